From an optimization exercise on the open Yosys and OpenROAD flow, aimed at small area and a short achievable clock period; shortcuts taken in it are not production practice.
At most, simulation tests tie the RTL to the original design; equivalence was not proved.
The runs stand in the order in which they began. Some may have run side by side, so a run need not build on the results above it, and the first need not be the original design.
Not every run is shown, and edits may drop behaviour that the tests do not exercise.
Function not checked in runs 8 and 9: the RTL went through the layout flow alone.
The flow treats the clock pin as an ideal source, which a real chip does not have.
Power figures rest on the tool's default switching activity, not on a simulated workload.

==> flow/design.v <==
`timescale 1ns / 1ps
module encrypter_top(
    input             clk,
    input      [0:79] data_in,
    input      [0:63] master_key,
    input      [0:63] baby_key,
    output reg [0:79] data_out,
    output reg [0:7]  crc
    );
    reg  [0:79] data_q;
    reg  [0:63] master_q;
    reg  [0:63] baby_q;
    wire [0:79] data_c;
    wire [0:7]  crc_c;
    encrypter core (
        .data_in(data_q),
        .master_key(master_q),
        .baby_key(baby_q),
        .data_out(data_c),
        .crc(crc_c)
    );
    always @(posedge clk) begin
        data_q   <= data_in;
        master_q <= master_key;
        baby_q   <= baby_key;
        data_out <= data_c;
        crc      <= crc_c;
    end
endmodule

`timescale 1ns / 1ps
module CRC(
    input  [0:79] data_in,
    output [0:7]  crc
);
    localparam [7:0] POLY = 8'b01010101;
    wire [7:0] crc_chain [0:80];
    assign crc_chain[0] = 8'b0;
    genvar k;
    generate
        for (k = 0; k < 80; k = k + 1) begin : CRC_LOOP
            wire msb = crc_chain[k][7];
            wire msb_xor = data_in[k] ^ crc_chain[k][7];
            assign crc_chain[k+1] = msb ? ((crc_chain[k] << 1) | data_in[k]) ^ POLY : ((crc_chain[k] << 1) | data_in[k]);
        end
    endgenerate
    assign crc = crc_chain[80];
endmodule
`timescale 1ns / 1ps
module key_creation(
    input [0:63] master_key,
    input [0:63] baby_key,
    output [0:63] final_key
    );
    assign final_key[0:7] = (master_key[0:7] > baby_key[0:7])? master_key[0:7]:baby_key[0:7];
    assign final_key[8:15] = (master_key[8:15] > baby_key[8:15])? master_key[8:15]:baby_key[8:15];
    assign final_key[16:23] = (master_key[16:23] > baby_key[16:23])? master_key[16:23]:baby_key[16:23];
    assign final_key[24:31] = (master_key[24:31] > baby_key[24:31])? master_key[24:31]:baby_key[24:31];
    assign final_key[32:39] = (master_key[32:39] > baby_key[32:39])? master_key[32:39]:baby_key[32:39];
    assign final_key[40:47] = (master_key[40:47] > baby_key[40:47])? master_key[40:47]:baby_key[40:47];
    assign final_key[48:55] = (master_key[48:55] > baby_key[48:55])? master_key[48:55]:baby_key[48:55];
    assign final_key[56:63] = (master_key[56:63] > baby_key[56:63])? master_key[56:63]:baby_key[56:63];
endmodule
`timescale 1ns / 1ps
module bit_level_mixing_encode(
    input  [0:79] data_in,
    input  [0:63] final_key,
    output [0:79] data_out
);
    assign data_out[0:7]   = (data_in[0:7]   >> (final_key[0:7]   & 3'b111)) | (data_in[0:7]   << (8 - (final_key[0:7]   & 3'b111)));
    assign data_out[8:15]  = (data_in[8:15]  >> (final_key[8:15]  & 3'b111)) | (data_in[8:15]  << (8 - (final_key[8:15]  & 3'b111)));
    assign data_out[16:23] = (data_in[16:23] >> (final_key[16:23] & 3'b111)) | (data_in[16:23] << (8 - (final_key[16:23] & 3'b111)));
    assign data_out[24:31] = (data_in[24:31] >> (final_key[24:31] & 3'b111)) | (data_in[24:31] << (8 - (final_key[24:31] & 3'b111)));
    assign data_out[32:39] = (data_in[32:39] >> (final_key[32:39] & 3'b111)) | (data_in[32:39] << (8 - (final_key[32:39] & 3'b111)));
    assign data_out[40:47] = (data_in[40:47] >> (final_key[40:47] & 3'b111)) | (data_in[40:47] << (8 - (final_key[40:47] & 3'b111)));
    assign data_out[48:55] = (data_in[48:55] >> (final_key[48:55] & 3'b111)) | (data_in[48:55] << (8 - (final_key[48:55] & 3'b111)));
    assign data_out[56:63] = (data_in[56:63] >> (final_key[56:63] & 3'b111)) | (data_in[56:63] << (8 - (final_key[56:63] & 3'b111)));
    assign data_out[64:71] = (data_in[64:71] >> (final_key[0:7]   & 3'b111)) | (data_in[64:71] << (8 - (final_key[0:7]   & 3'b111)));
    assign data_out[72:79] = (data_in[72:79] >> (final_key[8:15]  & 3'b111)) | (data_in[72:79] << (8 - (final_key[8:15]  & 3'b111)));
endmodule
`timescale 1ns / 1ps
module shift_encoding(
    input  [0:79] data_in,
    input  [0:63] final_key,
    output [0:79] data_out
);
    wire [3:0] start;
    assign start = (final_key[0:7]   + final_key[8:15]  + 
                    final_key[16:23] + final_key[24:31] + 
                    final_key[32:39] + final_key[40:47] + 
                    final_key[48:55] + final_key[56:63]) % 10;
    wire [7:0] raw_step = final_key[0:7];
    wire [7:0] step_odd  = (raw_step[0] == 1'b0) ? raw_step + 1 : raw_step; 
    wire [7:0] step      = (step_odd % 5 == 0) ? step_odd + 2 : step_odd;  
    wire [0:7] bytes_in[0:9];
    genvar i;
    generate
        for (i=0; i<10; i=i+1) begin
            assign bytes_in[i] = data_in[8*i +: 8]; 
        end
    endgenerate
    wire [3:0] idx[0:9];
    genvar j;
    generate
        for (j=0; j<10; j=j+1) begin 
            wire [7:0] tmp = start + j*step;
            assign idx[j] = tmp % 10;  
        end
    endgenerate
    reg [0:79] data_out_reg;
    integer k;
    always @(*) begin
        data_out_reg = 80'b0;
        for (k=0; k<10; k=k+1) begin
            case(idx[k])
                0: data_out_reg[0:7]    = bytes_in[k];
                1: data_out_reg[8:15]   = bytes_in[k];
                2: data_out_reg[16:23]  = bytes_in[k];
                3: data_out_reg[24:31]  = bytes_in[k];
                4: data_out_reg[32:39]  = bytes_in[k];
                5: data_out_reg[40:47]  = bytes_in[k];
                6: data_out_reg[48:55]  = bytes_in[k];
                7: data_out_reg[56:63]  = bytes_in[k];
                8: data_out_reg[64:71]  = bytes_in[k];
                9: data_out_reg[72:79]  = bytes_in[k];
            endcase
        end
    end
    assign data_out = data_out_reg;
endmodule
`timescale 1ns / 1ps
module xor_encoding(
        input [0:79] data_in,
        input [0:63] final_key,
        output [0:79] data_out
    );
    assign data_out[0:7] = data_in[0:7] ^ final_key[0:7];
    assign data_out[8:15] = data_in[8:15] ^ final_key[8:15];
    assign data_out[16:23] = data_in[16:23] ^ final_key[16:23];
    assign data_out[24:31] = data_in[24:31] ^ final_key[24:31];
    assign data_out[32:39] = data_in[32:39] ^ final_key[32:39];
    assign data_out[40:47] = data_in[40:47] ^ final_key[40:47];
    assign data_out[48:55] = data_in[48:55] ^ final_key[48:55];
    assign data_out[56:63] = data_in[56:63] ^ final_key[56:63];
    assign data_out[64:71] = data_in[64:71] ^ final_key[0:7];
    assign data_out[72:79] = data_in[72:79] ^ final_key[8:15];    
endmodule
`timescale 1ns / 1ps
module encrypter(
    input [0:79] data_in,
    input [0:63] master_key,
    input [0:63] baby_key,
    output [0:79] data_out,
    output [0:7] crc
    );
    wire [0:63] final_key;
    wire [0:79] stage_1_in = data_in;
    wire [0:79] stage_1_out;
    CRC stage_crc( .data_in(stage_1_in), .crc(crc));
    key_creation creat_key( .master_key(master_key), .baby_key(baby_key), .final_key(final_key) );
    bit_level_mixing_encode stage_1( .data_in(stage_1_in), .data_out(stage_1_out), .final_key(final_key));
    wire [0:79] stage_2_out;
    shift_encoding stage_2( .data_in(stage_1_out), .final_key(final_key), .data_out(stage_2_out));
    xor_encoding stage_3( .data_in(stage_2_out), .final_key(final_key), .data_out(data_out));
endmodule
==> flow/run.sh <==
#!/bin/bash
# synth_recipe.tcl (not shown) runs the flow's synth.tcl, then flattens the netlist and writes it again
# the make line also repeats each setting of config.mk as NAME=value (left out here)
make -C /OpenROAD-flow-scripts/flow DESIGN_CONFIG=/design/flow/config.mk WORK_HOME=/design/flow/orfs CLKGATE_MAP_FILE= SYNTH_SCRIPT=/design/flow/synth_recipe.tcl finish
==> flow/config.mk <==
export PLATFORM = sky130hd
export DESIGN_NAME = encrypter_top
export DESIGN_NICKNAME = encrypter_top
export VERILOG_FILES = /design/flow/design.v
export SDC_FILE = /design/flow/constraint.sdc
export NUM_CORES = 4
export LEC_CHECK = 0
export CAP_MARGIN = 20
export CORE_MARGIN = 2
export CORE_UTILIZATION = 40
export SLEW_MARGIN = 20
==> flow/constraint.sdc <==
create_clock -name core_clock -period 22.0 [get_ports {clk}]
set_input_delay 4.4000 -clock core_clock [delete_from_list [all_inputs] [get_ports {clk}]]
set_output_delay 4.4000 -clock core_clock [all_outputs]
set_load 0.01 [all_outputs]
==> flow_summary.json, run 1 <==
{
  "relSlewSlack_pct": 14.0,
  "final_max_slew_viol_count": 0,
  "grt_max_degree": 56,
  "critPathArrivalTime_ps": 21450,
  "cp.required_ps": 22480,
  "port_buffers": 296,
  "cp_slowest_cell": "fa_1",
  "core_mm2": 0.0969,
  "synthToLayoutAreaGrowth_pct": 17.5,
  "synthCells": 5271,
  "routed_wl_mm": 182,
  "die-area_mm2": 0.100,
  "clkSlewWorstSetupHoldPaths_ps": 80,
  "overflow": 0,
  "min_period_ps": 20970,
  "vias": 45100,
  "place_inst": 6785,
  "cts.sinks": 296,
  "crit_top_cell": "inv_1",
  "seq_area_frac_synth_pct": 15.1,
  "ys.flop_type": "dfxtp_1",
  "antenna_found_initial": 5,
  "io_pins": 297,
  "syn_area_per_cell_um2": 7.43,
  "final_area_mm2": 0.0460,
  "async_flop_share_pct": 0,
  "start_kind": "register",
  "worstSkewPairLatency_ps": 620,
  "finClkSkew_ps": 24.7,
  "grt_pass1_wl_mm": 263,
  "cts_buffer_depth": 3,
  "placed_area_mm2": 0.0442,
  "fmax_ghz": 0.0477,
  "worst-path-max-fanout": 20,
  "status": "complete, no violations",
  "place_ws_ps": -423,
  "yosysUniqueCellTypes": 144,
  "syn_area_mm2": 0.0391,
  "drt_iter0_markers": 6209,
  "yosysWarnings": 3,
  "min_path_type": "reg -> reg",
  "end_kind": "register",
  "cpPeakStageDelay_ps": 660,
  "grt_pass1_vias": 41100,
  "die_y_um": 317,
  "fin_ws_ps": 1030,
  "synth_common_cells": "nor2_1 (482), nand2_1 (420), a21oi_1 (352)",
  "layout-drive-gt1-share_pct": 11.0,
  "ys_ff_latch": 296,
  "drc": 0,
  "tightest_slew_ps": 1280,
  "clock-root-buffer": "clkbuf_16",
  "num_rows": 114,
  "drtPass1Iterations": 9,
  "grt_usage_pct": 34.2,
  "place_congestion": 1.09,
  "cts_tree": "done",
  "dp_hpwl_mm": 144,
  "setup_viol": 0,
  "numCtsBuffers": 31,
  "synth_area_leaders": "dfxtp_1 (15%), ha_1 (6.7%), xnor2_1 (5.5%)",
  "post_drt_via_cell_ratio": 6.57,
  "ctsHtreeMaxLevel": 1,
  "synth_area_leader_cell": "dfxtp_1",
  "instances_no_fill": 6872,
  "yosysTopAreaCellShare_pct": 15.1,
  "die-width_um": 317,
  "initial_core_util_pct": 40.4,
  "finalCritPeriodShare_pct": 95.3,
  "final_util_pct": 47.5,
  "synth_edf_count": 0,
  "post_drt_wl_per_cell_um": 26.5,
  "yosysMostFrequentCell": "nor2_1",
  "worstSetupPathType": "reg -> reg",
  "hold_viol": 0,
  "drv_cap": 0,
  "ant_nets": 0,
  "nets": 6039
}
[logic make-up (layout without fill, tap and decap cells)]
| kind of cell | Yosys count | count (layout) | share of synthesized area (%) |
|---|---|---|---|
| AO/OA/AOI/OAI | 1870 | 1870 | 34.3 |
| AND/OR/NAND/NOR | 1732 | 1732 | 21.5 |
| buffers and inverters | 560 | 878 | 5.63 |
| XOR/XNOR | 312 | 312 | 7.31 |
| flip-flops | 296 | 296 | 15.1 |
| adder cells (fa/ha/maj) | 276 | 276 | 9.85 |
| multiplexers | 225 | 225 | 6.24 |
| other | 0 | 7 | 0 |
[layer usage]
| layer | share of wire (%) | global-route usage, % | vias up |
|---|---|---|---|
| li1 | - | - | 20500 |
| met1 | 42 | 46.6 | 21600 |
| met2 | 43 | 51.9 | 2493 |
| met3 | 11 | 8.45 | 491 |
| met4 | 4.5 | 13.0 | 6 |
| met5 | 0.062 | 0.521 | - |
[final cells by class]
class | count | area [um2]
Clock inverter | 18 | 263
Tap cell | 1276 | 1600
Fill cell | 9630 | 50900
Antenna cell | 7 | 17.5
Clock buffer | 40 | 860
Multi-Input combinational cell | 4415 | 31600
Inverter | 313 | 1180
Sequential cell | 296 | 5930
Timing Repair Buffer | 507 | 4560
[stage by stage]
stage	TNS, ps	hold WS, ps
floorplan	0	559
global route	-296	696
detailed placement	-3530	646
global placement	-619	626
CTS	0	666
finish	0	658
[cells in the final DEF, fill, tap and decap left out, types with 31 or more instances in the layout]
cell type / count
nor2_1: 475
nand2_1: 418
a21oi_1: 338
dfxtp_1: 296
clkdlybuf4s50_1: 296
inv_1: 280
xnor2_1: 242
o21ai_0: 240
buf_4: 209
ha_1: 208
nand3_1: 177
nor3_1: 160
mux2i_1: 157
o22ai_1: 157
o211ai_1: 91
a211oi_1: 91
a31oi_1: 68
nand2b_1: 62
a21o_1: 61
fa_1: 57
xor2_1: 55
and2_1: 55
or3_1: 54
o21ai_1: 54
o21a_1: 50
o221ai_1: 49
a22oi_1: 49
and3_1: 47
a211o_1: 46
o31ai_1: 44
or2_2: 44
mux2_2: 44
nor2b_1: 37
nand4_1: 36
a221oi_1: 31
clkbuf_16: 31
[what timing repair did]
item,in CTS,in global routing
buffers inserted,2,20
hold endpoints to repair,0,0
hold buffers,0,0
pin swaps,1,16
gates resized for setup,6,84
setup endpoints to repair,34,80
[final timing paths]
kind              startpoint      endpoint  slack, ps  cells after the start
setup / recovery  baby_q[14]  data_out[72]       1030                     80
hold / removal    baby_q[24]  data_out[24]        660                      2
setup reg to reg  baby_q[14]  data_out[72]       1030                     80
hold reg to reg   baby_q[24]  data_out[24]        660                      2
[worst max-delay path: cells and delay by family, from the launching register on]
kind / cells / cell delay, ps
flops: 1 / 340
xor+xnor: 5 / 1280
simple gates: 22 / 5670
buf+inv: 11 / 1410
fa+ha+maj: 11 / 4520
mux: 2 / 680
compound gates: 29 / 6920
Power of run 1 is left out: the tool's default activity adds up to more than one toggle a clock period on the data nets, which glitch-free logic cannot reach.
==> run 2, diff against run 1 <==
==> flow/design.v (replaced) <==
`timescale 1ns / 1ps
module encrypter_top(
    input             clk,
    input      [0:79] data_in,
    input      [0:63] master_key,
    input      [0:63] baby_key,
    output reg [0:79] data_out,
    output reg [0:7]  crc
    );
    reg  [0:79] data_q;
    reg  [0:63] master_q;
    reg  [0:63] baby_q;
    wire [0:79] data_c;
    wire [0:7]  crc_c;
    encrypter core (
        .data_in(data_q),
        .master_key(master_q),
        .baby_key(baby_q),
        .data_out(data_c),
        .crc(crc_c)
    );
    always @(posedge clk) begin
        data_q   <= data_in;
        master_q <= master_key;
        baby_q   <= baby_key;
        data_out <= data_c;
        crc      <= crc_c;
    end
endmodule

module CRC(
    input  [0:79] data_in,
    output [0:7]  crc
);
    wire [0:9] col [0:7];
    wire [0:9] par;
    genvar m, c;
    generate
        for (c = 0; c < 10; c = c + 1) begin : COL
            assign par[c] = data_in[c]      ^ data_in[c + 10] ^ data_in[c + 20] ^ data_in[c + 30] ^
                            data_in[c + 40] ^ data_in[c + 50] ^ data_in[c + 60] ^ data_in[c + 70];
        end
        for (c = 0; c < 8; c = c + 1) begin : OUT
            assign crc[c] = par[c + 2] ^ ((c % 2 == 0) ? par[0] : par[1]);
        end
    endgenerate
endmodule
`timescale 1ns / 1ps
module key_creation(
    input [0:63] master_key,
    input [0:63] baby_key,
    output [0:63] final_key
    );
    assign final_key[0:7] = (master_key[0:7] > baby_key[0:7])? master_key[0:7]:baby_key[0:7];
    assign final_key[8:15] = (master_key[8:15] > baby_key[8:15])? master_key[8:15]:baby_key[8:15];
    assign final_key[16:23] = (master_key[16:23] > baby_key[16:23])? master_key[16:23]:baby_key[16:23];
    assign final_key[24:31] = (master_key[24:31] > baby_key[24:31])? master_key[24:31]:baby_key[24:31];
    assign final_key[32:39] = (master_key[32:39] > baby_key[32:39])? master_key[32:39]:baby_key[32:39];
    assign final_key[40:47] = (master_key[40:47] > baby_key[40:47])? master_key[40:47]:baby_key[40:47];
    assign final_key[48:55] = (master_key[48:55] > baby_key[48:55])? master_key[48:55]:baby_key[48:55];
    assign final_key[56:63] = (master_key[56:63] > baby_key[56:63])? master_key[56:63]:baby_key[56:63];
endmodule
module bit_level_mixing_encode(
    input  [0:79] data_in,
    input  [0:63] final_key,
    output [0:79] data_out
);
    function [0:7] rotr;
        input [0:7] x;
        input [2:0] s;
        reg   [0:7] a, b;
        begin
            a    = s[0] ? {x[7],   x[0:6]} : x;
            b    = s[1] ? {a[6:7], a[0:5]} : a;
            rotr = s[2] ? {b[4:7], b[0:3]} : b;
        end
    endfunction
    genvar b;
    generate
        for (b = 0; b < 10; b = b + 1) begin : BYTE
            assign data_out[8*b +: 8] = rotr(data_in[8*b +: 8], final_key[8*(b % 8) + 5 +: 3]);
        end
    endgenerate
endmodule
module shift_encoding(
    input  [0:79] data_in,
    input  [0:63] final_key,
    output [0:79] data_out
);
    function [4:0] res5;
        input [3:0] x;
        begin
            res5[0] = (x == 4'd0) | (x == 4'd5) | (x == 4'd10) | (x == 4'd15);
            res5[1] = (x == 4'd1) | (x == 4'd6) | (x == 4'd11);
            res5[2] = (x == 4'd2) | (x == 4'd7) | (x == 4'd12);
            res5[3] = (x == 4'd3) | (x == 4'd8) | (x == 4'd13);
            res5[4] = (x == 4'd4) | (x == 4'd9) | (x == 4'd14);
        end
    endfunction
    function [4:0] add5;
        input [4:0] a, b;
        begin
            add5[0] = (a[0] & b[0]) | (a[1] & b[4]) | (a[2] & b[3]) | (a[3] & b[2]) | (a[4] & b[1]);
            add5[1] = (a[0] & b[1]) | (a[1] & b[0]) | (a[2] & b[4]) | (a[3] & b[3]) | (a[4] & b[2]);
            add5[2] = (a[0] & b[2]) | (a[1] & b[1]) | (a[2] & b[0]) | (a[3] & b[4]) | (a[4] & b[3]);
            add5[3] = (a[0] & b[3]) | (a[1] & b[2]) | (a[2] & b[1]) | (a[3] & b[0]) | (a[4] & b[4]);
            add5[4] = (a[0] & b[4]) | (a[1] & b[3]) | (a[2] & b[2]) | (a[3] & b[1]) | (a[4] & b[0]);
        end
    endfunction
    function [4:0] neg5;
        input [3:0] x;
        reg   [4:0] r;
        begin
            r    = res5(x);
            neg5 = {r[1], r[2], r[3], r[4], r[0]};
        end
    endfunction
    function [4:0] dec5;
        input [4:0] a;
        begin
            dec5 = {a[0], a[4:1]};
        end
    endfunction
    wire [7:0] kb [0:7];
    wire [4:0] kr [0:7];
    genvar i;
    generate
        for (i = 0; i < 8; i = i + 1) begin : KRES
            assign kb[i] = final_key[8*i +: 8];
            assign kr[i] = add5(res5(kb[i][7:4]), res5(kb[i][3:0]));
        end
    endgenerate
    wire [4:0] start5 = add5(add5(add5(kr[0], kr[1]), add5(kr[2], kr[3])),
                             add5(add5(kr[4], kr[5]), add5(kr[6], kr[7])));
    wire       start2 = kb[0][0] ^ kb[1][0] ^ kb[2][0] ^ kb[3][0] ^
                        kb[4][0] ^ kb[5][0] ^ kb[6][0] ^ kb[7][0];
    wire [3:0] start;
    assign start[0] = start2;
    assign start[1] = start2 ? (start5[3] | start5[2]) : (start5[2] | start5[1]);   
    assign start[2] = start2 ? (start5[0] | start5[2]) : (start5[4] | start5[1]);   
    assign start[3] = start2 ? start5[4] : start5[3];                               
    wire [7:0] s1   = {kb[0][7:1], 1'b1};
    wire [4:0] s1r  = add5(res5(s1[7:4]), res5(s1[3:0]));
    wire       bump = s1r[0];                  
    wire [7:0] step = bump ? s1 + 8'd2 : s1;
    wire       s1max = &s1;
    wire [4:0] s5   = bump ? (s1max ? 5'b00010 : 5'b00100) : s1r;
    wire [11:0] prod [1:9];
    assign prod[1] = {4'd0, step};
    assign prod[2] = {3'd0, step, 1'b0};
    assign prod[3] = {4'd0, step} + {3'd0, step, 1'b0};
    assign prod[4] = {2'd0, step, 2'b0};
    assign prod[5] = {4'd0, step} + {2'd0, step, 2'b0};
    assign prod[6] = {prod[3][10:0], 1'b0};
    assign prod[7] = {1'd0, step, 3'b0} - {4'd0, step};
    assign prod[8] = {1'd0, step, 3'b0};
    assign prod[9] = {1'd0, step, 3'b0} + {4'd0, step};
    wire [4:0] ix5 [0:9];
    assign ix5[0] = start5;
    genvar j, k;
    generate
        for (j = 1; j < 10; j = j + 1) begin : IDX
            wire [3:0] hi = prod[j][11:8];
            wire [7:0] lo = prod[j][7:0];
            wire [4:0] js5;
            for (k = 0; k < 5; k = k + 1) begin : JS
                if (j % 5 == 0) begin : Z
                    assign js5[k] = (k == 0);
                end else begin : P
                    assign js5[k] = s5[(k * ((j % 5 == 1) ? 1 : (j % 5 == 2) ? 3 :
                                             (j % 5 == 3) ? 2 : 4)) % 5];
                end
            end
            wire [4:0] a = add5(js5, neg5(hi));
            wire [3:0] l4 = lo[3:0];
            wire g0 = l4[0] & start[0], p0 = l4[0] | start[0];
            wire g1 = l4[1] & start[1], p1 = l4[1] | start[1];
            wire g2 = l4[2] & start[2], p2 = l4[2] | start[2];
            wire g3 = l4[3] & start[3], p3 = l4[3] | start[3];
            wire c  = (&lo[7:4]) & (g3 | (p3 & g2) | (p3 & p2 & g1) | (p3 & p2 & p1 & g0));
            wire [4:0] sa = add5(start5, a);
            assign ix5[j] = c ? dec5(sa) : sa;
        end
    endgenerate
    wire [4:0] sel [0:9];
    generate
        for (j = 0; j < 10; j = j + 1) begin : SEL
            if (j >= 8) begin : LAST
                assign sel[j] = ix5[j];
            end else if (j >= 6) begin : L1
                assign sel[j] = ix5[j] & ~ix5[j+2];
            end else if (j >= 4) begin : L2
                assign sel[j] = ix5[j] & ~(ix5[j+2] | ix5[j+4]);
            end else if (j >= 2) begin : L3
                assign sel[j] = ix5[j] & ~(ix5[j+2] | ix5[j+4] | ix5[j+6]);
            end else begin : L4
                assign sel[j] = ix5[j] & ~(ix5[j+2] | ix5[j+4] | ix5[j+6] | ix5[j+8]);
            end
        end
    endgenerate
    wire [7:0] ev [0:4];
    wire [7:0] od [0:4];
    generate
        for (k = 0; k < 5; k = k + 1) begin : SLOT
            assign ev[k] = ({8{sel[0][k]}} & data_in[0:7])   | ({8{sel[2][k]}} & data_in[16:23]) |
                           ({8{sel[4][k]}} & data_in[32:39]) | ({8{sel[6][k]}} & data_in[48:55]) |
                           ({8{sel[8][k]}} & data_in[64:71]);
            assign od[k] = ({8{sel[1][k]}} & data_in[8:15])  | ({8{sel[3][k]}} & data_in[24:31]) |
                           ({8{sel[5][k]}} & data_in[40:47]) | ({8{sel[7][k]}} & data_in[56:63]) |
                           ({8{sel[9][k]}} & data_in[72:79]);
        end
    endgenerate
    genvar p;
    generate
        for (p = 0; p < 10; p = p + 1) begin : POS
            assign data_out[8*p +: 8] = ((p % 2) == 0) ? (start2 ? od[p % 5] : ev[p % 5])
                                                       : (start2 ? ev[p % 5] : od[p % 5]);
        end
    endgenerate
endmodule
`timescale 1ns / 1ps
module xor_encoding(
        input [0:79] data_in,
        input [0:63] final_key,
        output [0:79] data_out
    );
    assign data_out[0:7] = data_in[0:7] ^ final_key[0:7];
    assign data_out[8:15] = data_in[8:15] ^ final_key[8:15];
    assign data_out[16:23] = data_in[16:23] ^ final_key[16:23];
    assign data_out[24:31] = data_in[24:31] ^ final_key[24:31];
    assign data_out[32:39] = data_in[32:39] ^ final_key[32:39];
    assign data_out[40:47] = data_in[40:47] ^ final_key[40:47];
    assign data_out[48:55] = data_in[48:55] ^ final_key[48:55];
    assign data_out[56:63] = data_in[56:63] ^ final_key[56:63];
    assign data_out[64:71] = data_in[64:71] ^ final_key[0:7];
    assign data_out[72:79] = data_in[72:79] ^ final_key[8:15];    
endmodule
`timescale 1ns / 1ps
module encrypter(
    input [0:79] data_in,
    input [0:63] master_key,
    input [0:63] baby_key,
    output [0:79] data_out,
    output [0:7] crc
    );
    wire [0:63] final_key;
    wire [0:79] stage_1_in = data_in;
    wire [0:79] stage_1_out;
    CRC stage_crc( .data_in(stage_1_in), .crc(crc));
    key_creation creat_key( .master_key(master_key), .baby_key(baby_key), .final_key(final_key) );
    bit_level_mixing_encode stage_1( .data_in(stage_1_in), .data_out(stage_1_out), .final_key(final_key));
    wire [0:79] stage_2_out;
    shift_encoding stage_2( .data_in(stage_1_out), .final_key(final_key), .data_out(stage_2_out));
    xor_encoding stage_3( .data_in(stage_2_out), .final_key(final_key), .data_out(data_out));
endmodule
==> flow_summary.json, run 2 <==
{
  "status": "complete, no violations",
  "grt_pass1_wl_mm": 180,
  "regArea_mm2": 0.00593,
  "min_period_ps": 10570,
  "async_flop_share_pct": 0,
  "die-width_um": 278,
  "cts.sinks": 296,
  "grt_usage_pct": 29.8,
  "final_max_slew_viol_count": 0,
  "syn_area_mm2": 0.0300,
  "grt_pass1_vias": 28700,
  "ys_ff_latch": 296,
  "ctsHtreeMaxLevel": 2,
  "worstSetupPathType": "reg -> reg",
  "yosysTopAreaCellShare_pct": 19.7,
  "routed_wl_mm": 122,
  "synth_edf_count": 0,
  "fillers": 7298,
  "overflow": 0,
  "ys.flop_type": "dfxtp_1",
  "initial_core_util_pct": 40.4,
  "multiInputGateArea_mm2": 0.0228,
  "top_layer": "met4",
  "post_cts_resized": 0,
  "finClkSkew_ps": 29.9,
  "nets": 4294,
  "yosysMostFrequentCell": "mux2i_1",
  "relSlewSlack_pct": 20.0,
  "port_buffers": 296,
  "end_kind": "register",
  "cpPeakStageDelay_ps": 800,
  "drv_cap": 0,
  "yosysUniqueCellTypes": 123,
  "final_common_cell": "mux2i_1",
  "fmax_ghz": 0.0946,
  "met2_length_mm": 53.2,
  "io_pins": 297,
  "clkSlewWorstSetupHoldPaths_ps": 60,
  "setup_viol": 0,
  "crit_top_cell": "nor2_1",
  "clock-root-buffer": "clkbuf_16",
  "synth_area_leader_cell": "dfxtp_1",
  "route.met3.wl_mm": 11.0,
  "drt-met1-wl_mm": 52.8,
  "cts_hold_buf": 0,
  "core_mm2": 0.0743,
  "post_drt_via_cell_ratio": 6.37,
  "num_rows": 100,
  "cp_slowest_cell": "o2bb2ai_1",
  "grt_max_degree": 63,
  "yosysWarnings": 3,
  "worstSkewPairLatency_ps": 580,
  "min_path_type": "reg -> reg",
  "grt_setup_unrepaired": "false",
  "tightest_slew_ps": 1200,
  "final_cell_mix": "mux2i_1 (444), nand2_1 (398), nor2_1 (318), dfxtp_1 (296), clkdlybuf4s50_1 (296)",
  "drtPass1Iterations": 10,
  "timing.setup.tns_ps": 0,
  "ant_nets": 0,
  "antenna_found_initial": 2,
  "place_congestion": 1.04,
  "finalCritPeriodShare_pct": 48.0,
  "layout-drive-gt1-share_pct": 8.08,
  "drc": 0,
  "start_kind": "register",
  "diodes": 0,
  "cp.required_ps": 22420,
  "synth_area_leaders": "dfxtp_1 (20%), mux2i_1 (15%), nand2_1 (5.0%)",
  "seq_area_frac_synth_pct": 19.7,
  "cts_setup_buffers": 0,
  "syn_area_per_cell_um2": 7.90,
  "dp_hpwl_mm": 95.4,
  "die_y_um": 278,
  "synthCells": 3801,
  "synthToLayoutAreaGrowth_pct": 17.5,
  "drt_iter0_markers": 4188,
  "cts_tree": "done",
  "critPathArrivalTime_ps": 10990,
  "numCtsBuffers": 39,
  "vias": 31800,
  "worst-path-max-fanout": 19,
  "biggestRegsByFlops": "data_out x80, data_q x80",
  "post_drt_wl_per_cell_um": 24.4,
  "cts_buffer_depth": 3,
  "synth_common_cells": "mux2i_1 (450), nand2_1 (399), nor2_1 (318)",
  "die-area_mm2": 0.0773,
  "hold_viol": 0
}
run 2: cell count changes in the layout (fill, tap and decap cells not counted), sizes merged, moves of 140 or more:
cell   change
mux2i    +294
inv      -188
o21ai    -177
nor2     -161
buf      -153
a21oi    -140
run 2: final cells by class:
type	instances	area share, %
Clock inverter	23	0.979
Inverter	121	1.29
Timing Repair Buffer	355	9.71
Tap cell	969	3.44
Multi-Input combinational cell	3179	64.7
Clock buffer	49	3.10
Sequential cell	296	16.8
run 2: kinds of logic after synthesis:
group	count (synthesis)	share of synthesized area (%)
muxes	547	18.9
adders and majority gates	95	4.02
and+or+nand+nor	1216	19.3
buffers and inverters	326	4.80
DFF	296	19.7
xor gates and xnor gates	207	6.04
AOI/OAI and AO/OA	1114	27.2
run 2: worst paths after layout:
| path | startpoint | endpoint | slack [ps] | cells after the start |
|---|---|---|---|---|
| hold / removal | master_q[50] | data_out[50] | 700 | 2 |
| setup / recovery | baby_q[1] | data_out[16] | 11430 | 34 |
| hold reg to reg | master_q[50] | data_out[50] | 700 | 2 |
| setup reg to reg | baby_q[1] | data_out[16] | 11430 | 34 |
run 2: per-stage QoR:
step	hold slack (ps)	area, um2	utilization (%)	worst slack, ps	instances
after floorplan	569	30000	-	13710	3801
after global placement	696	33800	45.4	11610	4919
after detailed placement	695	33800	45.5	11770	4919
after CTS	708	35200	47.4	11760	4991
after global routing	769	35300	47.5	10790	4992
final	699	35300	47.5	11430	4992
run 2: layer usage:
| metal | GRT usage [%] | vias up |
|---|---|---|
| met5 | 0 | - |
| met4 | 10.5 | 0 |
| met3 | 5.04 | 302 |
| met2 | 46.8 | 1689 |
| met1 | 41.1 | 15100 |
| li1 | - | 14800 |
run 2: critical path: cells and delay by family, from the launching register on:
| kind | cells | cell delay (ps) |
|---|---|---|
| xor gates and xnor gates | 2 | 560 |
| adders and majority gates | 2 | 650 |
| muxes | 1 | 420 |
| buffers and inverters | 3 | 760 |
| DFF | 1 | 430 |
| and+or+nand+nor | 11 | 2650 |
| AOI/OAI and AO/OA | 15 | 4940 |
Power of run 2 is not shown: the default activity estimate is doubtful for this run.
==> run 3, diff against run 2 <==
==> flow/flow/run.sh (new file) <==
#!/bin/bash
# Layout flow: the standard ORFS flow, except that synthesis maps the
# logic with flow/abc.script (delay-targeted mapping with area recovery)
# instead of ORFS's ABC speed script, and leaves adders to ABC instead of
# extracting full/half adder cells. Registers, flattening and renaming are
# those of the standard synthesis.
set -uo pipefail
export MY_ABC_SCRIPT="$PWD/flow/abc.script"
bash standard.sh SYNTH_SCRIPT="$PWD/flow/my_synth.tcl" ADDER_MAP_FILE= finish > flow_make.log 2>&1
status=$?
cp -f orfs/logs/*/*/*/*.log . 2>/dev/null || true
exit $status
==> flow/flow/abc.script (new file) <==
strash
dch
map -D 4500
topo
stime -c
buffer -c
upsize -c -D 4500
dnsize -c -D 4500
==> flow/flow/my_synth.tcl (new file) <==
# synth_recipe.tcl with ABC's technology mapping script replaced.
proc synth {args} { yosys synth -nofsm -noshare {*}$args }
proc abc {args} {
  set out {}
  set i 0
  while {$i < [llength $args]} {
    set a [lindex $args $i]
    if {$a eq "-script"} {
      lappend out -script $::env(MY_ABC_SCRIPT)
      incr i 2
      continue
    }
    if {$a eq "-D"} {
      incr i 2
      continue
    }
    lappend out $a
    incr i
  }
  puts "abc (flow/abc.script): $out"
  yosys abc {*}$out
}
source $::env(SCRIPTS_DIR)/synth.tcl
# left out here: clear keep_hierarchy, flatten, clean up, hide names made inside functions, write 1_2_yosys.v
==> flow/standard.sh (new file) <==
#!/bin/bash
# synth_recipe.tcl (not shown) runs the flow's synth.tcl, then flattens the netlist and writes it again
# the make line also repeats each setting of config.mk as NAME=value (left out here)
make -C /OpenROAD-flow-scripts/flow DESIGN_CONFIG=/design/flow/config.mk WORK_HOME=/design/flow/orfs CLKGATE_MAP_FILE= SYNTH_SCRIPT=/design/flow/synth_recipe.tcl "${@:-finish}"
removed: flow/run.sh
==> flow_summary.json, run 3 <==
{
  "status": "complete, no violations",
  "die-area_mm2": 0.0591,
  "worstSetupPathType": "reg -> reg",
  "diodes": 0,
  "grt_setup_unrepaired": "false",
  "routed_wl_mm": 92.3,
  "clock-root-buffer": "clkbuf_16",
  "drtPass1Iterations": 8,
  "timing.setup.tns_ps": 0,
  "cts_setup_buffers": 0,
  "final_max_slew_viol_count": 0,
  "cts_buffer_depth": 3,
  "io_pins": 297,
  "overflow": 0,
  "numCtsBuffers": 37,
  "synth_common_cells": "nand2_1 (885), nor2_1 (328), inv_1 (313)",
  "yosysUniqueCellTypes": 78,
  "r2r_slack_ps": 12880,
  "yosysTopAreaCellShare_pct": 25.9,
  "yosysWarnings": 3,
  "syn_area_mm2": 0.0229,
  "min_path_type": "reg -> reg",
  "ys.flop_type": "dfxtp_1",
  "cts_hold_buf": 0,
  "critPathArrivalTime_ps": 9550,
  "post_cts_resized": 0,
  "hold_viol": 0,
  "fmax_ghz": 0.110,
  "final_cell_mix": "nand2_1 (885), nor2_1 (325), inv_1 (313), dfxtp_1 (296), clkdlybuf4s50_1 (296)",
  "layout-drive-gt1-share_pct": 7.39,
  "core_mm2": 0.0565,
  "async_flop_share_pct": 0,
  "num_rows": 87,
  "synthToLayoutAreaGrowth_pct": 21.7,
  "holdCritStartpoint": "master_q[24]",
  "cts.sinks": 296,
  "drc": 0,
  "post_drt_via_cell_ratio": 5.73,
  "worst-path-max-fanout": 32,
  "cts_tree": "done",
  "synth_edf_count": 0,
  "setup_viol": 0,
  "biggestRegsByFlops": "data_out x80, data_q x80",
  "final_util_pct": 49.3,
  "ys_ff_latch": 296,
  "end_kind": "register",
  "rr_startpoint": "master_q[48]",
  "finClkSkew_ps": 27.3,
  "grt_pass1_wl_mm": 139,
  "nets": 3944,
  "grt_max_degree": 82,
  "cp.required_ps": 22420,
  "cpPeakStageDelay_ps": 640,
  "min_period_ps": 9120,
  "rr_endpoint": "data_out[49]",
  "drt_iter0_markers": 3209,
  "synth_area_leader_cell": "dfxtp_1",
  "relSlewSlack_pct": 11.5,
  "final_common_cell": "nand2_1",
  "ctsHtreeMaxLevel": 2,
  "finalCritPeriodShare_pct": 41.5,
  "drv_cap": 0,
  "crit_top_cell": "nand2_1",
  "port_buffers": 296,
  "grt_usage_pct": 30.0,
  "cp_slowest_cell": "a21oi_1",
  "initial_core_util_pct": 40.5,
  "worstSkewPairLatency_ps": 580,
  "reg2reg_depth": 35,
  "synth_area_leaders": "dfxtp_1 (26%), nand2_1 (15%), a22oi_1 (5.6%)",
  "min_to": "data_out[24]",
  "yosysMostFrequentCell": "nand2_1",
  "holdPathStages": 4,
  "tightest_slew_ps": 1310,
  "place_congestion": 1.04,
  "post_drt_wl_per_cell_um": 20.4,
  "synthCells": 3477,
  "syn_area_per_cell_um2": 6.58,
  "vias": 25900,
  "fillers": 5668,
  "die-width_um": 243,
  "grt_pass1_vias": 23200,
  "clkSlewWorstSetupHoldPaths_ps": 70,
  "start_kind": "register",
  "seq_area_frac_synth_pct": 25.9,
  "die_y_um": 243,
  "ant_nets": 0,
  "antenna_found_initial": 0,
  "dp_hpwl_mm": 74.5
}
==> run 3: changes by cell type in the layout (fill, tap and decap cells not counted), moves of 74 or more <==
cell / delta
o21ai_0: +75
a21oi_1: -95
a22oi_1: +102
ha_1: -90
xnor2_1: -107
xor2_1: +74
o21ai_1: +95
mux2_2: -77
inv_1: +200
nand2_1: +487
mux2i_1: -404
==> run 3: how the worst max path moves through the flow <==
stage,startpoint,endpoint,slack (ps),depth (start not counted)
detailed placement,master_q[48],data_out[39],13090,34
CTS,master_q[48],data_out[39],13090,34
finish,master_q[48],data_out[49],12880,35
global route,master_q[48],data_out[58],12110,34
global placement,master_q[48],data_out[39],13230,34
floorplan,master_q[1],data_out[59],16180,42
==> run 3: area by class of cell <==
type	instances	area, um2	share of cell area (%)
clock buffers	50	1080	3.86
clock inverters	17	226	0.813
inverters	358	1340	4.83
multi-input cells	2718	15200	54.4
flip-flops and latches	296	5930	21.3
well taps	756	946	3.40
repair buffers	324	3170	11.4
==> run 3: per-stage QoR <==
| step | hold WS, ps | setup slack (ps) | instances | area (um2) |
|---|---|---|---|---|
| floorplan | 545 | 16180 | 3477 | 22900 |
| global placement | 616 | 13230 | 4451 | 26500 |
| detailed placement | 624 | 13090 | 4451 | 26500 |
| CTS | 634 | 13090 | 4518 | 27800 |
| global route | 694 | 12110 | 4519 | 27900 |
| finish | 624 | 12880 | 4519 | 27900 |
==> run 3: critical path: cells and delay by family (launching register included) <==
kind | cells | cell delay, ps
AOI/OAI and AO/OA | 14 | 4110
xor gates and xnor gates | 1 | 230
DFF | 1 | 310
buffers and inverters | 4 | 950
and+or+nand+nor | 16 | 3360
==> run 3: logic make-up after synthesis <==
family	Yosys count	share of synthesized area, %
AOI/OAI and AO/OA	973	28.8
muxes	46	2.08
buffers and inverters	463	8.08
DFF	296	25.9
xor gates and xnor gates	172	6.58
and+or+nand+nor	1527	28.6
==> run 3: layer usage <==
layer / vias to the layer above / share of wire (%) / routed length (um) / GRT usage [%]
li1: 12600 / - / - / -
met1: 11700 / 41 / 37900 / 38.4
met2: 1297 / 43 / 40100 / 46.4
met5: - / 0 / 0 / 0
met4: 0 / 6.6 / 6130 / 17.8
met3: 265 / 8.8 / 8090 / 6.23
Power of run 3 is left out: the tool's default activity adds up to more than one toggle a clock period on the data nets, which glitch-free logic cannot reach.
==> run 4, diff against run 3 <==
--- a/flow/flow/run.sh
+++ b/flow/flow/run.sh
@@ -6,7 +6,7 @@
 # those of the standard synthesis.
 set -uo pipefail
 export MY_ABC_SCRIPT="$PWD/flow/abc.script"
-bash standard.sh SYNTH_SCRIPT="$PWD/flow/my_synth.tcl" ADDER_MAP_FILE= finish > flow_make.log 2>&1
+bash standard.sh SYNTH_SCRIPT="$PWD/flow/my_synth.tcl" ADDER_MAP_FILE= SETUP_SLACK_MARGIN=16 finish > flow_make.log 2>&1
 status=$?
 cp -f orfs/logs/*/*/*/*.log . 2>/dev/null || true
 exit $status
==> flow_summary.json, run 4 <==
{
  "status": "complete, no violations",
  "overflow": 0,
  "synthCells": 3477,
  "drc": 0,
  "post_drt_via_cell_ratio": 6.03,
  "antenna_found_initial": 0,
  "synth_area_leader_cell": "dfxtp_1",
  "end_kind": "register",
  "clock-root-buffer": "clkbuf_16",
  "synth_area_leaders": "dfxtp_1 (26%), nand2_1 (15%), a22oi_1 (5.6%)",
  "syn_area_mm2": 0.0229,
  "grt_pass1_wl_mm": 162,
  "grt_usage_pct": 34.8,
  "yosys.area_share.simple_pct": 28.6,
  "place_inst": 4451,
  "instances_no_fill": 4909,
  "ctsHtreeMaxLevel": 2,
  "layout-drive-gt1-share_pct": 34.7,
  "port_buffers": 296,
  "die-area_mm2": 0.0591,
  "yosys.area_share.adder_pct": 0,
  "cts_buffer_depth": 3,
  "routed_wl_mm": 113,
  "cpPeakStageDelay_ps": 390,
  "die_y_um": 243,
  "drtPass1Iterations": 7,
  "worstSetupPathType": "reg -> reg",
  "final_max_slew_viol_count": 0,
  "ys_ff_latch": 296,
  "cts.sinks": 296,
  "worst-path-max-fanout": 5,
  "busiest_layer": "met2",
  "ys.flop_type": "dfxtp_1",
  "cp_slowest_cell": "nor2_4",
  "core_mm2": 0.0565,
  "min_period_ps": 7110,
  "ant_nets": 0,
  "grt_max_degree": 82,
  "synth_edf_count": 0,
  "finalCritPeriodShare_pct": 32.3,
  "yosysMostFrequentCell": "nand2_1",
  "post_drt_wl_per_cell_um": 22.9,
  "synthMuxAreaShare_pct": 2.08,
  "drt_iter0_markers": 3758,
  "synth_compound_area_share_pct": 28.8,
  "final_cell_mix": "nand2_1 (695), buf_4 (316), clkdlybuf4s50_1 (295), inv_1 (288), dfxtp_1 (286)",
  "placed_area_mm2": 0.0265,
  "start_kind": "register",
  "grt_pass1_vias": 27200,
  "synth_top_family_by_area": "compound AO/OA/AOI/OAI gates",
  "tightest_slew_ps": 1380,
  "cts_hold_buf": 0,
  "r2r_slack_ps": 14890,
  "drv_cap": 0,
  "yosysWarnings": 3,
  "final_area_mm2": 0.0368,
  "use_met2_pct": 54.7,
  "num_rows": 87,
  "initial_core_util_pct": 40.5,
  "seq_area_frac_synth_pct": 25.9,
  "io_pins": 297,
  "timing.setup.tns_ps": 0,
  "yosysTopAreaCellShare_pct": 25.9,
  "syn_area_per_cell_um2": 6.58,
  "biggestRegsByFlops": "data_out x80, data_q x80",
  "worstSkewPairLatency_ps": 590,
  "synthXorXnorAreaFrac_pct": 6.58,
  "hold_slack_ps": 643,
  "clkSlewWorstSetupHoldPaths_ps": 60,
  "synth_common_cells": "nand2_1 (885), nor2_1 (328), inv_1 (313)",
  "cp.required_ps": 22440,
  "min_path_type": "reg -> reg",
  "fmax_ghz": 0.141,
  "final_common_cell": "nand2_1",
  "met3_usage_pct": 8.31,
  "nets": 4334,
  "use_met1_pct": 42.2,
  "hold_viol": 0,
  "place_congestion": 1.04,
  "relSlewSlack_pct": 7.11,
  "diodes": 0,
  "vias": 29600,
  "numCtsBuffers": 37,
  "yosysUniqueCellTypes": 78,
  "die-width_um": 243,
  "grt_setup_unrepaired": "true",
  "synthToLayoutAreaGrowth_pct": 60.7,
  "cts_tree": "done",
  "finClkSkew_ps": 33.3,
  "async_flop_share_pct": 0,
  "critPathArrivalTime_ps": 7550,
  "dp_hpwl_mm": 74.5,
  "setup_viol": 0
}
## run 4: logic make-up (layout without fill, tap and decap cells)
kind of cell	Yosys count	after routing
AOI/OAI and AO/OA	973	978
muxes	46	46
DFF	296	296
xor gates and xnor gates	172	172
buffers and inverters	463	1130
and+or+nand+nor	1527	1531
## run 4: critical path, delay by kind of cell, from the launching register on
kind	cells	cell delay, ps
and+or+nand+nor	19	2710
AOI/OAI and AO/OA	13	2320
buffers and inverters	10	1290
DFF	1	330
xor gates and xnor gates	1	230
## run 4: metal layers
metal / part of all wire, % / vias up
met5: 0 / -
met4: 8.3 / 0
met3: 10 / 543
met2: 44 / 1898
met1: 38 / 13700
li1: - / 13400
## run 4: final cells by class
type / instances / area, um2
Clock buffer: 50 / 1080
Inverter: 358 / 1440
Timing Repair inverter: 3 / 18.8
Fill cell: 4590 / 19700
Sequential cell: 296 / 5950
Clock inverter: 17 / 226
Multi-Input combinational cell: 2727 / 20300
Timing Repair Buffer: 702 / 6850
Tap cell: 756 / 946
## run 4: timing repair
action                                 4_1_cts  5_1_grt
endpoints found under the hold margin        0        0
cloned                                      17        5
gates resized for setup                    897      333
buffers inserted                           279       89
setup endpoints to repair                   84       81
pin swaps                                  211      208
## run 4: final timing paths
kind,startpoint,to,cells after the start
worst max-delay path,master_q[1],data_out[61],43
worst max register to register,master_q[1],data_out[61],43
worst min-delay path,master_q[24],data_out[24],4
worst min register to register,master_q[24],data_out[24],4
## run 4: per-stage QoR
step | setup WS, ps | util, %
finish | 14890 | 65.1
global route | 14680 | 65.1
detailed placement | 13090 | 47.0
global placement | 13230 | 47.0
floorplan | 16180 | -
CTS | 15420 | 61.2
Power of run 4 is left out for the same reason.
==> run 5, diff against run 4 <==
--- a/flow/design.v
+++ b/flow/design.v
@@ -45,20 +45,19 @@
         end
     endgenerate
 endmodule
-`timescale 1ns / 1ps
 module key_creation(
-    input [0:63] master_key,
-    input [0:63] baby_key,
-    output [0:63] final_key
-    );
-    assign final_key[0:7] = (master_key[0:7] > baby_key[0:7])? master_key[0:7]:baby_key[0:7];
-    assign final_key[8:15] = (master_key[8:15] > baby_key[8:15])? master_key[8:15]:baby_key[8:15];
-    assign final_key[16:23] = (master_key[16:23] > baby_key[16:23])? master_key[16:23]:baby_key[16:23];
-    assign final_key[24:31] = (master_key[24:31] > baby_key[24:31])? master_key[24:31]:baby_key[24:31];
-    assign final_key[32:39] = (master_key[32:39] > baby_key[32:39])? master_key[32:39]:baby_key[32:39];
-    assign final_key[40:47] = (master_key[40:47] > baby_key[40:47])? master_key[40:47]:baby_key[40:47];
-    assign final_key[48:55] = (master_key[48:55] > baby_key[48:55])? master_key[48:55]:baby_key[48:55];
-    assign final_key[56:63] = (master_key[56:63] > baby_key[56:63])? master_key[56:63]:baby_key[56:63];
+    input  [0:63] master_key,
+    input  [0:63] baby_key,
+    output [0:63] final_key,
+    output [0:7]  gt
+);
+    genvar i;
+    generate
+        for (i = 0; i < 8; i = i + 1) begin : BYTE
+            assign gt[i] = master_key[8*i +: 8] > baby_key[8*i +: 8];
+            assign final_key[8*i +: 8] = gt[i] ? master_key[8*i +: 8] : baby_key[8*i +: 8];
+        end
+    endgenerate
 endmodule
 module bit_level_mixing_encode(
     input  [0:79] data_in,
@@ -85,6 +84,9 @@
 module shift_encoding(
     input  [0:79] data_in,
     input  [0:63] final_key,
+    input  [0:63] master_key,
+    input  [0:63] baby_key,
+    input  [0:7]  key_gt,        
     output [0:79] data_out
 );
     function [4:0] res5;
@@ -107,82 +109,215 @@
             add5[4] = (a[0] & b[4]) | (a[1] & b[3]) | (a[2] & b[2]) | (a[3] & b[1]) | (a[4] & b[0]);
         end
     endfunction
-    function [4:0] neg5;
-        input [3:0] x;
-        reg   [4:0] r;
-        begin
-            r    = res5(x);
-            neg5 = {r[1], r[2], r[3], r[4], r[0]};
-        end
-    endfunction
-    function [4:0] dec5;
-        input [4:0] a;
-        begin
-            dec5 = {a[0], a[4:1]};
-        end
-    endfunction
     wire [7:0] kb [0:7];
     wire [4:0] kr [0:7];
     genvar i;
     generate
         for (i = 0; i < 8; i = i + 1) begin : KRES
+            wire [7:0] mb = master_key[8*i +: 8];
+            wire [7:0] bb = baby_key[8*i +: 8];
+            wire [4:0] mr = add5(res5(mb[7:4]), res5(mb[3:0]));
+            wire [4:0] br = add5(res5(bb[7:4]), res5(bb[3:0]));
             assign kb[i] = final_key[8*i +: 8];
-            assign kr[i] = add5(res5(kb[i][7:4]), res5(kb[i][3:0]));
+            assign kr[i] = key_gt[i] ? mr : br;
         end
     endgenerate
     wire [4:0] start5 = add5(add5(add5(kr[0], kr[1]), add5(kr[2], kr[3])),
                              add5(add5(kr[4], kr[5]), add5(kr[6], kr[7])));
     wire       start2 = kb[0][0] ^ kb[1][0] ^ kb[2][0] ^ kb[3][0] ^
                         kb[4][0] ^ kb[5][0] ^ kb[6][0] ^ kb[7][0];
-    wire [3:0] start;
-    assign start[0] = start2;
-    assign start[1] = start2 ? (start5[3] | start5[2]) : (start5[2] | start5[1]);   
-    assign start[2] = start2 ? (start5[0] | start5[2]) : (start5[4] | start5[1]);   
-    assign start[3] = start2 ? start5[4] : start5[3];                               
-    wire [7:0] s1   = {kb[0][7:1], 1'b1};
-    wire [4:0] s1r  = add5(res5(s1[7:4]), res5(s1[3:0]));
-    wire       bump = s1r[0];                  
-    wire [7:0] step = bump ? s1 + 8'd2 : s1;
-    wire       s1max = &s1;
-    wire [4:0] s5   = bump ? (s1max ? 5'b00010 : 5'b00100) : s1r;
-    wire [11:0] prod [1:9];
-    assign prod[1] = {4'd0, step};
-    assign prod[2] = {3'd0, step, 1'b0};
-    assign prod[3] = {4'd0, step} + {3'd0, step, 1'b0};
-    assign prod[4] = {2'd0, step, 2'b0};
-    assign prod[5] = {4'd0, step} + {2'd0, step, 2'b0};
-    assign prod[6] = {prod[3][10:0], 1'b0};
-    assign prod[7] = {1'd0, step, 3'b0} - {4'd0, step};
-    assign prod[8] = {1'd0, step, 3'b0};
-    assign prod[9] = {1'd0, step, 3'b0} + {4'd0, step};
-    wire [4:0] ix5 [0:9];
-    assign ix5[0] = start5;
-    genvar j, k;
+    wire [9:0] st10;
     generate
-        for (j = 1; j < 10; j = j + 1) begin : IDX
-            wire [3:0] hi = prod[j][11:8];
-            wire [7:0] lo = prod[j][7:0];
-            wire [4:0] js5;
-            for (k = 0; k < 5; k = k + 1) begin : JS
-                if (j % 5 == 0) begin : Z
-                    assign js5[k] = (k == 0);
-                end else begin : P
-                    assign js5[k] = s5[(k * ((j % 5 == 1) ? 1 : (j % 5 == 2) ? 3 :
-                                             (j % 5 == 3) ? 2 : 4)) % 5];
-                end
-            end
-            wire [4:0] a = add5(js5, neg5(hi));
-            wire [3:0] l4 = lo[3:0];
-            wire g0 = l4[0] & start[0], p0 = l4[0] | start[0];
-            wire g1 = l4[1] & start[1], p1 = l4[1] | start[1];
-            wire g2 = l4[2] & start[2], p2 = l4[2] | start[2];
-            wire g3 = l4[3] & start[3], p3 = l4[3] | start[3];
-            wire c  = (&lo[7:4]) & (g3 | (p3 & g2) | (p3 & p2 & g1) | (p3 & p2 & p1 & g0));
-            wire [4:0] sa = add5(start5, a);
-            assign ix5[j] = c ? dec5(sa) : sa;
+        for (i = 0; i < 10; i = i + 1) begin : ST10
+            assign st10[i] = start5[i % 5] & (start2 == (i % 2));
+        end
+    endgenerate
+    wire [9:1] ts;
+    generate
+        for (i = 1; i <= 9; i = i + 1) begin : TS
+            assign ts[i] = |(st10 >> i);
+        end
+    endgenerate
+    wire [6:0] r7   = kb[0][7:1];
+    wire       top  = &r7;
+    wire [4:0] s1r  = add5(res5(r7[6:3]), res5({r7[2:0], 1'b1}));
+    wire       bump = s1r[0];
+    wire [4:0] sg   = bump ? (top ? 5'b00010 : 5'b00100) : s1r;
+    wire [4:0] sm [0:4];
+    assign sm[0] = 5'b00001;
+    assign sm[1] = sg;
+    assign sm[2] = {sg[2], sg[4], sg[1], sg[3], 1'b0};    
+    assign sm[3] = {sg[3], sg[1], sg[4], sg[2], 1'b0};    
+    assign sm[4] = {sg[1], sg[2], sg[3], sg[4], 1'b0};    
+    wire [4:0] tq [0:4];
+    assign tq[0] = start5;
+    generate
+        for (i = 1; i < 5; i = i + 1) begin : TQ
+            assign tq[i] = add5(start5, sm[i]);
         end
     endgenerate
+    wire eq31 = ((r7 == 7'd15));
+    wire eq51 = ((r7 == 7'd25));
+    wire eq63 = ((r7 == 7'd31));
+    wire eq73 = ((r7 == 7'd36));
+    wire eq83 = ((r7 == 7'd41));
+    wire eq101 = ((r7 == 7'd50));
+    wire eq109 = ((r7 == 7'd54));
+    wire eq113 = ((r7 == 7'd56));
+    wire eq127 = ((r7 == 7'd62) | (r7 == 7'd63));
+    wire eq153 = ((r7 == 7'd76));
+    wire eq159 = ((r7 == 7'd79));
+    wire eq169 = ((r7 == 7'd84));
+    wire eq191 = ((r7 == 7'd95));
+    wire eq199 = ((r7 == 7'd99));
+    wire eq203 = ((r7 == 7'd101));
+    wire eq213 = ((r7 == 7'd106));
+    wire eq219 = ((r7 == 7'd109));
+    wire eq223 = ((r7 == 7'd111));
+    wire eq227 = ((r7 == 7'd112) | (r7 == 7'd113));
+    wire eq247 = ((r7 == 7'd122) | (r7 == 7'd123));
+    wire eq249 = ((r7 == 7'd124));
+    wire eq251 = ((r7 == 7'd125));
+    wire eq253 = ((r7 == 7'd126));
+    wire g_1_1 = (eq247 & ts[9]) | (eq249 & ts[7]) | (eq251 & ts[5]) | (eq253 & ts[3]);
+    wire g_2_1 = (r7[6] & ~top) | (eq127 & ts[2]);
+    wire g_2_2 = (eq253 & ts[6]);
+    wire g_3_1 = ((r7[6] | (r7[5] & (r7[4] | (r7[3] & (r7[2] | r7[1]))))) & ~top) | (eq83 & ts[7]);
+    wire g_3_2 = ((r7[6] & (r7[5] | (r7[4] & (r7[3] | (r7[2] & (r7[1] | r7[0])))))) & ~top) | (eq169 & ts[5]);
+    wire g_3_3 = (eq253 & ts[9]);
+    wire g_4_1 = ((r7[6] | r7[5]) & ~top) | (eq63 & ts[4]);
+    wire g_4_2 = (r7[6] & ~top) | (eq127 & ts[4]);
+    wire g_4_3 = ((r7[6] & r7[5]) & ~top) | (eq191 & ts[4]);
+    wire g_4_4 = 1'b0;
+    wire g_5_1 = ((r7[6] | (r7[5] | (r7[4] & (r7[3] & (r7[2] | r7[1]))))) & ~top) | (eq51 & ts[1]);
+    wire g_5_2 = ((r7[6] | (r7[5] & (r7[4] & (r7[3] | (r7[2] | (r7[1] & r7[0])))))) & ~top) | (eq101 & ts[7]);
+    wire g_5_3 = ((r7[6] & (r7[5] | (r7[4] | (r7[3] & (r7[2] & (r7[1] | r7[0])))))) & ~top) | (eq153 & ts[3]);
+    wire g_5_4 = ((r7[6] & (r7[5] & (r7[4] | (r7[3] | (r7[2] & r7[1]))))) & ~top) | (eq203 & ts[9]);
+    wire g_5_5 = 1'b0;
+    wire g_6_1 = ((r7[6] | (r7[5] | (r7[4] & (r7[3] | (r7[2] & (r7[1] | r7[0])))))) & ~top);
+    wire g_6_2 = ((r7[6] | (r7[5] & (r7[4] | (r7[3] & (r7[2] | r7[1]))))) & ~top);
+    wire g_6_3 = (r7[6] & ~top) | (eq127 & ts[6]);
+    wire g_6_4 = ((r7[6] & (r7[5] | (r7[4] & (r7[3] | (r7[2] & (r7[1] | r7[0])))))) & ~top);
+    wire g_6_5 = ((r7[6] & (r7[5] & (r7[4] | (r7[3] & (r7[2] | (r7[1] & r7[0])))))) & ~top) | (eq213 & ts[2]);
+    wire g_6_6 = 1'b0;
+    wire g_7_1 = ((r7[6] | (r7[5] | (r7[4] & (r7[3] | (r7[2] | (r7[1] | r7[0])))))) & ~top);
+    wire g_7_2 = ((r7[6] | (r7[5] & (r7[4] | (r7[3] | (r7[2] & (r7[1] | r7[0])))))) & ~top) | (eq73 & ts[1]);
+    wire g_7_3 = ((r7[6] | (r7[5] & (r7[4] & (r7[3] | (r7[2] & (r7[1] & r7[0])))))) & ~top) | (eq109 & ts[5]);
+    wire g_7_4 = ((r7[6] & (r7[5] | (r7[4] | r7[3]))) & ~top);
+    wire g_7_5 = ((r7[6] & (r7[5] | (r7[4] & (r7[3] & (r7[2] | (r7[1] & r7[0])))))) & ~top);
+    wire g_7_6 = ((r7[6] & (r7[5] & (r7[4] | (r7[3] & (r7[2] & r7[1]))))) & ~top) | (eq219 & ts[3]);
+    wire g_7_7 = 1'b0;
+    wire g_8_1 = ((r7[6] | (r7[5] | r7[4])) & ~top) | (eq31 & ts[8]);
+    wire g_8_2 = ((r7[6] | r7[5]) & ~top) | (eq63 & ts[8]);
+    wire g_8_3 = ((r7[6] | (r7[5] & (r7[4] | (r7[3] & (r7[2] & (r7[1] & r7[0])))))) & ~top);
+    wire g_8_4 = (r7[6] & ~top) | (eq127 & ts[8]);
+    wire g_8_5 = ((r7[6] & (r7[5] | r7[4])) & ~top) | (eq159 & ts[8]);
+    wire g_8_6 = ((r7[6] & r7[5]) & ~top) | (eq191 & ts[8]);
+    wire g_8_7 = ((r7[6] & (r7[5] & r7[4])) & ~top) | (eq223 & ts[8]);
+    wire g_8_8 = 1'b0;
+    wire g_9_1 = ((r7[6] | (r7[5] | (r7[4] | (r7[3] & (r7[2] & r7[1]))))) & ~top);
+    wire g_9_2 = ((r7[6] | (r7[5] | (r7[4] & (r7[3] & (r7[2] | (r7[1] & r7[0])))))) & ~top);
+    wire g_9_3 = ((r7[6] | (r7[5] & (r7[4] | (r7[3] & (r7[2] | r7[1]))))) & ~top);
+    wire g_9_4 = ((r7[6] | (r7[5] & (r7[4] & (r7[3] & (r7[2] | (r7[1] | r7[0])))))) & ~top) | (eq113 & ts[7]);
+    wire g_9_5 = ((r7[6] & (r7[5] | (r7[4] | (r7[3] | (r7[2] & (r7[1] & r7[0])))))) & ~top);
+    wire g_9_6 = ((r7[6] & (r7[5] | (r7[4] & (r7[3] | (r7[2] & (r7[1] | r7[0])))))) & ~top);
+    wire g_9_7 = ((r7[6] & (r7[5] & (r7[4] | (r7[3] | r7[2])))) & ~top) | (eq199 & ts[1]);
+    wire g_9_8 = ((r7[6] & (r7[5] & (r7[4] & (r7[3] | (r7[2] | r7[1]))))) & ~top) | (eq227 & ts[5]);
+    wire g_9_9 = 1'b0;
+    wire [4:0] ix5 [0:9];
+    assign ix5[0] = start5;
+    wire n1_0 = ~g_1_1;
+    wire n1_1 = g_1_1;
+    wire n1_2 = 1'b0;
+    wire n1_3 = 1'b0;
+    wire n1_4 = 1'b0;
+    assign ix5[1][0] = (n1_0 & tq[1][0]) | (n1_1 & tq[1][1]);
+    assign ix5[1][1] = (n1_0 & tq[1][1]) | (n1_1 & tq[1][2]);
+    assign ix5[1][2] = (n1_0 & tq[1][2]) | (n1_1 & tq[1][3]);
+    assign ix5[1][3] = (n1_0 & tq[1][3]) | (n1_1 & tq[1][4]);
+    assign ix5[1][4] = (n1_0 & tq[1][4]) | (n1_1 & tq[1][0]);
+    wire n2_0 = ~g_2_1;
+    wire n2_1 = (g_2_1 & ~g_2_2);
+    wire n2_2 = g_2_2;
+    wire n2_3 = 1'b0;
+    wire n2_4 = 1'b0;
+    assign ix5[2][0] = (n2_0 & tq[2][0]) | (n2_1 & tq[2][1]) | (n2_2 & tq[2][2]);
+    assign ix5[2][1] = (n2_0 & tq[2][1]) | (n2_1 & tq[2][2]) | (n2_2 & tq[2][3]);
+    assign ix5[2][2] = (n2_0 & tq[2][2]) | (n2_1 & tq[2][3]) | (n2_2 & tq[2][4]);
+    assign ix5[2][3] = (n2_0 & tq[2][3]) | (n2_1 & tq[2][4]) | (n2_2 & tq[2][0]);
+    assign ix5[2][4] = (n2_0 & tq[2][4]) | (n2_1 & tq[2][0]) | (n2_2 & tq[2][1]);
+    wire n3_0 = ~g_3_1;
+    wire n3_1 = (g_3_1 & ~g_3_2);
+    wire n3_2 = (g_3_2 & ~g_3_3);
+    wire n3_3 = g_3_3;
+    wire n3_4 = 1'b0;
+    assign ix5[3][0] = (n3_0 & tq[3][0]) | (n3_1 & tq[3][1]) | (n3_2 & tq[3][2]) | (n3_3 & tq[3][3]);
+    assign ix5[3][1] = (n3_0 & tq[3][1]) | (n3_1 & tq[3][2]) | (n3_2 & tq[3][3]) | (n3_3 & tq[3][4]);
+    assign ix5[3][2] = (n3_0 & tq[3][2]) | (n3_1 & tq[3][3]) | (n3_2 & tq[3][4]) | (n3_3 & tq[3][0]);
+    assign ix5[3][3] = (n3_0 & tq[3][3]) | (n3_1 & tq[3][4]) | (n3_2 & tq[3][0]) | (n3_3 & tq[3][1]);
+    assign ix5[3][4] = (n3_0 & tq[3][4]) | (n3_1 & tq[3][0]) | (n3_2 & tq[3][1]) | (n3_3 & tq[3][2]);
+    wire n4_0 = ~g_4_1;
+    wire n4_1 = (g_4_1 & ~g_4_2);
+    wire n4_2 = (g_4_2 & ~g_4_3);
+    wire n4_3 = (g_4_3 & ~g_4_4);
+    wire n4_4 = g_4_4;
+    assign ix5[4][0] = (n4_0 & tq[4][0]) | (n4_1 & tq[4][1]) | (n4_2 & tq[4][2]) | (n4_3 & tq[4][3]) | (n4_4 & tq[4][4]);
+    assign ix5[4][1] = (n4_0 & tq[4][1]) | (n4_1 & tq[4][2]) | (n4_2 & tq[4][3]) | (n4_3 & tq[4][4]) | (n4_4 & tq[4][0]);
+    assign ix5[4][2] = (n4_0 & tq[4][2]) | (n4_1 & tq[4][3]) | (n4_2 & tq[4][4]) | (n4_3 & tq[4][0]) | (n4_4 & tq[4][1]);
+    assign ix5[4][3] = (n4_0 & tq[4][3]) | (n4_1 & tq[4][4]) | (n4_2 & tq[4][0]) | (n4_3 & tq[4][1]) | (n4_4 & tq[4][2]);
+    assign ix5[4][4] = (n4_0 & tq[4][4]) | (n4_1 & tq[4][0]) | (n4_2 & tq[4][1]) | (n4_3 & tq[4][2]) | (n4_4 & tq[4][3]);
+    wire n5_0 = ~g_5_1 | g_5_5;
+    wire n5_1 = (g_5_1 & ~g_5_2);
+    wire n5_2 = (g_5_2 & ~g_5_3);
+    wire n5_3 = (g_5_3 & ~g_5_4);
+    wire n5_4 = (g_5_4 & ~g_5_5);
+    assign ix5[5][0] = (n5_0 & tq[0][0]) | (n5_1 & tq[0][1]) | (n5_2 & tq[0][2]) | (n5_3 & tq[0][3]) | (n5_4 & tq[0][4]);
+    assign ix5[5][1] = (n5_0 & tq[0][1]) | (n5_1 & tq[0][2]) | (n5_2 & tq[0][3]) | (n5_3 & tq[0][4]) | (n5_4 & tq[0][0]);
+    assign ix5[5][2] = (n5_0 & tq[0][2]) | (n5_1 & tq[0][3]) | (n5_2 & tq[0][4]) | (n5_3 & tq[0][0]) | (n5_4 & tq[0][1]);
+    assign ix5[5][3] = (n5_0 & tq[0][3]) | (n5_1 & tq[0][4]) | (n5_2 & tq[0][0]) | (n5_3 & tq[0][1]) | (n5_4 & tq[0][2]);
+    assign ix5[5][4] = (n5_0 & tq[0][4]) | (n5_1 & tq[0][0]) | (n5_2 & tq[0][1]) | (n5_3 & tq[0][2]) | (n5_4 & tq[0][3]);
+    wire n6_0 = ~g_6_1 | (g_6_5 & ~g_6_6);
+    wire n6_1 = (g_6_1 & ~g_6_2) | g_6_6;
+    wire n6_2 = (g_6_2 & ~g_6_3);
+    wire n6_3 = (g_6_3 & ~g_6_4);
+    wire n6_4 = (g_6_4 & ~g_6_5);
+    assign ix5[6][0] = (n6_0 & tq[1][0]) | (n6_1 & tq[1][1]) | (n6_2 & tq[1][2]) | (n6_3 & tq[1][3]) | (n6_4 & tq[1][4]);
+    assign ix5[6][1] = (n6_0 & tq[1][1]) | (n6_1 & tq[1][2]) | (n6_2 & tq[1][3]) | (n6_3 & tq[1][4]) | (n6_4 & tq[1][0]);
+    assign ix5[6][2] = (n6_0 & tq[1][2]) | (n6_1 & tq[1][3]) | (n6_2 & tq[1][4]) | (n6_3 & tq[1][0]) | (n6_4 & tq[1][1]);
+    assign ix5[6][3] = (n6_0 & tq[1][3]) | (n6_1 & tq[1][4]) | (n6_2 & tq[1][0]) | (n6_3 & tq[1][1]) | (n6_4 & tq[1][2]);
+    assign ix5[6][4] = (n6_0 & tq[1][4]) | (n6_1 & tq[1][0]) | (n6_2 & tq[1][1]) | (n6_3 & tq[1][2]) | (n6_4 & tq[1][3]);
+    wire n7_0 = ~g_7_1 | (g_7_5 & ~g_7_6);
+    wire n7_1 = (g_7_1 & ~g_7_2) | (g_7_6 & ~g_7_7);
+    wire n7_2 = (g_7_2 & ~g_7_3) | g_7_7;
+    wire n7_3 = (g_7_3 & ~g_7_4);
+    wire n7_4 = (g_7_4 & ~g_7_5);
+    assign ix5[7][0] = (n7_0 & tq[2][0]) | (n7_1 & tq[2][1]) | (n7_2 & tq[2][2]) | (n7_3 & tq[2][3]) | (n7_4 & tq[2][4]);
+    assign ix5[7][1] = (n7_0 & tq[2][1]) | (n7_1 & tq[2][2]) | (n7_2 & tq[2][3]) | (n7_3 & tq[2][4]) | (n7_4 & tq[2][0]);
+    assign ix5[7][2] = (n7_0 & tq[2][2]) | (n7_1 & tq[2][3]) | (n7_2 & tq[2][4]) | (n7_3 & tq[2][0]) | (n7_4 & tq[2][1]);
+    assign ix5[7][3] = (n7_0 & tq[2][3]) | (n7_1 & tq[2][4]) | (n7_2 & tq[2][0]) | (n7_3 & tq[2][1]) | (n7_4 & tq[2][2]);
+    assign ix5[7][4] = (n7_0 & tq[2][4]) | (n7_1 & tq[2][0]) | (n7_2 & tq[2][1]) | (n7_3 & tq[2][2]) | (n7_4 & tq[2][3]);
+    wire n8_0 = ~g_8_1 | (g_8_5 & ~g_8_6);
+    wire n8_1 = (g_8_1 & ~g_8_2) | (g_8_6 & ~g_8_7);
+    wire n8_2 = (g_8_2 & ~g_8_3) | (g_8_7 & ~g_8_8);
+    wire n8_3 = (g_8_3 & ~g_8_4) | g_8_8;
+    wire n8_4 = (g_8_4 & ~g_8_5);
+    assign ix5[8][0] = (n8_0 & tq[3][0]) | (n8_1 & tq[3][1]) | (n8_2 & tq[3][2]) | (n8_3 & tq[3][3]) | (n8_4 & tq[3][4]);
+    assign ix5[8][1] = (n8_0 & tq[3][1]) | (n8_1 & tq[3][2]) | (n8_2 & tq[3][3]) | (n8_3 & tq[3][4]) | (n8_4 & tq[3][0]);
+    assign ix5[8][2] = (n8_0 & tq[3][2]) | (n8_1 & tq[3][3]) | (n8_2 & tq[3][4]) | (n8_3 & tq[3][0]) | (n8_4 & tq[3][1]);
+    assign ix5[8][3] = (n8_0 & tq[3][3]) | (n8_1 & tq[3][4]) | (n8_2 & tq[3][0]) | (n8_3 & tq[3][1]) | (n8_4 & tq[3][2]);
+    assign ix5[8][4] = (n8_0 & tq[3][4]) | (n8_1 & tq[3][0]) | (n8_2 & tq[3][1]) | (n8_3 & tq[3][2]) | (n8_4 & tq[3][3]);
+    wire n9_0 = ~g_9_1 | (g_9_5 & ~g_9_6);
+    wire n9_1 = (g_9_1 & ~g_9_2) | (g_9_6 & ~g_9_7);
+    wire n9_2 = (g_9_2 & ~g_9_3) | (g_9_7 & ~g_9_8);
+    wire n9_3 = (g_9_3 & ~g_9_4) | (g_9_8 & ~g_9_9);
+    wire n9_4 = (g_9_4 & ~g_9_5) | g_9_9;
+    assign ix5[9][0] = (n9_0 & tq[4][0]) | (n9_1 & tq[4][1]) | (n9_2 & tq[4][2]) | (n9_3 & tq[4][3]) | (n9_4 & tq[4][4]);
+    assign ix5[9][1] = (n9_0 & tq[4][1]) | (n9_1 & tq[4][2]) | (n9_2 & tq[4][3]) | (n9_3 & tq[4][4]) | (n9_4 & tq[4][0]);
+    assign ix5[9][2] = (n9_0 & tq[4][2]) | (n9_1 & tq[4][3]) | (n9_2 & tq[4][4]) | (n9_3 & tq[4][0]) | (n9_4 & tq[4][1]);
+    assign ix5[9][3] = (n9_0 & tq[4][3]) | (n9_1 & tq[4][4]) | (n9_2 & tq[4][0]) | (n9_3 & tq[4][1]) | (n9_4 & tq[4][2]);
+    assign ix5[9][4] = (n9_0 & tq[4][4]) | (n9_1 & tq[4][0]) | (n9_2 & tq[4][1]) | (n9_3 & tq[4][2]) | (n9_4 & tq[4][3]);
     wire [4:0] sel [0:9];
+    genvar j, k;
     generate
         for (j = 0; j < 10; j = j + 1) begin : SEL
             if (j >= 8) begin : LAST
@@ -244,12 +379,13 @@
     output [0:7] crc
     );
     wire [0:63] final_key;
-    wire [0:79] stage_1_in = data_in;
+    wire [0:7]  key_gt;
     wire [0:79] stage_1_out;
-    CRC stage_crc( .data_in(stage_1_in), .crc(crc));
-    key_creation creat_key( .master_key(master_key), .baby_key(baby_key), .final_key(final_key) );
-    bit_level_mixing_encode stage_1( .data_in(stage_1_in), .data_out(stage_1_out), .final_key(final_key));
     wire [0:79] stage_2_out;
-    shift_encoding stage_2( .data_in(stage_1_out), .final_key(final_key), .data_out(stage_2_out));
+    CRC stage_crc( .data_in(data_in), .crc(crc));
+    key_creation creat_key( .master_key(master_key), .baby_key(baby_key), .final_key(final_key), .gt(key_gt) );
+    bit_level_mixing_encode stage_1( .data_in(data_in), .data_out(stage_1_out), .final_key(final_key));
+    shift_encoding stage_2( .data_in(stage_1_out), .final_key(final_key), .master_key(master_key),
+                            .baby_key(baby_key), .key_gt(key_gt), .data_out(stage_2_out));
     xor_encoding stage_3( .data_in(stage_2_out), .final_key(final_key), .data_out(data_out));
 endmodule
--- a/flow/flow/run.sh
+++ b/flow/flow/run.sh
@@ -6,7 +6,11 @@
 # those of the standard synthesis.
 set -uo pipefail
 export MY_ABC_SCRIPT="$PWD/flow/abc.script"
-bash standard.sh SYNTH_SCRIPT="$PWD/flow/my_synth.tcl" ADDER_MAP_FILE= SETUP_SLACK_MARGIN=16 finish > flow_make.log 2>&1
+bash standard.sh SYNTH_SCRIPT="$PWD/flow/my_synth.tcl" ADDER_MAP_FILE= \
+    SETUP_SLACK_MARGIN=14 \
+    "BUFFER_PORTS_ARGS=-buffer_cell sky130_fd_sc_hd__buf_1" \
+    "CTS_ARGS=-sink_clustering_enable -repair_clock_nets -dont_use_dummy_load -buf_list sky130_fd_sc_hd__clkbuf_8 -sink_clustering_size 24" \
+    finish > flow_make.log 2>&1
 status=$?
 cp -f orfs/logs/*/*/*/*.log . 2>/dev/null || true
 exit $status
--- a/flow/config.mk
+++ b/flow/config.mk
@@ -7,5 +7,5 @@
 export LEC_CHECK = 0
 export CAP_MARGIN = 20
 export CORE_MARGIN = 2
-export CORE_UTILIZATION = 40
+export CORE_UTILIZATION = 55
 export SLEW_MARGIN = 20
==> flow_summary.json, run 5 <==
{
  "async_flop_share_pct": 0,
  "ys.flop_type": "dfxtp_1",
  "instances_no_fill": 4606,
  "cts.sinks": 296,
  "final_common_cell": "nand2_1",
  "drv_cap": 0,
  "intPower_w": 0.00160,
  "synth_area_leader_cell": "dfxtp_1",
  "cts_buffer_depth": 3,
  "ys_ff_latch": 296,
  "power.density_mw_per_mm2": 130,
  "drt_iter0_markers": 4269,
  "post_drt_wl_per_cell_um": 21.4,
  "yosysTopAreaCellShare_pct": 24.5,
  "placed_area_mm2": 0.0259,
  "grt_max_degree": 58,
  "synth_common_cells": "nand2_1 (680), inv_1 (546), nor2_1 (509)",
  "post_drt_via_cell_ratio": 6.29,
  "grt_pass1_vias": 26500,
  "seq_area_frac_synth_pct": 24.5,
  "num_rows": 76,
  "drc": 0,
  "power_switching_w": 0.00187,
  "final_area_mm2": 0.0268,
  "io_pins": 297,
  "syn_area_per_cell_um2": 6.51,
  "min_path_type": "reg -> reg",
  "start_kind": "register",
  "syn_area_mm2": 0.0242,
  "yosysWarnings": 3,
  "swShare_pct": 54.0,
  "yosysMostFrequentCell": "nand2_1",
  "layout-drive-gt1-share_pct": 7.44,
  "pwr-share-seq_pct": 21.3,
  "port_buffers": 296,
  "biggestRegsByFlops": "data_out x80, data_q x80",
  "hold_viol": 0,
  "synthCells": 3720,
  "status": "complete, no violations",
  "clkPwrFrac_pct": 11.8,
  "ctsHtreeMaxLevel": 2,
  "antenna_found_initial": 2,
  "finClkSkew_ps": 83.5,
  "routed_wl_mm": 98.4,
  "relSlewSlack_pct": 18.0,
  "final_max_slew_viol_count": 0,
  "die_y_um": 214,
  "synth_edf_count": 0,
  "timing.setup.tns_ps": 0,
  "grt_pass1_wl_mm": 147,
  "min_period_ps": 7740,
  "final_cell_mix": "nand2_1 (680), inv_1 (546), nor2_1 (503), dfxtp_1 (296), buf_1 (296)",
  "pwr-share-comb_pct": 66.9,
  "place_inst": 4545,
  "p_leak_nw": 11.6,
  "cp.required_ps": 22500,
  "core_mm2": 0.0433,
  "yosysUniqueCellTypes": 83,
  "drtPass1Iterations": 7,
  "grt_setup_unrepaired": "true",
  "clkSlewWorstSetupHoldPaths_ps": 60,
  "clock-root-buffer": "clkbuf_8",
  "worstSetupPathType": "reg -> reg",
  "dp_hpwl_mm": 77.8,
  "worstSkewPairLatency_ps": 660,
  "numCtsBuffers": 50,
  "ant_nets": 0,
  "critPathArrivalTime_ps": 8240,
  "place_congestion": 1.10,
  "worst-path-max-fanout": 24,
  "power.total_w": 0.00347,
  "vdd_ir_drop_max_uv": 82.2,
  "die-width_um": 214,
  "die-area_mm2": 0.0457,
  "tightest_slew_ps": 1220,
  "vias": 29000,
  "initial_core_util_pct": 55.9,
  "synthToLayoutAreaGrowth_pct": 10.7,
  "end_kind": "register",
  "fmax_ghz": 0.129,
  "setup_viol": 0,
  "cts_hold_buf": 0,
  "grt_usage_pct": 41.4,
  "nets": 4231,
  "overflow": 0,
  "synth_area_leaders": "dfxtp_1 (24%), nand2_1 (11%), inv_1 (8.5%)",
  "finalCritPeriodShare_pct": 35.2,
  "cts_tree": "done"
}
## run 5: cell types whose count changed after synthesis, moves of 30 or more
cell,before,now
o22ai_1,129,184
nand2_1,885,680
a21oi_1,117,167
o21ai_1,115,85
nor2_1,328,509
nand4_1,90,16
nand3_1,104,31
o2111ai_1,41,79
xor2_1,129,66
inv_1,313,546
inv_2,39,74
xnor2_1,43,99
## run 5: final timing paths
kind / start / depth (start not counted) / slack, ps / end
min: baby_q[56] / 2 / 600 / data_out[56]
max: baby_q[1] / 26 / 14260 / data_out[56]
min reg2reg: baby_q[56] / 2 / 600 / data_out[56]
max reg2reg: baby_q[1] / 26 / 14260 / data_out[56]
## run 5: metrics by stage
step	worst slack [ps]	utilization, %	hold slack, ps
2_1_floorplan	16680	-	534
3_3_place_gp	14000	59.9	587
3_5_place_dp	13890	59.9	593
4_1_cts	14150	61.6	594
5_1_grt	13970	61.9	642
6_report	14260	61.9	598
## run 5: layer usage
layer  share of wire [%]  vias up  wire (um)  GRT usage (%)
li1                    -    13400          -              -
met1                  39    13200      38700           52.5
met2                  43     1978      42500           64.7
met3                  11      448      10500           8.68
met4                 6.8        0       6700           25.3
met5                   0        -          0          0.431
## run 5: area by class of cell
type                            instances  area (um2)
Multi-Input combinational cell       2710       15600
Timing Repair Buffer                  338        1450
Sequential cell                       296        5930
Antenna cell                            1        2.50
Fill cell                            3988       16500
Inverter                              626        2350
Tap cell                              585         732
Clock buffer                           50         688
## run 5: power groups by stage
stage | clock, W | sequential (W) | combinational (W)
2_1_floorplan | 0 | 0.000755 | 0.00149
3_3_place_gp | 0 | 0.000742 | 0.00217
3_5_place_dp | 0 | 0.000744 | 0.00220
4_1_cts | 0.000415 | 0.000735 | 0.00221
5_1_grt | 0.000435 | 0.000744 | 0.00244
6_report | 0.000410 | 0.000739 | 0.00232
## run 5: timing repair
| item | CTS | global route |
|---|---|---|
| cloned | 0 | 2 |
| buffers inserted | 0 | 7 |
| endpoints found under the setup margin | 10 | 80 |
| pin swaps | 0 | 5 |
| resized for setup | 3 | 13 |
## run 5: kinds of logic (layout without fill, tap and decap cells)
| logic type | Yosys count | after routing | synth area share [%] |
|---|---|---|---|
| DFF | 296 | 296 | 24.5 |
| other | 0 | 1 | 0 |
| and+or+nand+nor | 1344 | 1346 | 23.6 |
| AOI/OAI and AO/OA | 1136 | 1136 | 31.9 |
| buffers and inverters | 716 | 1014 | 11.4 |
| xor gates and xnor gates | 165 | 165 | 5.97 |
| muxes | 63 | 63 | 2.61 |
## run 5: critical path, cell delays in order, from the launching register on
cell and delay, ps:
dfxtp_1 370, inv_1 90, a22oi_1 230, nand2_1 130, nor4_2 210, a21o_1 540
inv_2 230, nand2_1 120, o21ai_2 50, buf_4 260, inv_1 510, nor2_1 250
inv_1 140, nor2_1 70, nor2_1 230, o211ai_1 140, a211oi_1 770, nor2_1 280
nor4_2 880, inv_1 160, nand2_1 120, o221ai_1 240, and3_1 420, a22oi_1 220
o2111ai_1 180, mux2i_1 600, xor2_1 180
==> run 6, diff against run 5 <==
--- a/flow/design.v
+++ b/flow/design.v
@@ -138,11 +138,15 @@
             assign ts[i] = |(st10 >> i);
         end
     endgenerate
-    wire [6:0] r7   = kb[0][7:1];
-    wire       top  = &r7;
-    wire [4:0] s1r  = add5(res5(r7[6:3]), res5({r7[2:0], 1'b1}));
-    wire       bump = s1r[0];
-    wire [4:0] sg   = bump ? (top ? 5'b00010 : 5'b00100) : s1r;
+    wire [6:0] r7_m   = master_key[0:6];
+    wire [6:0] r7_b   = baby_key[0:6];
+    wire       top_m  = &r7_m;
+    wire       top_b  = &r7_b;
+    wire [4:0] s1r_m  = add5(res5(r7_m[6:3]), res5({r7_m[2:0], 1'b1}));
+    wire [4:0] s1r_b  = add5(res5(r7_b[6:3]), res5({r7_b[2:0], 1'b1}));
+    wire [4:0] sg_m   = s1r_m[0] ? (top_m ? 5'b00010 : 5'b00100) : s1r_m;
+    wire [4:0] sg_b   = s1r_b[0] ? (top_b ? 5'b00010 : 5'b00100) : s1r_b;
+    wire [4:0] sg     = key_gt[0] ? sg_m : sg_b;
     wire [4:0] sm [0:4];
     assign sm[0] = 5'b00001;
     assign sm[1] = sg;
@@ -156,73 +160,200 @@
             assign tq[i] = add5(start5, sm[i]);
         end
     endgenerate
-    wire eq31 = ((r7 == 7'd15));
-    wire eq51 = ((r7 == 7'd25));
-    wire eq63 = ((r7 == 7'd31));
-    wire eq73 = ((r7 == 7'd36));
-    wire eq83 = ((r7 == 7'd41));
-    wire eq101 = ((r7 == 7'd50));
-    wire eq109 = ((r7 == 7'd54));
-    wire eq113 = ((r7 == 7'd56));
-    wire eq127 = ((r7 == 7'd62) | (r7 == 7'd63));
-    wire eq153 = ((r7 == 7'd76));
-    wire eq159 = ((r7 == 7'd79));
-    wire eq169 = ((r7 == 7'd84));
-    wire eq191 = ((r7 == 7'd95));
-    wire eq199 = ((r7 == 7'd99));
-    wire eq203 = ((r7 == 7'd101));
-    wire eq213 = ((r7 == 7'd106));
-    wire eq219 = ((r7 == 7'd109));
-    wire eq223 = ((r7 == 7'd111));
-    wire eq227 = ((r7 == 7'd112) | (r7 == 7'd113));
-    wire eq247 = ((r7 == 7'd122) | (r7 == 7'd123));
-    wire eq249 = ((r7 == 7'd124));
-    wire eq251 = ((r7 == 7'd125));
-    wire eq253 = ((r7 == 7'd126));
+    wire eq31_m = ((r7_m == 7'd15));
+    wire eq31_b = ((r7_b == 7'd15));
+    wire eq31 = key_gt[0] ? eq31_m : eq31_b;
+    wire eq51_m = ((r7_m == 7'd25));
+    wire eq51_b = ((r7_b == 7'd25));
+    wire eq51 = key_gt[0] ? eq51_m : eq51_b;
+    wire eq63_m = ((r7_m == 7'd31));
+    wire eq63_b = ((r7_b == 7'd31));
+    wire eq63 = key_gt[0] ? eq63_m : eq63_b;
+    wire eq73_m = ((r7_m == 7'd36));
+    wire eq73_b = ((r7_b == 7'd36));
+    wire eq73 = key_gt[0] ? eq73_m : eq73_b;
+    wire eq83_m = ((r7_m == 7'd41));
+    wire eq83_b = ((r7_b == 7'd41));
+    wire eq83 = key_gt[0] ? eq83_m : eq83_b;
+    wire eq101_m = ((r7_m == 7'd50));
+    wire eq101_b = ((r7_b == 7'd50));
+    wire eq101 = key_gt[0] ? eq101_m : eq101_b;
+    wire eq109_m = ((r7_m == 7'd54));
+    wire eq109_b = ((r7_b == 7'd54));
+    wire eq109 = key_gt[0] ? eq109_m : eq109_b;
+    wire eq113_m = ((r7_m == 7'd56));
+    wire eq113_b = ((r7_b == 7'd56));
+    wire eq113 = key_gt[0] ? eq113_m : eq113_b;
+    wire eq127_m = ((r7_m == 7'd62) | (r7_m == 7'd63));
+    wire eq127_b = ((r7_b == 7'd62) | (r7_b == 7'd63));
+    wire eq127 = key_gt[0] ? eq127_m : eq127_b;
+    wire eq153_m = ((r7_m == 7'd76));
+    wire eq153_b = ((r7_b == 7'd76));
+    wire eq153 = key_gt[0] ? eq153_m : eq153_b;
+    wire eq159_m = ((r7_m == 7'd79));
+    wire eq159_b = ((r7_b == 7'd79));
+    wire eq159 = key_gt[0] ? eq159_m : eq159_b;
+    wire eq169_m = ((r7_m == 7'd84));
+    wire eq169_b = ((r7_b == 7'd84));
+    wire eq169 = key_gt[0] ? eq169_m : eq169_b;
+    wire eq191_m = ((r7_m == 7'd95));
+    wire eq191_b = ((r7_b == 7'd95));
+    wire eq191 = key_gt[0] ? eq191_m : eq191_b;
+    wire eq199_m = ((r7_m == 7'd99));
+    wire eq199_b = ((r7_b == 7'd99));
+    wire eq199 = key_gt[0] ? eq199_m : eq199_b;
+    wire eq203_m = ((r7_m == 7'd101));
+    wire eq203_b = ((r7_b == 7'd101));
+    wire eq203 = key_gt[0] ? eq203_m : eq203_b;
+    wire eq213_m = ((r7_m == 7'd106));
+    wire eq213_b = ((r7_b == 7'd106));
+    wire eq213 = key_gt[0] ? eq213_m : eq213_b;
+    wire eq219_m = ((r7_m == 7'd109));
+    wire eq219_b = ((r7_b == 7'd109));
+    wire eq219 = key_gt[0] ? eq219_m : eq219_b;
+    wire eq223_m = ((r7_m == 7'd111));
+    wire eq223_b = ((r7_b == 7'd111));
+    wire eq223 = key_gt[0] ? eq223_m : eq223_b;
+    wire eq227_m = ((r7_m == 7'd112) | (r7_m == 7'd113));
+    wire eq227_b = ((r7_b == 7'd112) | (r7_b == 7'd113));
+    wire eq227 = key_gt[0] ? eq227_m : eq227_b;
+    wire eq247_m = ((r7_m == 7'd122) | (r7_m == 7'd123));
+    wire eq247_b = ((r7_b == 7'd122) | (r7_b == 7'd123));
+    wire eq247 = key_gt[0] ? eq247_m : eq247_b;
+    wire eq249_m = ((r7_m == 7'd124));
+    wire eq249_b = ((r7_b == 7'd124));
+    wire eq249 = key_gt[0] ? eq249_m : eq249_b;
+    wire eq251_m = ((r7_m == 7'd125));
+    wire eq251_b = ((r7_b == 7'd125));
+    wire eq251 = key_gt[0] ? eq251_m : eq251_b;
+    wire eq253_m = ((r7_m == 7'd126));
+    wire eq253_b = ((r7_b == 7'd126));
+    wire eq253 = key_gt[0] ? eq253_m : eq253_b;
+    wire ge29_m = ((r7_m[6] | (r7_m[5] | (r7_m[4] | (r7_m[3] & (r7_m[2] & r7_m[1]))))) & ~top_m);
+    wire ge29_b = ((r7_b[6] | (r7_b[5] | (r7_b[4] | (r7_b[3] & (r7_b[2] & r7_b[1]))))) & ~top_b);
+    wire ge29 = key_gt[0] ? ge29_m : ge29_b;
+    wire ge32_m = ((r7_m[6] | (r7_m[5] | r7_m[4])) & ~top_m);
+    wire ge32_b = ((r7_b[6] | (r7_b[5] | r7_b[4])) & ~top_b);
+    wire ge32 = key_gt[0] ? ge32_m : ge32_b;
+    wire ge37_m = ((r7_m[6] | (r7_m[5] | (r7_m[4] & (r7_m[3] | (r7_m[2] | (r7_m[1] | r7_m[0])))))) & ~top_m);
+    wire ge37_b = ((r7_b[6] | (r7_b[5] | (r7_b[4] & (r7_b[3] | (r7_b[2] | (r7_b[1] | r7_b[0])))))) & ~top_b);
+    wire ge37 = key_gt[0] ? ge37_m : ge37_b;
+    wire ge43_m = ((r7_m[6] | (r7_m[5] | (r7_m[4] & (r7_m[3] | (r7_m[2] & (r7_m[1] | r7_m[0])))))) & ~top_m);
+    wire ge43_b = ((r7_b[6] | (r7_b[5] | (r7_b[4] & (r7_b[3] | (r7_b[2] & (r7_b[1] | r7_b[0])))))) & ~top_b);
+    wire ge43 = key_gt[0] ? ge43_m : ge43_b;
+    wire ge52_m = ((r7_m[6] | (r7_m[5] | (r7_m[4] & (r7_m[3] & (r7_m[2] | r7_m[1]))))) & ~top_m);
+    wire ge52_b = ((r7_b[6] | (r7_b[5] | (r7_b[4] & (r7_b[3] & (r7_b[2] | r7_b[1]))))) & ~top_b);
+    wire ge52 = key_gt[0] ? ge52_m : ge52_b;
+    wire ge57_m = ((r7_m[6] | (r7_m[5] | (r7_m[4] & (r7_m[3] & (r7_m[2] | (r7_m[1] & r7_m[0])))))) & ~top_m);
+    wire ge57_b = ((r7_b[6] | (r7_b[5] | (r7_b[4] & (r7_b[3] & (r7_b[2] | (r7_b[1] & r7_b[0])))))) & ~top_b);
+    wire ge57 = key_gt[0] ? ge57_m : ge57_b;
+    wire ge64_m = ((r7_m[6] | r7_m[5]) & ~top_m);
+    wire ge64_b = ((r7_b[6] | r7_b[5]) & ~top_b);
+    wire ge64 = key_gt[0] ? ge64_m : ge64_b;
+    wire ge74_m = ((r7_m[6] | (r7_m[5] & (r7_m[4] | (r7_m[3] | (r7_m[2] & (r7_m[1] | r7_m[0])))))) & ~top_m);
+    wire ge74_b = ((r7_b[6] | (r7_b[5] & (r7_b[4] | (r7_b[3] | (r7_b[2] & (r7_b[1] | r7_b[0])))))) & ~top_b);
+    wire ge74 = key_gt[0] ? ge74_m : ge74_b;
+    wire ge86_m = ((r7_m[6] | (r7_m[5] & (r7_m[4] | (r7_m[3] & (r7_m[2] | r7_m[1]))))) & ~top_m);
+    wire ge86_b = ((r7_b[6] | (r7_b[5] & (r7_b[4] | (r7_b[3] & (r7_b[2] | r7_b[1]))))) & ~top_b);
+    wire ge86 = key_gt[0] ? ge86_m : ge86_b;
+    wire ge96_m = ((r7_m[6] | (r7_m[5] & (r7_m[4] | (r7_m[3] & (r7_m[2] & (r7_m[1] & r7_m[0])))))) & ~top_m);
+    wire ge96_b = ((r7_b[6] | (r7_b[5] & (r7_b[4] | (r7_b[3] & (r7_b[2] & (r7_b[1] & r7_b[0])))))) & ~top_b);
+    wire ge96 = key_gt[0] ? ge96_m : ge96_b;
+    wire ge103_m = ((r7_m[6] | (r7_m[5] & (r7_m[4] & (r7_m[3] | (r7_m[2] | (r7_m[1] & r7_m[0])))))) & ~top_m);
+    wire ge103_b = ((r7_b[6] | (r7_b[5] & (r7_b[4] & (r7_b[3] | (r7_b[2] | (r7_b[1] & r7_b[0])))))) & ~top_b);
+    wire ge103 = key_gt[0] ? ge103_m : ge103_b;
+    wire ge110_m = ((r7_m[6] | (r7_m[5] & (r7_m[4] & (r7_m[3] | (r7_m[2] & (r7_m[1] & r7_m[0])))))) & ~top_m);
+    wire ge110_b = ((r7_b[6] | (r7_b[5] & (r7_b[4] & (r7_b[3] | (r7_b[2] & (r7_b[1] & r7_b[0])))))) & ~top_b);
+    wire ge110 = key_gt[0] ? ge110_m : ge110_b;
+    wire ge114_m = ((r7_m[6] | (r7_m[5] & (r7_m[4] & (r7_m[3] & (r7_m[2] | (r7_m[1] | r7_m[0])))))) & ~top_m);
+    wire ge114_b = ((r7_b[6] | (r7_b[5] & (r7_b[4] & (r7_b[3] & (r7_b[2] | (r7_b[1] | r7_b[0])))))) & ~top_b);
+    wire ge114 = key_gt[0] ? ge114_m : ge114_b;
+    wire ge128_m = (r7_m[6] & ~top_m);
+    wire ge128_b = (r7_b[6] & ~top_b);
+    wire ge128 = key_gt[0] ? ge128_m : ge128_b;
+    wire ge143_m = ((r7_m[6] & (r7_m[5] | (r7_m[4] | (r7_m[3] | (r7_m[2] & (r7_m[1] & r7_m[0])))))) & ~top_m);
+    wire ge143_b = ((r7_b[6] & (r7_b[5] | (r7_b[4] | (r7_b[3] | (r7_b[2] & (r7_b[1] & r7_b[0])))))) & ~top_b);
+    wire ge143 = key_gt[0] ? ge143_m : ge143_b;
+    wire ge147_m = ((r7_m[6] & (r7_m[5] | (r7_m[4] | r7_m[3]))) & ~top_m);
+    wire ge147_b = ((r7_b[6] & (r7_b[5] | (r7_b[4] | r7_b[3]))) & ~top_b);
+    wire ge147 = key_gt[0] ? ge147_m : ge147_b;
+    wire ge154_m = ((r7_m[6] & (r7_m[5] | (r7_m[4] | (r7_m[3] & (r7_m[2] & (r7_m[1] | r7_m[0])))))) & ~top_m);
+    wire ge154_b = ((r7_b[6] & (r7_b[5] | (r7_b[4] | (r7_b[3] & (r7_b[2] & (r7_b[1] | r7_b[0])))))) & ~top_b);
+    wire ge154 = key_gt[0] ? ge154_m : ge154_b;
+    wire ge160_m = ((r7_m[6] & (r7_m[5] | r7_m[4])) & ~top_m);
+    wire ge160_b = ((r7_b[6] & (r7_b[5] | r7_b[4])) & ~top_b);
+    wire ge160 = key_gt[0] ? ge160_m : ge160_b;
+    wire ge171_m = ((r7_m[6] & (r7_m[5] | (r7_m[4] & (r7_m[3] | (r7_m[2] & (r7_m[1] | r7_m[0])))))) & ~top_m);
+    wire ge171_b = ((r7_b[6] & (r7_b[5] | (r7_b[4] & (r7_b[3] | (r7_b[2] & (r7_b[1] | r7_b[0])))))) & ~top_b);
+    wire ge171 = key_gt[0] ? ge171_m : ge171_b;
+    wire ge183_m = ((r7_m[6] & (r7_m[5] | (r7_m[4] & (r7_m[3] & (r7_m[2] | (r7_m[1] & r7_m[0])))))) & ~top_m);
+    wire ge183_b = ((r7_b[6] & (r7_b[5] | (r7_b[4] & (r7_b[3] & (r7_b[2] | (r7_b[1] & r7_b[0])))))) & ~top_b);
+    wire ge183 = key_gt[0] ? ge183_m : ge183_b;
+    wire ge192_m = ((r7_m[6] & r7_m[5]) & ~top_m);
+    wire ge192_b = ((r7_b[6] & r7_b[5]) & ~top_b);
+    wire ge192 = key_gt[0] ? ge192_m : ge192_b;
+    wire ge200_m = ((r7_m[6] & (r7_m[5] & (r7_m[4] | (r7_m[3] | r7_m[2])))) & ~top_m);
+    wire ge200_b = ((r7_b[6] & (r7_b[5] & (r7_b[4] | (r7_b[3] | r7_b[2])))) & ~top_b);
+    wire ge200 = key_gt[0] ? ge200_m : ge200_b;
+    wire ge205_m = ((r7_m[6] & (r7_m[5] & (r7_m[4] | (r7_m[3] | (r7_m[2] & r7_m[1]))))) & ~top_m);
+    wire ge205_b = ((r7_b[6] & (r7_b[5] & (r7_b[4] | (r7_b[3] | (r7_b[2] & r7_b[1]))))) & ~top_b);
+    wire ge205 = key_gt[0] ? ge205_m : ge205_b;
+    wire ge214_m = ((r7_m[6] & (r7_m[5] & (r7_m[4] | (r7_m[3] & (r7_m[2] | (r7_m[1] & r7_m[0])))))) & ~top_m);
+    wire ge214_b = ((r7_b[6] & (r7_b[5] & (r7_b[4] | (r7_b[3] & (r7_b[2] | (r7_b[1] & r7_b[0])))))) & ~top_b);
+    wire ge214 = key_gt[0] ? ge214_m : ge214_b;
+    wire ge220_m = ((r7_m[6] & (r7_m[5] & (r7_m[4] | (r7_m[3] & (r7_m[2] & r7_m[1]))))) & ~top_m);
+    wire ge220_b = ((r7_b[6] & (r7_b[5] & (r7_b[4] | (r7_b[3] & (r7_b[2] & r7_b[1]))))) & ~top_b);
+    wire ge220 = key_gt[0] ? ge220_m : ge220_b;
+    wire ge224_m = ((r7_m[6] & (r7_m[5] & r7_m[4])) & ~top_m);
+    wire ge224_b = ((r7_b[6] & (r7_b[5] & r7_b[4])) & ~top_b);
+    wire ge224 = key_gt[0] ? ge224_m : ge224_b;
+    wire ge228_m = ((r7_m[6] & (r7_m[5] & (r7_m[4] & (r7_m[3] | (r7_m[2] | r7_m[1]))))) & ~top_m);
+    wire ge228_b = ((r7_b[6] & (r7_b[5] & (r7_b[4] & (r7_b[3] | (r7_b[2] | r7_b[1]))))) & ~top_b);
+    wire ge228 = key_gt[0] ? ge228_m : ge228_b;
     wire g_1_1 = (eq247 & ts[9]) | (eq249 & ts[7]) | (eq251 & ts[5]) | (eq253 & ts[3]);
-    wire g_2_1 = (r7[6] & ~top) | (eq127 & ts[2]);
+    wire g_2_1 = ge128 | (eq127 & ts[2]);
     wire g_2_2 = (eq253 & ts[6]);
-    wire g_3_1 = ((r7[6] | (r7[5] & (r7[4] | (r7[3] & (r7[2] | r7[1]))))) & ~top) | (eq83 & ts[7]);
-    wire g_3_2 = ((r7[6] & (r7[5] | (r7[4] & (r7[3] | (r7[2] & (r7[1] | r7[0])))))) & ~top) | (eq169 & ts[5]);
+    wire g_3_1 = ge86 | (eq83 & ts[7]);
+    wire g_3_2 = ge171 | (eq169 & ts[5]);
     wire g_3_3 = (eq253 & ts[9]);
-    wire g_4_1 = ((r7[6] | r7[5]) & ~top) | (eq63 & ts[4]);
-    wire g_4_2 = (r7[6] & ~top) | (eq127 & ts[4]);
-    wire g_4_3 = ((r7[6] & r7[5]) & ~top) | (eq191 & ts[4]);
+    wire g_4_1 = ge64 | (eq63 & ts[4]);
+    wire g_4_2 = ge128 | (eq127 & ts[4]);
+    wire g_4_3 = ge192 | (eq191 & ts[4]);
     wire g_4_4 = 1'b0;
-    wire g_5_1 = ((r7[6] | (r7[5] | (r7[4] & (r7[3] & (r7[2] | r7[1]))))) & ~top) | (eq51 & ts[1]);
-    wire g_5_2 = ((r7[6] | (r7[5] & (r7[4] & (r7[3] | (r7[2] | (r7[1] & r7[0])))))) & ~top) | (eq101 & ts[7]);
-    wire g_5_3 = ((r7[6] & (r7[5] | (r7[4] | (r7[3] & (r7[2] & (r7[1] | r7[0])))))) & ~top) | (eq153 & ts[3]);
-    wire g_5_4 = ((r7[6] & (r7[5] & (r7[4] | (r7[3] | (r7[2] & r7[1]))))) & ~top) | (eq203 & ts[9]);
+    wire g_5_1 = ge52 | (eq51 & ts[1]);
+    wire g_5_2 = ge103 | (eq101 & ts[7]);
+    wire g_5_3 = ge154 | (eq153 & ts[3]);
+    wire g_5_4 = ge205 | (eq203 & ts[9]);
     wire g_5_5 = 1'b0;
-    wire g_6_1 = ((r7[6] | (r7[5] | (r7[4] & (r7[3] | (r7[2] & (r7[1] | r7[0])))))) & ~top);
-    wire g_6_2 = ((r7[6] | (r7[5] & (r7[4] | (r7[3] & (r7[2] | r7[1]))))) & ~top);
-    wire g_6_3 = (r7[6] & ~top) | (eq127 & ts[6]);
-    wire g_6_4 = ((r7[6] & (r7[5] | (r7[4] & (r7[3] | (r7[2] & (r7[1] | r7[0])))))) & ~top);
-    wire g_6_5 = ((r7[6] & (r7[5] & (r7[4] | (r7[3] & (r7[2] | (r7[1] & r7[0])))))) & ~top) | (eq213 & ts[2]);
+    wire g_6_1 = ge43;
+    wire g_6_2 = ge86;
+    wire g_6_3 = ge128 | (eq127 & ts[6]);
+    wire g_6_4 = ge171;
+    wire g_6_5 = ge214 | (eq213 & ts[2]);
     wire g_6_6 = 1'b0;
-    wire g_7_1 = ((r7[6] | (r7[5] | (r7[4] & (r7[3] | (r7[2] | (r7[1] | r7[0])))))) & ~top);
-    wire g_7_2 = ((r7[6] | (r7[5] & (r7[4] | (r7[3] | (r7[2] & (r7[1] | r7[0])))))) & ~top) | (eq73 & ts[1]);
-    wire g_7_3 = ((r7[6] | (r7[5] & (r7[4] & (r7[3] | (r7[2] & (r7[1] & r7[0])))))) & ~top) | (eq109 & ts[5]);
-    wire g_7_4 = ((r7[6] & (r7[5] | (r7[4] | r7[3]))) & ~top);
-    wire g_7_5 = ((r7[6] & (r7[5] | (r7[4] & (r7[3] & (r7[2] | (r7[1] & r7[0])))))) & ~top);
-    wire g_7_6 = ((r7[6] & (r7[5] & (r7[4] | (r7[3] & (r7[2] & r7[1]))))) & ~top) | (eq219 & ts[3]);
+    wire g_7_1 = ge37;
+    wire g_7_2 = ge74 | (eq73 & ts[1]);
+    wire g_7_3 = ge110 | (eq109 & ts[5]);
+    wire g_7_4 = ge147;
+    wire g_7_5 = ge183;
+    wire g_7_6 = ge220 | (eq219 & ts[3]);
     wire g_7_7 = 1'b0;
-    wire g_8_1 = ((r7[6] | (r7[5] | r7[4])) & ~top) | (eq31 & ts[8]);
-    wire g_8_2 = ((r7[6] | r7[5]) & ~top) | (eq63 & ts[8]);
-    wire g_8_3 = ((r7[6] | (r7[5] & (r7[4] | (r7[3] & (r7[2] & (r7[1] & r7[0])))))) & ~top);
-    wire g_8_4 = (r7[6] & ~top) | (eq127 & ts[8]);
-    wire g_8_5 = ((r7[6] & (r7[5] | r7[4])) & ~top) | (eq159 & ts[8]);
-    wire g_8_6 = ((r7[6] & r7[5]) & ~top) | (eq191 & ts[8]);
-    wire g_8_7 = ((r7[6] & (r7[5] & r7[4])) & ~top) | (eq223 & ts[8]);
+    wire g_8_1 = ge32 | (eq31 & ts[8]);
+    wire g_8_2 = ge64 | (eq63 & ts[8]);
+    wire g_8_3 = ge96;
+    wire g_8_4 = ge128 | (eq127 & ts[8]);
+    wire g_8_5 = ge160 | (eq159 & ts[8]);
+    wire g_8_6 = ge192 | (eq191 & ts[8]);
+    wire g_8_7 = ge224 | (eq223 & ts[8]);
     wire g_8_8 = 1'b0;
-    wire g_9_1 = ((r7[6] | (r7[5] | (r7[4] | (r7[3] & (r7[2] & r7[1]))))) & ~top);
-    wire g_9_2 = ((r7[6] | (r7[5] | (r7[4] & (r7[3] & (r7[2] | (r7[1] & r7[0])))))) & ~top);
-    wire g_9_3 = ((r7[6] | (r7[5] & (r7[4] | (r7[3] & (r7[2] | r7[1]))))) & ~top);
-    wire g_9_4 = ((r7[6] | (r7[5] & (r7[4] & (r7[3] & (r7[2] | (r7[1] | r7[0])))))) & ~top) | (eq113 & ts[7]);
-    wire g_9_5 = ((r7[6] & (r7[5] | (r7[4] | (r7[3] | (r7[2] & (r7[1] & r7[0])))))) & ~top);
-    wire g_9_6 = ((r7[6] & (r7[5] | (r7[4] & (r7[3] | (r7[2] & (r7[1] | r7[0])))))) & ~top);
-    wire g_9_7 = ((r7[6] & (r7[5] & (r7[4] | (r7[3] | r7[2])))) & ~top) | (eq199 & ts[1]);
-    wire g_9_8 = ((r7[6] & (r7[5] & (r7[4] & (r7[3] | (r7[2] | r7[1]))))) & ~top) | (eq227 & ts[5]);
+    wire g_9_1 = ge29;
+    wire g_9_2 = ge57;
+    wire g_9_3 = ge86;
+    wire g_9_4 = ge114 | (eq113 & ts[7]);
+    wire g_9_5 = ge143;
+    wire g_9_6 = ge171;
+    wire g_9_7 = ge200 | (eq199 & ts[1]);
+    wire g_9_8 = ge228 | (eq227 & ts[5]);
     wire g_9_9 = 1'b0;
     wire [4:0] ix5 [0:9];
     assign ix5[0] = start5;
--- a/flow/flow/run.sh
+++ b/flow/flow/run.sh
@@ -3,11 +3,16 @@
 # logic with flow/abc.script (delay-targeted mapping with area recovery)
 # instead of ORFS's ABC speed script, and leaves adders to ABC instead of
 # extracting full/half adder cells. Registers, flattening and renaming are
-# those of the standard synthesis.
+# those of the standard synthesis. Placement buffers the ports with buf_1,
+# CTS uses clkbuf_8 without dummy loads, and the output registers' clock is
+# delayed as a group after CTS (flow/pre_cts.tcl, flow/post_cts.tcl).
 set -uo pipefail
 export MY_ABC_SCRIPT="$PWD/flow/abc.script"
+export SKEW_CELLS=2 SKEW_CELL=sky130_fd_sc_hd__clkdlybuf4s25_1
 bash standard.sh SYNTH_SCRIPT="$PWD/flow/my_synth.tcl" ADDER_MAP_FILE= \
-    SETUP_SLACK_MARGIN=14 \
+    SETUP_SLACK_MARGIN=15.5 \
+    SKIP_CTS_REPAIR_TIMING=1 \
+    PRE_CTS_TCL="$PWD/flow/pre_cts.tcl" POST_CTS_TCL="$PWD/flow/post_cts.tcl" \
     "BUFFER_PORTS_ARGS=-buffer_cell sky130_fd_sc_hd__buf_1" \
     "CTS_ARGS=-sink_clustering_enable -repair_clock_nets -dont_use_dummy_load -buf_list sky130_fd_sc_hd__clkbuf_8 -sink_clustering_size 24" \
     finish > flow_make.log 2>&1
==> flow/flow/post_cts.tcl (new file) <==
# After CTS: delay the output registers' clock (see pre_cts.tcl) by a chain
# of delay cells in front of skew_out_buf, then repair timing with the skew
# in place.
set skew_block [ord::get_db_block]
set skew_db [ord::get_db]
set skew_cells [expr {[info exists ::env(SKEW_CELLS)] ? $::env(SKEW_CELLS) : 2}]
set skew_master [$skew_db findMaster [expr {[info exists ::env(SKEW_CELL)] ? $::env(SKEW_CELL) : "sky130_fd_sc_hd__clkdlybuf4s25_1"}]]
set skew_inst [$skew_block findInst skew_out_buf]
set skew_a [$skew_inst findITerm A]
set skew_prev [$skew_a getNet]
$skew_a disconnect
set skew_loc [$skew_inst getLocation]
for {set k 0} {$k < $skew_cells} {incr k} {
  set d [odb::dbInst_create $skew_block $skew_master skew_dly_$k]
  set dn [odb::dbNet_create $skew_block clk_skew_dly_$k]
  $dn setSigType CLOCK
  [$d findITerm A] connect $skew_prev
  [$d findITerm X] connect $dn
  $d setLocation [lindex $skew_loc 0] [lindex $skew_loc 1]
  $d setPlacementStatus PLACED
  set skew_prev $dn
}
$skew_a connect $skew_prev
puts "post_cts: $skew_cells delay cells in front of skew_out_buf"
detailed_placement
estimate_parasitics -placement
# cts.tcl's own repair is skipped (SKIP_CTS_REPAIR_TIMING=1) so that it
# sees this skew; the same steps follow here.
repair_timing_helper
detailed_placement
check_placement -verbose
==> flow/flow/pre_cts.tcl (new file) <==
set skew_block [ord::get_db_block]
set skew_db [ord::get_db]
set skew_clknet [$skew_block findNet clk]
set skew_inst [odb::dbInst_create $skew_block [$skew_db findMaster sky130_fd_sc_hd__clkbuf_8] skew_out_buf]
set skew_net [odb::dbNet_create $skew_block clk_skew_out]
$skew_net setSigType CLOCK
[$skew_inst findITerm A] connect $skew_clknet
[$skew_inst findITerm X] connect $skew_net
set skew_n 0
set skew_x 0
set skew_y 0
foreach it [$skew_clknet getITerms] {
  set inst [$it getInst]
  if {[regexp {^(data_out|crc)\\?\[} [$inst getName]] && [[$it getMTerm] getName] eq "CLK"} {
    $it disconnect
    $it connect $skew_net
    set loc [$inst getLocation]
    incr skew_x [lindex $loc 0]
    incr skew_y [lindex $loc 1]
    incr skew_n
  }
}
puts "pre_cts: moved $skew_n output register clock pins to clk_skew_out"
$skew_inst setLocation [expr {$skew_x / $skew_n}] [expr {$skew_y / $skew_n}]
$skew_inst setPlacementStatus PLACED
detailed_placement
==> flow_summary.json, run 6 <==
{
  "tightest_slew_ps": 1270,
  "intPower_w": 0.00155,
  "synthCells": 3824,
  "die_y_um": 216,
  "cp.required_ps": 17600,
  "post_drt_wl_per_cell_um": 20.8,
  "diodes": 0,
  "synth_common_cells": "nand2_1 (750), inv_1 (598), nor2_1 (482)",
  "r2r_slack_ps": 15640,
  "grt_pass1_vias": 26100,
  "cp_top_family": "flip-flops",
  "num_rows": 77,
  "power.density_mw_per_mm2": 114,
  "yosysWarnings": 3,
  "cp_slowest_cell": "dfxtp_1",
  "placed_area_mm2": 0.0264,
  "ant_nets": 0,
  "final_cell_mix": "nand2_1 (739), inv_1 (592), nor2_1 (459), buf_1 (296), dfxtp_1 (285)",
  "vias": 29700,
  "swShare_pct": 52.4,
  "drv_cap": 0,
  "io_pins": 297,
  "drt-met1-wl_mm": 38.9,
  "biggestRegsByFlops": "data_out x80, data_q x80",
  "end_kind": "output pin",
  "pwr-share-seq_pct": 23.0,
  "start_kind": "register",
  "status": "finished with violations",
  "final_util_pct": 64.4,
  "setup_viol": 0,
  "final_area_mm2": 0.0285,
  "syn_area_per_cell_um2": 6.44,
  "grt_pass1_wl_mm": 148,
  "overflow": 0,
  "fin_ws_ps": 15550,
  "synth_area_leader_cell": "dfxtp_1",
  "cts_tree": "done",
  "finalCritPeriodShare_pct": 29.3,
  "drt_iter0_markers": 4439,
  "async_flop_share_pct": 0,
  "path_cells": "buf_1",
  "syn_area_mm2": 0.0246,
  "p_leak_nw": 12.5,
  "final_max_slew_viol_count": 0,
  "synth_area_leaders": "dfxtp_1 (24%), nand2_1 (11%), inv_1 (9.1%)",
  "so_faults": "hold timing",
  "synthToLayoutAreaGrowth_pct": 15.6,
  "route.met3.wl_mm": 11.8,
  "path_depth": 1,
  "nets": 4406,
  "timing.setup.tns_ps": 0,
  "relSlewSlack_pct": 14.3,
  "drc": 0,
  "min_period_ps": 6450,
  "holdPathStages": 2,
  "pwr-share-comb_pct": 63.5,
  "port_buffers": 296,
  "seq_area_frac_synth_pct": 24.0,
  "yosysUniqueCellTypes": 77,
  "met2_length_mm": 41.9,
  "ys_ff_latch": 296,
  "initial_core_util_pct": 55.7,
  "fillers": 4099,
  "min_path_type": "reg -> reg",
  "layout-drive-gt1-share_pct": 9.63,
  "vdd_ir_drop_max_uv": 89.6,
  "die-width_um": 216,
  "grt_usage_pct": 40.4,
  "finClkSkew_ps": 728,
  "reg2reg_depth": 35,
  "ys.flop_type": "dfxtp_1",
  "fmax_ghz": 0.155,
  "antenna_found_initial": 3,
  "yosysTopAreaCellShare_pct": 24.0,
  "grt_setup_unrepaired": "false",
  "hold_slack_ps": -32.9,
  "place_congestion": 1.08,
  "hold_viol": 3,
  "final_common_cell": "nand2_1",
  "die-area_mm2": 0.0465,
  "worstSetupPathType": "reg -> out",
  "yosysMostFrequentCell": "nand2_1",
  "routed_wl_mm": 99.7,
  "synth_edf_count": 0,
  "worstSkewPairLatency_ps": 1390,
  "dp_hpwl_mm": 76.9,
  "critPathBufInv": 1,
  "place_ws_ps": 14140,
  "clkSlewWorstSetupHoldPaths_ps": 120,
  "critPathArrivalTime_ps": 2050,
  "core_mm2": 0.0442,
  "power_switching_w": 0.00170,
  "drtPass1Iterations": 13,
  "clkPwrFrac_pct": 13.5,
  "top_layer": "met5",
  "cpPeakStageDelay_ps": 440,
  "worst-path-max-fanout": 1,
  "grt_max_degree": 56,
  "post_drt_via_cell_ratio": 6.21
}
## run 6: cell types whose count changed after synthesis, sizes merged, moves of 19 or more
cell / before / now
nor2: 531 / 497
o21ai: 292 / 267
nand4: 17 / 55
nand3: 32 / 52
a221oi: 43 / 62
a21oi: 169 / 149
nand2: 686 / 756
o2111ai: 80 / 58
mux2i: 62 / 82
xnor2: 99 / 64
a22oi: 162 / 189
xor2: 66 / 100
## run 6: kinds of logic after synthesis
group	Yosys count	share of synthesized area, %
flops	296	24.0
simple gates	1444	24.7
mux	82	3.33
buf+inv	718	11.2
xor+xnor	165	5.92
compound gates	1119	30.8
## run 6: cell type report, clock buffers not listed
type,count,area (um2),share of cell area (%)
multi-input combinational,2814,16700,58.8
sequential,296,5940,20.9
inverter,642,2430,8.54
timing repair buffer,391,1920,6.74
tap,592,741,2.60
buffer,3,33.8,0.119
## run 6: power by group through the flow
stage	registers (W)	logic [W]	clock network (W)
floorplan	0.000750	0.00120	0
global placement	0.000754	0.00180	0
detailed placement	0.000751	0.00180	0
global route	0.000749	0.00216	0.000463
finish	0.000747	0.00206	0.000439
## run 6: final timing paths
check,from,end
worst min register to register,baby_q[32],data_out[32]
worst min-delay path,baby_q[32],data_out[32]
worst max register to register,baby_q[3],data_out[60]
worst max-delay path,data_out[44],data_out[44]
## run 6: worst register-to-register path: cells and delay by family, from the launching register on
family                    cells  cell delay [ps]
AOI/OAI and AO/OA             9             2090
buffers and inverters         6             1050
DFF                           1              510
and+or+nand+nor              18             2860
xor gates and xnor gates      1              200
muxes                         1              200
## run 6: routing by layer
| metal | GRT usage, % | vias up |
|---|---|---|
| li1 | - | 13900 |
| met1 | 52.4 | 13300 |
| met2 | 60.8 | 2089 |
| met3 | 9.57 | 432 |
| met4 | 24.7 | 6 |
| met5 | 0 | - |
## run 6: through the flow
stage          cells  power, W
2_1_floorplan   3824   0.00195
3_3_place_gp    4666   0.00256
3_5_place_dp    4666   0.00255
5_1_grt         4787   0.00337
6_report        4787   0.00325
==> run 7, diff against run 6 <==
==> flow/design.v: back to that of run 5 <==
==> flow/flow/run.sh (replaced) <==
#!/bin/bash
# Layout flow: the standard ORFS flow, except that synthesis maps the
# logic with flow/abc.script (delay-targeted mapping with area recovery)
# instead of ORFS's ABC speed script, and leaves adders to ABC instead of
# extracting full/half adder cells. Registers, flattening and renaming are
# those of the standard synthesis.
set -uo pipefail
export MY_ABC_SCRIPT="$PWD/flow/abc.script"
bash standard.sh SYNTH_SCRIPT="$PWD/flow/my_synth.tcl" ADDER_MAP_FILE= \
    SETUP_SLACK_MARGIN=15 \
    "BUFFER_PORTS_ARGS=-buffer_cell sky130_fd_sc_hd__buf_1" \
    "CTS_ARGS=-sink_clustering_enable -repair_clock_nets -dont_use_dummy_load -buf_list sky130_fd_sc_hd__clkbuf_8 -sink_clustering_size 24" \
    finish > flow_make.log 2>&1
status=$?
cp -f orfs/logs/*/*/*/*.log . 2>/dev/null || true
exit $status
removed: flow/flow/post_cts.tcl
removed: flow/flow/pre_cts.tcl
==> flow_summary.json, run 7 <==
{
  "num_rows": 76,
  "clkPwrFrac_pct": 10.8,
  "final_common_cell": "nand2_1",
  "power.density_mw_per_mm2": 133,
  "post_drt_via_cell_ratio": 6.33,
  "initial_core_util_pct": 55.9,
  "synthXorXnorAreaFrac_pct": 5.97,
  "p_leak_nw": 12.3,
  "overflow": 0,
  "synth_common_cells": "nand2_1 (680), inv_1 (546), nor2_1 (509)",
  "port_buffers": 296,
  "power_switching_w": 0.00201,
  "end_kind": "register",
  "numCtsBuffers": 50,
  "setup_viol": 0,
  "cp.required_ps": 22570,
  "pwr-share-seq_pct": 19.5,
  "critPathBufInv": 6,
  "drc": 0,
  "ys_ff_latch": 296,
  "grt_pass1_vias": 26700,
  "ys.flop_type": "dfxtp_1",
  "synthMuxAreaShare_pct": 2.61,
  "die-area_mm2": 0.0457,
  "swShare_pct": 53.1,
  "grt_pass1_wl_mm": 148,
  "place_ws_ps": 13890,
  "cts.sinks": 296,
  "drt_iter0_markers": 4350,
  "synth_compound_area_share_pct": 31.9,
  "clkSlewWorstSetupHoldPaths_ps": 60,
  "cp_top_family": "compound AO/OA/AOI/OAI gates",
  "synthCells": 3720,
  "clock-root-buffer": "clkbuf_8",
  "vias": 29700,
  "cts_buffer_depth": 3,
  "status": "complete, no violations",
  "grt_max_degree": 58,
  "synthToLayoutAreaGrowth_pct": 17.9,
  "instances_no_fill": 4688,
  "nets": 4313,
  "yosysTopAreaCellShare_pct": 24.5,
  "ctsHtreeMaxLevel": 2,
  "drtPass1Iterations": 9,
  "yosysWarnings": 3,
  "antenna_found_initial": 1,
  "yosys.area_share.simple_pct": 23.6,
  "fmax_ghz": 0.146,
  "syn_area_per_cell_um2": 6.51,
  "synth_area_leader_cell": "dfxtp_1",
  "critPathArrivalTime_ps": 7420,
  "yosysUniqueCellTypes": 83,
  "min_path_type": "reg -> reg",
  "worstSkewPairLatency_ps": 660,
  "dp_hpwl_mm": 77.8,
  "hold_viol": 0,
  "synth_top_family_by_area": "compound AO/OA/AOI/OAI gates",
  "min_period_ps": 6850,
  "power.total_w": 0.00379,
  "yosys.area_share.adder_pct": 0,
  "syn_area_mm2": 0.0242,
  "core_mm2": 0.0433,
  "yosysMostFrequentCell": "nand2_1",
  "final_area_mm2": 0.0285,
  "crit_top_cell": "inv_1",
  "start_kind": "register",
  "finClkSkew_ps": 79.4,
  "io_pins": 297,
  "grt_setup_unrepaired": "true",
  "async_flop_share_pct": 0,
  "seq_area_frac_synth_pct": 24.5,
  "cp_slowest_cell": "o21ai_4",
  "relSlewSlack_pct": 20.7,
  "vdd_ir_drop_max_uv": 87.1,
  "intPower_w": 0.00178,
  "layout-drive-gt1-share_pct": 12.5,
  "worst-path-max-fanout": 14,
  "cts_tree": "done",
  "final_max_slew_viol_count": 0,
  "synth_area_leaders": "dfxtp_1 (24%), nand2_1 (11%), inv_1 (8.5%)",
  "place_inst": 4545,
  "worstSetupPathType": "reg -> reg",
  "synth_edf_count": 0,
  "cpPeakStageDelay_ps": 510,
  "ant_nets": 0,
  "grt_usage_pct": 41.8,
  "biggestRegsByFlops": "data_out x80, data_q x80",
  "place_congestion": 1.10,
  "tightest_slew_ps": 1180,
  "fin_ws_ps": 15150,
  "finalCritPeriodShare_pct": 31.1,
  "die_y_um": 214,
  "final_cell_mix": "nand2_1 (670), inv_1 (544), nor2_1 (480), dfxtp_1 (296), buf_1 (296)",
  "placed_area_mm2": 0.0259,
  "post_drt_wl_per_cell_um": 21.6,
  "die-width_um": 214,
  "fillers": 3843,
  "drv_cap": 0,
  "timing.setup.tns_ps": 0,
  "pwr-share-comb_pct": 69.6,
  "routed_wl_mm": 101
}
[run 7: path summary, 6_finish.rpt]
kind | to | startpoint | slack (ps) | cells past startpoint
worst max-delay path | data_out[17] | master_q[1] | 15150 | 27
worst min-delay path | data_out[56] | baby_q[56] | 600 | 2
worst max register to register | data_out[17] | master_q[1] | 15150 | 27
worst min register to register | data_out[56] | baby_q[56] | 600 | 2
[run 7: area by class of cell]
cell class                 instances  area, um2  share of cell area, %
multi-input combinational       2713      16600                   58.1
inverter                         626       2380                   8.34
antenna                            1       2.50                0.00877
tap                              585        732                   2.57
clock buffer                      50        688                   2.41
sequential                       296       5930                   20.8
timing repair buffer             417       2230                   7.83
[run 7: metal layers]
metal  GRT usage [%]  routed length [um]  vias up
met5           0.431                  20        -
met4            25.8                6920        2
met3            9.56               11100      445
met2            65.3               44200     2063
met1            52.2               38800    13600
li1                -                   -    13500
[run 7: worst register-to-register path, delay by kind of cell (launching register included)]
kind	cells	cell delay (ps)
buffers and inverters	6	1020
XOR/XNOR	1	170
multiplexers	1	410
flip-flops	1	460
AND/OR/NAND/NOR	9	2080
AO/OA/AOI/OAI	10	2670
[run 7: cells by family after synthesis]
| group | Yosys count |
|---|---|
| buf+inv | 716 |
| compound gates | 1136 |
| simple gates | 1344 |
| flops | 296 |
| mux | 63 |
| xor+xnor | 165 |
[run 7: repair_timing]
action | CTS | global route
gates cloned | 4 | 4
hold endpoints to repair | 0 | 0
buffers inserted | 12 | 71
hold buffers | 0 | 0
pin swaps | 9 | 33
resized for setup | 51 | 170
endpoints found under the setup margin | 80 | 80
[run 7: metrics by stage]
| step | hold WS (ps) | util, % |
|---|---|---|
| global placement | 587 | 59.9 |
| global route | 642 | 65.9 |
| finish | 598 | 65.9 |
| floorplan | 534 | - |
| CTS | 594 | 62.6 |
| detailed placement | 593 | 59.9 |
[run 7: power by group through the flow]
stage	Sequential, W	Combinational [W]	Clock [W]
2_1_floorplan	0.000755	0.00149	0
3_3_place_gp	0.000742	0.00217	0
3_5_place_dp	0.000744	0.00220	0
4_1_cts	0.000735	0.00229	0.000415
5_1_grt	0.000745	0.00276	0.000435
6_report	0.000740	0.00264	0.000412
==> run 8, diff against run 7 <==
--- a/flow/design.v
+++ b/flow/design.v
@@ -48,14 +48,13 @@
 module key_creation(
     input  [0:63] master_key,
     input  [0:63] baby_key,
-    output [0:63] final_key,
-    output [0:7]  gt
+    output [0:63] final_key
 );
     genvar i;
     generate
         for (i = 0; i < 8; i = i + 1) begin : BYTE
-            assign gt[i] = master_key[8*i +: 8] > baby_key[8*i +: 8];
-            assign final_key[8*i +: 8] = gt[i] ? master_key[8*i +: 8] : baby_key[8*i +: 8];
+            assign final_key[8*i +: 8] = (master_key[8*i +: 8] > baby_key[8*i +: 8]) ?
+                                         master_key[8*i +: 8] : baby_key[8*i +: 8];
         end
     endgenerate
 endmodule
@@ -84,9 +83,6 @@
 module shift_encoding(
     input  [0:79] data_in,
     input  [0:63] final_key,
-    input  [0:63] master_key,
-    input  [0:63] baby_key,
-    input  [0:7]  key_gt,        
     output [0:79] data_out
 );
     function [4:0] res5;
@@ -114,12 +110,8 @@
     genvar i;
     generate
         for (i = 0; i < 8; i = i + 1) begin : KRES
-            wire [7:0] mb = master_key[8*i +: 8];
-            wire [7:0] bb = baby_key[8*i +: 8];
-            wire [4:0] mr = add5(res5(mb[7:4]), res5(mb[3:0]));
-            wire [4:0] br = add5(res5(bb[7:4]), res5(bb[3:0]));
             assign kb[i] = final_key[8*i +: 8];
-            assign kr[i] = key_gt[i] ? mr : br;
+            assign kr[i] = add5(res5(kb[i][7:4]), res5(kb[i][3:0]));
         end
     endgenerate
     wire [4:0] start5 = add5(add5(add5(kr[0], kr[1]), add5(kr[2], kr[3])),
@@ -379,13 +371,11 @@
     output [0:7] crc
     );
     wire [0:63] final_key;
-    wire [0:7]  key_gt;
     wire [0:79] stage_1_out;
     wire [0:79] stage_2_out;
     CRC stage_crc( .data_in(data_in), .crc(crc));
-    key_creation creat_key( .master_key(master_key), .baby_key(baby_key), .final_key(final_key), .gt(key_gt) );
+    key_creation creat_key( .master_key(master_key), .baby_key(baby_key), .final_key(final_key) );
     bit_level_mixing_encode stage_1( .data_in(data_in), .data_out(stage_1_out), .final_key(final_key));
-    shift_encoding stage_2( .data_in(stage_1_out), .final_key(final_key), .master_key(master_key),
-                            .baby_key(baby_key), .key_gt(key_gt), .data_out(stage_2_out));
+    shift_encoding stage_2( .data_in(stage_1_out), .final_key(final_key), .data_out(stage_2_out));
     xor_encoding stage_3( .data_in(stage_2_out), .final_key(final_key), .data_out(data_out));
 endmodule
==> flow/flow/run.sh (replaced) <==
#!/bin/bash
# Layout flow: the standard ORFS flow, except that synthesis maps the
# logic with flow/abc.script (delay-targeted mapping with area recovery)
# instead of ORFS's ABC speed script, and leaves adders to ABC instead of
# extracting full/half adder cells. Registers, flattening and renaming are
# those of the standard synthesis. Placement buffers the ports with buf_1,
# CTS uses clkbuf_8 without dummy loads, and the output registers' clock is
# delayed as a group after CTS (flow/pre_cts.tcl, flow/post_cts.tcl).
set -uo pipefail
export MY_ABC_SCRIPT="$PWD/flow/abc.script"
export SKEW_CELLS=2 SKEW_CELL=sky130_fd_sc_hd__clkdlybuf4s25_1
bash standard.sh SYNTH_SCRIPT="$PWD/flow/my_synth.tcl" ADDER_MAP_FILE= \
    SETUP_SLACK_MARGIN=15.6 \
    SKIP_CTS_REPAIR_TIMING=1 \
    PRE_CTS_TCL="$PWD/flow/pre_cts.tcl" POST_CTS_TCL="$PWD/flow/post_cts.tcl" \
    "BUFFER_PORTS_ARGS=-buffer_cell sky130_fd_sc_hd__buf_1" \
    "CTS_ARGS=-sink_clustering_enable -repair_clock_nets -dont_use_dummy_load -buf_list {sky130_fd_sc_hd__clkbuf_8 sky130_fd_sc_hd__clkbuf_16}" \
    finish > flow_make.log 2>&1
status=$?
cp -f orfs/logs/*/*/*/*.log . 2>/dev/null || true
exit $status
==> flow/flow/post_cts.tcl (new file) <==
# After CTS: delay the output registers' clock (see pre_cts.tcl) by a chain
# of delay cells in front of skew_out_buf, then repair timing with the skew
# in place.
set skew_block [ord::get_db_block]
set skew_db [ord::get_db]
set skew_cells [expr {[info exists ::env(SKEW_CELLS)] ? $::env(SKEW_CELLS) : 2}]
set skew_master [$skew_db findMaster [expr {[info exists ::env(SKEW_CELL)] ? $::env(SKEW_CELL) : "sky130_fd_sc_hd__clkdlybuf4s25_1"}]]
set skew_inst [$skew_block findInst skew_out_buf]
set skew_a [$skew_inst findITerm A]
set skew_prev [$skew_a getNet]
$skew_a disconnect
set skew_loc [$skew_inst getLocation]
for {set k 0} {$k < $skew_cells} {incr k} {
  set d [odb::dbInst_create $skew_block $skew_master skew_dly_$k]
  set dn [odb::dbNet_create $skew_block clk_skew_dly_$k]
  $dn setSigType CLOCK
  [$d findITerm A] connect $skew_prev
  [$d findITerm X] connect $dn
  $d setLocation [lindex $skew_loc 0] [lindex $skew_loc 1]
  $d setPlacementStatus PLACED
  set skew_prev $dn
}
$skew_a connect $skew_prev
puts "post_cts: $skew_cells delay cells in front of skew_out_buf"
detailed_placement
estimate_parasitics -placement
# cts.tcl's own repair is skipped (SKIP_CTS_REPAIR_TIMING=1) so that it
# sees this skew; the same steps follow here.
repair_timing_helper
detailed_placement
check_placement -verbose
==> flow/flow/pre_cts.tcl (new file) <==
set skew_block [ord::get_db_block]
set skew_db [ord::get_db]
set skew_clknet [$skew_block findNet clk]
set skew_inst [odb::dbInst_create $skew_block [$skew_db findMaster sky130_fd_sc_hd__clkbuf_8] skew_out_buf]
set skew_net [odb::dbNet_create $skew_block clk_skew_out]
$skew_net setSigType CLOCK
[$skew_inst findITerm A] connect $skew_clknet
[$skew_inst findITerm X] connect $skew_net
set skew_n 0
set skew_x 0
set skew_y 0
foreach it [$skew_clknet getITerms] {
  set inst [$it getInst]
  if {[regexp {^(data_out|crc)\\?\[} [$inst getName]] && [[$it getMTerm] getName] eq "CLK"} {
    $it disconnect
    $it connect $skew_net
    set loc [$inst getLocation]
    incr skew_x [lindex $loc 0]
    incr skew_y [lindex $loc 1]
    incr skew_n
  }
}
puts "pre_cts: moved $skew_n output register clock pins to clk_skew_out"
$skew_inst setLocation [expr {$skew_x / $skew_n}] [expr {$skew_y / $skew_n}]
$skew_inst setPlacementStatus PLACED
detailed_placement
--- a/flow/config.mk
+++ b/flow/config.mk
@@ -5,7 +5,8 @@
 export SDC_FILE = /design/flow/constraint.sdc
 export NUM_CORES = 4
 export LEC_CHECK = 0
-export CAP_MARGIN = 20
+export CAP_MARGIN = 30
 export CORE_MARGIN = 2
 export CORE_UTILIZATION = 55
-export SLEW_MARGIN = 20
+export HOLD_SLACK_MARGIN = 0.1
+export SLEW_MARGIN = 30
==> flow_summary.json, run 8 <==
{
  "status": "aborted with a tool error",
  "lastStage": "global routing (5_1_grt)",
  "firstError": "[ERROR GRT-0232] Routing congestion too high. Check the congestion heatmap in the GUI.",
  "synth_area_leader_cell": "dfxtp_1",
  "async_flop_share_pct": 0,
  "synth_common_cells": "nand2_1 (928), inv_1 (309), dfxtp_1 (296)",
  "syn_area_per_cell_um2": 6.47,
  "port_buffers": 296,
  "yosysMostFrequentCell": "nand2_1",
  "grt_usage_pct": 84.0,
  "yosysUniqueCellTypes": 75,
  "ys_ff_latch": 296,
  "place_congestion": 1.08,
  "crit_endpoint": "data_out[43]$_DFF_P_/D",
  "seq_area_frac_synth_pct": 27.2,
  "synth_edf_count": 0,
  "syn_area_mm2": 0.0218,
  "num_rows": 72,
  "grt_max_degree": 75,
  "placed_area_mm2": 0.0234,
  "synthCells": 3365,
  "dp_hpwl_mm": 78.3,
  "synth_area_leaders": "dfxtp_1 (27%), nand2_1 (16%), a22oi_1 (6.2%)",
  "io_pins": 297,
  "yosysTopAreaCellShare_pct": 27.2,
  "die_y_um": 203,
  "overflow": 607,
  "yosysWarnings": 3,
  "die-width_um": 203,
  "ys.flop_type": "dfxtp_1",
  "initial_core_util_pct": 56.1,
  "endpoint_type": "sequential cell input"
}
run 8: changes by cell type after synthesis, moves of 58 or more:
cell	change
nand4_1	+98
xnor2_1	-58
o2111ai_1	-65
nand3_1	+195
nor2_1	-234
nand2_1	+248
o22ai_1	-97
inv_1	-237
run 8: layer usage:
metal  GRT usage, %  overflow
met1           81.5         5
met2           99.5       348
met3           71.1        23
met4           87.5       230
met5           41.1         1
run 8: worst min-delay path by stage:
stage                from            to  slack (ps)  depth (start not counted)
2_1_floorplan  baby_q[50]  data_out[50]         520                          3
3_3_place_gp   baby_q[50]  data_out[50]         570                          3
3_5_place_dp   baby_q[50]  data_out[50]         560                          3
run 8: logic make-up after synthesis:
kind of cell / after synthesis / synth area share, %
AND/OR/NAND/NOR: 1666 / 33.4
multiplexers: 38 / 1.75
flip-flops: 296 / 27.2
AO/OA/AOI/OAI: 801 / 24.3
XOR/XNOR: 142 / 5.71
buffers and inverters: 422 / 7.61
run 8: metrics by stage:
stage	instances	util, %	setup slack, ps
after detailed placement	4118	60.2	12970
after global placement	4118	60.1	12970
after floorplan	3365	-	16030
==> run 9, diff against run 8 <==
==> flow/flow/abc.script (replaced) <==
strash
dch
amap
topo
stime -c
buffer -c
upsize -c -D 4500
dnsize -c -D 4500
==> flow_summary.json, run 9 <==
{
  "async_flop_share_pct": 0,
  "place_congestion": 1.10,
  "num_rows": 68,
  "lastStage": "global routing (5_1_grt)",
  "die_y_um": 192,
  "status": "aborted with a tool error",
  "firstError": "[ERROR GRT-0116] Global routing finished with congestion. Check the congestion regions in the DRC Viewer.",
  "initial_core_util_pct": 56.2,
  "synthMuxAreaShare_pct": 0,
  "yosysMostFrequentCell": "nor2_1",
  "synth_area_leader_cell": "dfxtp_1",
  "yosysUniqueCellTypes": 66,
  "grt_pass1_vias": 31100,
  "overflow": 137,
  "syn_area_mm2": 0.0195,
  "syn_area_per_cell_um2": 7.08,
  "synth_area_leaders": "dfxtp_1 (30%), o22ai_1 (18%), nor2_1 (12%)",
  "yosysTopAreaCellShare_pct": 30.4,
  "port_buffers": 296,
  "die-width_um": 192,
  "synth_edf_count": 0,
  "seq_area_frac_synth_pct": 30.4,
  "ys.flop_type": "dfxtp_1",
  "yosys.area_share.simple_pct": 22.7,
  "grt_max_degree": 85,
  "synthXorXnorAreaFrac_pct": 1.88,
  "placed_area_mm2": 0.0216,
  "dp_hpwl_mm": 68.4,
  "synth_compound_area_share_pct": 37.8,
  "ys_ff_latch": 296,
  "grt_usage_pct": 66.5,
  "synth_common_cells": "nor2_1 (624), o22ai_1 (562), dfxtp_1 (296)",
  "yosys.area_share.adder_pct": 0,
  "grt_pass1_wl_mm": 188,
  "yosysWarnings": 3,
  "io_pins": 297,
  "synth_top_family_by_area": "compound AO/OA/AOI/OAI gates",
  "synthCells": 2756
}
run 9: cell count changes after synthesis, sizes merged, moves of 101 or more:
| cell | delta |
|---|---|
| o21ai | -209 |
| nand2 | -827 |
| nand3 | -195 |
| nor2 | +345 |
| a22oi | -174 |
| o22ai | +488 |
| nand4 | -101 |
run 9: cell families after synthesis:
family	after synthesis
xor+xnor	42
flops	296
simple gates	973
compound gates	1079
buf+inv	366
run 9: worst min path at each step:
stage	startpoint	end	slack [ps]
2_1_floorplan	baby_q[16]	data_out[16]	490
3_3_place_gp	baby_q[32]	data_out[32]	530
3_5_place_dp	baby_q[48]	data_out[48]	540
run 9: per-stage QoR:
stage | cells | setup slack, ps
after floorplan | 2756 | 15030
after detailed placement | 3448 | 11880
after global placement | 3447 | 12350
run 9: metal layers:
metal | overflow | track usage (%)
met2 | 56 | 87.2
met1 | 0 | 67.8
met5 | 1 | 16.9
met4 | 73 | 68.2
met3 | 7 | 42.6
==> run 10, diff against run 9 <==
==> flow/design.v: back to that of run 6 <==
==> flow/flow/abc.script (replaced) <==
strash
dch
map -D 4500
topo
stime -c
buffer -c
upsize -c -D 4500
dnsize -c -D 4500
==> flow_summary.json, run 10 <==
{
  "timing.setup.tns_ps": 0,
  "ys.flop_type": "dfxtp_1",
  "finalCritPeriodShare_pct": 29.0,
  "final_max_slew_viol_count": 0,
  "power.density_mw_per_mm2": 116,
  "end_kind": "output pin",
  "min_path_type": "reg -> reg",
  "ant_nets": 0,
  "synthToLayoutAreaGrowth_pct": 19.2,
  "overflow": 0,
  "biggestRegsByFlops": "data_out x80, data_q x80",
  "fmax_ghz": 0.157,
  "core_mm2": 0.0442,
  "place_inst": 4666,
  "yosysUniqueCellTypes": 77,
  "grt_pass1_vias": 26500,
  "yosysTopAreaCellShare_pct": 24.0,
  "drtPass1Iterations": 13,
  "layout-drive-gt1-share_pct": 11.0,
  "status": "complete, no violations",
  "synth_area_leaders": "dfxtp_1 (24%), nand2_1 (11%), inv_1 (9.1%)",
  "drt_iter0_markers": 4513,
  "cpPeakStageDelay_ps": 460,
  "die-width_um": 216,
  "setup_viol": 0,
  "min_period_ps": 6380,
  "grt_pass1_wl_mm": 150,
  "post_drt_wl_per_cell_um": 21.0,
  "antenna_found_initial": 1,
  "relSlewSlack_pct": 23.9,
  "grt_setup_unrepaired": "true",
  "syn_area_per_cell_um2": 6.44,
  "hold_slack_ps": 81.7,
  "path_cells": "buf_1",
  "cp_slowest_cell": "dfxtp_1",
  "critPathBufInv": 1,
  "die-area_mm2": 0.0465,
  "vdd_ir_drop_max_uv": 94.2,
  "start_kind": "register",
  "yosysMostFrequentCell": "nand2_1",
  "worstSetupPathType": "reg -> out",
  "worstSkewPairLatency_ps": 1320,
  "grt_max_degree": 56,
  "initial_core_util_pct": 55.7,
  "clkSlewWorstSetupHoldPaths_ps": 80,
  "hold_viol": 0,
  "routed_wl_mm": 102,
  "synth_area_leader_cell": "dfxtp_1",
  "ys_ff_latch": 296,
  "synth_edf_count": 0,
  "async_flop_share_pct": 0,
  "tightest_slew_ps": 1130,
  "dp_hpwl_mm": 77.0,
  "p_leak_nw": 12.9,
  "synth_common_cells": "nand2_1 (750), inv_1 (598), nor2_1 (482)",
  "port_buffers": 296,
  "grt_usage_pct": 40.7,
  "die_y_um": 216,
  "syn_area_mm2": 0.0246,
  "yosysWarnings": 3,
  "finClkSkew_ps": 686,
  "critPathArrivalTime_ps": 1980,
  "final_cell_mix": "nand2_1 (737), inv_1 (592), nor2_1 (450), buf_1 (296), dfxtp_1 (285)",
  "num_rows": 77,
  "instances_no_fill": 4830,
  "cp.required_ps": 17600,
  "final_util_pct": 66.4,
  "seq_area_frac_synth_pct": 24.0,
  "io_pins": 297,
  "vias": 30200,
  "worst-path-max-fanout": 1,
  "cts_tree": "done",
  "nets": 4447,
  "drc": 0,
  "place_congestion": 1.08,
  "power.total_w": 0.00341,
  "cp_top_family": "flip-flops",
  "final_common_cell": "nand2_1",
  "post_drt_via_cell_ratio": 6.26,
  "synthCells": 3824,
  "drv_cap": 0
}
## run 10: cell types whose count changed after synthesis, sizes merged, moves of 137 or more
| cell | before | now |
|---|---|---|
| nor2 | 634 | 497 |
| o21ai | 56 | 267 |
| a22oi | 5 | 189 |
| inv | 273 | 634 |
| nand2 | 111 | 756 |
| o22ai | 575 | 198 |
## run 10: worst register-to-register path, delay by kind of cell (launching register included)
| family | cells | cell delay [ps] |
|---|---|---|
| simple gates | 13 | 1660 |
| xor+xnor | 1 | 170 |
| mux | 2 | 630 |
| buf+inv | 8 | 1430 |
| compound gates | 12 | 2480 |
| flops | 1 | 480 |
## run 10: cells by family (layout without fill, tap and decap cells)
kind of cell           count (synthesis)  after routing  synth area share [%]
XOR/XNOR                             165            165                  5.92
multiplexers                          82             82                  3.33
buffers and inverters                718           1126                  11.2
AO/OA/AOI/OAI                       1119           1120                  30.8
AND/OR/NAND/NOR                     1444           1447                  24.7
flip-flops                           296            296                  24.0
other                                  0              2                     0
## run 10: area by class of cell, clock buffers not listed
type,count,area (um2)
Tap cell,592,741
Fill cell,4110,14900
Antenna cell,2,5.00
Sequential cell,296,5940
Buffer,3,33.8
Timing Repair Buffer,446,2420
Inverter,642,2430
Multi-Input combinational cell,2814,16900
## run 10: per-stage QoR
stage               worst slack (ps)  cell area (um2)
detailed placement             14200            26400
global route                   15430            29400
finish                         15620            29400
floorplan                      16610            24600
global placement               14170            26400
## run 10: final timing paths
| kind | cells after the start | slack, ps | start | endpoint |
|---|---|---|---|---|
| max | 1 | 15620 | data_out[78] | data_out[78] |
| min | 3 | 80 | master_q[27] | data_out[27] |
| max reg2reg | 36 | 15670 | master_q[3] | data_out[8] |
| min reg2reg | 3 | 80 | master_q[27] | data_out[27] |
## run 10: per-layer routing
| metal | share of wire (%) | track usage, % |
|---|---|---|
| met1 | 38 | 52.3 |
| met2 | 42 | 61.5 |
| met3 | 12 | 9.73 |
| met4 | 7.5 | 25.6 |
| met5 | 0 | 0 |
## run 10: report_power, final
part           total [W]  internal (W)  switching [W]
logic            0.00214      0.000728        0.00141
clock network   0.000524      0.000286       0.000238
registers       0.000747      0.000659      0.0000882
total            0.00341       0.00167        0.00173
==> run 11, diff against run 10 <==
==> flow/flow/abc.script (replaced) <==
strash
dch
map -D 4500
topo
stime -c
buffer -c
dnsize -c -D 4500
==> flow_summary.json, run 11 <==
{
  "finalCritPeriodShare_pct": 29.7,
  "antenna_found_initial": 1,
  "finClkSkew_ps": 644,
  "async_flop_share_pct": 0,
  "routed_wl_mm": 102,
  "drt_iter0_markers": 4588,
  "busiest_layer": "met2",
  "initial_core_util_pct": 55.8,
  "synthToLayoutAreaGrowth_pct": 20.9,
  "clkSlewWorstSetupHoldPaths_ps": 60,
  "final_max_slew_viol_count": 0,
  "synthCells": 3824,
  "grt_pass1_wl_mm": 147,
  "vdd_ir_drop_max_uv": 103,
  "place_ws_ps": 13100,
  "grt_setup_unrepaired": "false",
  "port_buffers": 296,
  "synth_edf_count": 0,
  "use_met1_pct": 53.2,
  "dp_hpwl_mm": 76.4,
  "layout-drive-gt1-share_pct": 9.52,
  "vias": 30100,
  "yosysWarnings": 3,
  "end_kind": "register",
  "yosysTopAreaCellShare_pct": 24.6,
  "drc": 0,
  "synth_area_leaders": "dfxtp_1 (25%), nand2_1 (12%), inv_1 (9.8%)",
  "nets": 4422,
  "start_kind": "register",
  "die-area_mm2": 0.0455,
  "cp_slowest_cell": "mux2i_2",
  "timing.setup.tns_ps": 0,
  "overflow": 0,
  "core_mm2": 0.0432,
  "crit_top_cell": "nand2_1",
  "die-width_um": 213,
  "die_y_um": 213,
  "fmax_ghz": 0.153,
  "yosysMostFrequentCell": "nand2_1",
  "relSlewSlack_pct": 14.9,
  "grt_pass1_vias": 26200,
  "drtPass1Iterations": 9,
  "post_drt_wl_per_cell_um": 21.2,
  "drv_cap": 0,
  "ant_nets": 0,
  "worstSkewPairLatency_ps": 1270,
  "syn_area_per_cell_um2": 6.30,
  "final_cell_mix": "nand2_1 (739), inv_1 (613), nor2_1 (461), buf_1 (296), dfxtp_1 (286)",
  "biggestRegsByFlops": "data_out x80, data_q x80",
  "yosysUniqueCellTypes": 52,
  "diodes": 0,
  "post_drt_via_cell_ratio": 6.27,
  "power.density_mw_per_mm2": 117,
  "min_period_ps": 6530,
  "use_met2_pct": 63.9,
  "met3_usage_pct": 10.0,
  "hold_viol": 0,
  "synth_common_cells": "nand2_1 (756), inv_1 (627), nor2_1 (496)",
  "syn_area_mm2": 0.0241,
  "critPathArrivalTime_ps": 7710,
  "tightest_slew_ps": 1260,
  "worst-path-max-fanout": 9,
  "cts_tree": "done",
  "final_common_cell": "nand2_1",
  "setup_viol": 0,
  "grt_max_degree": 50,
  "cpPeakStageDelay_ps": 650,
  "fin_ws_ps": 15470,
  "place_congestion": 1.12,
  "min_path_type": "reg -> reg",
  "cp.required_ps": 23180,
  "ys_ff_latch": 296,
  "ys.flop_type": "dfxtp_1",
  "status": "complete, no violations",
  "io_pins": 297,
  "p_leak_nw": 12.8,
  "synth_area_leader_cell": "dfxtp_1",
  "seq_area_frac_synth_pct": 24.6,
  "num_rows": 76,
  "grt_usage_pct": 42.0,
  "worstSetupPathType": "reg -> reg"
}
run 11: cell families (layout without fill, tap and decap cells):
logic type	count (synthesis)	count (layout)	share of synthesized area, %
buf+inv	718	1102	11.2
simple gates	1444	1445	24.1
mux	82	82	3.41
flops	296	296	24.6
xor+xnor	165	165	6.06
compound gates	1119	1121	30.6
run 11: power breakdown:
part	internal (W)	switching, W
clock network	0.000279	0.000222
logic	0.000735	0.00141
registers	0.000659	0.0000937
run 11: final timing paths:
path | from | to | slack (ps) | cells past startpoint
setup / recovery | master_q[2] | data_out[10] | 15470 | 35
hold / removal | master_q[27] | data_out[27] | 120 | 3
setup reg to reg | master_q[2] | data_out[10] | 15470 | 35
hold reg to reg | master_q[27] | data_out[27] | 120 | 3
run 11: final cells by class, clock buffers not listed:
cell class | instances | area, um2
Buffer | 3 | 33.8
Tap cell | 585 | 732
Fill cell | 3864 | 14100
Inverter | 642 | 2450
Multi-Input combinational cell | 2813 | 16800
Timing Repair Buffer | 423 | 2300
Sequential cell | 296 | 5940
run 11: per-stage QoR:
stage | util [%] | hold WS, ps | total power (W) | area [um2] | cells
2_1_floorplan | - | 522 | 0.00189 | 24100 | 3824
3_3_place_gp | 60.1 | 570 | 0.00248 | 25900 | 4664
3_5_place_dp | 60.2 | 571 | 0.00248 | 26000 | 4665
5_1_grt | 67.4 | 104 | 0.00352 | 29100 | 4796
6_report | 67.4 | 123 | 0.00340 | 29100 | 4796
run 11: per-layer routing:
| metal | vias up | part of all wire [%] |
|---|---|---|
| met1 | 13500 | 38 |
| li1 | 14000 | - |
| met4 | 0 | 7.7 |
| met5 | - | 0 |
| met3 | 498 | 12 |
| met2 | 2147 | 42 |
run 11: worst max-delay path: cells and delay by family (launching register included):
family / cells / cell delay [ps]
AOI/OAI and AO/OA: 13 / 2650
muxes: 1 / 650
buffers and inverters: 4 / 670
DFF: 1 / 530
xor gates and xnor gates: 1 / 190
and+or+nand+nor: 16 / 2350
==> run 12, diff against run 11 <==
--- a/flow/flow/run.sh
+++ b/flow/flow/run.sh
@@ -10,7 +10,7 @@
 export MY_ABC_SCRIPT="$PWD/flow/abc.script"
 export SKEW_CELLS=2 SKEW_CELL=sky130_fd_sc_hd__clkdlybuf4s25_1
 bash standard.sh SYNTH_SCRIPT="$PWD/flow/my_synth.tcl" ADDER_MAP_FILE= \
-    SETUP_SLACK_MARGIN=15.6 \
+    SETUP_SLACK_MARGIN=15.5 \
     SKIP_CTS_REPAIR_TIMING=1 \
     PRE_CTS_TCL="$PWD/flow/pre_cts.tcl" POST_CTS_TCL="$PWD/flow/post_cts.tcl" \
     "BUFFER_PORTS_ARGS=-buffer_cell sky130_fd_sc_hd__buf_1" \
==> flow/flow/abc.script (replaced) <==
strash
dch
map -D 4500
topo
stime -c
buffer -c
upsize -c -D 4500
dnsize -c -D 4500
==> flow_summary.json, run 12 <==
{
  "status": "complete, no violations",
  "instances_no_fill": 4804,
  "drt_iter0_markers": 4238,
  "min_path_type": "reg -> reg",
  "drv_cap": 0,
  "port_buffers": 296,
  "cp_slowest_cell": "a22oi_1",
  "grt_setup_unrepaired": "true",
  "worstSetupPathType": "reg -> reg",
  "worstSkewPairLatency_ps": 1320,
  "async_flop_share_pct": 0,
  "cts_tree": "done",
  "seq_area_frac_synth_pct": 24.0,
  "antenna_found_initial": 2,
  "fmax_ghz": 0.154,
  "syn_area_per_cell_um2": 6.44,
  "die-area_mm2": 0.0465,
  "end_kind": "register",
  "die-width_um": 216,
  "intPower_w": 0.00163,
  "synth_top_family_by_area": "compound AO/OA/AOI/OAI gates",
  "cp.required_ps": 23190,
  "synth_area_leaders": "dfxtp_1 (24%), nand2_1 (11%), inv_1 (9.1%)",
  "yosys.area_share.adder_pct": 0,
  "synth_area_leader_cell": "dfxtp_1",
  "pwr-share-comb_pct": 61.9,
  "fillers": 4146,
  "final_max_slew_viol_count": 0,
  "yosysUniqueCellTypes": 77,
  "drc": 0,
  "p_leak_nw": 12.8,
  "start_kind": "register",
  "hold_viol": 0,
  "relSlewSlack_pct": 22.6,
  "grt_usage_pct": 40.7,
  "cpPeakStageDelay_ps": 440,
  "finClkSkew_ps": 681,
  "initial_core_util_pct": 55.7,
  "critPathArrivalTime_ps": 7670,
  "crit_top_cell": "nand2_1",
  "dp_hpwl_mm": 77.0,
  "place_inst": 4666,
  "ys.flop_type": "dfxtp_1",
  "routed_wl_mm": 101,
  "syn_area_mm2": 0.0246,
  "yosysTopAreaCellShare_pct": 24.0,
  "overflow": 0,
  "pwr-share-seq_pct": 22.4,
  "final_cell_mix": "nand2_1 (738), inv_1 (590), nor2_1 (451), buf_1 (296), dfxtp_1 (283)",
  "die_y_um": 216,
  "synthXorXnorAreaFrac_pct": 5.92,
  "power_switching_w": 0.00171,
  "num_rows": 77,
  "yosysMostFrequentCell": "nand2_1",
  "grt_pass1_vias": 26500,
  "synthToLayoutAreaGrowth_pct": 17.9,
  "power.total_w": 0.00334,
  "synth_edf_count": 0,
  "io_pins": 297,
  "tightest_slew_ps": 1150,
  "ant_nets": 0,
  "layout-drive-gt1-share_pct": 10.0,
  "biggestRegsByFlops": "data_out x80, data_q x80",
  "place_congestion": 1.08,
  "setup_viol": 0,
  "grt_pass1_wl_mm": 149,
  "worst-path-max-fanout": 7,
  "yosys.area_share.simple_pct": 24.7,
  "finalCritPeriodShare_pct": 29.5,
  "post_drt_wl_per_cell_um": 21.0,
  "synth_compound_area_share_pct": 30.8,
  "clkSlewWorstSetupHoldPaths_ps": 60,
  "clkPwrFrac_pct": 15.7,
  "vias": 30000,
  "synth_common_cells": "nand2_1 (750), inv_1 (598), nor2_1 (482)",
  "timing.setup.tns_ps": 0,
  "min_period_ps": 6480,
  "power.density_mw_per_mm2": 115,
  "grt_max_degree": 56,
  "synthMuxAreaShare_pct": 3.33,
  "synthCells": 3824,
  "final_common_cell": "nand2_1",
  "nets": 4422,
  "yosysWarnings": 3,
  "vdd_ir_drop_max_uv": 93.6,
  "core_mm2": 0.0442,
  "ys_ff_latch": 296,
  "drtPass1Iterations": 9,
  "post_drt_via_cell_ratio": 6.24,
  "swShare_pct": 51.2
}
-- run 12: cell count changes in the layout (fill, tap and decap cells not counted), sizes merged, moves of 2 or more --
cell	delta
bufbuf	-2
dlygate4sd3	+10
clkbuf	+2
buf	-10
inv	+5
clkinvlp	-5
nor2	+3
-- run 12: cell families (layout without fill, tap and decap cells) --
logic type / after synthesis / after routing
multiplexers: 82 / 82
buffers and inverters: 718 / 1101
AO/OA/AOI/OAI: 1119 / 1119
other: 0 / 1
flip-flops: 296 / 296
AND/OR/NAND/NOR: 1444 / 1448
XOR/XNOR: 165 / 165
-- run 12: stage by stage --
stage | instance area, um2 | hold WS, ps | setup slack (ps) | utilization [%]
detailed placement | 26400 | 578 | 14200 | 59.7
floorplan | 24600 | 522 | 16610 | -
global placement | 26400 | 558 | 14170 | 59.7
finish | 29000 | 87.2 | 15520 | 65.7
global route | 29000 | 166 | 15340 | 65.7
-- run 12: final cells by class, clock buffers not listed --
type | instances | area (um2) | share of cell area, %
Buffer | 3 | 33.8 | 0.116
Timing Repair Buffer | 421 | 2200 | 7.59
Multi-Input combinational cell | 2814 | 16800 | 57.9
Antenna cell | 1 | 2.50 | 0.00861
Tap cell | 592 | 741 | 2.55
Inverter | 642 | 2430 | 8.36
Sequential cell | 296 | 5940 | 20.5
-- run 12: critical path: cells and delay by family (launching register included) --
kind                      cells  cell delay (ps)
buffers and inverters         3              320
DFF                           1              400
and+or+nand+nor              15             2480
muxes                         1              210
xor gates and xnor gates      1              330
AOI/OAI and AO/OA            13             3260
-- run 12: path summary, 6_finish.rpt --
check	startpoint	end	slack [ps]	cells past startpoint
worst max-delay path	baby_q[18]	data_out[15]	15520	33
worst max register to register	baby_q[18]	data_out[15]	15520	33
worst min register to register	master_q[27]	data_out[27]	90	3
worst min-delay path	master_q[27]	data_out[27]	90	3
-- run 12: power by group through the flow --
stage               logic (W)  clock network, W  registers [W]
floorplan             0.00120                 0       0.000750
global placement      0.00180                 0       0.000754
detailed placement    0.00180                 0       0.000750
global route          0.00216          0.000551       0.000749
finish                0.00207          0.000525       0.000747
-- run 12: routing by layer --
| metal | GRT usage, % | vias to the layer above | wire (um) |
|---|---|---|---|
| met2 | 61.4 | 2033 | 42300 |
| met1 | 52.5 | 13500 | 39500 |
| li1 | - | 14000 | - |
| met4 | 25.5 | 2 | 7610 |
| met3 | 9.47 | 491 | 11500 |
| met5 | 0 | - | 11 |
==> run 13, diff against run 12 <==
--- a/flow/flow/run.sh
+++ b/flow/flow/run.sh
@@ -8,9 +8,9 @@
 # delayed as a group after CTS (flow/pre_cts.tcl, flow/post_cts.tcl).
 set -uo pipefail
 export MY_ABC_SCRIPT="$PWD/flow/abc.script"
-export SKEW_CELLS=2 SKEW_CELL=sky130_fd_sc_hd__clkdlybuf4s25_1
+export SKEW_CELLS=3 SKEW_CELL=sky130_fd_sc_hd__clkdlybuf4s25_1
 bash standard.sh SYNTH_SCRIPT="$PWD/flow/my_synth.tcl" ADDER_MAP_FILE= \
-    SETUP_SLACK_MARGIN=15.5 \
+    SETUP_SLACK_MARGIN=15.35 \
     SKIP_CTS_REPAIR_TIMING=1 \
     PRE_CTS_TCL="$PWD/flow/pre_cts.tcl" POST_CTS_TCL="$PWD/flow/post_cts.tcl" \
     "BUFFER_PORTS_ARGS=-buffer_cell sky130_fd_sc_hd__buf_1" \
==> flow_summary.json, run 13 <==
{
  "cp.required_ps": 17600,
  "cpPeakStageDelay_ps": 460,
  "diodes": 0,
  "overflow": 0,
  "use_met2_pct": 62.5,
  "hold_slack_ps": 66.6,
  "die_y_um": 216,
  "nets": 4497,
  "synth_area_leader_cell": "dfxtp_1",
  "vdd_ir_drop_max_uv": 107,
  "post_drt_wl_per_cell_um": 21.0,
  "layout-drive-gt1-share_pct": 7.72,
  "worstSetupPathType": "reg -> out",
  "p_leak_nw": 13.0,
  "instances_no_fill": 4878,
  "synth_area_leaders": "dfxtp_1 (24%), nand2_1 (11%), inv_1 (9.1%)",
  "reg2reg_depth": 31,
  "yosysMostFrequentCell": "nand2_1",
  "fillers": 4028,
  "final_area_mm2": 0.0295,
  "holdPathStages": 2,
  "min_to": "data_out[45]",
  "syn_area_per_cell_um2": 6.44,
  "final_cell_mix": "nand2_1 (739), inv_1 (594), nor2_1 (465), buf_1 (295), dfxtp_1 (293)",
  "drv_cap": 0,
  "drt_iter0_markers": 4439,
  "hold_viol": 0,
  "path_cells": "buf_1",
  "synth_common_cells": "nand2_1 (750), inv_1 (598), nor2_1 (482)",
  "rr_endpoint": "data_out[71]",
  "place_congestion": 1.08,
  "start_kind": "register",
  "num_rows": 77,
  "critPathBufInv": 1,
  "fmax_ghz": 0.151,
  "worst-path-max-fanout": 1,
  "synthCells": 3824,
  "dp_hpwl_mm": 77.0,
  "placed_area_mm2": 0.0264,
  "status": "complete, no violations",
  "ys.flop_type": "dfxtp_1",
  "yosysUniqueCellTypes": 77,
  "yosysTopAreaCellShare_pct": 24.0,
  "grt_max_degree": 56,
  "final_max_slew_viol_count": 0,
  "power.density_mw_per_mm2": 114,
  "antenna_found_initial": 2,
  "grt_setup_unrepaired": "false",
  "port_buffers": 296,
  "post_drt_via_cell_ratio": 6.19,
  "grt_pass1_vias": 27200,
  "ant_nets": 0,
  "met3_usage_pct": 9.64,
  "grt_pass1_wl_mm": 153,
  "rr_startpoint": "master_q[18]",
  "relSlewSlack_pct": 18.4,
  "cp_slowest_cell": "dfxtp_1",
  "initial_core_util_pct": 55.7,
  "worstSkewPairLatency_ps": 1580,
  "drc": 0,
  "die-width_um": 216,
  "cp_top_family": "flip-flops",
  "timing.setup.tns_ps": 0,
  "busiest_layer": "met2",
  "critPathArrivalTime_ps": 2230,
  "end_kind": "output pin",
  "path_depth": 1,
  "synthToLayoutAreaGrowth_pct": 19.8,
  "grt_usage_pct": 41.5,
  "yosysWarnings": 3,
  "r2r_slack_ps": 15420,
  "holdCritStartpoint": "baby_q[45]",
  "min_path_type": "reg -> reg",
  "place_inst": 4666,
  "async_flop_share_pct": 0,
  "tightest_slew_ps": 1210,
  "die-area_mm2": 0.0465,
  "drtPass1Iterations": 14,
  "core_mm2": 0.0442,
  "crit_start": "data_out[78]",
  "ys_ff_latch": 296,
  "finalCritPeriodShare_pct": 30.1,
  "biggestRegsByFlops": "data_out x80, data_q x80",
  "syn_area_mm2": 0.0246,
  "vias": 30200,
  "use_met1_pct": 53.0,
  "synth_edf_count": 0,
  "min_period_ps": 6630,
  "routed_wl_mm": 103,
  "io_pins": 297,
  "finClkSkew_ps": 940,
  "clkSlewWorstSetupHoldPaths_ps": 90,
  "seq_area_frac_synth_pct": 24.0,
  "setup_viol": 0,
  "final_common_cell": "nand2_1",
  "cts_tree": "done"
}
==> run 13: cell counts after synthesis <==
Identical to the previous run, type by type.
==> run 13: worst max path at each step <==
stage | endpoint | slack, ps
after global routing | data_out[33] | 15230
after global placement | data_out[16] | 14170
after floorplan | data_out[1] | 16610
final | data_out[78] | 15370
after detailed placement | data_out[52] | 14200
==> run 13: metal layers <==
layer / part of all wire, % / up-vias
met1: 39 / 13600
met5: 0.013 / -
met2: 42 / 2058
met3: 11 / 456
met4: 7.5 / 2
li1: - / 14100
==> run 13: stage by stage <==
stage	setup slack [ps]	utilization [%]	total power (W)
2_1_floorplan	16610	-	0.00195
5_1_grt	15230	66.8	0.00348
3_5_place_dp	14200	59.7	0.00255
6_report	15370	66.8	0.00335
3_3_place_gp	14170	59.7	0.00256
==> run 13: layout make-up, clock buffers not listed <==
class                      count  area (um2)  area share (%)
sequential                   296        5930            20.1
tap                          592         741            2.51
buffer                         4        43.8           0.148
multi-input combinational   2812       16500            55.9
inverter                     642        2420            8.20
timing repair buffer         497        3010            10.2
==> run 13: cells by family (layout without fill, tap and decap cells) <==
logic type	Yosys count	in the layout	share of synthesized area, %
multiplexers	82	82	3.33
buffers and inverters	718	1178	11.2
flip-flops	296	296	24.0
AO/OA/AOI/OAI	1119	1119	30.8
XOR/XNOR	165	165	5.92
AND/OR/NAND/NOR	1444	1446	24.7
==> run 13: power breakdown <==
group          total (W)  switching (W)  internal, W
Clock           0.000529       0.000240     0.000289
Combinational    0.00208        0.00138     0.000700
Sequential      0.000746      0.0000874     0.000659
Total            0.00335        0.00171      0.00165
==> run 14, diff against run 13 <==
--- a/flow/flow/run.sh
+++ b/flow/flow/run.sh
@@ -8,10 +8,10 @@
 # delayed as a group after CTS (flow/pre_cts.tcl, flow/post_cts.tcl).
 set -uo pipefail
 export MY_ABC_SCRIPT="$PWD/flow/abc.script"
-export SKEW_CELLS=3 SKEW_CELL=sky130_fd_sc_hd__clkdlybuf4s25_1
+export SKEW_CELLS=2 SKEW_CELL=sky130_fd_sc_hd__clkdlybuf4s25_1
 bash standard.sh SYNTH_SCRIPT="$PWD/flow/my_synth.tcl" ADDER_MAP_FILE= \
-    SETUP_SLACK_MARGIN=15.35 \
-    SKIP_CTS_REPAIR_TIMING=1 \
+    SETUP_SLACK_MARGIN=15.6 \
+    SKIP_CTS_REPAIR_TIMING=1 REMOVE_ABC_BUFFERS=1 \
     PRE_CTS_TCL="$PWD/flow/pre_cts.tcl" POST_CTS_TCL="$PWD/flow/post_cts.tcl" \
     "BUFFER_PORTS_ARGS=-buffer_cell sky130_fd_sc_hd__buf_1" \
     "CTS_ARGS=-sink_clustering_enable -repair_clock_nets -dont_use_dummy_load -buf_list {sky130_fd_sc_hd__clkbuf_8 sky130_fd_sc_hd__clkbuf_16}" \
==> flow_summary.json, run 14 <==
{
  "num_rows": 77,
  "swShare_pct": 50.4,
  "yosysUniqueCellTypes": 77,
  "fmax_ghz": 0.157,
  "cp_slowest_cell": "a221oi_1",
  "seq_area_frac_synth_pct": 24.0,
  "async_flop_share_pct": 0,
  "grt_pass1_wl_mm": 149,
  "pwr-share-comb_pct": 62.5,
  "yosysTopAreaCellShare_pct": 24.0,
  "nets": 4422,
  "die_y_um": 216,
  "clkSlewWorstSetupHoldPaths_ps": 70,
  "regArea_mm2": 0.00594,
  "synthToLayoutAreaGrowth_pct": 19.2,
  "pwr-share-seq_pct": 21.8,
  "reg2reg_depth": 32,
  "synth_edf_count": 0,
  "finalCritPeriodShare_pct": 29.0,
  "worstSkewPairLatency_ps": 1280,
  "initial_core_util_pct": 55.7,
  "cts_tree": "done",
  "post_drt_wl_per_cell_um": 20.8,
  "rr_endpoint": "data_out[68]",
  "vias": 29900,
  "drt_iter0_markers": 4640,
  "setup_viol": 0,
  "rr_startpoint": "master_q[0]",
  "synth_common_cells": "nand2_1 (750), inv_1 (598), nor2_1 (482)",
  "ys_ff_latch": 296,
  "min_path_type": "reg -> reg",
  "worst-path-max-fanout": 8,
  "yosysWarnings": 3,
  "finClkSkew_ps": 640,
  "routed_wl_mm": 99.8,
  "cp.required_ps": 23120,
  "ys.flop_type": "dfxtp_1",
  "min_period_ps": 6380,
  "dp_hpwl_mm": 75.7,
  "r2r_slack_ps": 15620,
  "synthCells": 3824,
  "drc": 0,
  "multiInputGateArea_mm2": 0.0171,
  "final_common_cell": "nand2_1",
  "grt_usage_pct": 40.6,
  "holdCritStartpoint": "baby_q[34]",
  "holdPathStages": 3,
  "cpPeakStageDelay_ps": 600,
  "timing.setup.tns_ps": 0,
  "p_leak_nw": 12.8,
  "die-width_um": 216,
  "drv_cap": 0,
  "antenna_found_initial": 1,
  "post_drt_via_cell_ratio": 6.22,
  "drtPass1Iterations": 7,
  "final_max_slew_viol_count": 0,
  "place_congestion": 1.11,
  "port_buffers": 296,
  "overflow": 0,
  "fillers": 4062,
  "synth_area_leaders": "dfxtp_1 (24%), nand2_1 (11%), inv_1 (9.1%)",
  "start_kind": "register",
  "crit_top_cell": "nand2_1",
  "relSlewSlack_pct": 19.2,
  "tightest_slew_ps": 1200,
  "diodes": 0,
  "grt_pass1_vias": 26400,
  "power_switching_w": 0.00170,
  "intPower_w": 0.00167,
  "worstSetupPathType": "reg -> reg",
  "vdd_ir_drop_max_uv": 100,
  "power.density_mw_per_mm2": 115,
  "grt_max_degree": 55,
  "core_mm2": 0.0442,
  "yosysMostFrequentCell": "nand2_1",
  "biggestRegsByFlops": "data_out x80, data_q x80",
  "clkPwrFrac_pct": 15.7,
  "critPathArrivalTime_ps": 7500,
  "final_cell_mix": "nand2_1 (730), inv_1 (592), nor2_1 (444), buf_1 (296), dfxtp_1 (287)",
  "die-area_mm2": 0.0465,
  "hold_viol": 0,
  "grt_setup_unrepaired": "true",
  "syn_area_mm2": 0.0246,
  "end_kind": "register",
  "power.total_w": 0.00337,
  "min_to": "data_out[34]",
  "io_pins": 297,
  "synth_area_leader_cell": "dfxtp_1",
  "ant_nets": 0,
  "status": "complete, no violations",
  "syn_area_per_cell_um2": 6.44,
  "layout-drive-gt1-share_pct": 10.9
}
## run 14: power by group through the flow
stage	clock network (W)	registers, W	logic, W
detailed placement	0	0.000737	0.00179
global route	0.000554	0.000737	0.00221
floorplan	0	0.000751	0.00119
global placement	0	0.000740	0.00179
finish	0.000529	0.000733	0.00210
## run 14: through the flow
stage               cell area [um2]  utilization [%]  setup slack (ps)  cells  hold slack, ps
finish                        29400             66.4             15620   4803            98.1
global route                  29400             66.4             15430   4803             106
detailed placement            26500             59.8             14300   4673             586
global placement              26400             59.8             14340   4673             562
floorplan                     24300                -             13680   3748             522
## run 14: final cells by class, clock buffers not listed
| cell class | count | area share (%) |
|---|---|---|
| multi-input combinational | 2813 | 58.2 |
| sequential | 296 | 20.2 |
| inverter | 642 | 8.28 |
| tap | 592 | 2.52 |
| buffer | 3 | 0.115 |
| timing repair buffer | 420 | 7.57 |
## run 14: how the worst max path moves through the flow
stage	startpoint	to	slack, ps	depth (start not counted)
after floorplan	baby_q[3]	data_out[6]	13680	30
after global placement	baby_q[3]	data_out[14]	14340	36
after detailed placement	baby_q[3]	data_out[19]	14300	32
after global routing	master_q[0]	data_out[66]	15430	36
final	master_q[0]	data_out[68]	15620	32
## run 14: layer usage
metal  global-route usage [%]  up-vias  routed length (um)
li1                         -    13900                   -
met1                     53.4    13500               39200
met2                     60.3     1977               41200
met3                     10.5      431               12400
met4                     22.6        0                6940
met5                        0        -                   0
## run 14: kinds of logic after synthesis
family	after synthesis	synth area share, %
buffers and inverters	718	11.2
and+or+nand+nor	1444	24.7
xor gates and xnor gates	165	5.92
AOI/OAI and AO/OA	1119	30.8
DFF	296	24.0
muxes	82	3.33
## run 14: critical path, delay by kind of cell, from the launching register on
family	cells	cell delay, ps
AOI/OAI and AO/OA	10	2380
xor gates and xnor gates	1	200
buffers and inverters	3	440
DFF	1	500
muxes	1	180
and+or+nand+nor	17	3090
==> run 15, diff against run 14 <==
--- a/flow/flow/run.sh
+++ b/flow/flow/run.sh
@@ -8,10 +8,10 @@
 # delayed as a group after CTS (flow/pre_cts.tcl, flow/post_cts.tcl).
 set -uo pipefail
 export MY_ABC_SCRIPT="$PWD/flow/abc.script"
-export SKEW_CELLS=2 SKEW_CELL=sky130_fd_sc_hd__clkdlybuf4s25_1
+export SKEW_CELLS="sky130_fd_sc_hd__clkdlybuf4s25_1 sky130_fd_sc_hd__clkdlybuf4s25_1 sky130_fd_sc_hd__clkbuf_1"
 bash standard.sh SYNTH_SCRIPT="$PWD/flow/my_synth.tcl" ADDER_MAP_FILE= \
     SETUP_SLACK_MARGIN=15.6 \
-    SKIP_CTS_REPAIR_TIMING=1 REMOVE_ABC_BUFFERS=1 \
+    SKIP_CTS_REPAIR_TIMING=1 \
     PRE_CTS_TCL="$PWD/flow/pre_cts.tcl" POST_CTS_TCL="$PWD/flow/post_cts.tcl" \
     "BUFFER_PORTS_ARGS=-buffer_cell sky130_fd_sc_hd__buf_1" \
     "CTS_ARGS=-sink_clustering_enable -repair_clock_nets -dont_use_dummy_load -buf_list {sky130_fd_sc_hd__clkbuf_8 sky130_fd_sc_hd__clkbuf_16}" \
==> flow/flow/post_cts.tcl (replaced) <==
# After CTS: delay the output registers' clock (see pre_cts.tcl) by a chain
# of delay cells in front of skew_out_buf, then repair timing with the skew
# in place.
set skew_block [ord::get_db_block]
set skew_db [ord::get_db]
# SKEW_CELLS: the delay cells, first to last
set skew_list $::env(SKEW_CELLS)
set skew_inst [$skew_block findInst skew_out_buf]
set skew_a [$skew_inst findITerm A]
set skew_prev [$skew_a getNet]
$skew_a disconnect
set skew_loc [$skew_inst getLocation]
for {set k 0} {$k < [llength $skew_list]} {incr k} {
  set d [odb::dbInst_create $skew_block [$skew_db findMaster [lindex $skew_list $k]] skew_dly_$k]
  set dn [odb::dbNet_create $skew_block clk_skew_dly_$k]
  $dn setSigType CLOCK
  [$d findITerm A] connect $skew_prev
  [$d findITerm X] connect $dn
  $d setLocation [lindex $skew_loc 0] [lindex $skew_loc 1]
  $d setPlacementStatus PLACED
  set skew_prev $dn
}
$skew_a connect $skew_prev
puts "post_cts: delay cells $skew_list in front of skew_out_buf"
detailed_placement
estimate_parasitics -placement
# cts.tcl's own repair is skipped (SKIP_CTS_REPAIR_TIMING=1) so that it
# sees this skew; the same steps follow here.
repair_timing_helper
detailed_placement
check_placement -verbose
==> flow_summary.json, run 15 <==
{
  "status": "complete, no violations",
  "drt_iter0_markers": 4240,
  "synth_common_cells": "nand2_1 (750), inv_1 (598), nor2_1 (482)",
  "worstSkewPairLatency_ps": 1390,
  "io_pins": 297,
  "critPathBufInv": 1,
  "worstSetupPathType": "reg -> out",
  "layout-drive-gt1-share_pct": 10.3,
  "rr_endpoint": "data_out[40]",
  "final_cell_mix": "nand2_1 (738), inv_1 (592), nor2_1 (456), buf_1 (292), dfxtp_1 (285)",
  "grt_pass1_vias": 26700,
  "die-area_mm2": 0.0465,
  "yosysTopAreaCellShare_pct": 24.0,
  "instances_no_fill": 4846,
  "power.density_mw_per_mm2": 115,
  "post_drt_wl_per_cell_um": 21.1,
  "min_to": "data_out[76]",
  "critPathArrivalTime_ps": 2000,
  "tightest_slew_ps": 1170,
  "synth_area_leader_cell": "dfxtp_1",
  "vias": 30300,
  "dp_hpwl_mm": 77.0,
  "diodes": 0,
  "yosysWarnings": 3,
  "place_congestion": 1.08,
  "seq_area_frac_synth_pct": 24.0,
  "final_max_slew_viol_count": 0,
  "swShare_pct": 51.0,
  "num_rows": 77,
  "finClkSkew_ps": 747,
  "drc": 0,
  "die-width_um": 216,
  "rr_startpoint": "master_q[23]",
  "grt_usage_pct": 41.0,
  "syn_area_mm2": 0.0246,
  "yosysUniqueCellTypes": 77,
  "fillers": 4116,
  "p_leak_nw": 12.9,
  "die_y_um": 216,
  "path_cells": "buf_2",
  "yosysMostFrequentCell": "nand2_1",
  "finalCritPeriodShare_pct": 29.1,
  "grt_max_degree": 56,
  "cts_tree": "done",
  "cp.required_ps": 17600,
  "overflow": 0,
  "holdPathStages": 3,
  "worst-path-max-fanout": 1,
  "min_path_type": "reg -> reg",
  "pwr-share-seq_pct": 22.1,
  "cpPeakStageDelay_ps": 430,
  "power_switching_w": 0.00173,
  "ant_nets": 0,
  "holdCritStartpoint": "master_q[12]",
  "place_inst": 4666,
  "syn_area_per_cell_um2": 6.44,
  "fmax_ghz": 0.156,
  "antenna_found_initial": 1,
  "cp_top_family": "flip-flops",
  "hold_slack_ps": 110,
  "post_drt_via_cell_ratio": 6.25,
  "synth_area_leaders": "dfxtp_1 (24%), nand2_1 (11%), inv_1 (9.1%)",
  "min_period_ps": 6400,
  "final_common_cell": "nand2_1",
  "drv_cap": 0,
  "clkSlewWorstSetupHoldPaths_ps": 70,
  "grt_setup_unrepaired": "false",
  "grt_pass1_wl_mm": 151,
  "synthToLayoutAreaGrowth_pct": 19.3,
  "ys_ff_latch": 296,
  "ys.flop_type": "dfxtp_1",
  "pwr-share-comb_pct": 62.4,
  "cp_slowest_cell": "dfxtp_1",
  "port_buffers": 296,
  "end_kind": "output pin",
  "hold_viol": 0,
  "r2r_slack_ps": 15650,
  "synthCells": 3824,
  "power.total_w": 0.00339,
  "vdd_ir_drop_max_uv": 93.3,
  "setup_viol": 0,
  "intPower_w": 0.00166,
  "relSlewSlack_pct": 20.8,
  "clkPwrFrac_pct": 15.6,
  "routed_wl_mm": 102,
  "core_mm2": 0.0442,
  "placed_area_mm2": 0.0264,
  "drtPass1Iterations": 9,
  "reg2reg_depth": 35,
  "synth_edf_count": 0,
  "timing.setup.tns_ps": 0,
  "start_kind": "register",
  "biggestRegsByFlops": "data_out x80, data_q x80",
  "initial_core_util_pct": 55.7,
  "nets": 4465,
  "final_area_mm2": 0.0294,
  "async_flop_share_pct": 0
}
[run 15: cell counts after synthesis]
Identical to the previous run, type by type.
[run 15: stage by stage]
| stage | setup WS [ps] | utilization (%) |
|---|---|---|
| after floorplan | 16610 | - |
| after global placement | 14170 | 59.7 |
| after detailed placement | 14200 | 59.7 |
| after global routing | 15340 | 66.5 |
| final | 15600 | 66.5 |
[run 15: power by group through the flow]
stage / clock (W) / sequential [W] / combinational, W
6_report: 0.000528 / 0.000747 / 0.00211
5_1_grt: 0.000551 / 0.000749 / 0.00221
3_5_place_dp: 0 / 0.000750 / 0.00180
3_3_place_gp: 0 / 0.000754 / 0.00180
2_1_floorplan: 0 / 0.000750 / 0.00120
[run 15: area by class of cell, clock buffers not listed]
class | count | area [um2] | share of cell area, %
inverters | 642 | 2430 | 8.26
multi-input cells | 2815 | 16800 | 57.1
plain buffers | 4 | 37.5 | 0.128
well taps | 592 | 741 | 2.52
flip-flops and latches | 296 | 5940 | 20.2
repair buffers | 462 | 2600 | 8.83
[run 15: layer usage]
metal	vias to the layer above	track usage [%]	routed length [um]
met1	13700	52.9	39600
met3	451	9.33	12100
li1	14100	-	-
met5	-	0	0
met2	2072	61.7	42700
met4	0	26.0	7690
[run 15: cell families after synthesis]
group,share of synthesized area [%]
multiplexers,3.33
flip-flops,24.0
XOR/XNOR,5.92
AND/OR/NAND/NOR,24.7
AO/OA/AOI/OAI,30.8
buffers and inverters,11.2
[run 15: worst max path at each step]
stage	from	to	cells after the start
finish	data_out[44]	data_out[44]	1
global placement	baby_q[49]	data_out[16]	32
detailed placement	baby_q[3]	data_out[52]	33
global route	baby_q[8]	data_out[1]	37
floorplan	master_q[16]	data_out[1]	33
==> run 16, diff against run 15 <==
--- a/flow/design.v
+++ b/flow/design.v
@@ -91,12 +91,15 @@
 );
     function [4:0] res5;
         input [3:0] x;
+        reg   [3:0] h, l;
         begin
-            res5[0] = (x == 4'd0) | (x == 4'd5) | (x == 4'd10) | (x == 4'd15);
-            res5[1] = (x == 4'd1) | (x == 4'd6) | (x == 4'd11);
-            res5[2] = (x == 4'd2) | (x == 4'd7) | (x == 4'd12);
-            res5[3] = (x == 4'd3) | (x == 4'd8) | (x == 4'd13);
-            res5[4] = (x == 4'd4) | (x == 4'd9) | (x == 4'd14);
+            h = {x[3] & x[2], x[3] & ~x[2], ~x[3] & x[2], ~x[3] & ~x[2]};
+            l = {x[1] & x[0], x[1] & ~x[0], ~x[1] & x[0], ~x[1] & ~x[0]};
+            res5[0] = (h[0] & l[0]) | (h[1] & l[1]) | (h[2] & l[2]) | (h[3] & l[3]);
+            res5[1] = (h[0] & l[1]) | (h[1] & l[2]) | (h[2] & l[3]);
+            res5[2] = (h[0] & l[2]) | (h[1] & l[3]) | (h[3] & l[0]);
+            res5[3] = (h[0] & l[3]) | (h[2] & l[0]) | (h[3] & l[1]);
+            res5[4] = (h[1] & l[0]) | (h[2] & l[1]) | (h[3] & l[2]);
         end
     endfunction
     function [4:0] add5;
==> flow/flow/run.sh (replaced) <==
#!/bin/bash
set -uo pipefail
export MY_ABC_SCRIPT="$PWD/flow/abc.script"
export SKEW_CELLS="sky130_fd_sc_hd__clkdlybuf4s25_1 sky130_fd_sc_hd__clkdlybuf4s25_1 sky130_fd_sc_hd__clkbuf_1"
bash standard.sh SYNTH_SCRIPT="$PWD/flow/my_synth.tcl" ADDER_MAP_FILE= \
    SETUP_SLACK_MARGIN=15.6 \
    SKIP_CTS_REPAIR_TIMING=1 \
    PRE_CTS_TCL="$PWD/flow/pre_cts.tcl" POST_CTS_TCL="$PWD/flow/post_cts.tcl" \
    "BUFFER_PORTS_ARGS=-buffer_cell sky130_fd_sc_hd__buf_1" \
    "CTS_ARGS=-sink_clustering_enable -repair_clock_nets -dont_use_dummy_load -buf_list {sky130_fd_sc_hd__clkbuf_8 sky130_fd_sc_hd__clkbuf_16}" \
    finish > flow_make.log 2>&1
status=$?
cp -f orfs/logs/*/*/*/*.log . 2>/dev/null || true
exit $status
==> flow_summary.json, run 16 <==
{
  "syn_area_per_cell_um2": 6.41,
  "port_buffers": 296,
  "ant_nets": 0,
  "final_max_slew_viol_count": 0,
  "clkSlewWorstSetupHoldPaths_ps": 60,
  "yosysTopAreaCellShare_pct": 24.0,
  "syn_area_mm2": 0.0247,
  "vias": 29900,
  "post_drt_via_cell_ratio": 6.14,
  "worst-path-max-fanout": 1,
  "die-width_um": 216,
  "worstSetupPathType": "reg -> out",
  "routed_wl_mm": 98.9,
  "drc": 0,
  "status": "complete, no violations",
  "die-area_mm2": 0.0466,
  "drtPass1Iterations": 27,
  "holdPathStages": 3,
  "grt_max_degree": 52,
  "async_flop_share_pct": 0,
  "biggestRegsByFlops": "data_out x80, data_q x80",
  "place_congestion": 1.08,
  "overflow": 0,
  "synth_area_leaders": "dfxtp_1 (24%), nand2_1 (11%), inv_1 (9.4%)",
  "diodes": 0,
  "yosysUniqueCellTypes": 80,
  "core_mm2": 0.0443,
  "seq_area_frac_synth_pct": 24.0,
  "place_ws_ps": 13910,
  "drv_cap": 0,
  "path_cells": "buf_2",
  "p_leak_nw": 13.1,
  "grt_pass1_vias": 26300,
  "synth_area_leader_cell": "dfxtp_1",
  "io_pins": 297,
  "fmax_ghz": 0.156,
  "end_kind": "output pin",
  "critPathArrivalTime_ps": 2020,
  "die_y_um": 216,
  "synth_edf_count": 0,
  "nets": 4489,
  "vdd_ir_drop_max_uv": 103,
  "start_kind": "register",
  "placed_area_mm2": 0.0266,
  "min_path_type": "reg -> reg",
  "initial_core_util_pct": 55.8,
  "hold_viol": 0,
  "final_common_cell": "nand2_1",
  "layout-drive-gt1-share_pct": 10.2,
  "setup_viol": 0,
  "timing.setup.tns_ps": 0,
  "path_depth": 1,
  "hold_slack_ps": 71.7,
  "grt_usage_pct": 39.8,
  "synthCells": 3853,
  "fillers": 4015,
  "synth_common_cells": "nand2_1 (751), inv_1 (621), nor2_1 (478)",
  "relSlewSlack_pct": 13.3,
  "worstSkewPairLatency_ps": 1420,
  "cp_slowest_cell": "dfxtp_1",
  "yosysMostFrequentCell": "nand2_1",
  "num_rows": 77,
  "post_drt_wl_per_cell_um": 20.3,
  "ys_ff_latch": 296,
  "tightest_slew_ps": 1290,
  "grt_pass1_wl_mm": 147,
  "ys.flop_type": "dfxtp_1",
  "synthToLayoutAreaGrowth_pct": 20.2,
  "min_period_ps": 6420,
  "cp_top_family": "flip-flops",
  "finClkSkew_ps": 811,
  "dp_hpwl_mm": 74.7,
  "final_cell_mix": "nand2_1 (742), inv_1 (619), nor2_1 (464), buf_1 (291), dfxtp_1 (275)",
  "power.density_mw_per_mm2": 118,
  "drt_iter0_markers": 4018,
  "grt_setup_unrepaired": "false",
  "cts_tree": "done",
  "finalCritPeriodShare_pct": 29.2,
  "fin_ws_ps": 15580,
  "antenna_found_initial": 0,
  "critPathBufInv": 1,
  "yosysWarnings": 3,
  "reg2reg_depth": 32,
  "cpPeakStageDelay_ps": 420,
  "final_area_mm2": 0.0297,
  "cp.required_ps": 17600,
  "final_util_pct": 67.0
}
-- run 16: through the flow --
step	cells	total power [W]
after floorplan	3853	0.00200
final	4870	0.00349
after global placement	4699	0.00260
after global routing	4870	0.00364
after detailed placement	4699	0.00260
-- run 16: report_power, final --
part	leakage, nW	switching [W]	internal [W]
Clock	0.460	0.000226	0.000294
Sequential	2.50	0.0000862	0.000663
Combinational	10.2	0.00146	0.000768
Total	13.1	0.00177	0.00172
-- run 16: final timing paths --
| path | from | end | slack, ps |
|---|---|---|---|
| setup / recovery | data_out[32] | data_out[32] | 15580 |
| hold / removal | baby_q[27] | data_out[27] | 70 |
| hold reg to reg | baby_q[27] | data_out[27] | 70 |
| setup reg to reg | master_q[18] | data_out[15] | 15760 |
-- run 16: layer usage --
layer | wire length [um] | up-vias | GRT usage, %
met1 | 38600 | 13500 | 50.9
li1 | - | 14100 | -
met4 | 6640 | 0 | 21.4
met2 | 41800 | 1909 | 61.4
met3 | 11900 | 410 | 10.0
met5 | 0 | - | 0
-- run 16: final cells by class, clock buffers not listed --
cell class,count,area (um2),share of cell area [%]
multi-input combinational,2824,17000,57.2
sequential,296,5960,20.1
timing repair buffer,462,2610,8.79
inverter,656,2470,8.31
tap,592,741,2.49
buffer,4,37.5,0.126
-- run 16: logic make-up after synthesis --
logic type                after synthesis  share of synthesized area, %
xor gates and xnor gates              167                          6.01
DFF                                   296                          24.0
buffers and inverters                 737                          11.4
muxes                                  74                          3.00
AOI/OAI and AO/OA                    1136                          31.3
and+or+nand+nor                      1443                          24.2
==> run 17, diff against run 16 <==
--- a/flow/flow/run.sh
+++ b/flow/flow/run.sh
@@ -1,7 +1,14 @@
 #!/bin/bash
+# Layout flow: the standard ORFS flow, except that synthesis maps the
+# logic with flow/abc.script (delay-targeted mapping with area recovery)
+# instead of ORFS's ABC speed script, and leaves adders to ABC instead of
+# extracting full/half adder cells. Registers, flattening and renaming are
+# those of the standard synthesis. Placement buffers the ports with buf_1,
+# CTS uses clkbuf_8 without dummy loads, and the output registers' clock is
+# delayed as a group after CTS (flow/pre_cts.tcl, flow/post_cts.tcl).
 set -uo pipefail
 export MY_ABC_SCRIPT="$PWD/flow/abc.script"
-export SKEW_CELLS="sky130_fd_sc_hd__clkdlybuf4s25_1 sky130_fd_sc_hd__clkdlybuf4s25_1 sky130_fd_sc_hd__clkbuf_1"
+export SKEW_CELLS=2 SKEW_CELL=sky130_fd_sc_hd__clkdlybuf4s25_1
 bash standard.sh SYNTH_SCRIPT="$PWD/flow/my_synth.tcl" ADDER_MAP_FILE= \
     SETUP_SLACK_MARGIN=15.6 \
     SKIP_CTS_REPAIR_TIMING=1 \
==> flow/flow/post_cts.tcl (replaced) <==
# After CTS: delay the output registers' clock (see pre_cts.tcl) by a chain
# of delay cells in front of skew_out_buf, then repair timing with the skew
# in place.
set skew_block [ord::get_db_block]
set skew_db [ord::get_db]
set skew_cells [expr {[info exists ::env(SKEW_CELLS)] ? $::env(SKEW_CELLS) : 2}]
set skew_master [$skew_db findMaster [expr {[info exists ::env(SKEW_CELL)] ? $::env(SKEW_CELL) : "sky130_fd_sc_hd__clkdlybuf4s25_1"}]]
set skew_inst [$skew_block findInst skew_out_buf]
set skew_a [$skew_inst findITerm A]
set skew_prev [$skew_a getNet]
$skew_a disconnect
set skew_loc [$skew_inst getLocation]
for {set k 0} {$k < $skew_cells} {incr k} {
  set d [odb::dbInst_create $skew_block $skew_master skew_dly_$k]
  set dn [odb::dbNet_create $skew_block clk_skew_dly_$k]
  $dn setSigType CLOCK
  [$d findITerm A] connect $skew_prev
  [$d findITerm X] connect $dn
  $d setLocation [lindex $skew_loc 0] [lindex $skew_loc 1]
  $d setPlacementStatus PLACED
  set skew_prev $dn
}
$skew_a connect $skew_prev
puts "post_cts: $skew_cells delay cells in front of skew_out_buf"
detailed_placement
estimate_parasitics -placement
# cts.tcl's own repair is skipped (SKIP_CTS_REPAIR_TIMING=1) so that it
# sees this skew; the same steps follow here.
repair_timing_helper
detailed_placement
check_placement -verbose
==> flow_summary.json, run 17 <==
{
  "min_period_ps": 6350,
  "syn_area_per_cell_um2": 6.41,
  "fmax_ghz": 0.157,
  "num_rows": 77,
  "core_mm2": 0.0443,
  "path_depth": 1,
  "initial_core_util_pct": 55.8,
  "yosysWarnings": 3,
  "vias": 29800,
  "synth_edf_count": 0,
  "async_flop_share_pct": 0,
  "yosysTopAreaCellShare_pct": 24.0,
  "path_cells": "buf_1",
  "biggestRegsByFlops": "data_out x80, data_q x80",
  "p_leak_nw": 13.1,
  "worstSetupPathType": "reg -> out",
  "final_max_slew_viol_count": 0,
  "dp_hpwl_mm": 74.7,
  "synthCells": 3853,
  "hold_viol": 0,
  "synth_common_cells": "nand2_1 (751), inv_1 (621), nor2_1 (478)",
  "min_path_type": "reg -> reg",
  "finalCritPeriodShare_pct": 28.9,
  "die_y_um": 216,
  "nets": 4481,
  "reg2reg_depth": 37,
  "synthToLayoutAreaGrowth_pct": 20.1,
  "start_kind": "register",
  "place_congestion": 1.08,
  "hold_slack_ps": 86.8,
  "post_drt_via_cell_ratio": 6.13,
  "layout-drive-gt1-share_pct": 11.1,
  "seq_area_frac_synth_pct": 24.0,
  "drt_iter0_markers": 4171,
  "status": "complete, no violations",
  "synth_area_leaders": "dfxtp_1 (24%), nand2_1 (11%), inv_1 (9.4%)",
  "holdPathStages": 2,
  "cts_tree": "done",
  "vdd_ir_drop_max_uv": 106,
  "drv_cap": 0,
  "critPathBufInv": 1,
  "grt_max_degree": 52,
  "final_common_cell": "nand2_1",
  "tightest_slew_ps": 1220,
  "io_pins": 297,
  "grt_usage_pct": 39.3,
  "synth_area_leader_cell": "dfxtp_1",
  "grt_pass1_wl_mm": 145,
  "worstSkewPairLatency_ps": 1270,
  "die-area_mm2": 0.0466,
  "critPathArrivalTime_ps": 1950,
  "drtPass1Iterations": 27,
  "worst-path-max-fanout": 1,
  "ys.flop_type": "dfxtp_1",
  "cp_slowest_cell": "dfxtp_1",
  "final_cell_mix": "nand2_1 (737), inv_1 (617), nor2_1 (462), buf_1 (296), dfxtp_1 (285)",
  "timing.setup.tns_ps": 0,
  "ys_ff_latch": 296,
  "routed_wl_mm": 98.5,
  "r2r_slack_ps": 15730,
  "grt_pass1_vias": 26100,
  "relSlewSlack_pct": 17.5,
  "overflow": 0,
  "yosysMostFrequentCell": "nand2_1",
  "clkSlewWorstSetupHoldPaths_ps": 70,
  "grt_setup_unrepaired": "true",
  "cpPeakStageDelay_ps": 490,
  "post_drt_wl_per_cell_um": 20.3,
  "cp_top_family": "flip-flops",
  "ant_nets": 0,
  "antenna_found_initial": 2,
  "yosysUniqueCellTypes": 80,
  "setup_viol": 0,
  "syn_area_mm2": 0.0247,
  "drc": 0,
  "end_kind": "output pin",
  "die-width_um": 216,
  "finClkSkew_ps": 662,
  "cp.required_ps": 17600,
  "port_buffers": 296,
  "power.density_mw_per_mm2": 120
}
[run 17: path summary, 6_finish.rpt]
check | startpoint | endpoint
max | data_out[56] | data_out[56]
min | baby_q[51] | data_out[51]
max reg2reg | baby_q[0] | data_out[46]
min reg2reg | baby_q[51] | data_out[51]
[run 17: routing by layer]
metal / up-vias / GRT usage, % / share of wire, %
met4: 4 / 22.1 / 7.0
met3: 456 / 9.67 / 12
met2: 1969 / 60.6 / 42
met5: - / 0.625 / 0.092
li1: 14100 / - / -
met1: 13300 / 50.2 / 39
[run 17: logic make-up after synthesis]
group / after synthesis / synth area share [%]
XOR/XNOR: 167 / 6.01
AO/OA/AOI/OAI: 1136 / 31.3
multiplexers: 74 / 3.00
buffers and inverters: 737 / 11.4
AND/OR/NAND/NOR: 1443 / 24.2
flip-flops: 296 / 24.0
[run 17: where the power goes]
group | switching, W | internal, W | total (W)
clock network | 0.000224 | 0.000293 | 0.000517
logic | 0.00147 | 0.000813 | 0.00229
registers | 0.0000860 | 0.000659 | 0.000745
[run 17: cell type report, clock buffers not listed]
cell class              count  area [um2]
multi-input cells        2826       17100
fillers                  4034       14600
flip-flops and latches    296        5940
inverters                 656        2470
repair buffers            453        2460
well taps                 592         741
plain buffers               3        33.8
diodes                      1        2.50
[run 17: per-stage QoR]
stage          instance area [um2]  setup slack (ps)  total power [W]  instances  utilization, %
2_1_floorplan                24700             16400          0.00200       3853               -
3_3_place_gp                 26500             13980          0.00260       4699            59.9
3_5_place_dp                 26600             13910          0.00260       4699            59.9
5_1_grt                      29700             15410          0.00370       4862            66.9
6_report                     29700             15650          0.00355       4863            67.0
==> run 18, diff against run 17 <==
==> flow/flow/run.sh (replaced) <==
#!/bin/bash
set -uo pipefail
export MY_ABC_SCRIPT="$PWD/flow/abc.script"
export SKEW_CELLS="sky130_fd_sc_hd__clkdlybuf4s25_1 sky130_fd_sc_hd__clkdlybuf4s25_1 sky130_fd_sc_hd__clkbuf_1"
bash standard.sh SYNTH_SCRIPT="$PWD/flow/my_synth.tcl" ADDER_MAP_FILE= \
    SETUP_SLACK_MARGIN=15.6 \
    SKIP_CTS_REPAIR_TIMING=1 \
    PRE_CTS_TCL="$PWD/flow/pre_cts.tcl" POST_CTS_TCL="$PWD/flow/post_cts.tcl" \
    "BUFFER_PORTS_ARGS=-buffer_cell sky130_fd_sc_hd__buf_1" \
    "CTS_ARGS=-sink_clustering_enable -repair_clock_nets -dont_use_dummy_load -buf_list {sky130_fd_sc_hd__clkbuf_8 sky130_fd_sc_hd__clkbuf_16}" \
    finish > flow_make.log 2>&1
status=$?
cp -f orfs/logs/*/*/*/*.log . 2>/dev/null || true
exit $status
==> flow/flow/post_cts.tcl (replaced) <==
# After CTS: delay the output registers' clock (see pre_cts.tcl) by a chain
# of delay cells in front of skew_out_buf, then repair timing with the skew
# in place.
set skew_block [ord::get_db_block]
set skew_db [ord::get_db]
# SKEW_CELLS: the delay cells, first to last
set skew_list $::env(SKEW_CELLS)
set skew_inst [$skew_block findInst skew_out_buf]
set skew_a [$skew_inst findITerm A]
set skew_prev [$skew_a getNet]
$skew_a disconnect
set skew_loc [$skew_inst getLocation]
for {set k 0} {$k < [llength $skew_list]} {incr k} {
  set d [odb::dbInst_create $skew_block [$skew_db findMaster [lindex $skew_list $k]] skew_dly_$k]
  set dn [odb::dbNet_create $skew_block clk_skew_dly_$k]
  $dn setSigType CLOCK
  [$d findITerm A] connect $skew_prev
  [$d findITerm X] connect $dn
  $d setLocation [lindex $skew_loc 0] [lindex $skew_loc 1]
  $d setPlacementStatus PLACED
  set skew_prev $dn
}
$skew_a connect $skew_prev
puts "post_cts: delay cells $skew_list in front of skew_out_buf"
# The output registers and port buffers drive the output ports' paths,
# which the delayed clock makes the tightest at the ports: one size up.
set up_n 0
foreach inst [$skew_block getInsts] {
  set n [$inst getName]
  set m [[$inst getMaster] getName]
  if {[regexp {^(data_out|crc)\\?\[} $n] && $m eq "sky130_fd_sc_hd__dfxtp_1"} {
    $inst swapMaster [$skew_db findMaster sky130_fd_sc_hd__dfxtp_2]
    incr up_n
  } elseif {[regexp {^output[0-9]+$} $n] && $m eq "sky130_fd_sc_hd__buf_1"} {
    $inst swapMaster [$skew_db findMaster sky130_fd_sc_hd__buf_2]
    incr up_n
  }
}
puts "post_cts: sized up $up_n output registers and port buffers"
detailed_placement
estimate_parasitics -placement
# cts.tcl's own repair is skipped (SKIP_CTS_REPAIR_TIMING=1) so that it
# sees this skew; the same steps follow here.
repair_timing_helper
detailed_placement
check_placement -verbose
==> flow_summary.json, run 18 <==
{
  "path_cells": "buf_2",
  "yosysUniqueCellTypes": 80,
  "cp_top_family": "flip-flops",
  "drt_iter0_markers": 4141,
  "synthCells": 3853,
  "placed_area_mm2": 0.0266,
  "fmax_ghz": 0.156,
  "drtPass1Iterations": 27,
  "relSlewSlack_pct": 12.6,
  "worstSkewPairLatency_ps": 1410,
  "final_common_cell": "nand2_1",
  "hold_viol": 0,
  "yosysWarnings": 3,
  "grt_pass1_wl_mm": 147,
  "worstSetupPathType": "reg -> out",
  "ys_ff_latch": 296,
  "finalCritPeriodShare_pct": 29.1,
  "dp_hpwl_mm": 74.7,
  "seq_area_frac_synth_pct": 24.0,
  "io_pins": 297,
  "path_depth": 1,
  "final_cell_mix": "nand2_1 (741), inv_1 (619), nor2_1 (464), buf_1 (208), o21ai_0 (206)",
  "place_ws_ps": 13910,
  "synth_common_cells": "nand2_1 (751), inv_1 (621), nor2_1 (478)",
  "worst-path-max-fanout": 1,
  "yosysTopAreaCellShare_pct": 24.0,
  "overflow": 0,
  "nets": 4497,
  "grt_setup_unrepaired": "true",
  "cp.required_ps": 17600,
  "drc": 0,
  "r2r_slack_ps": 15660,
  "clkSlewWorstSetupHoldPaths_ps": 70,
  "ant_nets": 0,
  "syn_area_mm2": 0.0247,
  "critPathArrivalTime_ps": 1990,
  "post_drt_wl_per_cell_um": 20.4,
  "final_area_mm2": 0.0299,
  "core_mm2": 0.0443,
  "finClkSkew_ps": 799,
  "antenna_found_initial": 1,
  "die-area_mm2": 0.0466,
  "vias": 30000,
  "worstSetupEndpoint": "data_out[56]",
  "ys.flop_type": "dfxtp_1",
  "cts_tree": "done",
  "synth_area_leaders": "dfxtp_1 (24%), nand2_1 (11%), inv_1 (9.4%)",
  "routed_wl_mm": 99.7,
  "async_flop_share_pct": 0,
  "end_kind": "output pin",
  "reg2reg_depth": 30,
  "die-width_um": 216,
  "synth_edf_count": 0,
  "critPathBufInv": 1,
  "port_buffers": 296,
  "holdPathStages": 3,
  "start_kind": "register",
  "place_congestion": 1.08,
  "synthToLayoutAreaGrowth_pct": 21.2,
  "drv_cap": 0,
  "syn_area_per_cell_um2": 6.41,
  "status": "complete, no violations",
  "grt_pass1_vias": 26400,
  "cpPeakStageDelay_ps": 410,
  "final_max_slew_viol_count": 0,
  "setup_viol": 0,
  "min_path_type": "reg -> reg",
  "synth_area_leader_cell": "dfxtp_1",
  "grt_max_degree": 52,
  "yosysMostFrequentCell": "nand2_1",
  "biggestRegsByFlops": "data_out x80, data_q x80",
  "rr_endpoint": "data_out[59]",
  "layout-drive-gt1-share_pct": 14.0,
  "vdd_ir_drop_max_uv": 104,
  "crit_start": "data_out[56]",
  "cp_slowest_cell": "dfxtp_2",
  "die_y_um": 216,
  "power.density_mw_per_mm2": 118,
  "fin_ws_ps": 15610,
  "initial_core_util_pct": 55.8,
  "min_period_ps": 6390,
  "grt_usage_pct": 39.9,
  "rr_startpoint": "master_q[18]",
  "timing.setup.tns_ps": 0,
  "p_leak_nw": 13.4,
  "post_drt_via_cell_ratio": 6.15,
  "num_rows": 77,
  "tightest_slew_ps": 1300
}
[run 18: cell types whose count changed in the layout (fill, tap and decap cells not counted), sizes merged]
cell         delta
nor2            -2
clkbuf          +1
buf            -23
dlygate4sd3    +40
[run 18: metrics by stage]
step	power (W)	util (%)	instances	hold slack [ps]
2_1_floorplan	0.00200	-	3853	534
3_3_place_gp	0.00260	59.9	4699	562
5_1_grt	0.00367	67.6	4878	119
6_report	0.00353	67.6	4879	81.8
3_5_place_dp	0.00260	59.9	4699	568
[run 18: worst min-delay path by stage]
stage                            start           end  slack, ps
final                     master_q[28]  data_out[28]         80
after global routing        baby_q[28]  data_out[28]        120
after detailed placement    baby_q[48]  data_out[48]        570
after global placement      baby_q[48]  data_out[48]        560
after floorplan             baby_q[16]  data_out[16]        530
[run 18: kinds of logic after synthesis]
logic type	after synthesis	synth area share, %
DFF	296	24.0
and+or+nand+nor	1443	24.2
AOI/OAI and AO/OA	1136	31.3
muxes	74	3.00
xor gates and xnor gates	167	6.01
buffers and inverters	737	11.4
[run 18: per-layer routing]
layer / vias to the layer above / GRT usage (%) / part of all wire (%)
met3: 431 / 10.2 / 12
met2: 1915 / 61.9 / 43
met5: - / 0 / 0
li1: 14100 / - / -
met1: 13500 / 50.9 / 39
met4: 0 / 21.2 / 6.6
[run 18: layout make-up, clock buffers not listed]
type / instances / area, um2
diodes: 1 / 2.50
plain buffers: 4 / 37.5
fillers: 3964 / 14400
inverters: 656 / 2470
multi-input cells: 2824 / 17000
flip-flops and latches: 296 / 6050
well taps: 592 / 741
repair buffers: 470 / 2780
[run 18: power by group]
part | total, W | switching (W) | internal [W]
Sequential | 0.000761 | 0.0000841 | 0.000677
Combinational | 0.00225 | 0.00146 | 0.000790
Clock | 0.000520 | 0.000227 | 0.000294
==> run 19, diff against run 18 <==
--- a/flow/design.v
+++ b/flow/design.v
@@ -141,15 +141,10 @@
             assign ts[i] = |(st10 >> i);
         end
     endgenerate
-    wire [6:0] r7_m   = master_key[0:6];
-    wire [6:0] r7_b   = baby_key[0:6];
-    wire       top_m  = &r7_m;
-    wire       top_b  = &r7_b;
-    wire [4:0] s1r_m  = add5(res5(r7_m[6:3]), res5({r7_m[2:0], 1'b1}));
-    wire [4:0] s1r_b  = add5(res5(r7_b[6:3]), res5({r7_b[2:0], 1'b1}));
-    wire [4:0] sg_m   = s1r_m[0] ? (top_m ? 5'b00010 : 5'b00100) : s1r_m;
-    wire [4:0] sg_b   = s1r_b[0] ? (top_b ? 5'b00010 : 5'b00100) : s1r_b;
-    wire [4:0] sg     = key_gt[0] ? sg_m : sg_b;
+    wire [6:0] r7_k   = kb[0][7:1];
+    wire       top_k  = &r7_k;
+    wire [4:0] s1r_k  = add5(res5(r7_k[6:3]), res5({r7_k[2:0], 1'b1}));
+    wire [4:0] sg     = s1r_k[0] ? (top_k ? 5'b00010 : 5'b00100) : s1r_k;
     wire [4:0] sm [0:4];
     assign sm[0] = 5'b00001;
     assign sm[1] = sg;
@@ -163,156 +158,56 @@
             assign tq[i] = add5(start5, sm[i]);
         end
     endgenerate
-    wire eq31_m = ((r7_m == 7'd15));
-    wire eq31_b = ((r7_b == 7'd15));
-    wire eq31 = key_gt[0] ? eq31_m : eq31_b;
-    wire eq51_m = ((r7_m == 7'd25));
-    wire eq51_b = ((r7_b == 7'd25));
-    wire eq51 = key_gt[0] ? eq51_m : eq51_b;
-    wire eq63_m = ((r7_m == 7'd31));
-    wire eq63_b = ((r7_b == 7'd31));
-    wire eq63 = key_gt[0] ? eq63_m : eq63_b;
-    wire eq73_m = ((r7_m == 7'd36));
-    wire eq73_b = ((r7_b == 7'd36));
-    wire eq73 = key_gt[0] ? eq73_m : eq73_b;
-    wire eq83_m = ((r7_m == 7'd41));
-    wire eq83_b = ((r7_b == 7'd41));
-    wire eq83 = key_gt[0] ? eq83_m : eq83_b;
-    wire eq101_m = ((r7_m == 7'd50));
-    wire eq101_b = ((r7_b == 7'd50));
-    wire eq101 = key_gt[0] ? eq101_m : eq101_b;
-    wire eq109_m = ((r7_m == 7'd54));
-    wire eq109_b = ((r7_b == 7'd54));
-    wire eq109 = key_gt[0] ? eq109_m : eq109_b;
-    wire eq113_m = ((r7_m == 7'd56));
-    wire eq113_b = ((r7_b == 7'd56));
-    wire eq113 = key_gt[0] ? eq113_m : eq113_b;
-    wire eq127_m = ((r7_m == 7'd62) | (r7_m == 7'd63));
-    wire eq127_b = ((r7_b == 7'd62) | (r7_b == 7'd63));
-    wire eq127 = key_gt[0] ? eq127_m : eq127_b;
-    wire eq153_m = ((r7_m == 7'd76));
-    wire eq153_b = ((r7_b == 7'd76));
-    wire eq153 = key_gt[0] ? eq153_m : eq153_b;
-    wire eq159_m = ((r7_m == 7'd79));
-    wire eq159_b = ((r7_b == 7'd79));
-    wire eq159 = key_gt[0] ? eq159_m : eq159_b;
-    wire eq169_m = ((r7_m == 7'd84));
-    wire eq169_b = ((r7_b == 7'd84));
-    wire eq169 = key_gt[0] ? eq169_m : eq169_b;
-    wire eq191_m = ((r7_m == 7'd95));
-    wire eq191_b = ((r7_b == 7'd95));
-    wire eq191 = key_gt[0] ? eq191_m : eq191_b;
-    wire eq199_m = ((r7_m == 7'd99));
-    wire eq199_b = ((r7_b == 7'd99));
-    wire eq199 = key_gt[0] ? eq199_m : eq199_b;
-    wire eq203_m = ((r7_m == 7'd101));
-    wire eq203_b = ((r7_b == 7'd101));
-    wire eq203 = key_gt[0] ? eq203_m : eq203_b;
-    wire eq213_m = ((r7_m == 7'd106));
-    wire eq213_b = ((r7_b == 7'd106));
-    wire eq213 = key_gt[0] ? eq213_m : eq213_b;
-    wire eq219_m = ((r7_m == 7'd109));
-    wire eq219_b = ((r7_b == 7'd109));
-    wire eq219 = key_gt[0] ? eq219_m : eq219_b;
-    wire eq223_m = ((r7_m == 7'd111));
-    wire eq223_b = ((r7_b == 7'd111));
-    wire eq223 = key_gt[0] ? eq223_m : eq223_b;
-    wire eq227_m = ((r7_m == 7'd112) | (r7_m == 7'd113));
-    wire eq227_b = ((r7_b == 7'd112) | (r7_b == 7'd113));
-    wire eq227 = key_gt[0] ? eq227_m : eq227_b;
-    wire eq247_m = ((r7_m == 7'd122) | (r7_m == 7'd123));
-    wire eq247_b = ((r7_b == 7'd122) | (r7_b == 7'd123));
-    wire eq247 = key_gt[0] ? eq247_m : eq247_b;
-    wire eq249_m = ((r7_m == 7'd124));
-    wire eq249_b = ((r7_b == 7'd124));
-    wire eq249 = key_gt[0] ? eq249_m : eq249_b;
-    wire eq251_m = ((r7_m == 7'd125));
-    wire eq251_b = ((r7_b == 7'd125));
-    wire eq251 = key_gt[0] ? eq251_m : eq251_b;
-    wire eq253_m = ((r7_m == 7'd126));
-    wire eq253_b = ((r7_b == 7'd126));
-    wire eq253 = key_gt[0] ? eq253_m : eq253_b;
-    wire ge29_m = ((r7_m[6] | (r7_m[5] | (r7_m[4] | (r7_m[3] & (r7_m[2] & r7_m[1]))))) & ~top_m);
-    wire ge29_b = ((r7_b[6] | (r7_b[5] | (r7_b[4] | (r7_b[3] & (r7_b[2] & r7_b[1]))))) & ~top_b);
-    wire ge29 = key_gt[0] ? ge29_m : ge29_b;
-    wire ge32_m = ((r7_m[6] | (r7_m[5] | r7_m[4])) & ~top_m);
-    wire ge32_b = ((r7_b[6] | (r7_b[5] | r7_b[4])) & ~top_b);
-    wire ge32 = key_gt[0] ? ge32_m : ge32_b;
-    wire ge37_m = ((r7_m[6] | (r7_m[5] | (r7_m[4] & (r7_m[3] | (r7_m[2] | (r7_m[1] | r7_m[0])))))) & ~top_m);
-    wire ge37_b = ((r7_b[6] | (r7_b[5] | (r7_b[4] & (r7_b[3] | (r7_b[2] | (r7_b[1] | r7_b[0])))))) & ~top_b);
-    wire ge37 = key_gt[0] ? ge37_m : ge37_b;
-    wire ge43_m = ((r7_m[6] | (r7_m[5] | (r7_m[4] & (r7_m[3] | (r7_m[2] & (r7_m[1] | r7_m[0])))))) & ~top_m);
-    wire ge43_b = ((r7_b[6] | (r7_b[5] | (r7_b[4] & (r7_b[3] | (r7_b[2] & (r7_b[1] | r7_b[0])))))) & ~top_b);
-    wire ge43 = key_gt[0] ? ge43_m : ge43_b;
-    wire ge52_m = ((r7_m[6] | (r7_m[5] | (r7_m[4] & (r7_m[3] & (r7_m[2] | r7_m[1]))))) & ~top_m);
-    wire ge52_b = ((r7_b[6] | (r7_b[5] | (r7_b[4] & (r7_b[3] & (r7_b[2] | r7_b[1]))))) & ~top_b);
-    wire ge52 = key_gt[0] ? ge52_m : ge52_b;
-    wire ge57_m = ((r7_m[6] | (r7_m[5] | (r7_m[4] & (r7_m[3] & (r7_m[2] | (r7_m[1] & r7_m[0])))))) & ~top_m);
-    wire ge57_b = ((r7_b[6] | (r7_b[5] | (r7_b[4] & (r7_b[3] & (r7_b[2] | (r7_b[1] & r7_b[0])))))) & ~top_b);
-    wire ge57 = key_gt[0] ? ge57_m : ge57_b;
-    wire ge64_m = ((r7_m[6] | r7_m[5]) & ~top_m);
-    wire ge64_b = ((r7_b[6] | r7_b[5]) & ~top_b);
-    wire ge64 = key_gt[0] ? ge64_m : ge64_b;
-    wire ge74_m = ((r7_m[6] | (r7_m[5] & (r7_m[4] | (r7_m[3] | (r7_m[2] & (r7_m[1] | r7_m[0])))))) & ~top_m);
-    wire ge74_b = ((r7_b[6] | (r7_b[5] & (r7_b[4] | (r7_b[3] | (r7_b[2] & (r7_b[1] | r7_b[0])))))) & ~top_b);
-    wire ge74 = key_gt[0] ? ge74_m : ge74_b;
-    wire ge86_m = ((r7_m[6] | (r7_m[5] & (r7_m[4] | (r7_m[3] & (r7_m[2] | r7_m[1]))))) & ~top_m);
-    wire ge86_b = ((r7_b[6] | (r7_b[5] & (r7_b[4] | (r7_b[3] & (r7_b[2] | r7_b[1]))))) & ~top_b);
-    wire ge86 = key_gt[0] ? ge86_m : ge86_b;
-    wire ge96_m = ((r7_m[6] | (r7_m[5] & (r7_m[4] | (r7_m[3] & (r7_m[2] & (r7_m[1] & r7_m[0])))))) & ~top_m);
-    wire ge96_b = ((r7_b[6] | (r7_b[5] & (r7_b[4] | (r7_b[3] & (r7_b[2] & (r7_b[1] & r7_b[0])))))) & ~top_b);
-    wire ge96 = key_gt[0] ? ge96_m : ge96_b;
-    wire ge103_m = ((r7_m[6] | (r7_m[5] & (r7_m[4] & (r7_m[3] | (r7_m[2] | (r7_m[1] & r7_m[0])))))) & ~top_m);
-    wire ge103_b = ((r7_b[6] | (r7_b[5] & (r7_b[4] & (r7_b[3] | (r7_b[2] | (r7_b[1] & r7_b[0])))))) & ~top_b);
-    wire ge103 = key_gt[0] ? ge103_m : ge103_b;
-    wire ge110_m = ((r7_m[6] | (r7_m[5] & (r7_m[4] & (r7_m[3] | (r7_m[2] & (r7_m[1] & r7_m[0])))))) & ~top_m);
-    wire ge110_b = ((r7_b[6] | (r7_b[5] & (r7_b[4] & (r7_b[3] | (r7_b[2] & (r7_b[1] & r7_b[0])))))) & ~top_b);
-    wire ge110 = key_gt[0] ? ge110_m : ge110_b;
-    wire ge114_m = ((r7_m[6] | (r7_m[5] & (r7_m[4] & (r7_m[3] & (r7_m[2] | (r7_m[1] | r7_m[0])))))) & ~top_m);
-    wire ge114_b = ((r7_b[6] | (r7_b[5] & (r7_b[4] & (r7_b[3] & (r7_b[2] | (r7_b[1] | r7_b[0])))))) & ~top_b);
-    wire ge114 = key_gt[0] ? ge114_m : ge114_b;
-    wire ge128_m = (r7_m[6] & ~top_m);
-    wire ge128_b = (r7_b[6] & ~top_b);
-    wire ge128 = key_gt[0] ? ge128_m : ge128_b;
-    wire ge143_m = ((r7_m[6] & (r7_m[5] | (r7_m[4] | (r7_m[3] | (r7_m[2] & (r7_m[1] & r7_m[0])))))) & ~top_m);
-    wire ge143_b = ((r7_b[6] & (r7_b[5] | (r7_b[4] | (r7_b[3] | (r7_b[2] & (r7_b[1] & r7_b[0])))))) & ~top_b);
-    wire ge143 = key_gt[0] ? ge143_m : ge143_b;
-    wire ge147_m = ((r7_m[6] & (r7_m[5] | (r7_m[4] | r7_m[3]))) & ~top_m);
-    wire ge147_b = ((r7_b[6] & (r7_b[5] | (r7_b[4] | r7_b[3]))) & ~top_b);
-    wire ge147 = key_gt[0] ? ge147_m : ge147_b;
-    wire ge154_m = ((r7_m[6] & (r7_m[5] | (r7_m[4] | (r7_m[3] & (r7_m[2] & (r7_m[1] | r7_m[0])))))) & ~top_m);
-    wire ge154_b = ((r7_b[6] & (r7_b[5] | (r7_b[4] | (r7_b[3] & (r7_b[2] & (r7_b[1] | r7_b[0])))))) & ~top_b);
-    wire ge154 = key_gt[0] ? ge154_m : ge154_b;
-    wire ge160_m = ((r7_m[6] & (r7_m[5] | r7_m[4])) & ~top_m);
-    wire ge160_b = ((r7_b[6] & (r7_b[5] | r7_b[4])) & ~top_b);
-    wire ge160 = key_gt[0] ? ge160_m : ge160_b;
-    wire ge171_m = ((r7_m[6] & (r7_m[5] | (r7_m[4] & (r7_m[3] | (r7_m[2] & (r7_m[1] | r7_m[0])))))) & ~top_m);
-    wire ge171_b = ((r7_b[6] & (r7_b[5] | (r7_b[4] & (r7_b[3] | (r7_b[2] & (r7_b[1] | r7_b[0])))))) & ~top_b);
-    wire ge171 = key_gt[0] ? ge171_m : ge171_b;
-    wire ge183_m = ((r7_m[6] & (r7_m[5] | (r7_m[4] & (r7_m[3] & (r7_m[2] | (r7_m[1] & r7_m[0])))))) & ~top_m);
-    wire ge183_b = ((r7_b[6] & (r7_b[5] | (r7_b[4] & (r7_b[3] & (r7_b[2] | (r7_b[1] & r7_b[0])))))) & ~top_b);
-    wire ge183 = key_gt[0] ? ge183_m : ge183_b;
-    wire ge192_m = ((r7_m[6] & r7_m[5]) & ~top_m);
-    wire ge192_b = ((r7_b[6] & r7_b[5]) & ~top_b);
-    wire ge192 = key_gt[0] ? ge192_m : ge192_b;
-    wire ge200_m = ((r7_m[6] & (r7_m[5] & (r7_m[4] | (r7_m[3] | r7_m[2])))) & ~top_m);
-    wire ge200_b = ((r7_b[6] & (r7_b[5] & (r7_b[4] | (r7_b[3] | r7_b[2])))) & ~top_b);
-    wire ge200 = key_gt[0] ? ge200_m : ge200_b;
-    wire ge205_m = ((r7_m[6] & (r7_m[5] & (r7_m[4] | (r7_m[3] | (r7_m[2] & r7_m[1]))))) & ~top_m);
-    wire ge205_b = ((r7_b[6] & (r7_b[5] & (r7_b[4] | (r7_b[3] | (r7_b[2] & r7_b[1]))))) & ~top_b);
-    wire ge205 = key_gt[0] ? ge205_m : ge205_b;
-    wire ge214_m = ((r7_m[6] & (r7_m[5] & (r7_m[4] | (r7_m[3] & (r7_m[2] | (r7_m[1] & r7_m[0])))))) & ~top_m);
-    wire ge214_b = ((r7_b[6] & (r7_b[5] & (r7_b[4] | (r7_b[3] & (r7_b[2] | (r7_b[1] & r7_b[0])))))) & ~top_b);
-    wire ge214 = key_gt[0] ? ge214_m : ge214_b;
-    wire ge220_m = ((r7_m[6] & (r7_m[5] & (r7_m[4] | (r7_m[3] & (r7_m[2] & r7_m[1]))))) & ~top_m);
-    wire ge220_b = ((r7_b[6] & (r7_b[5] & (r7_b[4] | (r7_b[3] & (r7_b[2] & r7_b[1]))))) & ~top_b);
-    wire ge220 = key_gt[0] ? ge220_m : ge220_b;
-    wire ge224_m = ((r7_m[6] & (r7_m[5] & r7_m[4])) & ~top_m);
-    wire ge224_b = ((r7_b[6] & (r7_b[5] & r7_b[4])) & ~top_b);
-    wire ge224 = key_gt[0] ? ge224_m : ge224_b;
-    wire ge228_m = ((r7_m[6] & (r7_m[5] & (r7_m[4] & (r7_m[3] | (r7_m[2] | r7_m[1]))))) & ~top_m);
-    wire ge228_b = ((r7_b[6] & (r7_b[5] & (r7_b[4] & (r7_b[3] | (r7_b[2] | r7_b[1]))))) & ~top_b);
-    wire ge228 = key_gt[0] ? ge228_m : ge228_b;
+    wire eq31 = ((r7_k == 7'd15));
+    wire eq51 = ((r7_k == 7'd25));
+    wire eq63 = ((r7_k == 7'd31));
+    wire eq73 = ((r7_k == 7'd36));
+    wire eq83 = ((r7_k == 7'd41));
+    wire eq101 = ((r7_k == 7'd50));
+    wire eq109 = ((r7_k == 7'd54));
+    wire eq113 = ((r7_k == 7'd56));
+    wire eq127 = ((r7_k == 7'd62) | (r7_k == 7'd63));
+    wire eq153 = ((r7_k == 7'd76));
+    wire eq159 = ((r7_k == 7'd79));
+    wire eq169 = ((r7_k == 7'd84));
+    wire eq191 = ((r7_k == 7'd95));
+    wire eq199 = ((r7_k == 7'd99));
+    wire eq203 = ((r7_k == 7'd101));
+    wire eq213 = ((r7_k == 7'd106));
+    wire eq219 = ((r7_k == 7'd109));
+    wire eq223 = ((r7_k == 7'd111));
+    wire eq227 = ((r7_k == 7'd112) | (r7_k == 7'd113));
+    wire eq247 = ((r7_k == 7'd122) | (r7_k == 7'd123));
+    wire eq249 = ((r7_k == 7'd124));
+    wire eq251 = ((r7_k == 7'd125));
+    wire eq253 = ((r7_k == 7'd126));
+    wire ge29 = ((r7_k[6] | (r7_k[5] | (r7_k[4] | (r7_k[3] & (r7_k[2] & r7_k[1]))))) & ~top_k);
+    wire ge32 = ((r7_k[6] | (r7_k[5] | r7_k[4])) & ~top_k);
+    wire ge37 = ((r7_k[6] | (r7_k[5] | (r7_k[4] & (r7_k[3] | (r7_k[2] | (r7_k[1] | r7_k[0])))))) & ~top_k);
+    wire ge43 = ((r7_k[6] | (r7_k[5] | (r7_k[4] & (r7_k[3] | (r7_k[2] & (r7_k[1] | r7_k[0])))))) & ~top_k);
+    wire ge52 = ((r7_k[6] | (r7_k[5] | (r7_k[4] & (r7_k[3] & (r7_k[2] | r7_k[1]))))) & ~top_k);
+    wire ge57 = ((r7_k[6] | (r7_k[5] | (r7_k[4] & (r7_k[3] & (r7_k[2] | (r7_k[1] & r7_k[0])))))) & ~top_k);
+    wire ge64 = ((r7_k[6] | r7_k[5]) & ~top_k);
+    wire ge74 = ((r7_k[6] | (r7_k[5] & (r7_k[4] | (r7_k[3] | (r7_k[2] & (r7_k[1] | r7_k[0])))))) & ~top_k);
+    wire ge86 = ((r7_k[6] | (r7_k[5] & (r7_k[4] | (r7_k[3] & (r7_k[2] | r7_k[1]))))) & ~top_k);
+    wire ge96 = ((r7_k[6] | (r7_k[5] & (r7_k[4] | (r7_k[3] & (r7_k[2] & (r7_k[1] & r7_k[0])))))) & ~top_k);
+    wire ge103 = ((r7_k[6] | (r7_k[5] & (r7_k[4] & (r7_k[3] | (r7_k[2] | (r7_k[1] & r7_k[0])))))) & ~top_k);
+    wire ge110 = ((r7_k[6] | (r7_k[5] & (r7_k[4] & (r7_k[3] | (r7_k[2] & (r7_k[1] & r7_k[0])))))) & ~top_k);
+    wire ge114 = ((r7_k[6] | (r7_k[5] & (r7_k[4] & (r7_k[3] & (r7_k[2] | (r7_k[1] | r7_k[0])))))) & ~top_k);
+    wire ge128 = (r7_k[6] & ~top_k);
+    wire ge143 = ((r7_k[6] & (r7_k[5] | (r7_k[4] | (r7_k[3] | (r7_k[2] & (r7_k[1] & r7_k[0])))))) & ~top_k);
+    wire ge147 = ((r7_k[6] & (r7_k[5] | (r7_k[4] | r7_k[3]))) & ~top_k);
+    wire ge154 = ((r7_k[6] & (r7_k[5] | (r7_k[4] | (r7_k[3] & (r7_k[2] & (r7_k[1] | r7_k[0])))))) & ~top_k);
+    wire ge160 = ((r7_k[6] & (r7_k[5] | r7_k[4])) & ~top_k);
+    wire ge171 = ((r7_k[6] & (r7_k[5] | (r7_k[4] & (r7_k[3] | (r7_k[2] & (r7_k[1] | r7_k[0])))))) & ~top_k);
+    wire ge183 = ((r7_k[6] & (r7_k[5] | (r7_k[4] & (r7_k[3] & (r7_k[2] | (r7_k[1] & r7_k[0])))))) & ~top_k);
+    wire ge192 = ((r7_k[6] & r7_k[5]) & ~top_k);
+    wire ge200 = ((r7_k[6] & (r7_k[5] & (r7_k[4] | (r7_k[3] | r7_k[2])))) & ~top_k);
+    wire ge205 = ((r7_k[6] & (r7_k[5] & (r7_k[4] | (r7_k[3] | (r7_k[2] & r7_k[1]))))) & ~top_k);
+    wire ge214 = ((r7_k[6] & (r7_k[5] & (r7_k[4] | (r7_k[3] & (r7_k[2] | (r7_k[1] & r7_k[0])))))) & ~top_k);
+    wire ge220 = ((r7_k[6] & (r7_k[5] & (r7_k[4] | (r7_k[3] & (r7_k[2] & r7_k[1]))))) & ~top_k);
+    wire ge224 = ((r7_k[6] & (r7_k[5] & r7_k[4])) & ~top_k);
+    wire ge228 = ((r7_k[6] & (r7_k[5] & (r7_k[4] & (r7_k[3] | (r7_k[2] | r7_k[1]))))) & ~top_k);
     wire g_1_1 = (eq247 & ts[9]) | (eq249 & ts[7]) | (eq251 & ts[5]) | (eq253 & ts[3]);
     wire g_2_1 = ge128 | (eq127 & ts[2]);
     wire g_2_2 = (eq253 & ts[6]);
--- a/flow/flow/run.sh
+++ b/flow/flow/run.sh
@@ -1,7 +1,14 @@
 #!/bin/bash
+# Layout flow: the standard ORFS flow, except that synthesis maps the
+# logic with flow/abc.script (delay-targeted mapping with area recovery)
+# instead of ORFS's ABC speed script, and leaves adders to ABC instead of
+# extracting full/half adder cells. Registers, flattening and renaming are
+# those of the standard synthesis. Placement buffers the ports with buf_1,
+# CTS uses clkbuf_8 without dummy loads, and the output registers' clock is
+# delayed as a group after CTS (flow/pre_cts.tcl, flow/post_cts.tcl).
 set -uo pipefail
 export MY_ABC_SCRIPT="$PWD/flow/abc.script"
-export SKEW_CELLS="sky130_fd_sc_hd__clkdlybuf4s25_1 sky130_fd_sc_hd__clkdlybuf4s25_1 sky130_fd_sc_hd__clkbuf_1"
+export SKEW_CELLS=2 SKEW_CELL=sky130_fd_sc_hd__clkdlybuf4s25_1
 bash standard.sh SYNTH_SCRIPT="$PWD/flow/my_synth.tcl" ADDER_MAP_FILE= \
     SETUP_SLACK_MARGIN=15.6 \
     SKIP_CTS_REPAIR_TIMING=1 \
==> flow/flow/post_cts.tcl (replaced) <==
# After CTS: delay the output registers' clock (see pre_cts.tcl) by a chain
# of delay cells in front of skew_out_buf, then repair timing with the skew
# in place.
set skew_block [ord::get_db_block]
set skew_db [ord::get_db]
set skew_cells [expr {[info exists ::env(SKEW_CELLS)] ? $::env(SKEW_CELLS) : 2}]
set skew_master [$skew_db findMaster [expr {[info exists ::env(SKEW_CELL)] ? $::env(SKEW_CELL) : "sky130_fd_sc_hd__clkdlybuf4s25_1"}]]
set skew_inst [$skew_block findInst skew_out_buf]
set skew_a [$skew_inst findITerm A]
set skew_prev [$skew_a getNet]
$skew_a disconnect
set skew_loc [$skew_inst getLocation]
for {set k 0} {$k < $skew_cells} {incr k} {
  set d [odb::dbInst_create $skew_block $skew_master skew_dly_$k]
  set dn [odb::dbNet_create $skew_block clk_skew_dly_$k]
  $dn setSigType CLOCK
  [$d findITerm A] connect $skew_prev
  [$d findITerm X] connect $dn
  $d setLocation [lindex $skew_loc 0] [lindex $skew_loc 1]
  $d setPlacementStatus PLACED
  set skew_prev $dn
}
$skew_a connect $skew_prev
puts "post_cts: $skew_cells delay cells in front of skew_out_buf"
detailed_placement
estimate_parasitics -placement
# cts.tcl's own repair is skipped (SKIP_CTS_REPAIR_TIMING=1) so that it
# sees this skew; the same steps follow here.
repair_timing_helper
detailed_placement
check_placement -verbose
==> flow_summary.json, run 19 <==
{
  "start_kind": "register",
  "relSlewSlack_pct": 7.58,
  "critPathArrivalTime_ps": 1990,
  "ant_nets": 0,
  "reg2reg_depth": 33,
  "cp_top_family": "flip-flops",
  "syn_area_per_cell_um2": 6.49,
  "synth_edf_count": 0,
  "syn_area_mm2": 0.0242,
  "p_leak_nw": 12.6,
  "min_to": "data_out[19]",
  "die_y_um": 214,
  "hold_viol": 0,
  "route.met3.wl_mm": 12.9,
  "post_drt_wl_per_cell_um": 22.1,
  "grt_max_degree": 56,
  "drc": 0,
  "worstSkewPairLatency_ps": 1280,
  "die-width_um": 214,
  "worstSetupPathType": "reg -> out",
  "port_buffers": 296,
  "routed_wl_mm": 104,
  "end_kind": "output pin",
  "overflow": 0,
  "rr_endpoint": "data_out[42]",
  "seq_area_frac_synth_pct": 24.5,
  "synthCells": 3728,
  "status": "complete, no violations",
  "yosysMostFrequentCell": "nand2_1",
  "layout-drive-gt1-share_pct": 11.8,
  "clkSlewWorstSetupHoldPaths_ps": 90,
  "setup_viol": 0,
  "drt_iter0_markers": 4064,
  "post_drt_via_cell_ratio": 6.35,
  "antenna_found_initial": 2,
  "synth_area_leader_cell": "dfxtp_1",
  "r2r_slack_ps": 15680,
  "intPower_w": 0.00185,
  "power_switching_w": 0.00208,
  "final_max_slew_viol_count": 0,
  "synth_area_leaders": "dfxtp_1 (24%), nand2_1 (11%), inv_1 (8.9%)",
  "final_cell_mix": "nand2_1 (689), inv_1 (567), nor2_1 (462), buf_1 (296), dfxtp_1 (293)",
  "grt_setup_unrepaired": "true",
  "timing.setup.tns_ps": 0,
  "pwr-share-seq_pct": 19.2,
  "path_cells": "buf_1",
  "dp_hpwl_mm": 79.1,
  "ys_ff_latch": 296,
  "synthToLayoutAreaGrowth_pct": 20.6,
  "grt_pass1_wl_mm": 151,
  "pwr-share-comb_pct": 67.6,
  "holdCritStartpoint": "baby_q[19]",
  "initial_core_util_pct": 55.9,
  "drtPass1Iterations": 9,
  "fmax_ghz": 0.157,
  "rr_startpoint": "master_q[21]",
  "power.density_mw_per_mm2": 135,
  "biggestRegsByFlops": "data_out x80, data_q x80",
  "grt_pass1_vias": 27100,
  "clkPwrFrac_pct": 13.1,
  "worst-path-max-fanout": 1,
  "cts_tree": "done",
  "final_common_cell": "nand2_1",
  "finalCritPeriodShare_pct": 29.0,
  "async_flop_share_pct": 0,
  "yosysUniqueCellTypes": 81,
  "met2_length_mm": 44.4,
  "yosysWarnings": 3,
  "min_path_type": "reg -> reg",
  "finClkSkew_ps": 650,
  "top_layer": "met5",
  "die-area_mm2": 0.0457,
  "final_util_pct": 67.4,
  "vias": 29900,
  "synth_common_cells": "nand2_1 (694), inv_1 (572), nor2_1 (498)",
  "critPathBufInv": 1,
  "num_rows": 76,
  "drv_cap": 0,
  "core_mm2": 0.0433,
  "tightest_slew_ps": 1370,
  "vdd_ir_drop_max_uv": 98.5,
  "place_congestion": 1.12,
  "yosysTopAreaCellShare_pct": 24.5,
  "io_pins": 297,
  "cp_slowest_cell": "dfxtp_1",
  "cp.required_ps": 17600,
  "drt-met1-wl_mm": 38.7,
  "ys.flop_type": "dfxtp_1",
  "grt_usage_pct": 42.7,
  "holdPathStages": 3,
  "min_period_ps": 6390,
  "cpPeakStageDelay_ps": 530,
  "swShare_pct": 52.9,
  "nets": 4326
}
-- run 19: cell types whose count changed after synthesis, sizes merged, moves of 19 or more --
cell / delta
a21oi: +36
a221oi: -19
a22oi: -21
clkbuf: +21
inv: -38
nand2: -57
nand4: -34
nor2: +26
o2111ai: +43
xnor2: +35
xor2: -36
-- run 19: per-stage QoR --
step	cells	setup WS, ps	cell area (um2)	hold WS [ps]	power (W)
2_1_floorplan	3728	16640	24200	522	0.00228
3_3_place_gp	4553	13890	25900	567	0.00296
3_5_place_dp	4553	13910	25900	578	0.00299
5_1_grt	4700	15410	29200	134	0.00408
6_report	4703	15610	29200	112	0.00394
-- run 19: final cells by class, clock buffers not listed --
cell class | count | area (um2)
multi-input cells | 2730 | 17000
well taps | 585 | 732
inverters | 619 | 2340
flip-flops and latches | 296 | 5930
diodes | 3 | 7.51
repair buffers | 431 | 2280
fillers | 3766 | 14100
repair inverters | 1 | 5.00
plain buffers | 3 | 33.8
-- run 19: cell families after synthesis --
logic type	synth area share, %
mux	2.65
xor+xnor	6.04
buf+inv	11.3
simple gates	24.0
flops	24.5
compound gates	31.5
-- run 19: how the worst max path moves through the flow --
stage / startpoint / end / slack, ps / depth (start not counted)
3_3_place_gp: baby_q[0] / data_out[43] / 13890 / 28
5_1_grt: baby_q[30] / data_out[5] / 15410 / 34
2_1_floorplan: baby_q[41] / data_out[68] / 16640 / 35
6_report: data_out[26] / data_out[26] / 15610 / 1
3_5_place_dp: baby_q[4] / data_out[43] / 13910 / 32
-- run 19: tightest hold or removal path: cells and delay by family, from the launching register on --
kind / cells / cell delay [ps]
buf+inv: 1 / 90
xor+xnor: 1 / 150
compound gates: 1 / 110
flops: 1 / 330
-- run 19: routing by layer --
layer	track usage (%)	vias up
met5	0.647	-
met1	51.3	13700
met2	66.5	2045
li1	-	13600
met4	26.3	4
met3	13.5	515
-- run 19: power groups by stage --
stage	clock network, W	registers [W]	logic (W)
5_1_grt	0.000536	0.000757	0.00279
3_3_place_gp	0	0.000759	0.00220
6_report	0.000516	0.000758	0.00266
2_1_floorplan	0	0.000755	0.00152
3_5_place_dp	0	0.000756	0.00224

[re-timing with driven ports]
Ports are ideal in the flow. The routed layouts listed here were re-timed in OpenROAD.
Step 1, drivers: a clkbuf_16 drives clk and a buf_2 each remaining input, both assumed.
Step 2, shift: input delay + t, output delay - t, t = (earliest + latest rising clock arrival at the registers) / 2. This alone moves slack from input paths to output paths.
Three values: ideal, step 1, step 2; two values: the first two.
run	t (ns)	setup slack, ns	worst hold slack (ns)	latest minus earliest clock arrival (ns)
run 1	0.678	1.033 / 1.033 / 1.033	0.658 / 0.658 / 0.658	0.025 / 0.025
run 2	0.634	11.431 / 11.431 / 11.431	0.699 / 0.699 / 0.699	0.030 / 0.030
run 3	0.627	12.876 / 12.876 / 12.876	0.624 / 0.624 / 0.624	0.028 / 0.027
run 4	0.639	14.893 / 14.893 / 14.893	0.643 / 0.643 / 0.643	0.033 / 0.033
run 5	0.684	14.259 / 14.259 / 14.259	0.598 / 0.598 / 0.598	0.083 / 0.084
run 6	1.091	15.550 / 15.485 / 15.644	-0.033 / -0.033 / -0.033	0.728 / 0.728
run 7	0.683	15.151 / 15.151 / 15.151	0.598 / 0.598 / 0.598	0.079 / 0.080
run 10	1.050	15.618 / 15.548 / 15.668	0.082 / 0.082 / 0.082	0.686 / 0.687
run 11	1.019	15.472 / 15.472 / 15.472	0.123 / 0.123 / 0.123	0.644 / 0.643
run 12	1.051	15.520 / 15.520 / 15.520	0.087 / 0.087 / 0.087	0.681 / 0.681
run 13	1.180	15.372 / 15.302 / 15.425	0.067 / 0.067 / 0.067	0.941 / 0.940
run 14	1.024	15.620 / 15.620 / 15.620	0.098 / 0.098 / 0.098	0.640 / 0.640
run 15	1.086	15.597 / 15.527 / 15.649	0.110 / 0.110 / 0.110	0.746 / 0.746
run 16	1.090	15.584 / 15.511 / 15.756	0.072 / 0.072 / 0.072	0.811 / 0.811
run 17	1.016	15.647 / 15.571 / 15.725	0.087 / 0.087 / 0.087	0.662 / 0.662
run 18	1.087	15.607 / 15.533 / 15.663	0.082 / 0.082 / 0.082	0.800 / 0.800
run 19	1.033	15.613 / 15.536 / 15.675	0.112 / 0.112 / 0.112	0.650 / 0.650
Clock arrivals are far apart in 11 of these runs, so t is only a midpoint there and step 2 fits no single register.
